From an optimization exercise on the open Yosys and OpenROAD flow, aimed at small area; shortcuts taken in it are not production practice. Only simulation tests tie the RTL to the original design; equivalence was not proved. The runs stand in the order in which they began. Some may have run side by side, so a run need not build on the results above it, and the first need not be the original design. Not every run is shown, and edits may drop behaviour that the tests do not exercise. No activity file was given, so power comes from the tool's default toggle rates.

==> flow/config.mk <==
export PLATFORM = sky130hd
export DESIGN_NAME = TCAM_TOP
export DESIGN_NICKNAME = TCAM_TOP
export VERILOG_FILES = /design/flow/design.v
export SDC_FILE = /design/flow/constraint.sdc
export NUM_CORES = 4
export LEC_CHECK = 0
export CAP_MARGIN = 20
export CORE_MARGIN = 2
export CORE_UTILIZATION = 40
export SLEW_MARGIN = 20
==> flow/constraint.sdc <==
create_clock -name core_clock -period 10.0 [get_ports {CLK}]
set_input_delay 2.0000 -clock core_clock [delete_from_list [all_inputs] [get_ports {CLK}]]
set_output_delay 2.0000 -clock core_clock [all_outputs]
set_load 0.01 [all_outputs]
==> flow/design.v <==
module TCAM_TOP (
        input                   CLK
       ,input                   RESET
       ,input                   SEARCH
       ,input                   SETTING
       ,input   [DATA_BITS-1:0] KEY
       ,input   [IDWID-1:0]     SETTING_ID
       ,input   [MASKWID-1:0]   SETTING_MASKID
       ,input   [IDWID-1:0]     SETTING_PRIORITY
       ,output  [IDWID-1:0]     RULEID
       ,output                  SETTING_COMPLETE
       ,output                  SEARCH_COMPLETE
       ,output                  MISMATCH
       ,input                     DDR3_AVL_INIT
       ,input   [SDRAM_DATA-1:0]  DDR3_AVL_READDATA
       ,input                     DDR3_AVL_WAITREQUEST
       ,input                     DDR3_AVL_READDATAVALID
       ,output                    DDR3_AVL_READ
       ,output                    DDR3_AVL_WRITE
       ,output  [SDRAM_ADDR-1:0]  DDR3_AVL_ADDRESS
       ,output  [SDRAM_DATA-1:0]  DDR3_AVL_WRITEDATA
       ,output                    DDR3_AVL_BURSTCOUNT
       ,output                    DDR3_AVL_INITCOMPLETE
	);
    parameter   DATA_BITS = 128;  
    parameter   FRAGMENTS = 8;	 
    parameter   FRAG_BITS = 3;	 
    parameter   IDWID     = 16;   
    parameter   MASKWID   = 18;
    parameter   SDRAM_ADDR = 19;
    parameter   SDRAM_DATA = 256;
    localparam  FRAG_WID  = (DATA_BITS/FRAGMENTS);
    localparam  ADDR_WID  = FRAG_BITS+FRAG_WID;
    localparam  PRIOWID   = IDWID;
    localparam  KWID      = DATA_BITS;
    localparam  SEGWID    = 2+IDWID+MASKWID+KWID+PRIOWID;  
    wire [ DATA_BITS-1:0 ] in_key      = KEY;
    wire [     IDWID-1:0 ] in_id       = SETTING_ID;
    wire [   MASKWID-1:0 ] in_maskid   = SETTING_MASKID;
    wire [   PRIOWID-1:0 ] in_priority = SETTING_PRIORITY;
    wire                 w_read;
    wire                 w_write;
    wire  [ADDR_WID-1:0] w_address;
    wire  [  SEGWID-1:0] w_readdata;
    wire  [  SEGWID-1:0] w_writedata;
    wire                 w_waitrequest;
    wire                 w_readdatavalid;
    TCAM_CONTROLLER
    #( 
        .DATA_BITS            ( DATA_BITS ), 
        .FRAGMENTS            ( FRAGMENTS ), 
        .FRAG_BITS            ( FRAG_BITS ), 
        .IDWID                ( IDWID     ),
        .MASKWID              ( MASKWID   )
    )    
    TCAM_TOP_INST    
    (
        .CLK                  ( CLK              ),
        .RESET                ( RESET            ),
        .SEARCH               ( SEARCH           ),   
        .SETTING              ( SETTING          ),   
        .KEY                  ( in_key           ),   
        .SETTING_ID           ( in_id            ),   
        .SETTING_MASKID       ( in_maskid        ),   
        .SETTING_PRIORITY     ( in_priority      ),   
        .RULEID               ( RULEID           ),   
        .SETTING_COMPLETE     ( SETTING_COMPLETE ),   
        .SEARCH_COMPLETE      ( SEARCH_COMPLETE  ),   
        .MISMATCH             ( MISMATCH         ),   
        .SDRAM_READ           ( w_read           ),
        .SDRAM_WRITE          ( w_write          ),
        .SDRAM_ADDRESS        ( w_address        ),
        .SDRAM_READDATA       ( w_readdata       ),
        .SDRAM_WRITEDATA      ( w_writedata      ),
        .SDRAM_WAITREQUEST    ( w_waitrequest    ),
        .SDRAM_READDATAVALID  ( w_readdatavalid  )
    );
    SDRAM_CONTROLLER  
    #(
        .ADDR_WID                   ( SDRAM_ADDR ),
        .DATA_WID                   ( SDRAM_DATA )
    )	
    SDRAM_CONTROLLER_INST 
    (
        .CLK                        ( CLK                    ),
        .RESET                      ( RESET                  ),
        .AVM_M0_WAITREQUEST         ( DDR3_AVL_WAITREQUEST   ),
        .AVM_M0_READDATA            ( DDR3_AVL_READDATA      ),
        .AVM_M0_READDATAVALID       ( DDR3_AVL_READDATAVALID ),
        .AVM_M0_READ                ( DDR3_AVL_READ          ),
        .AVM_M0_WRITE               ( DDR3_AVL_WRITE         ),
        .AVM_M0_WRITEDATA           ( DDR3_AVL_WRITEDATA     ),
        .AVM_M0_ADDRESS             ( DDR3_AVL_ADDRESS       ),	
        .AVM_M0_BURSTCOUNT          ( DDR3_AVL_BURSTCOUNT    ),
        .AVM_S0_INIT                ( DDR3_AVL_INIT          ),   
        .AVM_S0_READ                ( w_read                 ),   
        .AVM_S0_WRITE               ( w_write                ),   
        .AVM_S0_ADDRESS             ( w_address              ),   
        .AVM_S0_WRITEDATA           ( w_writedata            ),   
        .AVM_S0_READDATA            ( w_readdata             ),   
        .AVM_S0_WAITREQUEST         ( w_waitrequest          ),   
        .AVM_S0_READDATAVALID       ( w_readdatavalid        ),   
        .AVM_S0_INITCOMPLETE        ( DDR3_AVL_INITCOMPLETE  )    
    );
endmodule
module TCAM_CONTROLLER  (
        input                       CLK
       ,input                       RESET
       ,input                       SEARCH
       ,input                       SETTING
       ,input     [    KWID-1:0 ]   KEY
       ,input     [   IDWID-1:0 ]   SETTING_ID
       ,input     [ MASKWID-1:0 ]   SETTING_MASKID
       ,input     [ PRIOWID-1:0 ]   SETTING_PRIORITY
       ,output    [   IDWID-1:0 ]   RULEID
       ,output                      SETTING_COMPLETE
       ,output                      SEARCH_COMPLETE
       ,output                      MISMATCH
       ,input     [   SEGWID-1:0 ]  SDRAM_READDATA
       ,input                       SDRAM_WAITREQUEST
       ,input                       SDRAM_READDATAVALID
       ,output                      SDRAM_READ
       ,output                      SDRAM_WRITE
       ,output    [ ADDR_WID-1:0 ]  SDRAM_ADDRESS
       ,output    [   SEGWID-1:0 ]  SDRAM_WRITEDATA
	);
    parameter   DATA_BITS = 10;  
    parameter   FRAGMENTS = 5;	 
    parameter   FRAG_BITS = 3;	 
    parameter   IDWID     = 2;   
    parameter   MASKWID   = 5;
    localparam  FRAG_WID  = (DATA_BITS/FRAGMENTS);
    localparam  ADDR_WID  = FRAG_BITS+FRAG_WID;
    localparam  PRIOWID   = IDWID;
    localparam  KWID      = DATA_BITS;
    localparam  SEGWID    = 2+IDWID+MASKWID+KWID+PRIOWID;  
    reg                  search_en_sync1;
    reg                  setting_en_sync1;
    reg  [   KWID-1:0]	 key_sync1;
    reg  [  IDWID-1:0]	 setting_id_sync1;
    reg  [MASKWID-1:0]   setting_maskid_sync1;
    reg  [PRIOWID-1:0]   setting_priority_sync1;
    always @(posedge CLK or posedge RESET)
    begin 
        if (RESET) begin 
            key_sync1              <= 0;
            search_en_sync1        <= 0;
            setting_en_sync1       <= 0;
            setting_id_sync1       <= 0;
            setting_maskid_sync1   <= 0;
            setting_priority_sync1 <= 0;
        end 
        else begin
            key_sync1		       <= KEY;
            search_en_sync1        <= SEARCH;
            setting_en_sync1       <= SETTING;
            setting_id_sync1       <= SETTING_ID;
            setting_maskid_sync1   <= SETTING_MASKID;
            setting_priority_sync1 <= SETTING_PRIORITY;
        end
    end
    wire                    w_cntl_searchcomplete;	
    wire                    w_cntl_searchdatavalid;
    wire    [SEGWID-1:0] 	w_confirm_segment;
    wire                    w_compare_complete;
    segment_engine  
    #( 
        .DATA_BITS                  ( DATA_BITS ), 
        .FRAGMENTS                  ( FRAGMENTS ), 
        .FRAG_BITS                  ( FRAG_BITS ), 
        .IDWID                      ( IDWID     ),
        .MASKWID                    ( MASKWID   )
    ) 
    SEGMENTATION_INST   
    (
        .clk                        ( CLK                    ),
        .reset                      ( RESET                  ), 
        .i_search                   ( search_en_sync1        ),
        .i_setting                  ( setting_en_sync1       ),
        .i_key                      ( key_sync1              ),
        .i_setting_id               ( setting_id_sync1       ),
        .i_setting_maskid           ( setting_maskid_sync1   ),
        .i_setting_priority         ( setting_priority_sync1 ),
        .o_search_complete          ( w_cntl_searchcomplete  ),
        .o_setting_complete			( SETTING_COMPLETE       ),
        .o_cntl_m0_searchdatavalid  ( w_cntl_searchdatavalid ),
        .i_sdram_readdata           ( SDRAM_READDATA         ),
        .i_sdram_waitrequest        ( SDRAM_WAITREQUEST      ),
        .i_sdram_readdatavalid		( SDRAM_READDATAVALID    ),
        .o_sdram_read               ( SDRAM_READ             ),
        .o_sdram_write              ( SDRAM_WRITE            ),
        .o_sdram_address            ( SDRAM_ADDRESS          ),
        .o_sdram_writedata          ( SDRAM_WRITEDATA        )
    );
    wire [  IDWID-1:0] w_mask_confirm_id;
    wire [MASKWID-1:0] w_mask_confirm_maskid;
    wire [PRIOWID-1:0] w_mask_confirm_priority;
    wire [   KWID-1:0] w_mask_confirm_key;
    wire               w_mask_confirm_id_update;
    wire               w_mask_complete;
    mask_engine 
    #( 
        .DATA_BITS                  ( DATA_BITS ), 
        .FRAGMENTS                  ( FRAGMENTS ), 
        .FRAG_BITS                  ( FRAG_BITS ), 
        .IDWID                      ( IDWID     ),
        .MASKWID                    ( MASKWID   )
    )
    MASK_ENGINE_INST   
    (
        .clk                        ( CLK                      ),
        .reset                      ( RESET                    ),
        .i_sdram_readdata           ( SDRAM_READDATA           ),
        .o_id                       ( w_mask_confirm_id        ),
        .o_maskid                   ( w_mask_confirm_maskid    ),
        .o_confirm_key              ( w_mask_confirm_key       ),
        .o_priority                 ( w_mask_confirm_priority  ),
        .i_cntl_s0_searchdatavalid  ( w_cntl_searchdatavalid   ),
        .i_segment_complete         ( w_cntl_searchcomplete    ),
        .o_id_update                ( w_mask_confirm_id_update ),
        .o_mask_complete            ( w_mask_complete          )
    );
    wire [KWID-1:0] w_pp_key6;
    ffxkclkx #(6,KWID) pp_search_key (CLK,RESET,key_sync1,w_pp_key6);
    wire [  IDWID-1:0]  w_confirm_prio_ruleid;
    wire [PRIOWID-1:0]  w_confirm_prio_priority;
    wire                w_confirm_complete;
    wire                w_confirm_prio_valid;
    confirm_engine 
    #( 
        .DATA_BITS                  ( DATA_BITS ), 
        .FRAGMENTS                  ( FRAGMENTS ), 
        .FRAG_BITS                  ( FRAG_BITS ), 
        .IDWID                      ( IDWID     ),
        .MASKWID                    ( MASKWID   )
    )
    CONFIRM_ENGINE_INST   
    (
        .clk                        ( CLK                      ),
        .reset                      ( RESET                    ),
        .i_key                      ( w_pp_key6                ),
        .i_id                       ( w_mask_confirm_id        ),
        .i_maskid                   ( w_mask_confirm_maskid    ),
        .i_priority                 ( w_mask_confirm_priority  ),
        .i_confirm_key              ( w_mask_confirm_key       ),
        .o_confirm_ruleid           ( w_confirm_prio_ruleid    ),
        .o_confirm_priority         ( w_confirm_prio_priority  ),
        .i_id_update                ( w_mask_confirm_id_update ),     
        .i_mask_complete            ( w_mask_complete          ),
        .o_confirm_complete         ( w_confirm_complete       ), 
        .o_confirm_valid            ( w_confirm_prio_valid     )
    );
    priority_engine 
    #( 
        .DATA_BITS                  ( DATA_BITS ), 
        .FRAGMENTS                  ( FRAGMENTS ), 
        .FRAG_BITS                  ( FRAG_BITS ), 
        .IDWID                      ( IDWID     ),
        .MASKWID                    ( MASKWID   )
    )
    PRIORITY_ENGINE_INST    
    (   
        .clk                        ( CLK                     ),
        .reset                      ( RESET                   ),
        .i_confirm_ruleid           ( w_confirm_prio_ruleid   ),
        .i_confirm_priority         ( w_confirm_prio_priority ),
        .o_final_id                 ( RULEID                  ), 
        .o_mismatch                 ( MISMATCH                ),
        .i_confirm_valid            ( w_confirm_prio_valid    ),
        .i_confirm_complete         ( w_confirm_complete      ),
        .o_priority_complete        ( SEARCH_COMPLETE         )
    );
endmodule
module SDRAM_CONTROLLER (
        input 		                CLK
       ,input 		                RESET
       ,input                       AVM_M0_WAITREQUEST
       ,input       [DATA_WID-1:0]	AVM_M0_READDATA
       ,input                       AVM_M0_READDATAVALID
       ,output                      AVM_M0_READ
       ,output                      AVM_M0_WRITE
       ,output reg  [DATA_WID-1:0]	AVM_M0_WRITEDATA
       ,output reg  [ADDR_WID-1:0]	AVM_M0_ADDRESS
       ,output      [        10:0]  AVM_M0_BURSTCOUNT
       ,input                       AVM_S0_INIT
       ,input                       AVM_S0_READ
       ,input                       AVM_S0_WRITE
       ,input       [ADDR_WID-1:0]  AVM_S0_ADDRESS
       ,input       [DATA_WID-1:0]  AVM_S0_WRITEDATA
       ,output reg  [DATA_WID-1:0]  AVM_S0_READDATA
       ,output                      AVM_S0_INITCOMPLETE
       ,output                      AVM_S0_WAITREQUEST
       ,output                      AVM_S0_READDATAVALID
	);
    parameter ADDR_WID = 27;
    parameter DATA_WID = 32;
    localparam IDLE  = 2'd0;
    localparam INIT  = 2'd1;
    localparam READ  = 2'd2;
    localparam WRITE = 2'd3;
    reg [ADDR_WID-1:0] 	avs_address_sync1;
    reg [DATA_WID-1:0] 	avs_writedata_sync1;
    reg 				avs_init_sync1;
    reg 				avs_read_sync1;
    reg 				avs_write_sync1;
    always @(posedge CLK or posedge RESET)
    begin 
        if (RESET) begin 
            avs_init_sync1  	<= 0;
            avs_read_sync1  	<= 0;
            avs_write_sync1 	<= 0;
            avs_address_sync1 	<= 0;
            avs_writedata_sync1 <= 0;
        end 
        else begin 
            avs_init_sync1  	<= AVM_S0_INIT;
            avs_read_sync1  	<= AVM_S0_READ;
            avs_write_sync1 	<= AVM_S0_WRITE;
            avs_address_sync1 	<= AVM_S0_ADDRESS;
            avs_writedata_sync1 <= AVM_S0_WRITEDATA;
        end
    end
    wire [ADDR_WID-1:0] max_address;
    assign max_address = {ADDR_WID{1'b1}};
    wire max_avm_address;
    assign max_avm_address = (AVM_M0_ADDRESS == max_address) ? 1'b1 : 1'b0;
    reg [3:0] wr_burst_count;
    reg drv_status_waitrequest;
    reg drv_status_init_complete;
    reg drv_status_readdatavalid;
    reg [1:0] current_state;
    always @(posedge CLK or posedge RESET) 	 
    begin 
        if (RESET) begin
            current_state <= IDLE;
            drv_status_init_complete <= 0;
        end
        else begin
            case (current_state)
                IDLE : begin
                    drv_status_waitrequest   <= 1'b0;
                    drv_status_readdatavalid <= 1'b1;
                    if (avs_init_sync1 == 1) begin
                        AVM_M0_ADDRESS   <= 0;
                        AVM_M0_WRITEDATA <= 0;
                        wr_burst_count 	 <= 0;
                        current_state 	 <= INIT;	 
                        drv_status_init_complete <= 0;
                    end
                    else if (avs_read_sync1 == 1) begin 
                        AVM_M0_ADDRESS <= avs_address_sync1;
                        drv_status_readdatavalid <= 1'b0;
                        current_state  <= READ;	 
                    end 
                    else if (avs_write_sync1 == 1) begin
                        AVM_M0_ADDRESS   <= avs_address_sync1;
                        AVM_M0_WRITEDATA <= avs_writedata_sync1;
                        current_state    <= WRITE;  
                    end
                    else begin
                        AVM_M0_ADDRESS   <= AVM_M0_ADDRESS;
                        AVM_M0_WRITEDATA <= AVM_M0_WRITEDATA;
                        current_state <= IDLE; 	 
                    end
                end
                INIT : begin
                    drv_status_waitrequest <= 1'b1;
                    if (!AVM_M0_WAITREQUEST & !max_avm_address) begin 
                        if (wr_burst_count == 0) begin 
                            AVM_M0_ADDRESS <= AVM_M0_ADDRESS + 1;
                            wr_burst_count <= 0;
                        end
                        else begin 
                            wr_burst_count <= wr_burst_count + 1;
                        end
                    end
                    else if (!AVM_M0_WAITREQUEST & max_avm_address) begin 
                        if (wr_burst_count == 0) begin 
                            drv_status_init_complete <= 1;
                            current_state <= IDLE;	 
                        end
                        else begin 
                            wr_burst_count <= wr_burst_count + 1;
                        end
                    end
                    else begin 
                        wr_burst_count <= wr_burst_count + 1;
                    end 
                end
                READ : begin
                    drv_status_waitrequest <= 1'b1;
                    if (!AVM_M0_WAITREQUEST & !AVM_M0_READDATAVALID) begin
                        current_state <= READ;	 
                    end
                    else if (!AVM_M0_WAITREQUEST & AVM_M0_READDATAVALID) begin
                        drv_status_readdatavalid <= 1'b1;
                        current_state <= IDLE; 
                    end
                    else begin
                        current_state <= READ;  
                    end
                end
                WRITE : begin
                    drv_status_waitrequest <= 1'b1;
                    if (!AVM_M0_WAITREQUEST)	current_state <= IDLE;
                    else 						current_state <= WRITE;  
                end 
                default : begin 
                    current_state <= current_state;
                end 
            endcase
        end
    end 
    assign AVM_M0_BURSTCOUNT = 1;
    assign AVM_M0_WRITE = ((current_state==WRITE || current_state==INIT) && RESET==0) ? 1'b1 : 1'b0;
    assign AVM_M0_READ  = (current_state==READ && RESET==0) ? 1'b1 : 1'b0;
    assign AVM_S0_WAITREQUEST   = drv_status_waitrequest;
    assign AVM_S0_INITCOMPLETE  = drv_status_init_complete;
    assign AVM_S0_READDATAVALID = drv_status_readdatavalid;
    always @(posedge CLK or posedge RESET) 
    begin 
        if 		(RESET)					AVM_S0_READDATA <= 0;
        else if (AVM_M0_READDATAVALID)	AVM_S0_READDATA <= AVM_M0_READDATA;
        else 							AVM_S0_READDATA <= AVM_S0_READDATA;
    end 
endmodule
module segment_engine (
        input 					clk
       ,input 					reset
       ,input                   i_search
       ,input                   i_setting
       ,input   [   KWID-1:0]   i_key
       ,input   [MASKWID-1:0]   i_setting_maskid
       ,input   [PRIOWID-1:0]   i_setting_priority
       ,input   [  IDWID-1:0]   i_setting_id
       ,output                  o_search_complete
       ,output                  o_setting_complete
       ,output                  o_cntl_m0_searchdatavalid
       ,input   [ SEGWID-1:0]   i_sdram_readdata
       ,input                   i_sdram_waitrequest
       ,input                   i_sdram_readdatavalid
       ,output                  o_sdram_read
       ,output                  o_sdram_write
       ,output  [ADDR_WID-1:0]  o_sdram_address
       ,output  [  SEGWID-1:0]  o_sdram_writedata
	);
    parameter   DATA_BITS = 10;  
    parameter   FRAGMENTS = 5;	 
    parameter   FRAG_BITS = 3;	 
    parameter   IDWID     = 2;   
    parameter   MASKWID   = 5;
    localparam  FRAG_WID  = (DATA_BITS/FRAGMENTS);
    localparam  ADDR_WID  = FRAG_BITS+FRAG_WID;
    localparam  PRIOWID   = IDWID;
    localparam  KWID      = DATA_BITS;
    localparam  SEGWID    = 2+IDWID+MASKWID+KWID+PRIOWID;  
	reg 				search_en_sync1;
	reg 				setting_en_sync1;
	reg   [   KWID-1:0]	key_sync1;
	reg   [  IDWID-1:0]	setting_id_sync1;
	reg	  [MASKWID-1:0]	setting_maskid_sync1;
    reg   [PRIOWID-1:0] setting_priority_sync1;
	always @(posedge clk or posedge reset)
	begin 
		if (reset) begin 
			key_sync1 		  	   <= 0;
			search_en_sync1   	   <= 0;
			setting_en_sync1  	   <= 0;
			setting_id_sync1  	   <= 0;
			setting_maskid_sync1   <= 0;
            setting_priority_sync1 <= 0;
		end 
		else begin
			key_sync1		       <= i_key;
			search_en_sync1        <= i_search;
			setting_en_sync1       <= i_setting;
			setting_id_sync1       <= i_setting_id;
			setting_maskid_sync1   <= i_setting_maskid;
            setting_priority_sync1 <= i_setting_priority;
		end
	end 
    wire					w_cntl_load;
    wire 					w_cntl_modify;
    wire					w_cntl_shift;
    wire 					w_cntl_search;
    wire 					w_cntl_modify_done;
    wire   [ADDR_WID-1:0]	w_fragment_key;
    fragmentation  
    #( 
        .DATA_BITS                 ( DATA_BITS          ), 
        .FRAGMENTS                 ( FRAGMENTS          ), 
        .FRAG_BITS                 ( FRAG_BITS          ), 
        .IDWID                     ( IDWID              ),
        .MASKWID                   ( MASKWID            )
    )
    FRAGMENT_INST  
    (
        .clk	                   ( clk                ),
        .reset                     ( reset              ),
        .i_key                     ( key_sync1          ),
        .o_fragment_key            ( w_fragment_key     ),
        .i_load				       ( w_cntl_load        ),
        .i_shift                   ( w_cntl_shift       )
    );
    segment_controller 
    #( 
        .FRAGMENTS                 ( FRAGMENTS                 )  
    )	
    SEGMENT_CONTROLLER_INST   
    (
        .clk                       ( clk                       ),
        .reset                     ( reset                     ), 
        .i_search_enable           ( search_en_sync1           ),
        .i_setting_enable          ( setting_en_sync1          ),
        .o_sdram_read              ( o_sdram_read              ),
        .o_sdram_write             ( o_sdram_write             ),
        .i_sdram_waitrequest       ( i_sdram_waitrequest       ),
        .i_sdram_readdatavalid     ( i_sdram_readdatavalid     ),
        .o_cntl_m0_load            ( w_cntl_load               ),
        .o_cntl_m0_modify          ( w_cntl_modify             ),
        .o_cntl_m0_shift           ( w_cntl_shift              ),
        .i_cntl_m0_modify_done     ( w_cntl_modify_done        ),
        .o_cntl_m0_searchdatavalid ( o_cntl_m0_searchdatavalid ),
        .o_search_complete         ( o_search_complete         ),
        .o_setting_complete        ( o_setting_complete        )
    );
    segment_datapath  
    #( 
        .DATA_BITS                 ( DATA_BITS              ), 
        .FRAGMENTS                 ( FRAGMENTS              ), 
        .FRAG_BITS                 ( FRAG_BITS              ), 
        .IDWID                     ( IDWID                  ),
        .MASKWID                   ( MASKWID                )
    )	
    SEGMENT_DATAPATH_INST  
    (
        .clk					   ( clk                    ),
        .reset					   ( reset                  ), 
        .i_setting_id		       ( setting_id_sync1       ),
        .i_setting_key		       ( key_sync1              ),
        .i_setting_maskid		   ( setting_maskid_sync1   ),
        .i_setting_priority        ( setting_priority_sync1 ),
        .i_fragment_key            ( w_fragment_key         ),
        .i_sdram_readdata          ( i_sdram_readdata       ),		
        .o_sdram_writedata		   ( o_sdram_writedata      ),
        .o_sdram_segment_address   ( o_sdram_address        ), 
        .i_cntl_s0_modify          ( w_cntl_modify          ),
        .o_cntl_s0_modify_done     ( w_cntl_modify_done     )
    );
endmodule
module segment_controller (
        input 		 clk
       ,input 		 reset
       ,input 		 i_search_enable
       ,input		 i_setting_enable
       ,input 		 i_sdram_waitrequest
       ,input 		 i_sdram_readdatavalid
       ,output 	reg	 o_sdram_read
       ,output 	reg	 o_sdram_write
       ,input 		 i_cntl_m0_modify_done
       ,output  	 o_cntl_m0_load
       ,output 	reg  o_cntl_m0_modify
       ,output	reg  o_cntl_m0_shift
       ,output  reg  o_cntl_m0_searchdatavalid
       ,output       o_search_complete
       ,output       o_setting_complete
	);
    parameter  FRAGMENTS = 5;	 
    localparam IDLE        = 4'b0000;  
    localparam SHIFT       = 4'b0001;  
    localparam STABLE_RD_1 = 4'b0010;  
    localparam STABLE_RD_2 = 4'b0011;  
    localparam READ        = 4'b0100;  
    localparam MODIFY      = 4'b0101;  
    localparam STABLE_WR   = 4'b0110;  
    localparam WRITE       = 4'b0111;  
    localparam COUNT       = 4'b1000;  
	reg search_mode;
	reg setting_mode;
	reg [3:0] loop_count;  
	reg [3:0] current_state; 
	always @(posedge clk or posedge reset)
	begin 
		if (reset) begin
			loop_count    <= FRAGMENTS;
			search_mode   <= 0;
			setting_mode  <= 0;
			current_state <= IDLE;
			o_sdram_read     <= 0;
			o_sdram_write    <= 0;
			o_cntl_m0_shift  <= 0;
			o_cntl_m0_modify <= 0;
			o_cntl_m0_searchdatavalid <= 0;
		end
		else begin 
			case (current_state) 
				IDLE : begin
					o_sdram_read     <= 0;
					o_sdram_write    <= 0;
					o_cntl_m0_shift  <= 0;
					o_cntl_m0_modify <= 0;
					o_cntl_m0_searchdatavalid <= 0;
					search_mode <= 0;
					setting_mode <= 0;
					loop_count <= FRAGMENTS;
					if (i_setting_enable) begin
						setting_mode  <= 1'b1;   
						current_state <= SHIFT;	 
					end 
					else if (i_search_enable) begin 
						search_mode    <= 1'b1;   
						current_state  <= SHIFT;  
					end 
					else begin 
						current_state <= IDLE;	 
					end 
				end 
				SHIFT : begin 
					o_cntl_m0_shift <= 1'b1;
					current_state <= STABLE_RD_1;  
				end 
				STABLE_RD_1 : begin
					o_cntl_m0_shift <= 1'b0;
					current_state <= STABLE_RD_2;
				end
				STABLE_RD_2 : begin
					current_state <= READ;
				end
				READ : begin
					o_sdram_read    <= 1'b1;  
					if (i_sdram_waitrequest & !i_sdram_readdatavalid) begin 
						o_sdram_read    <= 1'b0;  
						current_state <= READ;  
					end
					else if (i_sdram_waitrequest & i_sdram_readdatavalid & setting_mode) begin
						o_sdram_read    <= 1'b0;  
						current_state <= MODIFY;  
					end
					else if (i_sdram_waitrequest & i_sdram_readdatavalid & search_mode) begin
						o_sdram_read    <= 1'b0;  
						o_cntl_m0_searchdatavalid <= 1'b1;  
						current_state <= COUNT;  
					end 
					else begin 
						current_state <= READ;  
					end 
				end 
				MODIFY : begin
					o_cntl_m0_modify <= 1'b1;  
					if (i_cntl_m0_modify_done == 1) begin 
						o_cntl_m0_modify <= 1'b0;
						current_state  <= STABLE_WR;  
					end 
					else begin
						current_state <= MODIFY;  
					end 
				end 
				STABLE_WR : begin
					o_cntl_m0_modify <= 1'b0;
					current_state <= WRITE;
				end 
				WRITE : begin
					o_sdram_write    <= 1'b1;
					if 	  (i_sdram_waitrequest) 	current_state <= COUNT;	 
					else 						current_state <= WRITE;
				end 
				COUNT : begin
					o_sdram_read  <= 1'b0;
					o_sdram_write <= 1'b0;
					o_cntl_m0_searchdatavalid <= 1'b0;
					if (loop_count > 1) begin 
						loop_count <= loop_count - 1;
						current_state <= SHIFT;  
					end 
					else begin 
						current_state <= IDLE;  
					end 
				end
				default : begin
					current_state <= current_state;
				end	 
			endcase 
		end 
	end
	assign o_cntl_m0_load 	  = (current_state==IDLE & reset==0) ? 1'b1 : 1'b0;
	assign o_search_complete  = (search_mode==0 	 & reset==0) ? 1'b1 : 1'b0;
	assign o_setting_complete = (setting_mode==0 	 & reset==0) ? 1'b1 : 1'b0;
endmodule 
module segment_datapath (
        input                   clk
       ,input                   reset
       ,input   [  IDWID-1:0]   i_setting_id
       ,input   [   KWID-1:0]   i_setting_key
       ,input   [MASKWID-1:0]   i_setting_maskid
       ,input   [PRIOWID-1:0]   i_setting_priority
       ,input   [ SEGWID-1:0]   i_sdram_readdata    
       ,output  [ SEGWID-1:0]   o_sdram_writedata   
       ,input   [ADDR_WID-1:0]	i_fragment_key
       ,output  [ADDR_WID-1:0]	o_sdram_segment_address  
       ,input                   i_cntl_s0_modify
       ,output                  o_cntl_s0_modify_done
    );
    parameter	DATA_BITS = 10;  
    parameter 	FRAGMENTS = 5;	 
    parameter 	FRAG_BITS = 3;	 
    parameter	IDWID     = 2;   
    parameter   MASKWID   = 5;
    localparam 	FRAG_WID  = (DATA_BITS/FRAGMENTS);
    localparam 	ADDR_WID  = FRAG_BITS+FRAG_WID;
    localparam  PRIOWID   = IDWID;
    localparam 	KWID	  = DATA_BITS;
    localparam 	SEGWID	  = 2+IDWID+MASKWID+KWID+PRIOWID;  
    reg [SEGWID-1:0] sdram_readdata;
    always @(posedge clk or posedge reset)
    begin 
        if (reset) begin 
            sdram_readdata <= 0;
        end
        else begin 
            sdram_readdata <= i_sdram_readdata;
        end 
    end 
    addresspath_orientator 
    #( 
        .DATA_BITS                ( DATA_BITS          ), 
        .FRAGMENTS                ( FRAGMENTS          ), 
        .FRAG_BITS                ( FRAG_BITS          )
    )  
    ADDRESS_ORIENTATOR_INST   
    (
        .clk                      (clk),
        .reset                    (reset), 
        .i_fragment_key           (i_fragment_key),
        .o_sdram_segment_address  (o_sdram_segment_address)  
    );
    status_generator 
    #( 
        .DATA_BITS             ( DATA_BITS            ), 
        .FRAGMENTS             ( FRAGMENTS            ), 
        .FRAG_BITS             ( FRAG_BITS            ), 
        .IDWID                 ( IDWID                ),
        .MASKWID               ( MASKWID              )
    )
    STATUS_GENERATOR_INST   
    (
        .clk                   ( clk                   ),
        .reset                 ( reset                 ), 
        .i_modify              ( i_cntl_s0_modify      ),
        .i_setting_id          ( i_setting_id          ),
        .i_setting_key         ( i_setting_key         ),
        .i_setting_maskid      ( i_setting_maskid      ),  
        .i_setting_priority    ( i_setting_priority    ),
        .i_sdram_readdata      ( sdram_readdata        ),
        .o_sdram_writedata     ( o_sdram_writedata     ),  
        .o_modify_complete     ( o_cntl_s0_modify_done )
    );
endmodule
module addresspath_orientator (
        input						clk,
        input 						reset, 
        input		[ADDR_WID-1:0]	i_fragment_key,
        output 	reg [ADDR_WID-1:0]	o_sdram_segment_address  
	);
    parameter	DATA_BITS = 10;  
    parameter 	FRAGMENTS = 5;	 
    parameter 	FRAG_BITS = 3;	 
    localparam 	FRAG_WID  = (DATA_BITS/FRAGMENTS);
    localparam 	ADDR_WID  = FRAG_BITS+FRAG_WID;
	always @(posedge clk or posedge reset)
	begin 
		if   (reset)	o_sdram_segment_address <= 0;
		else 			o_sdram_segment_address <= i_fragment_key;
	end
endmodule
module status_generator (
        input			            clk
       ,input 			            reset 
       ,input 						i_modify
       ,input       [    KWID-1:0 ] i_setting_key
       ,input  		[   IDWID-1:0 ]	i_setting_id
       ,input 		[ MASKWID-1:0 ]	i_setting_maskid
       ,input       [ PRIOWID-1:0 ] i_setting_priority
       ,input		[  SEGWID-1:0 ]	i_sdram_readdata
       ,output 	reg	[  SEGWID-1:0 ]	o_sdram_writedata
       ,output 	 					o_modify_complete
	);
    parameter   DATA_BITS = 10;  
    parameter   FRAGMENTS = 5;	 
    parameter   FRAG_BITS = 3;	 
    parameter   IDWID     = 2;   
    parameter   MASKWID   = 5;
    localparam  FRAG_WID  = (DATA_BITS/FRAGMENTS);
    localparam  ADDR_WID  = FRAG_BITS+FRAG_WID;
    localparam  PRIOWID   = IDWID;
    localparam  KWID      = DATA_BITS;
    localparam  SEGWID    = 2+IDWID+MASKWID+KWID+PRIOWID;  
    localparam IDLE     = 0;
    localparam MODIFY   = 1;
    localparam COMPLETE = 2;
    wire cell_empty;
    assign cell_empty = ~i_sdram_readdata[SEGWID-2];
    reg [		1:0] current_state;
    reg [SEGWID-1:0] writedata_mod;
    reg				 reg_modify_complete;
    always @(posedge clk or posedge reset) 
    begin 
        if (reset) begin
            writedata_mod <= 0;
            current_state <= IDLE;
            reg_modify_complete	<= 0;
        end
        else begin 
            case (current_state)
                IDLE : begin
                    reg_modify_complete <= 1'b0;
                    if   (i_modify)	current_state <= MODIFY;  
                    else            current_state <= IDLE;  
                end 
                MODIFY : begin
                    reg_modify_complete <= 1'b0;
                    if (cell_empty) begin 
                        writedata_mod <= {2'b01, i_setting_id, i_setting_maskid, i_setting_key, i_setting_priority};
                        reg_modify_complete <= 1'b1;
                        current_state <= COMPLETE;	 
                    end
                    else begin 
                        writedata_mod <= {2'b11, i_sdram_readdata[SEGWID-3:0]};
                        reg_modify_complete <= 1'b1;
                        current_state <= COMPLETE;	 
                    end 
                end 
                COMPLETE : begin 
                    reg_modify_complete <= 1'b1;
                    current_state <= IDLE;  
                end 
                default : begin 
                    writedata_mod <= writedata_mod;
                end 
            endcase 
        end 
    end
    always @(posedge clk or posedge reset)
    begin 
        if (reset) begin 
            o_sdram_writedata <= 0;
        end 
        else if (reg_modify_complete) begin 
            o_sdram_writedata <= writedata_mod;
        end
        else begin 
            o_sdram_writedata <= o_sdram_writedata;
        end 
    end 
    assign o_modify_complete = reg_modify_complete;
endmodule
module fragmentation (
        input                       clk
       ,input                       reset
       ,input       [    KWID-1:0]  i_key
       ,output reg  [ADDR_WID-1:0]  o_fragment_key
       ,input                       i_load
       ,input                       i_shift
	);
    parameter   DATA_BITS = 10;  
    parameter   FRAGMENTS = 5;	 
    parameter   FRAG_BITS = 3;	 
    parameter   IDWID     = 2;   
    parameter   MASKWID   = 5;
    localparam  FRAG_WID  = (DATA_BITS/FRAGMENTS);
    localparam  ADDR_WID  = FRAG_BITS+FRAG_WID;
    localparam  PRIOWID   = IDWID;
    localparam  KWID      = DATA_BITS;
    localparam  SEGWID    = 2+IDWID+MASKWID+KWID+PRIOWID;  
    wire [FRAG_WID-1:0] zeros;
    assign zeros = {FRAG_WID{1'b0}};
    reg [     KWID-1:0] shift_register;
    reg [FRAG_BITS-1:0] prefix_address;
    always @(posedge clk or posedge reset)
    begin 
        if (reset) begin
            o_fragment_key <= 0;		
            shift_register <= 0;
            prefix_address <= 0;
        end 
        else if (i_load) begin 
            shift_register <= i_key;
            prefix_address <= 0;
        end
        else if (i_shift) begin
            prefix_address <= prefix_address + 1;
            o_fragment_key <= {prefix_address, shift_register[FRAG_WID-1:0]};
            shift_register <= {zeros, shift_register[KWID-1:FRAG_WID]};
        end 
        else begin
            prefix_address <= prefix_address;
            shift_register <= shift_register; 
        end
    end 
endmodule
module mask_engine (
        input                         clk
       ,input                         reset
       ,input       [  SEGWID-1:0 ]   i_sdram_readdata    
       ,output      [   IDWID-1:0 ]   o_id
       ,output      [ MASKWID-1:0 ]   o_maskid
       ,output      [    KWID-1:0 ]   o_confirm_key
       ,output      [ PRIOWID-1:0 ]   o_priority
       ,input                         i_cntl_s0_searchdatavalid
       ,input                         i_segment_complete
       ,output                        o_id_update
       ,output                        o_mask_complete
    );
    parameter	DATA_BITS = 10;  
    parameter 	FRAGMENTS = 5;	 
    parameter 	FRAG_BITS = 3;	 
    parameter	IDWID     = 2;   
    parameter   MASKWID   = 5;
    localparam  PRIOWID   = IDWID;
    localparam 	KWID	  = DATA_BITS;
    localparam 	SEGWID	  = 2+IDWID+MASKWID+KWID+PRIOWID;  
    reg               r_id_valid;
    reg [  IDWID-1:0] r_id;
    reg [MASKWID-1:0] r_maskid;
    reg [   KWID-1:0] r_confirm_key;
    reg [PRIOWID-1:0] r_priority;
    always @(posedge clk or posedge reset)
    begin 
        if (reset) begin 
            r_id_valid    <= 'h0;
            r_id          <= 'h0;
            r_maskid      <= 'h0;
            r_priority    <= 'h0;
            r_confirm_key <= 'h0;
        end
        else if (i_cntl_s0_searchdatavalid) begin
            r_id_valid    <= (~i_sdram_readdata[SEGWID-1] & i_sdram_readdata[SEGWID-2]);  
            r_id          <= i_sdram_readdata[       SEGWID-3:KWID+MASKWID+PRIOWID ];
            r_maskid      <= i_sdram_readdata[ KWID+MASKWID+PRIOWID-1:KWID+PRIOWID ];
            r_confirm_key <= i_sdram_readdata[ KWID+PRIOWID-1:PRIOWID ];
            r_priority    <= i_sdram_readdata[      PRIOWID-1:0            ];
        end 
    end
    reg r_searchdatavalid_sync1;
    always @(posedge clk or posedge reset)
    begin 
        if (reset)  r_searchdatavalid_sync1 <= 0;
        else        r_searchdatavalid_sync1 <= i_cntl_s0_searchdatavalid;
    end 
    wire p_searchdatavalid; 
    assign p_searchdatavalid = (i_cntl_s0_searchdatavalid & ~r_searchdatavalid_sync1);
    reg r_segment_complete_sync1;
    always @(posedge clk or posedge reset)
    begin 
        if   (reset) r_segment_complete_sync1 <= 0;
        else         r_segment_complete_sync1 <= i_segment_complete;
    end 
    wire p_segment_complete;
    assign p_segment_complete = (i_segment_complete & ~r_segment_complete_sync1);
    wire p_segment_processing;
    assign p_segment_processing = (~i_segment_complete & r_segment_complete_sync1);
    reg [        1:0] ro_id_valid;
    reg [  IDWID-1:0] ro_id;
    reg [MASKWID-1:0] ro_maskid;
    reg [   KWID-1:0] ro_confirm_key;
    reg [PRIOWID-1:0] ro_priority;
    always @(posedge clk or posedge reset)
    begin 
        if (reset) begin 
            ro_id          <= 'h0;
            ro_maskid      <= 'h0;
            ro_priority    <= 'h0;
            ro_confirm_key <= 'h0;
        end
        else if (p_segment_complete) begin 
            ro_id          <= 'h0;
            ro_maskid      <= 'h0;
            ro_priority    <= 'h0;
            ro_confirm_key <= 'h0;
        end
        else if (r_id_valid) begin 
            ro_id          <= r_id;
            ro_maskid      <= r_maskid;
            ro_priority    <= r_priority;
            ro_confirm_key <= r_confirm_key;
        end  
        else begin 
            ro_id          <= ro_id;
            ro_maskid      <= ro_maskid;
            ro_priority    <= ro_priority;
            ro_confirm_key <= ro_confirm_key;
        end 
    end
    assign o_id          = ro_id;            
    assign o_maskid      = ro_maskid;     
    assign o_priority    = ro_priority;   
    assign o_confirm_key = ro_confirm_key;
    wire w_new_id;
    assign w_new_id = ~p_segment_complete & p_searchdatavalid & r_id_valid;
    reg ro_id_update;
    always @(posedge clk or posedge reset)
    begin 
        if      ( reset        )  ro_id_update <= 1'b0;
        else if ( w_new_id     )  ro_id_update <= 1'b1;
        else if ( ro_id_update )  ro_id_update <= 1'b0;
        else                      ro_id_update <= ro_id_update;
    end 
    assign o_id_update = ro_id_update;
    reg ro_mask_complete;
    always @(posedge clk or posedge reset)
    begin 
        if      ( reset                )  ro_mask_complete <= 1'b0;
        else if ( p_segment_complete   )  ro_mask_complete <= 1'b1;
        else if ( p_segment_processing )  ro_mask_complete <= 1'b0;
        else                              ro_mask_complete <= ro_mask_complete;
    end
    assign o_mask_complete = ro_mask_complete;
endmodule
module confirm_engine (
        input                       clk
       ,input                       reset
       ,input   [     KWID-1:0 ]    i_key
       ,input   [    IDWID-1:0 ]    i_id
       ,input   [  MASKWID-1:0 ]    i_maskid
       ,input   [  PRIOWID-1:0 ]    i_priority
       ,input   [     KWID-1:0 ]    i_confirm_key
       ,output  [    IDWID-1:0 ] 	o_confirm_ruleid
       ,output  [  PRIOWID-1:0 ]    o_confirm_priority
       ,input                       i_id_update       
       ,input                       i_mask_complete
       ,output                      o_confirm_complete
       ,output                      o_confirm_valid
	);
    parameter   DATA_BITS = 10;  
    parameter   FRAGMENTS = 5;	 
    parameter   FRAG_BITS = 3;	 
    parameter   IDWID     = 2;   
    parameter   MASKWID   = 5;
    localparam  FRAG_WID  = (DATA_BITS/FRAGMENTS);
    localparam  PRIOWID   = IDWID;
    localparam  KWID      = DATA_BITS;
    localparam  SEGWID    = 2+IDWID+MASKWID+KWID+PRIOWID;  
    localparam  CNFM_WID  = (DATA_BITS/MASKWID);
    reg r_mask_complete_sync1;
    always @(posedge clk or posedge reset)
    begin 
        if   (reset) r_mask_complete_sync1 <= 0;
        else         r_mask_complete_sync1 <= i_mask_complete;
    end 
    wire p_mask_complete;
    assign p_mask_complete = (i_mask_complete & ~r_mask_complete_sync1);
    wire p_mask_processing;
    assign p_mask_processing = (~i_mask_complete & r_mask_complete_sync1);
    reg [   KWID-1:0] r_key;
    reg [  IDWID-1:0] r_id;
    reg [MASKWID-1:0] r_maskid;
    reg [   KWID-1:0] r_confirm_key;
    reg [PRIOWID-1:0] r_priority; 
    always @(posedge clk or posedge reset)
    begin 
        if (reset) begin 
            r_key         <= 'h0;
            r_id          <= 'h0;
            r_maskid      <= 'h0;
            r_priority    <= 'h0;
            r_confirm_key <= 'h0;
        end 
        else if (p_mask_complete) begin 
            r_key         <= i_key;
            r_id          <= 'h0;
            r_maskid      <= 'h0;
            r_priority    <= 'h0;
            r_confirm_key <= 'h0;
        end 
        else if (i_id_update) begin 
            r_key         <= i_key;
            r_id          <= i_id;
            r_maskid      <= i_maskid;
            r_priority    <= i_priority;
            r_confirm_key <= i_confirm_key;
        end 
        else begin 
            r_key         <= r_key;
            r_id          <= r_id;
            r_maskid      <= r_maskid;
            r_priority    <= r_priority;
            r_confirm_key <= r_confirm_key;
        end 
    end 
    reg [MASKWID-1:0] r_id_match_vector;
    generate 
        genvar mask_idx;
    for (mask_idx = 0; mask_idx < MASKWID; mask_idx=mask_idx+1)
        begin: mask_bit
            always @(posedge clk or posedge reset)
            begin 
                if (reset) begin
                    r_id_match_vector[mask_idx] <= 0;
                end 
                else begin 
                    r_id_match_vector[mask_idx] <= (r_maskid[mask_idx]) ? 1'b1 : (r_confirm_key[(CNFM_WID+(CNFM_WID*mask_idx)-1):(CNFM_WID*mask_idx)] == r_key[(CNFM_WID+(CNFM_WID*mask_idx)-1):(CNFM_WID*mask_idx)]);
                end
            end
        end
    endgenerate
    wire w_id_match;
    assign w_id_match = &r_id_match_vector;
    reg [  IDWID-1:0] ro_confirm_ruleid;
    reg [PRIOWID-1:0] ro_confirm_priority;
    reg               ro_confirm_valid;
    always @(posedge clk or posedge reset)
    begin 
        if      ( reset      )  ro_confirm_ruleid <= 'h0;
        else if ( w_id_match )  ro_confirm_ruleid <= r_id;   
        else                    ro_confirm_ruleid <= ro_confirm_ruleid;
    end
    always @(posedge clk or posedge reset)
    begin 
        if      ( reset      )  ro_confirm_priority <= 'h0;
        else if ( w_id_match )  ro_confirm_priority <= r_priority; 
        else                    ro_confirm_priority <= ro_confirm_priority;
    end 
    always @(posedge clk or posedge reset) 
    begin 
        if      ( reset            )  ro_confirm_valid <= 1'b0;
        else if ( w_id_match       )  ro_confirm_valid <= 1'b1;
        else if ( ro_confirm_valid )  ro_confirm_valid <= 1'b0;
        else                          ro_confirm_valid <= ro_confirm_valid;
    end 
    assign o_confirm_ruleid   = ro_confirm_ruleid;
    assign o_confirm_priority = ro_confirm_priority;
    assign o_confirm_valid    = ro_confirm_valid;
    reg ro_confirm_complete; 
    always @(posedge clk or posedge reset)
    begin 
        if      ( reset             ) ro_confirm_complete <= 1'b0;
        else if ( p_mask_complete   ) ro_confirm_complete <= 1'b1;
        else if ( p_mask_processing ) ro_confirm_complete <= 1'b0;
        else                          ro_confirm_complete <= ro_confirm_complete;
    end 
    assign o_confirm_complete = ro_confirm_complete;
endmodule
module priority_engine (
        input                   clk
       ,input                   reset
       ,input  [   IDWID-1:0 ]  i_confirm_ruleid
       ,input  [ PRIOWID-1:0 ]  i_confirm_priority
       ,output [   IDWID-1:0 ]  o_final_id
       ,output                  o_mismatch
       ,input                   i_confirm_valid
       ,input                   i_confirm_complete
       ,output                  o_priority_complete
    );
    parameter	DATA_BITS = 10;  
    parameter 	FRAGMENTS = 5;	 
    parameter 	FRAG_BITS = 3;	 
    parameter	IDWID     = 2;   
    parameter   MASKWID   = 5;
    localparam  PRIOWID   = IDWID;
    localparam  KWID      = DATA_BITS;
    localparam  SEGWID    = 2+IDWID+MASKWID+KWID+PRIOWID;  
    reg r_confirm_complete_sync1;
    always @(posedge clk or posedge reset)
    begin 
        if   (reset) r_confirm_complete_sync1 <= 0;
        else         r_confirm_complete_sync1 <= i_confirm_complete;
    end 
    wire p_confirm_complete;
    assign p_confirm_complete = (i_confirm_complete & ~r_confirm_complete_sync1);
    wire p_confirm_processing; 
    assign p_confirm_processing = (~i_confirm_complete & r_confirm_complete_sync1);
    reg [  IDWID-1:0] r_confirm_ruleid;
    reg [PRIOWID-1:0] r_confirm_priority;
    always @(posedge clk or posedge reset)
    begin 
        if (reset) begin 
            r_confirm_ruleid   <= 'h0;
            r_confirm_priority <= 'h0;
        end 
        else if (i_confirm_complete) begin 
            r_confirm_ruleid   <= 'h0;
            r_confirm_priority <= 'h0;
        end
        else if (i_confirm_valid) begin 
            r_confirm_ruleid   <= i_confirm_ruleid;
            r_confirm_priority <= i_confirm_priority;
        end  
        else begin 
            r_confirm_ruleid   <= r_confirm_ruleid;  
            r_confirm_priority <= r_confirm_priority;
        end 
    end 
    wire w_id_select; 
    assign w_id_select = (r_confirm_priority > r_stored_priority) ? 1'b1 : 1'b0;
    reg [  IDWID-1:0] r_stored_id; 
    reg [PRIOWID-1:0] r_stored_priority;
    always @(posedge clk or posedge reset)
    begin 
        if (reset) begin 
            r_stored_id       <= 'h0;
            r_stored_priority <= 'h0;
        end 
        else if (p_confirm_complete) begin 
            r_stored_id       <= 'h0;
            r_stored_priority <= 'h0;
        end
        else if (w_id_select) begin 
            r_stored_id       <= r_confirm_ruleid;
            r_stored_priority <= r_confirm_priority;
        end
        else begin 
            r_stored_id       <= r_stored_id;
            r_stored_priority <= r_stored_priority;      
        end 
    end 
    wire w_id_match;
    assign w_id_match = ( i_confirm_valid & ~i_confirm_complete );
    reg ro_mismatch;
    always @(posedge clk or posedge reset)
    begin 
        if      ( reset              ) ro_mismatch <= 1'b1;  
        else if ( p_confirm_complete ) ro_mismatch <= 1'b1;
        else if ( w_id_match         ) ro_mismatch <= 1'b0;
        else                           ro_mismatch <= ro_mismatch;
    end
    assign o_mismatch = ro_mismatch;
    reg ro_priority_complete;
    always @(posedge clk or posedge reset)
    begin 
        if      ( reset                )  ro_priority_complete <= 1'b0;
        else if ( p_confirm_complete   )  ro_priority_complete <= 1'b1;
        else if ( p_confirm_processing )  ro_priority_complete <= 1'b0;
        else                              ro_priority_complete <= 1'b0;
    end
    assign o_priority_complete = ro_priority_complete;
    reg [IDWID-1:0] ro_final_id;
    always @(posedge clk or posedge reset)
    begin 
        if   ( reset )  ro_final_id <= 'h0;
        else            ro_final_id <= r_stored_id;    
    end 
    assign o_final_id = ro_final_id;
endmodule
module ffxkclk
    (
     clk,
     rst,
     idat,
     odat
     );
parameter           K = 3;     
input               clk,
                    rst;
input               idat;
output              odat;
wire                odat;
reg [K-1:0]         shift_dat;
wire [K:0]          shift_in;
assign              shift_in = {shift_dat,idat};
always @ (posedge clk)
    begin
    shift_dat <= shift_in[K-1:0];
    end
assign odat = shift_dat[K-1];
endmodule 
module ffxkclkx
    (
     clk,
     rst,
     idat,
     odat
     );
parameter           K = 3;   
parameter           W = 10;  
input               clk;
input               rst;
input [W-1:0]       idat;
output [W-1:0]      odat;
wire [W-1:0]        odat;
generate
    genvar bit_idx;
for (bit_idx=0;bit_idx<W;bit_idx=bit_idx+1'b1)
    begin: i_bit
    ffxkclk #(K)    flxodat (clk,rst,idat[bit_idx],odat[bit_idx]);
    end
endgenerate
endmodule 
==> flow/run.sh <==
#!/bin/bash
# synth_recipe.tcl (not shown) runs the flow's synth.tcl, then flattens the netlist and writes it again
# the make line also repeats each setting of config.mk as NAME=value (left out here)
make -C /OpenROAD-flow-scripts/flow DESIGN_CONFIG=/design/flow/config.mk WORK_HOME=/design/flow/orfs CLKGATE_MAP_FILE= SYNTH_SCRIPT=/design/flow/synth_recipe.tcl finish
==> out/metrics.csv, run 1 <==
metric;value;unit
clk_skew;0.0965;ns
cell area after synthesis;104000;sq um
post-route worst setup slack;4.33;ns
die area;265000;sq um
worst skew pair latency;0.97;ns
Initial Util;0.402;
clock-pin slew on the worst setup and hold paths;0.06;ns
Final period util;0.567;
Final Hold Violating Endpoints;0;
setup_tns;0;ns
mean post-synth cell area;15.1;sq um
slowest stage cell, crit path;clkdlybuf4s50_1;
Total GRT Usage;0.183;
1st-pass router iterations;5;
I/O pins;739;
worst path arrival time;3.67;ns
final wirelength;242000;um
initial DRC count;3528;
outcome;finished clean;
critical-path cell list;clkdlybuf4s50_1 > nor3_1 > clkdlybuf4s50_1;
Setup CP Type;primary input to output pin;
Overflow after GRT;0;
CP Max Fanout;10;
Die Ht;515;um
Synth Flop Type;dfrtp_1;
WP data required;8.00;ns
most frequent cells in the layout;dfrtp_1 (2256), dfxtp_1 (756), mux2_2 (675), mux2i_1 (675), nor2_1 (616);
max cap viols;0;
most frequent cell on the critical path;clkdlybuf4s50_1;
clock buffer depth;4;
post-synthesis sequential area ratio;0.747;
# setup viols final;0;
Slew headroom;0.268;
DRC viols;0;
H-tree depth;5;
clock period minus worst slack;5.67;ns
post-DP HPWL;155000;um
Synth Register Bits;3227;
Tot Pwr;35.5;mW
vias in the first global route;56100;
Post-synth EDFFs;205;
root buffer cell;clkbuf_16;
Hold Buf Count CTS;0;
Max VDD drop;174;uV
yosys warns;15;
TritonCTS clock tree;built;
Num CTS Buffers;338;
Hold WC Path Type;flip-flop to flip-flop;
routability-driven placement congestion ratio;0.804;
overall die width;515;um
CP endpoint kind;output pin;
port bufs;585;
Max Slew Vio Count;0;
P&R area growth vs syn;19.9;%
P_leak;54.1;nW
largest net degree at the start of global routing;182;
Post-CTS Resized;0;
vias per cell;4.76;
number of setup buffers added after CTS;0;
via count;53600;
Antenna Nets Post-Route;0;
Core Region;260000;sq um
unrepaired setup endpoints after global routing;false;
pre-CTS WS;4.28;ns
Peak Freq;177;MHz
async set or reset register ratio after synthesis;0.702;
first-pass GRT wire length;366000;um
initial antenna violation count;16;
DR WL/cell;21.5;um
Worst Tran Pin Value;1.10;ns
share of layout cells above drive strength 1;0.171;
synth unique cells;61;
commonest non-fill, non-tap cell in the layout;dfrtp_1;
Final nets;8040;
PD cells;284;nW/um^2
clk sinks;3227;
critical path startpoint category;primary input;
# rows;187;
Synth Instances;6913;
CP peak stage delay;0.77;ns
-- through the flow --
stage	cells	hold slack, ns	instance area (sq um)	utilization
after floorplan	6988	0.310	105000	-
after global placement	10600	0.310	114000	0.438
after detailed placement	10600	0.312	114000	0.438
after CTS	11200	0.258	125000	0.482
after global routing	11200	0.273	125000	0.482
final	11200	0.256	125000	0.482
-- final timing paths --
check,startpoint,end,slack [ns],depth (start not counted)
max in group asynchronous,RESET,TCAM_TOP_INST.SEGMENTATION_INST.key_sync1[105],5.75,4
worst max-delay path,RESET,DDR3_AVL_READ,4.33,3
worst max register to register,TCAM_TOP_INST.MASK_ENGINE_INST.ro_mask_complete,TCAM_TOP_INST.CONFIRM_ENGINE_INST.r_key[78],6.58,5
min in group asynchronous,RESET,TCAM_TOP_INST.CONFIRM_ENGINE_INST.r_maskid[4],2.10,2
worst min register to register,flip-flop,flip-flop,0.26,0
worst min-delay path,flip-flop,flip-flop,0.26,0
-- layer usage --
layer  vias to the layer above  global-route usage  wire length, um
met3                       364              0.0316            10200
met2                      1102               0.299           117000
met1                     27500               0.254           110000
li1                      24600                   -                -
met4                        10              0.0470             5380
met5                         -                   0               61
-- where the power goes --
group	total [mW]	leakage, nW	switching [mW]	internal [mW]
sequential	17.5	35.8	1.67	15.9
combinational	5.32	12.7	2.68	2.64
clock	12.7	5.65	4.99	7.68
-- cells in the mapped netlist, types with 18 or more instances --
| cell | count | area share |
|---|---|---|
| nor2b_1 | 184 | 0.011 |
| buf_4 | 83 | 0.0060 |
| o221ai_2 | 30 | 0.0043 |
| nor2_1 | 617 | 0.022 |
| a41o_1 | 18 | 0.0017 |
| buf_2 | 41 | 0.0020 |
| o21ai_1 | 125 | 0.0060 |
| mux2i_1 | 675 | 0.065 |
| nand2_1 | 299 | 0.011 |
| clkbuf_1 | 240 | 0.0086 |
| mux2_2 | 675 | 0.073 |
| edfxtp_1 | 205 | 0.059 |
| ha_1 | 27 | 0.0032 |
| dfxtp_1 | 756 | 0.14 |
| o21ai_0 | 25 | 0.0012 |
| nand4_1 | 43 | 0.0026 |
| dfrtp_1 | 2264 | 0.54 |
| a21oi_1 | 193 | 0.0092 |
| xor2_1 | 86 | 0.0072 |
| buf_1 | 45 | 0.0016 |
| xnor2_1 | 64 | 0.0054 |
| inv_1 | 35 | 0.0013 |
| nor4_1 | 23 | 0.0014 |
| nand3_1 | 62 | 0.0030 |
-- worst max-delay path, delay by kind of cell --
| kind | cells | cell delay (ns) |
|---|---|---|
| simple gates | 1 | 0.32 |
| buf+inv | 2 | 1.34 |
-- cells by family after synthesis --
| group | count (synthesis) | synth area share |
|---|---|---|
| DFF | 3227 | 0.747 |
| AOI/OAI and AO/OA | 415 | 0.0243 |
| and+or+nand+nor | 1281 | 0.0543 |
| other | 2 | 0.0000719 |
| muxes | 1361 | 0.139 |
| adders and majority gates | 27 | 0.00323 |
| buffers and inverters | 450 | 0.0203 |
| xor gates and xnor gates | 150 | 0.0126 |
-- area by class of cell --
type / instances / area, sq um
Fill cell: 22200 / 134000
Inverter: 36 / 139
Clock buffer: 489 / 10100
Timing Repair Buffer: 658 / 6720
Sequential cell: 3227 / 78000
Antenna cell: 7 / 17.5
Tap cell: 3402 / 4260
Clock inverter: 117 / 1320
Multi-Input combinational cell: 3311 / 24700
==> inputs of run 2 (changes only) <==
==> flow/design.v (replaced) <==
module TCAM_TOP (
        input                   CLK
       ,input                   RESET
       ,input                   SEARCH
       ,input                   SETTING
       ,input   [127:0]         KEY
       ,input   [15:0]          SETTING_ID
       ,input   [17:0]          SETTING_MASKID
       ,input   [15:0]          SETTING_PRIORITY
       ,output  [15:0]          RULEID
       ,output                  SETTING_COMPLETE
       ,output                  SEARCH_COMPLETE
       ,output                  MISMATCH
       ,input                   DDR3_AVL_INIT
       ,input   [255:0]         DDR3_AVL_READDATA
       ,input                   DDR3_AVL_WAITREQUEST
       ,input                   DDR3_AVL_READDATAVALID
       ,output                  DDR3_AVL_READ
       ,output                  DDR3_AVL_WRITE
       ,output  [18:0]          DDR3_AVL_ADDRESS
       ,output  [255:0]         DDR3_AVL_WRITEDATA
       ,output                  DDR3_AVL_BURSTCOUNT
       ,output                  DDR3_AVL_INITCOMPLETE
	);
    reg search_s1, setting_s1, search_s2, setting_s2;
    always @(posedge CLK or posedge RESET)
        if (RESET) begin
            search_s1 <= 0; setting_s1 <= 0; search_s2 <= 0; setting_s2 <= 0;
        end else begin
            search_s1 <= SEARCH;    setting_s1 <= SETTING;
            search_s2 <= search_s1; setting_s2 <= setting_s1;
        end
    localparam S_IDLE = 4'd0, S_SHIFT = 4'd1, S_RD1 = 4'd2, S_RD2 = 4'd3, S_READ = 4'd4,
               S_MODIFY = 4'd5, S_STWR = 4'd6, S_WRITE = 4'd7, S_COUNT = 4'd8;
    reg [3:0] sc_state;
    reg [3:0] loop_count;
    reg       search_mode, setting_mode;
    reg       sc_read, sc_write, sc_shift, sc_modify, sc_sdv;
    wire      drv_wr, drv_rdv;    
    wire      modify_done;        
    always @(posedge CLK or posedge RESET)
        if (RESET) begin
            loop_count <= 4'd8; search_mode <= 0; setting_mode <= 0; sc_state <= S_IDLE;
            sc_read <= 0; sc_write <= 0; sc_shift <= 0; sc_modify <= 0; sc_sdv <= 0;
        end else begin
            case (sc_state)
                S_IDLE: begin
                    sc_read <= 0; sc_write <= 0; sc_shift <= 0; sc_modify <= 0; sc_sdv <= 0;
                    search_mode <= 0; setting_mode <= 0; loop_count <= 4'd8;
                    if (setting_s2)     begin setting_mode <= 1'b1; sc_state <= S_SHIFT; end
                    else if (search_s2) begin search_mode  <= 1'b1; sc_state <= S_SHIFT; end
                end
                S_SHIFT: begin sc_shift <= 1'b1; sc_state <= S_RD1; end
                S_RD1:   begin sc_shift <= 1'b0; sc_state <= S_RD2; end
                S_RD2:   sc_state <= S_READ;
                S_READ: begin
                    sc_read <= 1'b1;
                    if (drv_wr & !drv_rdv) sc_read <= 1'b0;
                    else if (drv_wr & drv_rdv & setting_mode) begin sc_read <= 1'b0; sc_state <= S_MODIFY; end
                    else if (drv_wr & drv_rdv & search_mode) begin sc_read <= 1'b0; sc_sdv <= 1'b1; sc_state <= S_COUNT; end
                end
                S_MODIFY: begin
                    sc_modify <= 1'b1;
                    if (modify_done) begin sc_modify <= 1'b0; sc_state <= S_STWR; end
                end
                S_STWR:  begin sc_modify <= 1'b0; sc_state <= S_WRITE; end
                S_WRITE: begin
                    sc_write <= 1'b1;
                    if (drv_wr) sc_state <= S_COUNT;
                end
                S_COUNT: begin
                    sc_read <= 1'b0; sc_write <= 1'b0; sc_sdv <= 1'b0;
                    if (loop_count > 1) begin loop_count <= loop_count - 1'b1; sc_state <= S_SHIFT; end
                    else sc_state <= S_IDLE;
                end
                default: sc_state <= sc_state;
            endcase
        end
    wire seg_search_complete = ~search_mode & ~RESET;
    assign SETTING_COMPLETE  = ~setting_mode & ~RESET;
    reg [2:0] frag_idx, addr_idx, avs_idx;
    always @(posedge CLK or posedge RESET)
        if (RESET) begin
            frag_idx <= 0; addr_idx <= 0; avs_idx <= 0;
        end else begin
            if (sc_shift && sc_state != S_IDLE) frag_idx <= 3'd0 - loop_count[2:0];
            addr_idx <= frag_idx;
            avs_idx  <= addr_idx;
        end
    reg [15:0] key_frag;
    always @* begin
        case (avs_idx)
            3'd0: key_frag = KEY[ 15:  0];
            3'd1: key_frag = KEY[ 31: 16];
            3'd2: key_frag = KEY[ 47: 32];
            3'd3: key_frag = KEY[ 63: 48];
            3'd4: key_frag = KEY[ 79: 64];
            3'd5: key_frag = KEY[ 95: 80];
            3'd6: key_frag = KEY[111: 96];
            default: key_frag = KEY[127:112];
        endcase
    end
    localparam M_IDLE = 2'd0, M_INIT = 2'd1, M_READ = 2'd2, M_WRITE = 2'd3;
    reg         avs_init, avs_read, avs_write;
    always @(posedge CLK or posedge RESET)
        if (RESET) begin avs_init <= 0; avs_read <= 0; avs_write <= 0; end
        else begin avs_init <= DDR3_AVL_INIT; avs_read <= sc_read; avs_write <= sc_write; end
    reg [1:0]   m_state;
    reg         init_complete;
    reg         st_wr, st_rdv;
    reg [3:0]   burst_cnt;
    reg [18:0]  m_addr;
    reg [179:0] m_wdata;
    reg [179:0] wdata_mod;
    wire max_addr = &m_addr;
    always @(posedge CLK or posedge RESET)
        if (RESET) begin
            m_state <= M_IDLE; init_complete <= 0;
        end else begin
            case (m_state)
                M_IDLE: begin
                    if (avs_init) begin init_complete <= 0; m_state <= M_INIT; end
                    else if (avs_read) m_state <= M_READ;
                    else if (avs_write) m_state <= M_WRITE;
                end
                M_INIT: if (!DDR3_AVL_WAITREQUEST & max_addr & burst_cnt == 0) begin
                    init_complete <= 1; m_state <= M_IDLE;
                end
                M_READ: if (!DDR3_AVL_WAITREQUEST & DDR3_AVL_READDATAVALID) m_state <= M_IDLE;
                M_WRITE: if (!DDR3_AVL_WAITREQUEST) m_state <= M_IDLE;
            endcase
        end
    always @(posedge CLK)
        if (!RESET) begin
            case (m_state)
                M_IDLE: begin
                    st_wr  <= 1'b0;
                    st_rdv <= 1'b1;
                    if (avs_init) begin
                        m_addr <= 0; m_wdata <= 0; burst_cnt <= 0;
                    end else if (avs_read) begin
                        m_addr <= {avs_idx, key_frag}; st_rdv <= 1'b0;
                    end else if (avs_write) begin
                        m_addr <= {avs_idx, key_frag}; m_wdata <= wdata_mod;
                    end
                end
                M_INIT: begin
                    st_wr <= 1'b1;
                    if (!DDR3_AVL_WAITREQUEST) begin
                        if (burst_cnt == 0) begin
                            if (!max_addr) m_addr <= m_addr + 1'b1;
                        end else burst_cnt <= burst_cnt + 1'b1;
                    end else burst_cnt <= burst_cnt + 1'b1;
                end
                M_READ: begin
                    st_wr <= 1'b1;
                    if (!DDR3_AVL_WAITREQUEST & DDR3_AVL_READDATAVALID) st_rdv <= 1'b1;
                end
                M_WRITE: st_wr <= 1'b1;
            endcase
        end
    assign drv_wr  = st_wr;
    assign drv_rdv = st_rdv;
    assign DDR3_AVL_BURSTCOUNT   = 1'b1;
    assign DDR3_AVL_WRITE        = (m_state == M_WRITE) | (m_state == M_INIT);
    assign DDR3_AVL_READ         = (m_state == M_READ);
    assign DDR3_AVL_ADDRESS      = m_addr;
    assign DDR3_AVL_WRITEDATA    = {76'd0, m_wdata};
    assign DDR3_AVL_INITCOMPLETE = init_complete;
    reg [179:0] rdata;
    always @(posedge CLK)
        if (DDR3_AVL_READDATAVALID) rdata <= DDR3_AVL_READDATA[179:0];
    localparam G_IDLE = 2'd0, G_MODIFY = 2'd1, G_COMPLETE = 2'd2;
    reg [1:0] sg_state;
    reg       sg_done;
    always @(posedge CLK or posedge RESET)
        if (RESET) begin
            sg_state <= G_IDLE; sg_done <= 0;
        end else begin
            case (sg_state)
                G_IDLE:     begin sg_done <= 0; if (sc_modify) sg_state <= G_MODIFY; end
                G_MODIFY:   begin sg_done <= 1; sg_state <= G_COMPLETE; end
                G_COMPLETE: begin sg_done <= 1; sg_state <= G_IDLE; end
                default:    ;
            endcase
        end
    assign modify_done = sg_done;
    always @(posedge CLK)
        if (sg_state == G_IDLE && sc_modify)
            wdata_mod <= rdata[178] ? {2'b11, rdata[177:0]}
                                    : {2'b01, SETTING_ID, SETTING_MASKID, KEY, SETTING_PRIORITY};
    reg         r_id_valid;
    reg [15:0]  r_id, r_prio;
    reg [17:0]  r_mask;
    reg [125:0] r_ckey;
    always @(posedge CLK or posedge RESET)
        if (RESET) r_id_valid <= 0;
        else if (sc_sdv) r_id_valid <= ~rdata[179] & rdata[178];
    always @(posedge CLK)
        if (!RESET && sc_sdv) begin
            r_id   <= rdata[177:162];
            r_mask <= rdata[161:144];
            r_ckey <= rdata[141:16];
            r_prio <= rdata[15:0];
        end
    reg sdv_d, segc_d;
    always @(posedge CLK or posedge RESET)
        if (RESET) begin sdv_d <= 0; segc_d <= 0; end
        else begin sdv_d <= sc_sdv; segc_d <= seg_search_complete; end
    wire p_sdv      = sc_sdv & ~sdv_d;
    wire p_segc     = seg_search_complete & ~segc_d;
    wire p_segproc  = ~seg_search_complete & segc_d;
    wire w_new_id   = ~p_segc & p_sdv & r_id_valid;
    reg id_update, mask_complete;
    always @(posedge CLK or posedge RESET)
        if (RESET) begin id_update <= 0; mask_complete <= 0; end
        else begin
            id_update <= w_new_id;
            if (p_segc) mask_complete <= 1'b1;
            else if (p_segproc) mask_complete <= 1'b0;
        end
    wire [17:0] grp_ok;
    genvar gi;
    generate for (gi = 0; gi < 18; gi = gi + 1) begin : grp
        assign grp_ok[gi] = r_mask[gi] | (r_ckey[7*gi +: 7] == KEY[7*gi +: 7]);
    end endgenerate
    reg [15:0] h_id, h_prio;
    reg        h_match;
    always @(posedge CLK)
        if (!RESET && w_new_id) begin
            h_id <= r_id; h_prio <= r_prio; h_match <= &grp_ok;
        end
    reg mc_d;
    always @(posedge CLK or posedge RESET)
        if (RESET) mc_d <= 0; else mc_d <= mask_complete;
    wire p_mc   = mask_complete & ~mc_d;
    wire p_mproc = ~mask_complete & mc_d;
    reg        first_mc;      
    reg [15:0] c_id, c_prio;
    reg        c_match, c_match_d;
    always @(posedge CLK or posedge RESET)
        if (RESET) begin
            first_mc <= 1; c_id <= 0; c_prio <= 0; c_match <= 1; c_match_d <= 0;
        end else begin
            c_match_d <= c_match;
            if (p_mc) begin
                first_mc <= 0; c_id <= 0; c_prio <= 0;
                c_match <= first_mc | ~|KEY[125:0];
            end else if (id_update) begin
                c_id <= h_id; c_prio <= h_prio; c_match <= h_match;
            end
        end
    wire w_id_match = c_match_d;
    reg [15:0] cf_id, cf_prio;
    reg        cf_valid, cf_complete;
    always @(posedge CLK or posedge RESET)
        if (RESET) begin
            cf_id <= 0; cf_prio <= 0; cf_valid <= 0; cf_complete <= 0;
        end else begin
            if (w_id_match) begin cf_id <= c_id; cf_prio <= c_prio; end
            if (w_id_match) cf_valid <= 1'b1; else if (cf_valid) cf_valid <= 1'b0;
            if (p_mc) cf_complete <= 1'b1; else if (p_mproc) cf_complete <= 1'b0;
        end
    reg cc_d;
    always @(posedge CLK or posedge RESET)
        if (RESET) cc_d <= 0; else cc_d <= cf_complete;
    wire p_cc    = cf_complete & ~cc_d;
    wire p_cproc = ~cf_complete & cc_d;
    reg [15:0] p_id, p_prio, s_id, s_prio, final_id;
    reg        mismatch, prio_complete;
    wire       id_select = p_prio > s_prio;
    always @(posedge CLK or posedge RESET)
        if (RESET) begin
            p_id <= 0; p_prio <= 0; s_id <= 0; s_prio <= 0; final_id <= 0;
            mismatch <= 1; prio_complete <= 0;
        end else begin
            if (cf_complete) begin p_id <= 0; p_prio <= 0; end
            else if (cf_valid) begin p_id <= cf_id; p_prio <= cf_prio; end
            if (p_cc) begin s_id <= 0; s_prio <= 0; end
            else if (id_select) begin s_id <= p_id; s_prio <= p_prio; end
            if (p_cc) mismatch <= 1'b1;
            else if (cf_valid & ~cf_complete) mismatch <= 1'b0;
            prio_complete <= p_cc;
            final_id <= s_id;
        end
    assign RULEID          = final_id;
    assign MISMATCH        = mismatch;
    assign SEARCH_COMPLETE = prio_complete;
endmodule
==> run 2 against run 1 <==
Compared with the run above: via count decreased by 57%; maximum frequency grew 0.63%; synthesized cell count down 65%; power shrank 65%; sequential cell count shrank 2259; still clean on timing, DRC and antenna; register-to-register slack gained 0.31 ns; worst hold slack improved by 0.092 ns; clock-buffer cell count decreased by 349; sequential share of layout area down 4.8 points; core utilization grew 3.1 points; global-route usage is 5.2 points higher.
==> out/metrics.csv, run 2 <==
metric;value;unit
most frequent cell on the critical path;clkdlybuf4s50_1;
Yosys top cell by area;edfxtp_1;
async set or reset register ratio after synthesis;0.201;
clock buffer depth;3;
synth unique cells;65;
initial antenna violation count;29;
Cells after DPL;4188;
final instance area;48900;sq um
TritonCTS clock tree;built;
P&R area growth vs syn;26.8;%
# rows;113;
I/O pins;739;
top-count cell post-synth;edfxtp_1;
worst path bufs/invs;2;
Met3 Wirelength;9480;um
Max VDD drop;470;uV
Final period util;0.563;
Synth area leaders;edfxtp_1 (60%), dfrtp_1 (12%), mux2_2 (6.6%);
placed cell areas;45500;sq um
WP data required;8.00;ns
Setup CP Type;primary input to output pin;
Hold Buf Count CTS;0;
wire length on met2;57900;um
Synth Register Bits;968;
pre-CTS WS;4.33;ns
Hold WC Path Type;flip-flop to flip-flop;
# setup viols final;0;
vias in the first global route;23200;
clk sinks;968;
clock-pin slew on the worst setup and hold paths;0.06;ns
wl on met1;47500;um
post-DP HPWL;84100;um
1st-pass router iterations;7;
Post-synth EDFFs;773;
Post-CTS Resized;0;
mean post-synth cell area;15.9;sq um
Final nets;3493;
number of setup buffers added after CTS;0;
CP endpoint kind;output pin;
Max Slew Vio Count;0;
clock period minus worst slack;5.63;ns
largest net degree at the start of global routing;134;
Num CTS Buffers;101;
most frequent cells in the layout;edfxtp_1 (773), clkdlybuf4s50_1 (584), mux2_2 (226);
Synth Flop Type;edfxtp_1;
Synth Instances;2416;
Core Region;95200;sq um
Total GRT Usage;0.236;
Finished Layout Cells;4389;
Peak Freq;178;MHz
commonest non-fill, non-tap cell in the layout;edfxtp_1;
unrepaired setup endpoints after global routing;false;
CP top delay family;buffers and inverters;
initial DRC count;1963;
vias per cell;5.22;
clk_skew;0.0237;ns
post-synthesis sequential area ratio;0.729;
Synth top area share;0.603;
Fill cells;7947;
post-route worst setup slack;4.37;ns
outcome;finished clean;
cell area after synthesis;38500;sq um
Slew headroom;0.140;
max cap viols;0;
worst path arrival time;3.63;ns
Synth top cells by count;edfxtp_1 (773), mux2_2 (226), dfrtp_1 (191), nor2b_1 (190), nor2_1 (108);
DR WL/cell;26.9;um
Final Hold Violating Endpoints;0;
worst skew pair latency;0.69;ns
Antenna Nets Post-Route;0;
port bufs;585;
Die Ht;314;um
PD cells;253;nW/um^2
FF-to-FF setup slack;6.89;ns
H-tree depth;3;
Initial Util;0.405;
Highest Signal Layer;met5;
DRC viols;0;
area of the multi-input gates;9550;sq um
first-pass GRT wire length;167000;um
sequential cell area;28100;sq um
root buffer cell;clkbuf_16;
Overflow after GRT;0;
die area;98800;sq um
Worst Tran Pin Value;1.29;ns
final wirelength;118000;um
share of layout cells above drive strength 1;0.142;
routability-driven placement congestion ratio;0.871;
P_leak;17.4;nW
CP Max Fanout;9;
overall die width;314;um
critical-path cell list;clkdlybuf4s50_1 > nor2_1 > clkdlybuf4s50_1;
yosys warns;1;
slowest stage cell, crit path;clkdlybuf4s50_1;
CP peak stage delay;0.82;ns
setup_tns;0;ns
via count;22900;
Top Registers;m_wdata (180), rdata (180), wdata_mod (179);
critical path startpoint category;primary input;
run 2: changes by cell type after synthesis, sizes merged, moves of 460 or more:
cell	change
mux2i	-601
edfxtp	+568
dfrtp	-2073
mux2	-460
nor2	-508
dfxtp	-756
run 2: metrics by stage:
stage	total power, mW	util	hold slack [ns]
6_report	12.3	0.513	0.348
5_1_grt	12.9	0.513	0.352
4_1_cts	12.5	0.513	0.350
3_5_place_dp	8.69	0.478	0.336
3_3_place_gp	8.58	0.478	0.335
2_1_floorplan	7.50	-	0.331
run 2: area by class of cell:
class,instances,area share
Antenna cell,10,0.000512
Clock buffer,140,0.0600
Clock inverter,51,0.00807
Inverter,36,0.00292
Multi-Input combinational cell,1300,0.195
Sequential cell,968,0.575
Tap cell,1265,0.0324
Timing Repair Buffer,619,0.125
run 2: power breakdown:
part           switching (mW)  internal, mW  total, mW
registers               0.383          5.13       5.51
logic                    1.99          1.09       3.08
clock network            1.57          2.18       3.75
total                    3.95          8.39       12.3
run 2: final timing paths:
path | from | endpoint | depth (start not counted)
worst min-delay path | addr_idx[0] | avs_idx[0] | 0
worst max-delay path | RESET | SETTING_COMPLETE | 3
worst max register to register | rdata[178] | wdata_mod[104] | 3
max in group asynchronous | RESET | cf_valid | 3
worst min register to register | addr_idx[0] | avs_idx[0] | 0
min in group asynchronous | RESET | avs_init | 2
run 2: cell families (layout without fill, tap and decap cells):
kind of cell | Yosys count | count (layout) | share of synthesized area
DFF | 968 | 968 | 0.729
and+or+nand+nor | 509 | 509 | 0.0721
muxes | 304 | 304 | 0.0876
AOI/OAI and AO/OA | 236 | 236 | 0.0373
buffers and inverters | 223 | 846 | 0.0313
xor gates and xnor gates | 148 | 148 | 0.0336
adders and majority gates | 26 | 26 | 0.00844
other | 2 | 87 | 0.000195
run 2: worst register-to-register path, cell delays in order (launching register included):
cell      delay (ns)
edfxtp_1        0.53
buf_4           0.76
buf_4           0.99
mux2_2          0.56
run 2: routing by layer:
metal / track usage / vias up
li1: - / 10100
met1: 0.298 / 11700
met2: 0.390 / 896
met3: 0.0685 / 187
met4: 0.0755 / 28
met5: 0 / -
==> inputs of run 3 (changes only) <==
--- a/flow/design.v
+++ b/flow/design.v
@@ -111,6 +111,4 @@
     reg [3:0]   burst_cnt;
     reg [18:0]  m_addr;
-    reg [179:0] m_wdata;
-    reg [179:0] wdata_mod;
     wire max_addr = &m_addr;
     always @(posedge CLK or posedge RESET)
@@ -138,9 +136,9 @@
                     st_rdv <= 1'b1;
                     if (avs_init) begin
-                        m_addr <= 0; m_wdata <= 0; burst_cnt <= 0;
+                        m_addr <= 0; burst_cnt <= 0;
                     end else if (avs_read) begin
                         m_addr <= {avs_idx, key_frag}; st_rdv <= 1'b0;
                     end else if (avs_write) begin
-                        m_addr <= {avs_idx, key_frag}; m_wdata <= wdata_mod;
+                        m_addr <= {avs_idx, key_frag};
                     end
                 end
@@ -166,9 +164,14 @@
     assign DDR3_AVL_READ         = (m_state == M_READ);
     assign DDR3_AVL_ADDRESS      = m_addr;
-    assign DDR3_AVL_WRITEDATA    = {76'd0, m_wdata};
+    reg  [179:0] rdata;
+    assign DDR3_AVL_WRITEDATA    = {76'd0, rdata[178], m_state[1], rdata[177:0]};
     assign DDR3_AVL_INITCOMPLETE = init_complete;
-    reg [179:0] rdata;
+    wire take_init  = (m_state == M_IDLE) & avs_init;
+    wire take_write = (m_state == M_IDLE) & ~avs_init & ~avs_read & avs_write;
     always @(posedge CLK)
         if (DDR3_AVL_READDATAVALID) rdata <= DDR3_AVL_READDATA[179:0];
+        else if (take_init) rdata <= 180'd0;
+        else if (take_write & ~rdata[178])
+            rdata[177:0] <= {SETTING_ID, SETTING_MASKID, KEY, SETTING_PRIORITY};
     localparam G_IDLE = 2'd0, G_MODIFY = 2'd1, G_COMPLETE = 2'd2;
     reg [1:0] sg_state;
@@ -186,17 +189,14 @@
         end
     assign modify_done = sg_done;
-    always @(posedge CLK)
-        if (sg_state == G_IDLE && sc_modify)
-            wdata_mod <= rdata[178] ? {2'b11, rdata[177:0]}
-                                    : {2'b01, SETTING_ID, SETTING_MASKID, KEY, SETTING_PRIORITY};
     reg         r_id_valid;
     reg [15:0]  r_id, r_prio;
     reg [17:0]  r_mask;
     reg [125:0] r_ckey;
+    reg sdv_d, segc_d;
     always @(posedge CLK or posedge RESET)
         if (RESET) r_id_valid <= 0;
-        else if (sc_sdv) r_id_valid <= ~rdata[179] & rdata[178];
+        else if (sdv_d) r_id_valid <= ~rdata[179] & rdata[178];
     always @(posedge CLK)
-        if (!RESET && sc_sdv) begin
+        if (sdv_d) begin
             r_id   <= rdata[177:162];
             r_mask <= rdata[161:144];
@@ -204,5 +204,4 @@
             r_prio <= rdata[15:0];
         end
-    reg sdv_d, segc_d;
     always @(posedge CLK or posedge RESET)
         if (RESET) begin sdv_d <= 0; segc_d <= 0; end
@@ -225,10 +224,4 @@
         assign grp_ok[gi] = r_mask[gi] | (r_ckey[7*gi +: 7] == KEY[7*gi +: 7]);
     end endgenerate
-    reg [15:0] h_id, h_prio;
-    reg        h_match;
-    always @(posedge CLK)
-        if (!RESET && w_new_id) begin
-            h_id <= r_id; h_prio <= r_prio; h_match <= &grp_ok;
-        end
     reg mc_d;
     always @(posedge CLK or posedge RESET)
@@ -248,5 +241,5 @@
                 c_match <= first_mc | ~|KEY[125:0];
             end else if (id_update) begin
-                c_id <= h_id; c_prio <= h_prio; c_match <= h_match;
+                c_id <= r_id; c_prio <= r_prio; c_match <= &grp_ok;
             end
         end
==> run 3 against run 2 <==
Compared with the run above: non-clock buffer count is 5 lower; sequential share of layout area decreased by 9.9 points; area after synthesis shrank 30%; register-to-register slack lost 0.44 ns; still clean on timing, DRC and antenna; maximum frequency is 4.3% higher; synthesized cell count down 13%; via count fell by 15%.
==> out/metrics.csv, run 3 <==
metric;value;unit
TritonCTS clock tree;built;
clock period minus worst slack;5.40;ns
post-route worst setup slack;4.60;ns
critical path startpoint category;primary input;
Synth top area share;0.422;
largest net degree at the start of global routing;128;
top-count cell post-synth;edfxtp_1;
r2r worst-path depth;5;
post-synthesis sequential area ratio;0.603;
Die Ht;264;um
Synth Register Bits;576;
root buffer cell;clkbuf_16;
die area;69800;sq um
outcome;finished clean;
via count;19400;
Post-synth EDFFs;381;
port bufs;585;
pre-CTS WS;4.61;ns
Initial Util;0.403;
Final period util;0.540;
Synth Area in Compound Gates;0.125;
main combinational cell family by area after synthesis;compound AO/OA/AOI/OAI gates;
Overflow after GRT;0;
Tot Pwr;6.32;mW
synth unique cells;61;
WP data required;8.00;ns
first-pass GRT wire length;142000;um
Max VDD drop;96.9;uV
hold_sp;addr_idx[1];
Setup CP Type;primary input to output pin;
P&R area growth vs syn;26.7;%
Num CTS Buffers;66;
Synth area leaders;edfxtp_1 (42%), dfrtp_1 (18%), buf_4 (7.1%);
clock-pin slew on the worst setup and hold paths;0.06;ns
WHS Path Cells;0;
initial DRC count;1948;
number of setup buffers added after CTS;0;
Hold EP;avs_idx[1];
Antenna Nets Post-Route;0;
XOR/XNOR Fraction of Synth Area;0.0482;
async set or reset register ratio after synthesis;0.339;
Peak Freq;185;MHz
Synth Area in Simple Gates;0.0664;
Worst Tran Pin Value;1.17;ns
Synth Instances;2107;
Slew headroom;0.218;
commonest non-fill, non-tap cell in the layout;clkdlybuf4s50_1;
vias per cell;5.64;
clk sinks;576;
max cap viols;0;
Final nets;2951;
clock buffer depth;3;
DRC viols;0;
worst path arrival time;3.40;ns
unrepaired setup endpoints after global routing;false;
post-DP HPWL;74900;um
post-synthesis mux area share;0.0512;
Synth top cells by count;edfxtp_1 (381), buf_4 (258), dfrtp_1 (191), a22o_1 (178), nor2_1 (127);
I/O pins;739;
yosys warns;1;
Worst R2R End;rdata[62];
setup_tns;0;ns
Post-Synth Adder-Cell Area;0.0120;
Core Region;67200;sq um
Synth Flop Type;edfxtp_1;
overall die width;264;um
Yosys top cell by area;edfxtp_1;
1st-pass router iterations;6;
worst flop-to-flop path startpoint;m_state[0];
share of layout cells above drive strength 1;0.0659;
initial antenna violation count;35;
vias in the first global route;19400;
FF-to-FF setup slack;6.45;ns
most frequent cells in the layout;clkdlybuf4s50_1 (584), edfxtp_1 (381), dfrtp_1 (187);
P_leak;12.8;nW
clk_skew;0.0206;ns
final wirelength;101000;um
# setup viols final;0;
routability-driven placement congestion ratio;0.959;
mean post-synth cell area;12.9;sq um
Max Slew Vio Count;0;
max reg flops;180;
Post-CTS Resized;0;
Hold Buf Count CTS;0;
Hold WC Path Type;flip-flop to flip-flop;
# rows;95;
CP Max Fanout;6;
DR WL/cell;29.4;um
PD cells;184;nW/um^2
Total GRT Usage;0.284;
Top Registers;rdata (180), r_ckey (126), m_addr (19);
Final Hold Violating Endpoints;0;
H-tree depth;3;
worst skew pair latency;0.61;ns
Largest Register;rdata;
CP endpoint kind;output pin;
cell area after synthesis;27100;sq um
run 3: changes by cell type in the layout (fill, tap and decap cells not counted), moves of 33 or more:
| cell | delta |
|---|---|
| edfxtp_1 | -392 |
| mux2_2 | -220 |
| a22o_1 | +177 |
| nor2b_1 | -174 |
| o21ai_0 | -61 |
| mux2_1 | +45 |
| clkbuf_16 | -41 |
| nand3_1 | -34 |
| o21ai_1 | +34 |
| o221ai_1 | +34 |
| a21oi_1 | -33 |
run 3: worst max-delay path by stage:
stage / start / endpoint / cells after the start
after detailed placement: RESET / SETTING_COMPLETE / 3
after floorplan: RESET / addr_idx[0] / 1
after global routing: RESET / SETTING_COMPLETE / 3
after global placement: RESET / SETTING_COMPLETE / 3
final: RESET / SETTING_COMPLETE / 3
after CTS: RESET / SETTING_COMPLETE / 3
run 3: kinds of logic after synthesis:
logic type      count (synthesis)
fa+ha+maj                      26
buf+inv                       416
mux                           126
xor+xnor                      149
other cells                     2
simple gates                  367
flops                         576
compound gates                445
run 3: report_power, final:
| part | switching, mW | internal (mW) |
|---|---|---|
| combinational | 0.628 | 0.478 |
| clock | 1.01 | 1.32 |
| sequential | 0.159 | 2.73 |
| total | 1.79 | 4.53 |
run 3: stage by stage:
step / util / hold WS, ns / instance area (sq um) / instances
after detailed placement: 0.480 / 0.338 / 32200 / 3289
final: 0.511 / 0.351 / 34300 / 3431
after global placement: 0.480 / 0.336 / 32200 / 3289
after global routing: 0.511 / 0.363 / 34300 / 3422
after floorplan: - / 0.331 / 27400 / 2182
after CTS: 0.510 / 0.351 / 34300 / 3407
run 3: per-layer routing:
layer	GRT usage	vias to the layer above	share of wire
li1	-	8396	-
met1	0.354	9818	0.39
met5	0	-	0.00041
met2	0.458	948	0.48
met4	0.139	6	0.042
met3	0.0748	191	0.084
run 3: layout make-up:
class	count	area, sq um
clock buffer	87	1820
sequential	576	16300
clock inverter	31	239
inverter	36	143
antenna	24	60.1
multi-input combinational	1190	8550
fill	5743	32800
timing repair buffer	614	6090
tap	873	1090
run 3: worst max-delay path, cell delays in order:
cell             delay (ns)
clkdlybuf4s50_1        0.65
nor2_1                 0.19
clkdlybuf4s50_1        0.55
==> inputs of run 4 (changes only) <==
--- a/flow/design.v
+++ b/flow/design.v
@@ -193,10 +193,10 @@
     reg [17:0]  r_mask;
     reg [125:0] r_ckey;
-    reg sdv_d, segc_d;
+    reg sdv_d, sdv_dd, segc_d;
     always @(posedge CLK or posedge RESET)
         if (RESET) r_id_valid <= 0;
-        else if (sdv_d) r_id_valid <= ~rdata[179] & rdata[178];
+        else if (sdv_dd) r_id_valid <= ~rdata[179] & rdata[178];
     always @(posedge CLK)
-        if (sdv_d) begin
+        if (sdv_dd) begin
             r_id   <= rdata[177:162];
             r_mask <= rdata[161:144];
@@ -205,6 +205,6 @@
         end
     always @(posedge CLK or posedge RESET)
-        if (RESET) begin sdv_d <= 0; segc_d <= 0; end
-        else begin sdv_d <= sc_sdv; segc_d <= seg_search_complete; end
+        if (RESET) begin sdv_d <= 0; sdv_dd <= 0; segc_d <= 0; end
+        else begin sdv_d <= sc_sdv; sdv_dd <= sdv_d; segc_d <= seg_search_complete; end
     wire p_sdv      = sc_sdv & ~sdv_d;
     wire p_segc     = seg_search_complete & ~segc_d;
@@ -230,27 +230,23 @@
     wire p_mproc = ~mask_complete & mc_d;
     reg        first_mc;      
+    reg        iu_d, pmc_d;
     reg [15:0] c_id, c_prio;
-    reg        c_match, c_match_d;
+    reg        c_match, c_match_d, cf_valid, cf_complete;
     always @(posedge CLK or posedge RESET)
         if (RESET) begin
             first_mc <= 1; c_id <= 0; c_prio <= 0; c_match <= 1; c_match_d <= 0;
-        end else begin
+            iu_d <= 0; pmc_d <= 0; cf_valid <= 0; cf_complete <= 0;
+        end else begin
+            iu_d <= id_update;
+            pmc_d <= p_mc;
             c_match_d <= c_match;
             if (p_mc) begin
-                first_mc <= 0; c_id <= 0; c_prio <= 0;
+                first_mc <= 0;
                 c_match <= first_mc | ~|KEY[125:0];
-            end else if (id_update) begin
-                c_id <= r_id; c_prio <= r_prio; c_match <= &grp_ok;
-            end
-        end
-    wire w_id_match = c_match_d;
-    reg [15:0] cf_id, cf_prio;
-    reg        cf_valid, cf_complete;
-    always @(posedge CLK or posedge RESET)
-        if (RESET) begin
-            cf_id <= 0; cf_prio <= 0; cf_valid <= 0; cf_complete <= 0;
-        end else begin
-            if (w_id_match) begin cf_id <= c_id; cf_prio <= c_prio; end
-            if (w_id_match) cf_valid <= 1'b1; else if (cf_valid) cf_valid <= 1'b0;
+            end else if (id_update)
+                c_match <= &grp_ok;
+            if (pmc_d) begin c_id <= 0; c_prio <= 0; end
+            else if (iu_d) begin c_id <= r_id; c_prio <= r_prio; end
+            cf_valid <= c_match_d;
             if (p_mc) cf_complete <= 1'b1; else if (p_mproc) cf_complete <= 1'b0;
         end
@@ -260,22 +256,25 @@
     wire p_cc    = cf_complete & ~cc_d;
     wire p_cproc = ~cf_complete & cc_d;
-    reg [15:0] p_id, p_prio, s_id, s_prio, final_id;
+    wire       cand_load = cf_valid & ~cf_complete;
+    wire       c_chg     = iu_d | pmc_d;
+    reg        cand_new, cand_cmp, pcc_d;
+    reg [15:0] best_id, best_prio;
     reg        mismatch, prio_complete;
-    wire       id_select = p_prio > s_prio;
-    always @(posedge CLK or posedge RESET)
-        if (RESET) begin
-            p_id <= 0; p_prio <= 0; s_id <= 0; s_prio <= 0; final_id <= 0;
+    always @(posedge CLK or posedge RESET)
+        if (RESET) begin
+            cand_new <= 0; cand_cmp <= 0; pcc_d <= 0;
+            best_id <= 0; best_prio <= 0;
             mismatch <= 1; prio_complete <= 0;
         end else begin
-            if (cf_complete) begin p_id <= 0; p_prio <= 0; end
-            else if (cf_valid) begin p_id <= cf_id; p_prio <= cf_prio; end
-            if (p_cc) begin s_id <= 0; s_prio <= 0; end
-            else if (id_select) begin s_id <= p_id; s_prio <= p_prio; end
+            cand_new <= cand_load & ~c_chg;
+            cand_cmp <= cand_new & ~c_chg;
+            pcc_d    <= p_cc;
+            if (pcc_d) begin best_id <= 0; best_prio <= 0; end
+            else if (cand_cmp && c_prio > best_prio) begin best_id <= c_id; best_prio <= c_prio; end
             if (p_cc) mismatch <= 1'b1;
-            else if (cf_valid & ~cf_complete) mismatch <= 1'b0;
+            else if (cand_load) mismatch <= 1'b0;
             prio_complete <= p_cc;
-            final_id <= s_id;
-        end
-    assign RULEID          = final_id;
+        end
+    assign RULEID          = best_id;
     assign MISMATCH        = mismatch;
     assign SEARCH_COMPLETE = prio_complete;
==> flow/flow/run.sh (new file) <==
#!/bin/bash
# Standard ORFS layout; ports are buffered with the smallest buffer and CTS
# adds no dummy loads. Each tool's output is logged by ORFS under orfs/logs.
export BUFFER_PORTS_ARGS="-buffer_cell sky130_fd_sc_hd__buf_1"
export CTS_ARGS="-sink_clustering_enable -repair_clock_nets -dont_use_dummy_load"
bash standard.sh > standard.log 2>&1
==> flow/standard.sh (new file) <==
#!/bin/bash
# synth_recipe.tcl (not shown) runs the flow's synth.tcl, then flattens the netlist and writes it again
# the make line also repeats each setting of config.mk as NAME=value (left out here)
make -C /OpenROAD-flow-scripts/flow DESIGN_CONFIG=/design/flow/config.mk WORK_HOME=/design/flow/orfs CLKGATE_MAP_FILE= SYNTH_SCRIPT=/design/flow/synth_recipe.tcl "${@:-finish}"
removed: flow/run.sh
==> run 4 against run 3 <==
Compared with the run above: still clean on timing, DRC and antenna; non-clock buffer count shrank 2; global-route usage shrank 2.9 points; cell area shrank 22%; sequential cell count shrank 75; first-iteration DRC count shrank 27%; core utilization shrank 5.9 points; final cell count shrank 13%; wire length shrank 20%; largest cell class unchanged; highest routed layer unchanged.
==> out/metrics.csv, run 4 <==
metric;value;unit
outcome;finished clean;
initial DRC count;1428;
Synth Instances;1820;
cell area after synthesis;23900;sq um
main combinational cell family by area after synthesis;compound AO/OA/AOI/OAI gates;
worst skew pair latency;0.62;ns
share of layout cells above drive strength 1;0.0573;
Final period util;0.454;
Max VDD drop;191;uV
most frequent cells in the layout;buf_1 (584), edfxtp_1 (381), a22o_1 (176);
Slew headroom;0.256;
max reg flops;180;
critical-path cell list;buf_1 > nor2_1 > buf_1;
post-route worst setup slack;5.46;ns
Synth Area in Simple Gates;0.0739;
pre-CTS WS;5.14;ns
Largest Register;rdata;
Initial Util;0.405;
slowest stage cell, crit path;buf_1;
Worst setup endpoint;SETTING_COMPLETE;
Post-CTS Resized;0;
critical path startpoint category;primary input;
crit path from;RESET;
async set or reset register ratio after synthesis;0.240;
Tot Pwr;5.59;mW
post-synthesis mux area share;0.0466;
Worst Tran Pin Value;1.12;ns
WP data required;8.00;ns
Finished Layout Cells;2993;
Final nets;2686;
post-synthesis sequential area ratio;0.604;
Overflow after GRT;0;
I/O pins;739;
Top Registers;rdata (180), r_ckey (126), m_addr (19);
# setup viols final;0;
final wirelength;80800;um
via count;16400;
port bufs;585;
Hold Buf Count CTS;0;
# rows;89;
routability-driven placement congestion ratio;0.849;
Core Region;59000;sq um
worst path bufs/invs;2;
clock period minus worst slack;4.54;ns
Synth top cells by count;edfxtp_1 (381), buf_4 (257), a22o_1 (176), dfrtp_1 (116), xnor2_1 (81);
1st-pass router iterations;5;
most frequent cell on the critical path;buf_1;
Max Slew Vio Count;0;
Final Hold Violating Endpoints;0;
CP endpoint kind;output pin;
Antenna Nets Post-Route;0;
DRC viols;0;
unrepaired setup endpoints after global routing;false;
vias per cell;5.49;
Synth Area in Compound Gates;0.107;
clk sinks;501;
Synth Register Bits;501;
overall die width;249;um
CP Max Fanout;6;
post-DP HPWL;61200;um
Post-Synth Adder-Cell Area;0.0136;
Crit. path cell count;3;
Peak Freq;220;MHz
worst path arrival time;2.54;ns
Num CTS Buffers;54;
Total GRT Usage;0.255;
vias in the first global route;16200;
Synth top area share;0.478;
Synth area leaders;edfxtp_1 (48%), dfrtp_1 (12%), buf_4 (8.1%);
FF-to-FF setup slack;6.76;ns
die area;61800;sq um
DR WL/cell;27.0;um
Synth Flop Type;edfxtp_1;
XOR/XNOR Fraction of Synth Area;0.0538;
clock buffer depth;3;
PD cells;209;nW/um^2
P&R area growth vs syn;11.7;%
Worst R2R End;rdata[19];
synth unique cells;63;
TritonCTS clock tree;built;
mean post-synth cell area;13.1;sq um
Post-synth EDFFs;381;
commonest non-fill, non-tap cell in the layout;buf_1;
largest net degree at the start of global routing;78;
max cap viols;0;
worst flop-to-flop path startpoint;m_state[1];
Yosys top cell by area;edfxtp_1;
CP peak stage delay;0.32;ns
number of setup buffers added after CTS;0;
CP top delay family;buffers and inverters;
setup_tns;0;ns
Setup CP Type;primary input to output pin;
top-count cell post-synth;edfxtp_1;
clock-pin slew on the worst setup and hold paths;0.06;ns
Hold WC Path Type;flip-flop to flip-flop;
H-tree depth;2;
root buffer cell;clkbuf_16;
r2r worst-path depth;4;
Die Ht;249;um
P_leak;9.42;nW
clk_skew;0.0477;ns
Cells after DPL;2936;
initial antenna violation count;13;
first-pass GRT wire length;115000;um
yosys warns;1;
-- run 4: worst min-delay path by stage --
stage / start / endpoint / slack [ns] / cells past startpoint
after floorplan: addr_idx[0] / avs_idx[0] / 0.33 / 0
after global placement: addr_idx[1] / avs_idx[1] / 0.33 / 0
after detailed placement: addr_idx[2] / avs_idx[2] / 0.33 / 0
after CTS: setting_s1 / setting_s2 / 0.35 / 0
after global routing: search_s1 / search_s2 / 0.36 / 0
final: setting_s1 / setting_s2 / 0.34 / 0
-- run 4: routing by layer --
metal  up-vias  track usage  routed length (um)
li1       7184            -                   -
met1      8224        0.337               33400
met2       867        0.414               38000
met3       131       0.0738                7520
met4        12       0.0609                1770
met5         -            0                  75
-- run 4: per-stage QoR --
step	util	hold slack, ns	area, sq um
2_1_floorplan	-	0.331	24200
3_3_place_gp	0.429	0.332	25300
3_5_place_dp	0.429	0.335	25300
4_1_cts	0.452	0.345	26700
5_1_grt	0.452	0.356	26700
6_report	0.453	0.338	26700
-- run 4: cell families after synthesis --
family / count (synthesis)
adders and majority gates: 26
and+or+nand+nor: 328
DFF: 501
AOI/OAI and AO/OA: 338
xor gates and xnor gates: 147
other: 2
muxes: 98
buffers and inverters: 380
-- run 4: cell type report --
cell class	instances	area (sq um)
sequential	501	14500
multi-input combinational	1014	7380
antenna	3	7.51
timing repair buffer	612	2400
inverter	36	138
fill	5464	32300
tap	773	967
clock buffer	54	1350
-- run 4: power breakdown --
part | internal [mW] | switching (mW)
Combinational | 0.408 | 0.664
Sequential | 2.59 | 0.217
Clock | 0.939 | 0.771
Total | 3.94 | 1.65
==> inputs of run 5 (changes only) <==
==> flow/flow/run.sh (replaced) <==
#!/bin/bash
export BUFFER_PORTS_ARGS="-buffer_cell sky130_fd_sc_hd__buf_1"
export CTS_ARGS="-sink_clustering_enable -repair_clock_nets -dont_use_dummy_load -buf_list {sky130_fd_sc_hd__clkbuf_4 sky130_fd_sc_hd__clkbuf_8}"
bash standard.sh > standard.log 2>&1
--- a/flow/config.mk
+++ b/flow/config.mk
@@ -6,4 +6,5 @@
 export NUM_CORES = 4
 export LEC_CHECK = 0
+export ABC_AREA = 1
 export CAP_MARGIN = 20
 export CORE_MARGIN = 2
==> run 5 against run 4 <==
Compared with the run above: via count rose by 14%; cell area rose by 1.3%; worst hold slack got worse by 0.017 ns; synthesized cell count rose by 27%; highest routed layer unchanged.
==> out/metrics.csv, run 5 <==
metric;value;unit
Worst Tran Pin Value;1.06;ns
Num CTS Buffers;90;
initial DRC count;1959;
Synth top cells by count;edfxtp_1 (381), nand2_1 (374), inv_1 (264), buf_4 (263), o21ai_0 (179);
worst flop-to-flop path startpoint;avs_init;
Psw;2.18;mW
overall die width;251;um
Antenna Nets Post-Route;0;
r2r worst-path depth;7;
Total GRT Usage;0.275;
Die Ht;251;um
DRC viols;0;
most frequent cells in the layout;buf_1 (584), edfxtp_1 (381), nand2_1 (374);
number of setup buffers added after CTS;0;
clock-pin slew on the worst setup and hold paths;0.06;ns
Final nets;3214;
critical path startpoint category;primary input;
Synth top area share;0.469;
largest net degree at the start of global routing;81;
Final Hold Violating Endpoints;0;
Synth Register Bits;501;
max reg flops;180;
hold_sp;addr_idx[2];
Setup CP Type;primary input to output pin;
Overflow after GRT;0;
worst path arrival time;2.49;ns
Top Registers;rdata (180), r_ckey (126), m_addr (19);
Max VDD drop;110;uV
vias per cell;5.27;
clock period minus worst slack;4.49;ns
Synth Flop Type;edfxtp_1;
Sw Share;0.357;
clk_skew;0.0654;ns
post-DP HPWL;67400;um
CP endpoint kind;output pin;
Synth area leaders;edfxtp_1 (47%), dfrtp_1 (12%), buf_4 (8.1%);
Synth Instances;2311;
cell area after synthesis;24400;sq um
CP Max Fanout;4;
internal power;3.94;mW
# rows;90;
first-pass GRT wire length;125000;um
top-count cell post-synth;edfxtp_1;
mean post-synth cell area;10.6;sq um
hold_ws;0.321;ns
die area;63000;sq um
yosys warns;1;
Core Region;60400;sq um
worst skew pair latency;0.70;ns
Largest Register;rdata;
root buffer cell;clkbuf_8;
post-route worst setup slack;5.51;ns
Post-CTS Resized;0;
TritonCTS clock tree;built;
Post-synth EDFFs;381;
initial antenna violation count;31;
PD cells;226;nW/um^2
post-synthesis sequential area ratio;0.592;
vias in the first global route;18300;
power share of the sequential group;0.486;
via count;18700;
Hold EP;avs_idx[2];
outcome;finished clean;
setup_tns;0;ns
pre-CTS WS;5.12;ns
FF-to-FF setup slack;6.76;ns
final wirelength;88800;um
Initial Util;0.404;
Tot Pwr;6.12;mW
async set or reset register ratio after synthesis;0.240;
DR WL/cell;25.1;um
Combinational Power Share;0.255;
clock buffer depth;3;
Peak Freq;223;MHz
Final period util;0.449;
Worst R2R End;rdata[95];
1st-pass router iterations;6;
WP data required;8.00;ns
unrepaired setup endpoints after global routing;false;
WHS Path Cells;0;
share of layout cells above drive strength 1;0.0597;
I/O pins;739;
clock network fraction of total power;0.259;
max cap viols;0;
Hold Buf Count CTS;0;
H-tree depth;3;
routability-driven placement congestion ratio;0.956;
commonest non-fill, non-tap cell in the layout;buf_1;
Max Slew Vio Count;0;
P_leak;10.6;nW
clk sinks;501;
Finished Layout Cells;3544;
P&R area growth vs syn;10.8;%
# setup viols final;0;
Slew headroom;0.290;
port bufs;585;
Hold WC Path Type;flip-flop to flip-flop;
Yosys top cell by area;edfxtp_1;
Cells after DPL;3436;
Fill cells;5880;
synth unique cells;53;
[run 5: changes by cell type after synthesis, sizes merged, moves of 17 or more]
cell	delta
clkbuf	-36
nor2	+32
inv	+241
nand2	+343
a22o	-118
nor4	-41
o31ai	+29
xor2	-38
mux2i	-72
nand3	+90
nor3	+17
nand2b	-74
buf	+23
o21ai	+165
[run 5: area by class of cell]
class | instances | area [sq um] | share of cell area
multi-input cells | 1276 | 6960 | 0.257
repair buffers | 600 | 2340 | 0.0863
clock buffers | 90 | 1240 | 0.0458
inverters | 278 | 1050 | 0.0387
flip-flops and latches | 501 | 14500 | 0.534
well taps | 782 | 978 | 0.0362
diodes | 17 | 42.5 | 0.00157
[run 5: through the flow]
step	area (sq um)	utilization
2_1_floorplan	24700	-
3_3_place_gp	25700	0.426
3_5_place_dp	25700	0.426
4_1_cts	27000	0.447
5_1_grt	27000	0.448
6_report	27100	0.448
[run 5: cell families after synthesis]
kind of cell,after synthesis,share of synthesized area
compound gates,407,0.103
other cells,2,0.000308
flops,501,0.592
fa+ha+maj,26,0.0133
mux,3,0.00138
xor+xnor,97,0.0348
simple gates,666,0.120
buf+inv,609,0.136
[run 5: how the worst max path moves through the flow]
stage | to | cells after the start | slack (ns) | startpoint
finish | SETTING_COMPLETE | 3 | 5.51 | RESET
global placement | rdata[151] | 5 | 5.21 | DDR3_AVL_READDATAVALID
global route | SETTING_COMPLETE | 3 | 5.50 | RESET
detailed placement | rdata[86] | 5 | 5.12 | DDR3_AVL_READDATAVALID
CTS | SETTING_COMPLETE | 3 | 5.51 | RESET
floorplan | rdata[0] | 5 | 0.60 | m_state[1]
[run 5: per-layer routing]
metal	vias up	wire [um]	global-route usage
met3	164	8890	0.0899
met2	1035	40900	0.438
met5	-	126	0
met1	9065	36500	0.360
met4	20	2390	0.0804
li1	8380	-	-
[run 5: power groups by stage]
| stage | Sequential, mW | Clock [mW] | Combinational [mW] |
|---|---|---|---|
| 6_report | 2.98 | 1.58 | 1.56 |
| 3_5_place_dp | 3.01 | 0 | 1.54 |
| 2_1_floorplan | 2.99 | 0 | 1.11 |
| 4_1_cts | 2.98 | 1.62 | 1.55 |
| 3_3_place_gp | 2.99 | 0 | 1.52 |
| 5_1_grt | 3.01 | 1.70 | 1.69 |
[run 5: worst max-delay path, cell delays in order]
cell and delay, ns:
buf_1 0.27, nor2_1 0.08, buf_1 0.14
==> inputs of run 6 (changes only) <==
==> flow/flow/run.sh (replaced) <==
#!/bin/bash
export BUFFER_PORTS_ARGS="-buffer_cell sky130_fd_sc_hd__buf_1"
export CTS_ARGS="-sink_clustering_enable -repair_clock_nets -dont_use_dummy_load -sink_clustering_size 25 -sink_clustering_max_diameter 60"
bash standard.sh > standard.log 2>&1
--- a/flow/config.mk
+++ b/flow/config.mk
@@ -6,7 +6,6 @@
 export NUM_CORES = 4
 export LEC_CHECK = 0
-export ABC_AREA = 1
 export CAP_MARGIN = 20
 export CORE_MARGIN = 2
-export CORE_UTILIZATION = 40
+export CORE_UTILIZATION = 60
 export SLEW_MARGIN = 20
==> run 6 against run 5 <==
Compared with the run above: the flow now stops in I/O pin placement (3_2_place_iop); synthesized cell count shrank 21%; area after synthesis down 2.0%.
==> out/metrics.csv, run 6 <==
metric;value;unit
synth unique cells;63;
Synth Instances;1820;
Synth Flop Type;edfxtp_1;
error message;[ERROR PPL-0024] Number of IO pins (739) exceeds maximum number of available positions (732). Increase the die perimeter from 814.66um to 1005.04um.;
Yosys top cell by area;edfxtp_1;
overall die width;204;um
Synth top area share;0.478;
Synth Register Bits;501;
Initial Util;0.605;
top-count cell post-synth;edfxtp_1;
async set or reset register ratio after synthesis;0.240;
cell area after synthesis;23900;sq um
Post-synth EDFFs;381;
post-synthesis sequential area ratio;0.604;
Halt Stage;I/O pin placement (3_2_place_iop);
Synth area leaders;edfxtp_1 (48%), dfrtp_1 (12%), buf_4 (8.1%);
yosys warns;1;
outcome;aborted with a tool error;
# rows;73;
mean post-synth cell area;13.1;sq um
Die Ht;204;um
Synth top cells by count;edfxtp_1 (381), buf_4 (257), a22o_1 (176), dfrtp_1 (116), xnor2_1 (81);
-- run 6: logic make-up after synthesis --
family                   synth area share
multiplexers                       0.0466
adder cells (fa/ha/maj)            0.0136
flip-flops                          0.604
buffers and inverters               0.100
AO/OA/AOI/OAI                       0.107
AND/OR/NAND/NOR                    0.0739
other                            0.000314
XOR/XNOR                           0.0538
==> inputs of run 7 (changes only) <==
--- a/flow/design.v
+++ b/flow/design.v
@@ -79,13 +79,9 @@
     wire seg_search_complete = ~search_mode & ~RESET;
     assign SETTING_COMPLETE  = ~setting_mode & ~RESET;
-    reg [2:0] frag_idx, addr_idx, avs_idx;
-    always @(posedge CLK or posedge RESET)
-        if (RESET) begin
-            frag_idx <= 0; addr_idx <= 0; avs_idx <= 0;
-        end else begin
-            if (sc_shift && sc_state != S_IDLE) frag_idx <= 3'd0 - loop_count[2:0];
-            addr_idx <= frag_idx;
-            avs_idx  <= addr_idx;
-        end
+    reg [2:0] frag_idx;
+    always @(posedge CLK or posedge RESET)
+        if (RESET) frag_idx <= 0;
+        else if (sc_shift && sc_state != S_IDLE) frag_idx <= 3'd0 - loop_count[2:0];
+    wire [2:0] avs_idx = frag_idx;
     reg [15:0] key_frag;
     always @* begin
@@ -193,5 +189,5 @@
     reg [17:0]  r_mask;
     reg [125:0] r_ckey;
-    reg sdv_d, sdv_dd, segc_d;
+    reg sdv_d, sdv_dd, sdv_d3, sdv_d4, sdv_d5, sdv_d6, segc_d;
     always @(posedge CLK or posedge RESET)
         if (RESET) r_id_valid <= 0;
@@ -199,12 +195,19 @@
     always @(posedge CLK)
         if (sdv_dd) begin
-            r_id   <= rdata[177:162];
             r_mask <= rdata[161:144];
             r_ckey <= rdata[141:16];
+        end
+    always @(posedge CLK)
+        if (sdv_d6) begin
+            r_id   <= rdata[177:162];
             r_prio <= rdata[15:0];
         end
     always @(posedge CLK or posedge RESET)
-        if (RESET) begin sdv_d <= 0; sdv_dd <= 0; segc_d <= 0; end
-        else begin sdv_d <= sc_sdv; sdv_dd <= sdv_d; segc_d <= seg_search_complete; end
+        if (RESET) begin
+            sdv_d <= 0; sdv_dd <= 0; sdv_d3 <= 0; sdv_d4 <= 0; sdv_d5 <= 0; sdv_d6 <= 0; segc_d <= 0;
+        end else begin
+            sdv_d <= sc_sdv; sdv_dd <= sdv_d; sdv_d3 <= sdv_dd; sdv_d4 <= sdv_d3; sdv_d5 <= sdv_d4; sdv_d6 <= sdv_d5;
+            segc_d <= seg_search_complete;
+        end
     wire p_sdv      = sc_sdv & ~sdv_d;
     wire p_segc     = seg_search_complete & ~segc_d;
@@ -230,13 +233,13 @@
     wire p_mproc = ~mask_complete & mc_d;
     reg        first_mc;      
-    reg        iu_d, pmc_d;
-    reg [15:0] c_id, c_prio;
+    reg        iu_d, iu_d2, iu_d3, iu_d4, iu_d5, pmc_d;
     reg        c_match, c_match_d, cf_valid, cf_complete;
     always @(posedge CLK or posedge RESET)
         if (RESET) begin
-            first_mc <= 1; c_id <= 0; c_prio <= 0; c_match <= 1; c_match_d <= 0;
-            iu_d <= 0; pmc_d <= 0; cf_valid <= 0; cf_complete <= 0;
-        end else begin
-            iu_d <= id_update;
+            first_mc <= 1; c_match <= 1; c_match_d <= 0;
+            iu_d <= 0; iu_d2 <= 0; iu_d3 <= 0; iu_d4 <= 0; iu_d5 <= 0;
+            pmc_d <= 0; cf_valid <= 0; cf_complete <= 0;
+        end else begin
+            iu_d <= id_update; iu_d2 <= iu_d; iu_d3 <= iu_d2; iu_d4 <= iu_d3; iu_d5 <= iu_d4;
             pmc_d <= p_mc;
             c_match_d <= c_match;
@@ -246,6 +249,4 @@
             end else if (id_update)
                 c_match <= &grp_ok;
-            if (pmc_d) begin c_id <= 0; c_prio <= 0; end
-            else if (iu_d) begin c_id <= r_id; c_prio <= r_prio; end
             cf_valid <= c_match_d;
             if (p_mc) cf_complete <= 1'b1; else if (p_mproc) cf_complete <= 1'b0;
@@ -271,5 +272,5 @@
             pcc_d    <= p_cc;
             if (pcc_d) begin best_id <= 0; best_prio <= 0; end
-            else if (cand_cmp && c_prio > best_prio) begin best_id <= c_id; best_prio <= c_prio; end
+            else if (cand_cmp && (iu_d4 | iu_d5) && r_prio > best_prio) begin best_id <= r_id; best_prio <= r_prio; end
             if (p_cc) mismatch <= 1'b1;
             else if (cand_load) mismatch <= 1'b0;
==> flow/flow/run.sh (replaced) <==
#!/bin/bash
export BUFFER_PORTS_ARGS="-buffer_cell sky130_fd_sc_hd__buf_1"
export CTS_ARGS="-sink_clustering_enable -repair_clock_nets -dont_use_dummy_load -sink_clustering_size 12 -sink_clustering_max_diameter 50 -buf_list sky130_fd_sc_hd__clkbuf_8"
bash standard.sh > standard.log 2>&1
--- a/flow/config.mk
+++ b/flow/config.mk
@@ -8,4 +8,4 @@
 export CAP_MARGIN = 20
 export CORE_MARGIN = 2
-export CORE_UTILIZATION = 60
+export CORE_UTILIZATION = 40
 export SLEW_MARGIN = 20
==> run 7 against run 6 <==
Compared with the run above: the run now finishes clean; area after synthesis shrank 4.8%; synthesized cell count shrank 5.8%.
==> out/metrics.csv, run 7 <==
metric;value;unit
Hold Buf Count CTS;0;
mean post-synth cell area;13.3;sq um
clk sinks;471;
post-synthesis sequential area ratio;0.601;
overall die width;243;um
Max Slew Vio Count;0;
Final Hold Violating Endpoints;0;
Yosys top cell by area;edfxtp_1;
Hold WC Path Type;flip-flop to flip-flop;
FF-to-FF setup slack;6.85;ns
Psw;1.70;mW
Final period util;0.450;
share of layout cells above drive strength 1;0.0616;
outcome;finished clean;
die area;58900;sq um
Sw Share;0.322;
worst skew pair latency;0.66;ns
number of setup buffers added after CTS;0;
synth unique cells;67;
pre-CTS WS;4.93;ns
Synth top area share;0.502;
clock-pin slew on the worst setup and hold paths;0.08;ns
initial DRC count;1495;
root buffer cell;clkbuf_8;
Die Ht;243;um
Peak Freq;222;MHz
clock network fraction of total power;0.223;
vias per cell;5.43;
final core occ;0.443;
r2r worst-path depth;5;
# rows;87;
top-count cell post-synth;edfxtp_1;
Post-synth EDFFs;381;
CP Max Fanout;6;
routability-driven placement congestion ratio;0.879;
Synth Register Bits;471;
commonest non-fill, non-tap cell in the layout;buf_1;
yosys warns;1;
async set or reset register ratio after synthesis;0.191;
crit path from;RESET;
internal power;3.58;mW
cell area after synthesis;22800;sq um
1st-pass router iterations;5;
via count;15700;
I/O pins;739;
Worst Tran Pin Value;1.41;ns
Max VDD drop;116;uV
vias in the first global route;15200;
max cap viols;0;
Synth Flop Type;edfxtp_1;
initial antenna violation count;19;
clock buffer depth;3;
final wirelength;77900;um
first-pass GRT wire length;108000;um
port bufs;585;
Top Registers;rdata (180), r_ckey (126), m_addr (19);
Slew headroom;0.0606;
post-route worst setup slack;5.50;ns
Worst R2R End;rdata[94];
Setup CP Type;primary input to output pin;
Synth Instances;1715;
Combinational Power Share;0.236;
Core Region;56400;sq um
Synth top cells by count;edfxtp_1 (381), buf_4 (257), a22o_1 (180), dfrtp_1 (86), xnor2_1 (74);
CP endpoint kind;output pin;
Largest Register;rdata;
unrepaired setup endpoints after global routing;false;
post-DP HPWL;59300;um
setup_tns;0;ns
Synth area leaders;edfxtp_1 (50%), dfrtp_1 (9.4%), buf_4 (8.5%);
most frequent cells in the layout;buf_1 (584), edfxtp_1 (381), a22o_1 (180);
Num CTS Buffers;58;
WP data required;8.00;ns
Post-CTS Resized;0;
DRC viols;0;
Antenna Nets Post-Route;0;
max reg flops;180;
Initial Util;0.404;
worst path arrival time;2.50;ns
TritonCTS clock tree;built;
P&R area growth vs syn;9.71;%
Overflow after GRT;0;
Worst setup endpoint;SETTING_COMPLETE;
# setup viols final;0;
Final nets;2595;
DR WL/cell;27.0;um
PD cells;211;nW/um^2
power share of the sequential group;0.541;
clk_skew;0.0434;ns
worst flop-to-flop path startpoint;m_state[1];
critical path startpoint category;primary input;
largest net degree at the start of global routing;180;
Total GRT Usage;0.255;
H-tree depth;2;
P_leak;8.79;nW
clock period minus worst slack;4.50;ns
==> run 7: area by class of cell <==
type	instances	area [sq um]
fill	5345	31400
sequential	471	13700
multi-input combinational	951	6970
timing repair buffer	613	2430
tap	756	946
clock buffer	58	798
inverter	33	125
antenna	8	20.0
==> run 7: worst min-delay path by stage <==
stage / from / end / cells past startpoint
2_1_floorplan: c_match_d / cf_valid / 0
3_3_place_gp: sdv_d5 / sdv_d6 / 0
3_5_place_dp: setting_s1 / setting_s2 / 0
4_1_cts: sdv_d5 / sdv_d6 / 0
5_1_grt: sdv_d5 / sdv_d6 / 0
6_report: sdv_d5 / sdv_d6 / 0
==> run 7: per-layer routing <==
metal | track usage | up-vias | wire length, um
li1 | - | 6891 | -
met1 | 0.331 | 7858 | 31300
met2 | 0.434 | 845 | 38500
met3 | 0.0545 | 109 | 6440
met4 | 0.0664 | 4 | 1640
met5 | 0 | - | 24
==> run 7: metrics by stage <==
| step | power, mW | std cells | instance area [sq um] | hold slack [ns] |
|---|---|---|---|---|
| floorplan | 3.76 | 1790 | 23100 | 0.331 |
| global placement | 4.10 | 2824 | 24200 | 0.331 |
| detailed placement | 4.13 | 2824 | 24200 | 0.336 |
| CTS | 5.32 | 2882 | 25000 | 0.313 |
| global route | 5.54 | 2885 | 25000 | 0.320 |
| finish | 5.27 | 2890 | 25000 | 0.306 |
==> run 7: worst max-delay path, stage by stage <==
cell and delay, ns:
buf_1 0.28, nor2_1 0.08, buf_1 0.14
==> run 7: kinds of logic after synthesis <==
group,share of synthesized area
DFF,0.601
buffers and inverters,0.106
AOI/OAI and AO/OA,0.116
and+or+nand+nor,0.0750
xor gates and xnor gates,0.0565
muxes,0.0309
adders and majority gates,0.0143
other,0.000330
==> run 7: power by group through the flow <==
stage | Sequential, mW | Clock (mW) | Combinational, mW
finish | 2.85 | 1.18 | 1.25
CTS | 2.86 | 1.22 | 1.25
detailed placement | 2.89 | 0 | 1.24
global route | 2.89 | 1.29 | 1.36
global placement | 2.88 | 0 | 1.21
floorplan | 2.88 | 0 | 0.881
==> inputs of run 8 (changes only) <==
==> flow/flow/run.sh (replaced) <==
#!/bin/bash
export BUFFER_PORTS_ARGS="-buffer_cell sky130_fd_sc_hd__buf_1"
export CTS_ARGS="-sink_clustering_enable -repair_clock_nets -dont_use_dummy_load -sink_clustering_size 24 -sink_clustering_max_diameter 60 -buf_list sky130_fd_sc_hd__clkbuf_16"
bash standard.sh > standard.log 2>&1
==> run 8 against run 7 <==
Compared with the run above: power increased by 4.2%; clock-buffer cell count down 17; maximum frequency fell by 0.84%; via count down 0.43%; die area stayed put; combinational power is essentially flat; sequential share of layout area shrank 0.51 points; clock skew rose by 0.025 ns; critical endpoint unchanged; still clean; global-route usage down 0.13 points; core utilization rose by 0.41 points.
==> out/metrics.csv, run 8 <==
metric;value;unit
initial DRC count;1376;
clk sinks;471;
P_leak;8.88;nW
Synth Flop Type;edfxtp_1;
mean post-synth cell area;13.3;sq um
setup_tns;0;ns
Initial Util;0.404;
Synth top area share;0.502;
critical-path cell list;buf_1 > nor2_1 > buf_1;
most frequent cells in the layout;buf_1 (584), edfxtp_1 (381), a22o_1 (180);
pre-CTS WS;4.93;ns
initial antenna violation count;19;
Cells after DPL;2824;
synth unique cells;67;
I/O pins;739;
final wirelength;77700;um
Peak Freq;220;MHz
Max Slew Vio Count;0;
Final nets;2578;
number of setup buffers added after CTS;0;
cell area after synthesis;22800;sq um
CP endpoint kind;output pin;
Finished Layout Cells;2873;
Fill cells;5304;
root buffer cell;clkbuf_16;
worst skew pair latency;0.58;ns
Final period util;0.454;
async set or reset register ratio after synthesis;0.191;
# rows;87;
hold_sp;sdv_d5;
largest net degree at the start of global routing;180;
Slew headroom;0.0686;
max cap viols;0;
Synth Instances;1715;
commonest non-fill, non-tap cell in the layout;buf_1;
Met3 Wirelength;6100;um
clock-pin slew on the worst setup and hold paths;0.10;ns
Synth top cells by count;edfxtp_1 (381), buf_4 (257), a22o_1 (180), dfrtp_1 (86), xnor2_1 (74);
Final Hold Violating Endpoints;0;
critical path startpoint category;primary input;
yosys warns;1;
clock period minus worst slack;4.54;ns
Hold Buf Count CTS;0;
WP data required;8.00;ns
TritonCTS clock tree;built;
Max VDD drop;133;uV
Synth Register Bits;471;
H-tree depth;2;
clock buffer depth;3;
area of the multi-input gates;6970;sq um
port bufs;585;
# setup viols final;0;
Total GRT Usage;0.254;
die area;58900;sq um
Die Ht;243;um
DR WL/cell;27.1;um
Synth area leaders;edfxtp_1 (50%), dfrtp_1 (9.4%), buf_4 (8.5%);
Antenna Nets Post-Route;0;
Num CTS Buffers;41;
unrepaired setup endpoints after global routing;false;
Worst Tran Pin Value;1.40;ns
outcome;finished clean;
Overflow after GRT;0;
most frequent cell on the critical path;buf_1;
CP Max Fanout;6;
wire length on met2;38200;um
via count;15600;
Top Registers;rdata (180), r_ckey (126), m_addr (19);
overall die width;243;um
post-route worst setup slack;5.46;ns
Largest Register;rdata;
vias in the first global route;15100;
Yosys top cell by area;edfxtp_1;
DRC viols;0;
Highest Signal Layer;met5;
worst flop-to-flop path startpoint;m_state[1];
P&R area growth vs syn;10.7;%
wl on met1;31700;um
sequential cell area;13700;sq um
PD cells;218;nW/um^2
first-pass GRT wire length;108000;um
Hold WC Path Type;flip-flop to flip-flop;
Post-synth EDFFs;381;
clk_skew;0.0685;ns
worst path arrival time;2.54;ns
Core Region;56400;sq um
vias per cell;5.44;
1st-pass router iterations;5;
CP peak stage delay;0.31;ns
routability-driven placement congestion ratio;0.879;
Setup CP Type;primary input to output pin;
top-count cell post-synth;edfxtp_1;
Tot Pwr;5.49;mW
post-synthesis sequential area ratio;0.601;
post-DP HPWL;59300;um
max reg flops;180;
hold_ws;0.314;ns
share of layout cells above drive strength 1;0.0545;
crit path from;RESET;
Post-CTS Resized;0;
slowest stage cell, crit path;buf_1;
[run 8: cell counts after synthesis]
No cell type changed its count.
[run 8: cell families (layout without fill, tap and decap cells)]
| kind of cell | count (synthesis) | in the layout | synth area share |
|---|---|---|---|
| compound gates | 341 | 341 | 0.116 |
| xor+xnor | 147 | 147 | 0.0565 |
| fa+ha+maj | 26 | 26 | 0.0143 |
| buf+inv | 368 | 687 | 0.106 |
| flops | 471 | 471 | 0.601 |
| mux | 62 | 62 | 0.0309 |
| other cells | 2 | 85 | 0.000330 |
| simple gates | 298 | 298 | 0.0750 |
[run 8: final timing paths]
check / to / slack (ns) / cells past startpoint
max in group asynchronous: sdv_dd / 7.09 / 3
hold / removal: sdv_d6 / 0.31 / 0
hold reg to reg: sdv_d6 / 0.31 / 0
setup / recovery: SETTING_COMPLETE / 5.46 / 3
setup reg to reg: rdata[22] / 6.85 / 5
min in group asynchronous: avs_write / 1.54 / 2
[run 8: metrics by stage]
| step | area, sq um | util |
|---|---|---|
| global route | 25200 | 0.447 |
| floorplan | 23100 | - |
| CTS | 25200 | 0.447 |
| global placement | 24200 | 0.429 |
| detailed placement | 24200 | 0.429 |
| finish | 25200 | 0.447 |
[run 8: worst max-delay path, delay by kind of cell]
family	cells	cell delay, ns
simple gates	1	0.08
buf+inv	2	0.45
[run 8: area by class of cell]
| cell class | instances | area share |
|---|---|---|
| sequential | 471 | 0.543 |
| multi-input combinational | 951 | 0.277 |
| timing repair buffer | 613 | 0.0962 |
| clock buffer | 41 | 0.0407 |
| tap | 756 | 0.0375 |
| inverter | 33 | 0.00496 |
| antenna | 8 | 0.000794 |
[run 8: where the power goes]
part	internal, mW	total (mW)	switching (mW)	leakage (nW)
clock network	0.721	1.40	0.680	0.505
logic	0.478	1.24	0.764	3.49
registers	2.59	2.85	0.262	4.88
total	3.79	5.49	1.71	8.88
[run 8: routing by layer]
layer	track usage	up-vias
met5	0	-
met1	0.332	7866
li1	-	6863
met2	0.428	793
met4	0.0687	6
met3	0.0534	112
==> inputs of run 9 (changes only) <==
==> flow/flow/run.sh (replaced) <==
#!/bin/bash
# Standard ORFS layout; ports are buffered with the smallest buffer, CTS uses
# small clock buffers on small sink clusters and adds no dummy loads. Each
# tool writes its own log under orfs/logs; make output goes to standard.log.
export BUFFER_PORTS_ARGS="-buffer_cell sky130_fd_sc_hd__buf_1"
export CTS_ARGS="-sink_clustering_enable -repair_clock_nets -dont_use_dummy_load -sink_clustering_size 12 -sink_clustering_max_diameter 50 -buf_list sky130_fd_sc_hd__clkbuf_8"
bash standard.sh > standard.log 2>&1
==> run 9 against run 8 <==
Compared with the run above: combinational power barely moved; maximum frequency increased by 0.84%; global-route usage grew 0.13 points; area after synthesis did not move; synthesized cell count did not move; worst setup slack gained 0.038 ns; sequential power about the same; first-iteration DRC count up 8.6%; worst hold slack worse by 0.0081 ns; largest power group unchanged; highest routed layer unchanged; sequential cell count did not move; critical path depth unchanged.
==> out/metrics.csv, run 9 <==
metric;value;unit
Hold WC Path Type;flip-flop to flip-flop;
FF-to-FF setup slack;6.85;ns
critical path startpoint category;primary input;
pre-CTS WS;4.93;ns
port bufs;585;
mean post-synth cell area;13.3;sq um
Setup CP Type;primary input to output pin;
Max VDD drop;116;uV
Core Region;56400;sq um
post-synthesis sequential area ratio;0.601;
r2r worst-path depth;5;
Hold EP;sdv_d6;
first-pass GRT wire length;108000;um
most frequent cells in the layout;buf_1 (584), edfxtp_1 (381), a22o_1 (180);
Final Hold Violating Endpoints;0;
clock buffer depth;3;
Total GRT Usage;0.255;
WHS Path Cells;0;
Synth area leaders;edfxtp_1 (50%), dfrtp_1 (9.4%), buf_4 (8.5%);
final wirelength;77900;um
CP endpoint kind;output pin;
largest net degree at the start of global routing;180;
via count;15700;
Worst R2R End;rdata[94];
post-DP HPWL;59300;um
worst skew pair latency;0.66;ns
initial antenna violation count;19;
Post-synth EDFFs;381;
Top Registers;rdata (180), r_ckey (126), m_addr (19);
vias per cell;5.43;
# setup viols final;0;
Initial Util;0.404;
initial DRC count;1495;
die area;58900;sq um
Worst Tran Pin Value;1.41;ns
Die Ht;243;um
cell area after synthesis;22800;sq um
CP Max Fanout;6;
Num CTS Buffers;58;
final core occ;0.443;
clk sinks;471;
Finished Layout Cells;2890;
Synth Register Bits;471;
DR WL/cell;27.0;um
vias in the first global route;15200;
max reg flops;180;
Synth top area share;0.502;
Max Slew Vio Count;0;
Peak Freq;222;MHz
hold_sp;sdv_d5;
root buffer cell;clkbuf_8;
Antenna Nets Post-Route;0;
1st-pass router iterations;5;
top-count cell post-synth;edfxtp_1;
Largest Register;rdata;
Yosys top cell by area;edfxtp_1;
PD cells;211;nW/um^2
unrepaired setup endpoints after global routing;false;
clk_skew;0.0434;ns
Final period util;0.450;
TritonCTS clock tree;built;
outcome;finished clean;
H-tree depth;2;
routability-driven placement congestion ratio;0.879;
overall die width;243;um
worst path arrival time;2.50;ns
yosys warns;1;
Post-CTS Resized;0;
Synth Flop Type;edfxtp_1;
clock period minus worst slack;4.50;ns
Hold Buf Count CTS;0;
Cells after DPL;2824;
Slew headroom;0.0606;
share of layout cells above drive strength 1;0.0616;
Synth Instances;1715;
worst flop-to-flop path startpoint;m_state[1];
I/O pins;739;
async set or reset register ratio after synthesis;0.191;
max cap viols;0;
synth unique cells;67;
clock-pin slew on the worst setup and hold paths;0.08;ns
commonest non-fill, non-tap cell in the layout;buf_1;
number of setup buffers added after CTS;0;
Final nets;2595;
post-route worst setup slack;5.50;ns
setup_tns;0;ns
WP data required;8.00;ns
Synth top cells by count;edfxtp_1 (381), buf_4 (257), a22o_1 (180), dfrtp_1 (86), xnor2_1 (74);
DRC viols;0;
P_leak;8.79;nW
Tot Pwr;5.27;mW
Overflow after GRT;0;
# rows;87;
P&R area growth vs syn;9.71;%
-- run 9: changes by cell type in the layout (fill, tap and decap cells not counted) --
| cell | before | now |
|---|---|---|
| clkbuf_8 | 0 | 58 |
| clkbuf_16 | 41 | 0 |
| a2111oi_1 | 0 | 1 |
| a2111oi_2 | 1 | 0 |
-- run 9: final cells by class --
class / count / area, sq um
Fill cell: 5345 / 31400
Sequential cell: 471 / 13700
Multi-Input combinational cell: 951 / 6970
Timing Repair Buffer: 613 / 2430
Tap cell: 756 / 946
Clock buffer: 58 / 798
Inverter: 33 / 125
Antenna cell: 8 / 20.0
-- run 9: cell families after synthesis --
family	share of synthesized area
muxes	0.0309
AOI/OAI and AO/OA	0.116
and+or+nand+nor	0.0750
adders and majority gates	0.0143
DFF	0.601
buffers and inverters	0.106
xor gates and xnor gates	0.0565
other	0.000330
-- run 9: per-layer routing --
| metal | share of wire | up-vias | wire (um) | track usage |
|---|---|---|---|---|
| li1 | - | 6891 | - | - |
| met1 | 0.40 | 7858 | 31300 | 0.331 |
| met2 | 0.49 | 845 | 38500 | 0.434 |
| met3 | 0.083 | 109 | 6440 | 0.0545 |
| met4 | 0.021 | 4 | 1640 | 0.0664 |
| met5 | 0.00031 | - | 24 | 0 |
-- run 9: power by group --
group	switching, mW	internal [mW]
sequential	0.262	2.59
combinational	0.768	0.477
clock	0.666	0.509
total	1.70	3.58
-- run 9: how the worst max path moves through the flow --
stage,end,depth (start not counted),start,slack (ns)
finish,SETTING_COMPLETE,3,RESET,5.50
detailed placement,c_match,8,KEY[113],4.93
global route,SETTING_COMPLETE,3,RESET,5.45
global placement,c_match,8,KEY[113],4.92
CTS,SETTING_COMPLETE,3,RESET,5.50
floorplan,rdata[0],3,DDR3_AVL_READDATAVALID,2.60
-- run 9: critical path: stages --
cell and delay [ns]:
buf_1 0.28, nor2_1 0.08, buf_1 0.14
-- run 9: stage by stage --
stage	cell area [sq um]	hold WS [ns]
floorplan	23100	0.331
global placement	24200	0.331
detailed placement	24200	0.336
CTS	25000	0.313
global route	25000	0.320
finish	25000	0.306
==> inputs of run 10 (changes only) <==
==> flow/flow/run.sh (replaced) <==
#!/bin/bash
export BUFFER_PORTS_ARGS="-buffer_cell sky130_fd_sc_hd__buf_1"
export CTS_ARGS="-sink_clustering_enable -repair_clock_nets -dont_use_dummy_load -sink_clustering_size 18 -sink_clustering_max_diameter 60 -buf_list sky130_fd_sc_hd__clkbuf_8"
bash standard.sh > standard.log 2>&1
==> run 10 against run 9 <==
Compared with the run above: clock skew up 0.022 ns; sequential share of layout area up 0.44 points; die area is the same; largest cell class unchanged; area after synthesis unchanged; wire length down 0.30%; power fell by 3.3%; worst setup slack got worse by 0.035 ns; the layout now fails its checks (slew limit); maximum frequency is 0.76% lower; register-to-register slack barely moved.
==> out/metrics.csv, run 10 <==
metric;value;unit
Post-synth EDFFs;381;
# setup viols final;0;
pre-CTS WS;4.93;ns
CP Max Fanout;6;
CP endpoint kind;output pin;
routability-driven placement congestion ratio;0.879;
final wirelength;77700;um
Core Region;56400;sq um
initial DRC count;1347;
Slew headroom;-0.0148;
Synth top cells by count;edfxtp_1 (381), buf_4 (257), a22o_1 (180), dfrtp_1 (86), xnor2_1 (74);
critical-path cell list;buf_1 > nor2_1 > buf_1;
clock-pin slew on the worst setup and hold paths;0.11;ns
clock period minus worst slack;4.53;ns
P_leak;8.68;nW
top-count cell post-synth;edfxtp_1;
worst path arrival time;2.53;ns
vias per cell;5.44;
Total GRT Usage;0.254;
commonest non-fill, non-tap cell in the layout;buf_1;
Final period util;0.453;
PD cells;206;nW/um^2
Largest Register;rdata;
Num CTS Buffers;43;
WP data required;8.00;ns
# rows;87;
TritonCTS clock tree;built;
root buffer cell;clkbuf_8;
number of setup buffers added after CTS;0;
most frequent cells in the layout;buf_1 (584), edfxtp_1 (381), a22o_1 (180);
P&R area growth vs syn;8.83;%
Synth area leaders;edfxtp_1 (50%), dfrtp_1 (9.4%), buf_4 (8.5%);
outcome;complete, but fails checks;
Max Slew Vio Count;25;
DR WL/cell;27.0;um
Final Hold Violating Endpoints;0;
worst path bufs/invs;2;
Die Ht;243;um
Synth Instances;1715;
Top Registers;rdata (180), r_ckey (126), m_addr (19);
clock buffer depth;3;
Peak Freq;221;MHz
synth unique cells;67;
Max VDD drop;120;uV
largest net degree at the start of global routing;180;
port bufs;585;
DRC viols;0;
worst skew pair latency;0.64;ns
async set or reset register ratio after synthesis;0.191;
initial antenna violation count;20;
CP top delay family;buffers and inverters;
CP peak stage delay;0.31;ns
vias in the first global route;15100;
setup_tns;0;ns
via count;15700;
final core occ;0.440;
die area;58900;sq um
Synth Flop Type;edfxtp_1;
Post-CTS Resized;0;
max reg flops;180;
Final nets;2580;
share of layout cells above drive strength 1;0.0554;
Setup CP Type;primary input to output pin;
first-pass GRT wire length;108000;um
slowest stage cell, crit path;buf_1;
yosys warns;1;
cell area after synthesis;22800;sq um
post-route worst setup slack;5.47;ns
placed cell areas;24200;sq um
max cap viols;0;
Initial Util;0.404;
Hold Buf Count CTS;0;
Worst Tran Pin Value;1.52;ns
I/O pins;739;
post-synthesis sequential area ratio;0.601;
mean post-synth cell area;13.3;sq um
clk_skew;0.0651;ns
SO Faults;slew limit;
overall die width;243;um
clk sinks;471;
final instance area;24800;sq um
critical path startpoint category;primary input;
Yosys top cell by area;edfxtp_1;
Hold WC Path Type;flip-flop to flip-flop;
unrepaired setup endpoints after global routing;false;
Synth Register Bits;471;
Synth top area share;0.502;
post-DP HPWL;59300;um
most frequent cell on the critical path;buf_1;
H-tree depth;2;
1st-pass router iterations;5;
Antenna Nets Post-Route;0;
Overflow after GRT;0;
run 10: cell counts after synthesis:
Identical to the previous run, type by type.
run 10: cells by family (layout without fill, tap and decap cells):
family	Yosys count	count (layout)	synth area share
flip-flops	471	471	0.601
buffers and inverters	368	689	0.106
AO/OA/AOI/OAI	341	341	0.116
AND/OR/NAND/NOR	298	298	0.0750
XOR/XNOR	147	147	0.0565
multiplexers	62	62	0.0309
adder cells (fa/ha/maj)	26	26	0.0143
other	2	86	0.000330
run 10: cell type report:
type                            count  area (sq um)
Antenna cell                        9          22.5
Inverter                           33           125
Multi-Input combinational cell    951          6970
Sequential cell                   471         13700
Clock buffer                       43           592
Timing Repair Buffer              613          2430
Tap cell                          756           946
Fill cell                        5367         31600
run 10: worst paths after layout:
path / startpoint / end / slack (ns) / cells past startpoint
hold reg to reg: sdv_d5 / sdv_d6 / 0.30 / 0
hold / removal: sdv_d5 / sdv_d6 / 0.30 / 0
setup reg to reg: m_state[1] / rdata[22] / 6.85 / 5
min in group asynchronous: RESET / avs_write / 1.48 / 2
setup / recovery: RESET / SETTING_COMPLETE / 5.47 / 3
max in group asynchronous: RESET / sdv_dd / 7.16 / 3
run 10: through the flow:
| stage | power [mW] | hold slack, ns | instances |
|---|---|---|---|
| 2_1_floorplan | 3.76 | 0.331 | 1790 |
| 3_3_place_gp | 4.10 | 0.331 | 2824 |
| 3_5_place_dp | 4.13 | 0.336 | 2824 |
| 4_1_cts | 5.15 | 0.304 | 2867 |
| 5_1_grt | 5.36 | 0.303 | 2870 |
| 6_report | 5.10 | 0.299 | 2876 |
run 10: power breakdown:
part | switching, mW | internal [mW]
Combinational | 0.764 | 0.478
Clock | 0.627 | 0.384
Sequential | 0.261 | 2.59
run 10: metal layers:
metal  share of wire  routed length, um  vias up  track usage
met5         0.00031                 24        -            0
met1            0.40              31100     7840        0.331
met2            0.49              38000      830        0.430
met4           0.025               1920        4       0.0696
met3           0.084               6560      117       0.0531
li1                -                  -     6865            -
==> inputs of run 11 (changes only) <==
--- a/flow/design.v
+++ b/flow/design.v
@@ -126,5 +126,5 @@
         end
     always @(posedge CLK)
-        if (!RESET) begin
+        begin
             case (m_state)
                 M_IDLE: begin
@@ -233,4 +233,9 @@
     wire p_mproc = ~mask_complete & mc_d;
     reg        first_mc;      
+    wire [15:0] kf_bits = {key_frag[15:14] & {2{avs_idx != 3'd7}}, key_frag[13:0]};
+    reg         key_zero;
+    always @(posedge CLK)
+        if (sc_state == S_SHIFT && loop_count == 4'd8) key_zero <= ~|kf_bits;
+        else key_zero <= key_zero & ~|kf_bits;
     reg        iu_d, iu_d2, iu_d3, iu_d4, iu_d5, pmc_d;
     reg        c_match, c_match_d, cf_valid, cf_complete;
@@ -246,5 +251,5 @@
             if (p_mc) begin
                 first_mc <= 0;
-                c_match <= first_mc | ~|KEY[125:0];
+                c_match <= first_mc | key_zero;
             end else if (id_update)
                 c_match <= &grp_ok;
==> flow/flow/run.sh (replaced) <==
#!/bin/bash
# Standard ORFS layout; ports are buffered with the smallest buffer, CTS uses
# small clock buffers on small sink clusters and adds no dummy loads. Each
# tool writes its own log under orfs/logs; make output goes to standard.log.
export BUFFER_PORTS_ARGS="-buffer_cell sky130_fd_sc_hd__buf_1"
export CTS_ARGS="-sink_clustering_enable -repair_clock_nets -dont_use_dummy_load -sink_clustering_size 12 -sink_clustering_max_diameter 50 -buf_list sky130_fd_sc_hd__clkbuf_8"
bash standard.sh > standard.log 2>&1
==> run 11 against run 10 <==
Compared with the run above: the run now finishes clean; worst hold slack better by 0.031 ns; synthesized cell count down 1.5%; die area down 0.30%; largest cell class unchanged; non-clock buffer count down 10; via count down 4.0%; first-iteration DRC count down 19%; highest routed layer unchanged.
==> out/metrics.csv, run 11 <==
metric;value;unit
initial antenna violation count;9;
Max Slew Vio Count;0;
setup_tns;0;ns
first-pass GRT wire length;102000;um
H-tree depth;2;
Hold Buf Count CTS;0;
Final nets;2559;
CP endpoint kind;output pin;
WP data required;8.00;ns
Tot Pwr;6.00;mW
Antenna Nets Post-Route;0;
port bufs;585;
# setup viols final;0;
Synth area leaders;edfxtp_1 (50%), dfrtp_1 (9.5%), buf_4 (8.7%);
unrepaired setup endpoints after global routing;false;
post-route worst setup slack;5.53;ns
FF-to-FF setup slack;6.95;ns
clk sinks;472;
Top Registers;rdata (180), r_ckey (126), m_addr (19);
vias per cell;5.27;
commonest non-fill, non-tap cell in the layout;buf_1;
Highest Signal Layer;met5;
wl on met1;29700;um
async set or reset register ratio after synthesis;0.191;
hold_ws;0.330;ns
Worst R2R End;best_prio[10];
max reg flops;180;
Hold WC Path Type;flip-flop to flip-flop;
Worst Tran Pin Value;1.43;ns
WHS Path Cells;0;
clock period minus worst slack;4.47;ns
mean post-synth cell area;13.4;sq um
Peak Freq;224;MHz
die area;58700;sq um
Slew headroom;0.0469;
PD cells;242;nW/um^2
root buffer cell;clkbuf_8;
TritonCTS clock tree;built;
Setup CP Type;primary input to output pin;
cell area after synthesis;22700;sq um
Synth Instances;1689;
DR WL/cell;25.3;um
number of setup buffers added after CTS;0;
Max VDD drop;149;uV
vias in the first global route;14900;
overall die width;242;um
Largest Register;rdata;
post-DP HPWL;54400;um
Synth Flop Type;edfxtp_1;
Overflow after GRT;0;
largest net degree at the start of global routing;184;
max cap viols;0;
worst skew pair latency;0.65;ns
clock buffer depth;3;
share of layout cells above drive strength 1;0.0589;
clock-pin slew on the worst setup and hold paths;0.07;ns
top-count cell post-synth;edfxtp_1;
P&R area growth vs syn;9.25;%
Die Ht;242;um
I/O pins;739;
pre-CTS WS;5.30;ns
worst flop-to-flop path startpoint;r_prio[1];
Hold EP;sdv_d6;
# rows;87;
Post-CTS Resized;0;
P_leak;8.82;nW
Initial Util;0.403;
critical path startpoint category;primary input;
worst path arrival time;2.47;ns
most frequent cells in the layout;buf_1 (584), edfxtp_1 (380), a22o_1 (180);
clk_skew;0.0573;ns
r2r worst-path depth;9;
Num CTS Buffers;57;
outcome;finished clean;
Post-synth EDFFs;380;
Yosys top cell by area;edfxtp_1;
DRC viols;0;
via count;15000;
Met3 Wirelength;4800;um
Synth top cells by count;edfxtp_1 (380), buf_4 (263), a22o_1 (180), dfrtp_1 (86), xnor2_1 (80);
CP Max Fanout;3;
Final period util;0.447;
Synth Register Bits;472;
synth unique cells;87;
Final Hold Violating Endpoints;0;
final wirelength;72300;um
routability-driven placement congestion ratio;0.866;
yosys warns;1;
Synth top area share;0.503;
hold_sp;sdv_d5;
post-synthesis sequential area ratio;0.604;
wire length on met2;35800;um
Core Region;56300;sq um
initial DRC count;1088;
Total GRT Usage;0.239;
1st-pass router iterations;6;
[run 11: cell count changes after synthesis, moves of 7 or more]
cell and change:
mux2_2 -7, a221oi_1 -9, nand2_1 +11, o21ai_0 -9, buf_2 -9, nor4_1 -35, mux2i_1 +7, nor2b_1 -9
[run 11: worst max-delay path by stage]
stage                            from               end
4_1_cts                         RESET  SETTING_COMPLETE
5_1_grt                         RESET  SETTING_COMPLETE
2_1_floorplan  DDR3_AVL_READDATAVALID          rdata[0]
3_5_place_dp                 KEY[112]           c_match
3_3_place_gp                 KEY[112]           c_match
6_report                        RESET  SETTING_COMPLETE
[run 11: power breakdown]
part           switching, mW  internal, mW
combinational           1.09         0.606
sequential             0.351          2.79
clock                  0.658         0.502
[run 11: per-stage QoR]
stage	utilization	std cells	instance area (sq um)
after floorplan	-	1764	23000
after global placement	0.427	2789	24000
after detailed placement	0.427	2789	24000
after CTS	0.440	2846	24800
after global routing	0.441	2851	24800
final	0.441	2851	24800
[run 11: area by class of cell]
class | instances | area, sq um
Tap cell | 756 | 946
Clock buffer | 57 | 785
Sequential cell | 472 | 13700
Multi-Input combinational cell | 919 | 6840
Antenna cell | 5 | 12.5
Timing Repair Buffer | 603 | 2360
Inverter | 39 | 149
Fill cell | 5316 | 31500
[run 11: kinds of logic (layout without fill, tap and decap cells)]
kind of cell / Yosys count / count (layout) / share of synthesized area
mux: 66 / 66 / 0.0334
xor+xnor: 149 / 149 / 0.0575
buf+inv: 373 / 699 / 0.108
fa+ha+maj: 26 / 26 / 0.0143
other cells: 2 / 82 / 0.000331
flops: 472 / 472 / 0.604
compound gates: 335 / 335 / 0.117
simple gates: 266 / 266 / 0.0656
[run 11: per-layer routing]
| metal | global-route usage | vias to the layer above |
|---|---|---|
| li1 | - | 6706 |
| met1 | 0.312 | 7517 |
| met2 | 0.403 | 699 |
| met3 | 0.0433 | 100 |
| met4 | 0.0777 | 2 |
| met5 | 0 | - |
[run 11: critical path, cell delays in order]
cell and delay, ns:
buf_1 0.14, nor2_1 0.11, buf_1 0.22
==> inputs of run 12 (changes only) <==
==> flow/flow/run.sh (replaced) <==
#!/bin/bash
export BUFFER_PORTS_ARGS="-buffer_cell sky130_fd_sc_hd__buf_1"
export CTS_ARGS="-sink_clustering_enable -repair_clock_nets -dont_use_dummy_load -sink_clustering_size 8 -sink_clustering_max_diameter 40 -buf_list {sky130_fd_sc_hd__clkbuf_4 sky130_fd_sc_hd__clkbuf_8} -sink_clustering_buffer sky130_fd_sc_hd__clkbuf_4"
bash standard.sh > standard.log 2>&1
==> run 12 against run 11 <==
Compared with the run above: still clean on timing, DRC and antenna; synthesized cell count is the same; power is 0.96% lower; first-iteration DRC count grew 0.18%; final cell count is 1.0% higher; wire length increased by 0.25%; via count rose by 1.3%; global-route usage rose by 0.18 points; sequential cell count stayed put; largest cell class unchanged; largest power group unchanged.
==> out/metrics.csv, run 12 <==
metric;value;unit
outcome;finished clean;
Post-CTS Resized;0;
Worst Tran Pin Value;1.44;ns
Max Slew Vio Count;0;
Peak Freq;224;MHz
top-count cell post-synth;edfxtp_1;
clk sinks;472;
Setup CP Type;primary input to output pin;
mean post-synth cell area;13.4;sq um
largest net degree at the start of global routing;184;
async set or reset register ratio after synthesis;0.191;
final core occ;0.439;
vias per cell;5.28;
post-synthesis sequential area ratio;0.604;
routability-driven placement congestion ratio;0.866;
Total GRT Usage;0.241;
root buffer cell;clkbuf_8;
Synth Register Bits;472;
setup_tns;0;ns
I/O pins;739;
max cap viols;0;
share of layout cells above drive strength 1;0.0717;
final instance area;24700;sq um
Overflow after GRT;0;
max reg flops;180;
placed cell areas;24000;sq um
Synth top cells by count;edfxtp_1 (380), buf_4 (263), a22o_1 (180), dfrtp_1 (86), xnor2_1 (80);
clock buffer depth;3;
Fill cells;5316;
# setup viols final;0;
Synth top area share;0.503;
overall die width;242;um
Synth Flop Type;edfxtp_1;
Synth Instances;1689;
port bufs;585;
Largest Register;rdata;
Core Region;56300;sq um
TritonCTS clock tree;built;
1st-pass router iterations;6;
worst path arrival time;2.46;ns
first-pass GRT wire length;103000;um
Final Hold Violating Endpoints;0;
# rows;87;
clk_skew;0.0818;ns
final wirelength;72400;um
cell area after synthesis;22700;sq um
clock-pin slew on the worst setup and hold paths;0.09;ns
Yosys top cell by area;edfxtp_1;
critical path startpoint category;primary input;
vias in the first global route;15100;
Antenna Nets Post-Route;0;
P_leak;8.83;nW
Hold WC Path Type;flip-flop to flip-flop;
Slew headroom;0.0428;
Post-synth EDFFs;380;
DRC viols;0;
P&R area growth vs syn;8.88;%
Hold Buf Count CTS;0;
die area;58700;sq um
Top Registers;rdata (180), r_ckey (126), m_addr (19);
Final nets;2588;
Die Ht;242;um
H-tree depth;3;
CP Max Fanout;3;
Final period util;0.446;
FF-to-FF setup slack;6.96;ns
unrepaired setup endpoints after global routing;false;
Num CTS Buffers;86;
commonest non-fill, non-tap cell in the layout;buf_1;
worst skew pair latency;0.67;ns
initial DRC count;1090;
most frequent cells in the layout;buf_1 (584), edfxtp_1 (380), a22o_1 (180);
synth unique cells;87;
number of setup buffers added after CTS;0;
WP data required;8.00;ns
via count;15200;
post-DP HPWL;54400;um
yosys warns;1;
Initial Util;0.403;
clock period minus worst slack;4.46;ns
Tot Pwr;5.94;mW
initial antenna violation count;9;
CP endpoint kind;output pin;
PD cells;240;nW/um^2
DR WL/cell;25.2;um
Max VDD drop;103;uV
Synth area leaders;edfxtp_1 (50%), dfrtp_1 (9.5%), buf_4 (8.7%);
run 12: cell type report:
type                    instances  area (sq um)  area share
flip-flops and latches        472         13700       0.555
multi-input cells             919          6840       0.276
repair buffers                603          2360      0.0956
well taps                     756           946      0.0383
clock buffers                  86           702      0.0284
inverters                      39           149     0.00602
diodes                          5          12.5    0.000506
run 12: metrics by stage:
step / instances / setup slack, ns / hold slack (ns)
2_1_floorplan: 1764 / 2.87 / 0.331
3_3_place_gp: 2789 / 5.32 / 0.333
3_5_place_dp: 2789 / 5.30 / 0.335
4_1_cts: 2875 / 5.53 / 0.320
5_1_grt: 2880 / 5.50 / 0.319
6_report: 2880 / 5.54 / 0.315
run 12: path summary, 6_finish.rpt:
kind	cells past startpoint	start	to
worst max-delay path	3	RESET	SETTING_COMPLETE
worst max register to register	4	m_state[0]	rdata[66]
max in group asynchronous	3	RESET	sdv_dd
min in group asynchronous	2	RESET	setting_s1
worst min register to register	0	iu_d3	iu_d4
worst min-delay path	0	iu_d3	iu_d4
run 12: per-layer routing:
layer	track usage	wire, um
met5	0	10
met4	0.0764	2000
met3	0.0526	5260
met2	0.404	35700
met1	0.310	29400
run 12: worst max-delay path: stages:
cell and delay [ns]:
buf_1 0.13, nor2_1 0.11, buf_1 0.22
run 12: power breakdown:
| group | internal, mW | switching [mW] |
|---|---|---|
| clock network | 0.436 | 0.669 |
| registers | 2.79 | 0.350 |
| logic | 0.606 | 1.10 |
run 12: cells by family (layout without fill, tap and decap cells):
logic type | count (synthesis) | count (layout) | share of synthesized area
fa+ha+maj | 26 | 26 | 0.0143
compound gates | 335 | 335 | 0.117
buf+inv | 373 | 728 | 0.108
flops | 472 | 472 | 0.604
xor+xnor | 149 | 149 | 0.0575
other cells | 2 | 82 | 0.000331
mux | 66 | 66 | 0.0334
simple gates | 266 | 266 | 0.0656
==> inputs of run 13 (changes only) <==
==> flow/flow/run.sh (replaced) <==
#!/bin/bash
# Standard ORFS layout (standard.sh) with three changes that only
# affect cell choice, not the design or its constraints:
#  - synthesis maps logic with an area-oriented ABC script (flow/abc_area.script);
#    registers are untouched (ABC maps combinational logic only),
#  - ports are buffered with the smallest buffer (buf_1),
#  - CTS uses small clock buffers on small sink clusters, no dummy loads.
# Each tool writes its own log under orfs/logs; make's output is standard.log.
HERE=$(pwd)
{ head -n 1 synth_recipe.tcl
  echo "proc abc {args} { set i [lsearch \$args -script]; if {\$i >= 0} { lset args [expr {\$i + 1}] $HERE/flow/abc_area.script }; yosys abc {*}\$args }"
  tail -n +2 synth_recipe.tcl; } > synth_area.tcl
export BUFFER_PORTS_ARGS="-buffer_cell sky130_fd_sc_hd__buf_1"
export CTS_ARGS="-sink_clustering_enable -repair_clock_nets -dont_use_dummy_load -sink_clustering_size 8 -sink_clustering_max_diameter 40 -buf_list {sky130_fd_sc_hd__clkbuf_4 sky130_fd_sc_hd__clkbuf_8} -sink_clustering_buffer sky130_fd_sc_hd__clkbuf_4"
bash standard.sh SYNTH_SCRIPT=$HERE/synth_area.tcl finish > standard.log 2>&1
==> flow/flow/abc_area.script (new file) <==
&get -n
&st
&dch -f
&nf -a -R 1000
&put
==> run 13 against run 12 <==
Compared with the run above: first-iteration DRC count up 18%; clock-buffer cell count up 1; register-to-register slack got worse by 0.38 ns; clock skew grew 0.0049 ns; core utilization increased by 1.0 points; wire length fell by 4.8%; worst setup slack improved by 0.011 ns; area after synthesis fell by 6.1%; critical path type unchanged; largest cell class unchanged.
==> out/metrics.csv, run 13 <==
metric;value;unit
clk sinks;472;
overall die width;235;um
TritonCTS clock tree;built;
clock network fraction of total power;0.197;
post-synthesis sequential area ratio;0.643;
Cells after DPL;2604;
Synth top area share;0.535;
Synth top cells by count;edfxtp_1 (380), buf_4 (257), a22o_1 (212), dfrtp_1 (86), xor2_1 (68);
via count;14700;
Slew headroom;0.266;
Tot Pwr;5.62;mW
Worst Tran Pin Value;1.10;ns
first-pass GRT wire length;98600;um
final instance area;23700;sq um
Psw;1.99;mW
# setup viols final;0;
H-tree depth;3;
cell area after synthesis;21300;sq um
Die Ht;235;um
root buffer cell;clkbuf_8;
Max VDD drop;103;uV
post-DP HPWL;52000;um
clk_skew;0.0867;ns
post-route worst setup slack;5.55;ns
1st-pass router iterations;6;
initial DRC count;1281;
Hold EP;avs_read;
clock buffer depth;3;
post-synthesis mux area share;0.00305;
Max Slew Vio Count;0;
Final nets;2472;
Peak Freq;225;MHz
Initial Util;0.405;
power share of the sequential group;0.536;
Post-CTS Resized;0;
Largest Register;rdata;
Post-Synth Adder-Cell Area;0.0153;
internal power;3.63;mW
WP data required;8.00;ns
commonest non-fill, non-tap cell in the layout;buf_1;
worst path arrival time;2.45;ns
Yosys top cell by area;edfxtp_1;
outcome;finished clean;
die area;55100;sq um
WHS Path Cells;0;
CP endpoint kind;output pin;
Synth Area in Simple Gates;0.0484;
Core Region;52700;sq um
unrepaired setup endpoints after global routing;false;
Worst R2R End;rdata[64];
vias in the first global route;14800;
largest net degree at the start of global routing;152;
Post-synth EDFFs;380;
P_leak;8.47;nW
max reg flops;180;
Setup CP Type;primary input to output pin;
Finished Layout Cells;2699;
setup_tns;0;ns
final wirelength;69000;um
DRC viols;0;
wire length on met2;34500;um
pre-CTS WS;4.92;ns
share of layout cells above drive strength 1;0.0624;
most frequent cells in the layout;buf_1 (584), edfxtp_1 (380), a22o_1 (212);
vias per cell;5.44;
# rows;84;
routability-driven placement congestion ratio;0.868;
DR WL/cell;25.5;um
Synth area leaders;edfxtp_1 (54%), dfrtp_1 (10%), buf_4 (9.1%);
XOR/XNOR Fraction of Synth Area;0.0555;
PD cells;237;nW/um^2
async set or reset register ratio after synthesis;0.191;
P&R area growth vs syn;11.1;%
Synth Flop Type;edfxtp_1;
Synth Instances;1493;
critical path startpoint category;primary input;
max cap viols;0;
Overflow after GRT;0;
FF-to-FF setup slack;6.58;ns
main combinational cell family by area after synthesis;compound AO/OA/AOI/OAI gates;
clock-pin slew on the worst setup and hold paths;0.09;ns
mean post-synth cell area;14.3;sq um
Final period util;0.445;
hold_ws;0.315;ns
clock period minus worst slack;4.45;ns
wl on met1;26300;um
Num CTS Buffers;87;
Antenna Nets Post-Route;0;
final core occ;0.450;
worst skew pair latency;0.67;ns
worst flop-to-flop path startpoint;m_state[0];
port bufs;585;
hold_sp;sc_read;
Hold Buf Count CTS;0;
Combinational Power Share;0.267;
I/O pins;739;
synth unique cells;52;
top-count cell post-synth;edfxtp_1;
CP Max Fanout;3;
Sw Share;0.354;
Met3 Wirelength;6540;um
r2r worst-path depth;7;
Final Hold Violating Endpoints;0;
placed cell areas;23000;sq um
Synth Register Bits;472;
Synth Area in Compound Gates;0.138;
yosys warns;1;
number of setup buffers added after CTS;0;
initial antenna violation count;12;
Total GRT Usage;0.244;
Top Registers;rdata (180), r_ckey (126), m_addr (19);
Hold WC Path Type;flip-flop to flip-flop;
Highest Signal Layer;met5;
crit path from;RESET;
[run 13: changes by cell type after synthesis, sizes merged, moves of 16 or more]
cell	delta
nand2b	-59
clkbuf	-48
mux2i	-45
inv	-39
a22o	+32
clkinv	+30
buf	-28
a22oi	+25
a222oi	+16
[run 13: worst max-delay path by stage]
stage	cells after the start	slack, ns	to
finish	3	5.55	SETTING_COMPLETE
global route	3	5.47	SETTING_COMPLETE
CTS	3	5.51	SETTING_COMPLETE
detailed placement	9	4.92	c_match
global placement	9	4.91	c_match
floorplan	2	-7.78	rdata[0]
[run 13: cell families after synthesis]
logic type	after synthesis
other	2
AOI/OAI and AO/OA	370
xor gates and xnor gates	135
DFF	472
muxes	6
adders and majority gates	26
and+or+nand+nor	194
buffers and inverters	288
[run 13: final cells by class]
class,count,area (sq um)
Clock buffer,87,709
Inverter,30,114
Fill cell,4920,29000
Sequential cell,472,13700
Multi-Input combinational cell,808,5900
Antenna cell,8,20.0
Tap cell,688,861
Timing Repair Buffer,606,2370
[run 13: power groups by stage]
stage | combinational, mW | sequential (mW) | clock, mW
2_1_floorplan | 1.03 | 3.07 | 0
3_3_place_gp | 1.48 | 3.03 | 0
3_5_place_dp | 1.52 | 3.05 | 0
4_1_cts | 1.52 | 3.01 | 1.15
5_1_grt | 1.65 | 3.06 | 1.22
6_report | 1.50 | 3.01 | 1.11
[run 13: critical path: stages]
cell,delay [ns]
buf_1,0.12
nor2_1,0.14
buf_1,0.18
[run 13: routing by layer]
layer / global-route usage / vias to the layer above
met5: 0 / -
met4: 0.0750 / 6
met3: 0.0703 / 105
met2: 0.414 / 824
met1: 0.301 / 7245
li1: - / 6494
==> inputs of run 14 (changes only) <==
--- a/flow/flow/run.sh
+++ b/flow/flow/run.sh
@@ -12,4 +12,4 @@
   tail -n +2 synth_recipe.tcl; } > synth_area.tcl
 export BUFFER_PORTS_ARGS="-buffer_cell sky130_fd_sc_hd__buf_1"
-export CTS_ARGS="-sink_clustering_enable -repair_clock_nets -dont_use_dummy_load -sink_clustering_size 8 -sink_clustering_max_diameter 40 -buf_list {sky130_fd_sc_hd__clkbuf_4 sky130_fd_sc_hd__clkbuf_8} -sink_clustering_buffer sky130_fd_sc_hd__clkbuf_4"
+export CTS_ARGS="-sink_clustering_enable -repair_clock_nets -dont_use_dummy_load -sink_clustering_size 6 -sink_clustering_max_diameter 30 -buf_list {sky130_fd_sc_hd__clkbuf_2 sky130_fd_sc_hd__clkbuf_4 sky130_fd_sc_hd__clkbuf_8} -sink_clustering_buffer sky130_fd_sc_hd__clkbuf_2"
 bash standard.sh SYNTH_SCRIPT=$HERE/synth_area.tcl finish > standard.log 2>&1
==> run 14 against run 13 <==
Compared with the run above: still clean on timing, DRC and antenna; area after synthesis is the same; clock skew decreased by 0.0012 ns; worst setup slack got worse by 0.0015 ns; synthesized cell count is the same; cell area decreased by 0.33%; global-route usage is 0.072 points higher; worst hold slack worse by 0.024 ns; first-iteration DRC count grew 5.2%; maximum frequency is essentially flat; critical path depth is the same; via count is 0.48% higher; critical path type unchanged; largest power group unchanged.
==> out/metrics.csv, run 14 <==
metric;value;unit
outcome;finished clean;
mean post-synth cell area;14.3;sq um
Fill cells;4946;
Synth Instances;1493;
Overflow after GRT;0;
Max Slew Vio Count;0;
yosys warns;1;
Hold EP;sdv_d4;
critical path startpoint category;primary input;
Final Hold Violating Endpoints;0;
unrepaired setup endpoints after global routing;false;
TritonCTS clock tree;built;
Hold Buf Count CTS;0;
CP Max Fanout;3;
Setup CP Type;primary input to output pin;
CP endpoint kind;output pin;
Top Registers;rdata (180), r_ckey (126), m_addr (19);
Total GRT Usage;0.245;
max cap viols;0;
Post-synth EDFFs;380;
P_leak;8.54;nW
Initial Util;0.405;
clk sinks;472;
synth unique cells;52;
P&R area growth vs syn;10.8;%
Hold WC Path Type;flip-flop to flip-flop;
post-DP HPWL;52000;um
share of layout cells above drive strength 1;0.0735;
Post-CTS Resized;0;
final wirelength;69200;um
pre-CTS WS;4.92;ns
Worst Tran Pin Value;1.10;ns
root buffer cell;clkbuf_8;
die area;55100;sq um
clock-pin slew on the worst setup and hold paths;0.11;ns
WHS Path Cells;0;
via count;14700;
DRC viols;0;
Max VDD drop;115;uV
Peak Freq;225;MHz
top-count cell post-synth;edfxtp_1;
final core occ;0.448;
vias per cell;5.42;
Synth top area share;0.535;
initial DRC count;1348;
Die Ht;235;um
overall die width;235;um
Num CTS Buffers;111;
FF-to-FF setup slack;6.62;ns
H-tree depth;3;
initial antenna violation count;13;
Core Region;52700;sq um
clock period minus worst slack;4.45;ns
Antenna Nets Post-Route;0;
hold_sp;sdv_d3;
Tot Pwr;5.56;mW
# setup viols final;0;
worst flop-to-flop path startpoint;m_state[1];
Slew headroom;0.266;
clock buffer depth;3;
I/O pins;739;
first-pass GRT wire length;99000;um
DR WL/cell;25.4;um
Final period util;0.445;
async set or reset register ratio after synthesis;0.191;
max reg flops;180;
worst skew pair latency;0.66;ns
cell area after synthesis;21300;sq um
number of setup buffers added after CTS;0;
routability-driven placement congestion ratio;0.868;
final instance area;23600;sq um
Synth area leaders;edfxtp_1 (54%), dfrtp_1 (10%), buf_4 (9.1%);
area of the multi-input gates;5900;sq um
Synth Flop Type;edfxtp_1;
Synth Register Bits;472;
clk_skew;0.0854;ns
commonest non-fill, non-tap cell in the layout;buf_1;
WP data required;8.00;ns
Final nets;2496;
r2r worst-path depth;7;
placed cell areas;23000;sq um
sequential cell area;13700;sq um
largest net degree at the start of global routing;152;
Largest Register;rdata;
# rows;84;
Synth top cells by count;edfxtp_1 (380), buf_4 (257), a22o_1 (212), dfrtp_1 (86), xor2_1 (68);
1st-pass router iterations;6;
worst path arrival time;2.45;ns
Worst R2R End;rdata[31];
PD cells;235;nW/um^2
most frequent cells in the layout;buf_1 (584), edfxtp_1 (380), a22o_1 (212);
port bufs;585;
post-route worst setup slack;5.55;ns
vias in the first global route;15000;
post-synthesis sequential area ratio;0.643;
Yosys top cell by area;edfxtp_1;
## run 14: layout make-up
type                    instances  share of cell area
inverters                      30             0.00482
flip-flops and latches        472               0.581
well taps                     688              0.0365
multi-input cells             808               0.250
repair buffers                606               0.100
diodes                          7            0.000742
clock buffers                 111              0.0269
## run 14: cells by family (layout without fill, tap and decap cells)
kind of cell / after synthesis / in the layout / synth area share
AOI/OAI and AO/OA: 370 / 370 / 0.138
other: 2 / 84 / 0.000352
adders and majority gates: 26 / 26 / 0.0153
and+or+nand+nor: 194 / 194 / 0.0484
DFF: 472 / 472 / 0.643
muxes: 6 / 6 / 0.00305
xor gates and xnor gates: 135 / 135 / 0.0555
buffers and inverters: 288 / 747 / 0.0960
## run 14: worst max-delay path, cell delays in order
cell	delay, ns
buf_1	0.12
nor2_1	0.14
buf_1	0.18
## run 14: how the worst max path moves through the flow
stage | slack, ns | cells past startpoint | endpoint | from
5_1_grt | 5.47 | 3 | SETTING_COMPLETE | RESET
6_report | 5.55 | 3 | SETTING_COMPLETE | RESET
4_1_cts | 5.51 | 3 | SETTING_COMPLETE | RESET
2_1_floorplan | -7.78 | 2 | rdata[0] | DDR3_AVL_READDATAVALID
3_3_place_gp | 4.91 | 9 | c_match | KEY[28]
3_5_place_dp | 4.92 | 9 | c_match | KEY[28]
## run 14: report_power, final
part           total [mW]  internal [mW]  switching (mW)
logic                1.50          0.486            1.02
clock network        1.04          0.350           0.695
registers            3.01           2.70           0.307
total                5.56           3.54            2.02
## run 14: routing by layer
metal | GRT usage | share of wire | vias to the layer above
met3 | 0.0735 | 0.095 | 106
met1 | 0.301 | 0.38 | 7275
met5 | 0 | 0.00071 | -
li1 | - | - | 6537
met2 | 0.410 | 0.50 | 819
met4 | 0.0819 | 0.025 | 8
## run 14: metrics by stage
step / TNS (ns) / hold WS (ns) / cells
floorplan: -1384.05 / 0.331 / 1568
global placement: 0 / 0.334 / 2604
detailed placement: 0 / 0.335 / 2604
CTS: 0 / 0.292 / 2715
global route: 0 / 0.295 / 2720
finish: 0 / 0.292 / 2722
==> inputs of run 15 (changes only) <==
--- a/flow/design.v
+++ b/flow/design.v
@@ -125,33 +125,23 @@
             endcase
         end
-    always @(posedge CLK)
-        begin
-            case (m_state)
-                M_IDLE: begin
-                    st_wr  <= 1'b0;
-                    st_rdv <= 1'b1;
-                    if (avs_init) begin
-                        m_addr <= 0; burst_cnt <= 0;
-                    end else if (avs_read) begin
-                        m_addr <= {avs_idx, key_frag}; st_rdv <= 1'b0;
-                    end else if (avs_write) begin
-                        m_addr <= {avs_idx, key_frag};
-                    end
-                end
-                M_INIT: begin
-                    st_wr <= 1'b1;
-                    if (!DDR3_AVL_WAITREQUEST) begin
-                        if (burst_cnt == 0) begin
-                            if (!max_addr) m_addr <= m_addr + 1'b1;
-                        end else burst_cnt <= burst_cnt + 1'b1;
-                    end else burst_cnt <= burst_cnt + 1'b1;
-                end
-                M_READ: begin
-                    st_wr <= 1'b1;
-                    if (!DDR3_AVL_WAITREQUEST & DDR3_AVL_READDATAVALID) st_rdv <= 1'b1;
-                end
-                M_WRITE: st_wr <= 1'b1;
-            endcase
-        end
+    always @(posedge CLK) begin
+        st_wr  <= (m_state != M_IDLE);
+        st_rdv <= (m_state == M_IDLE) ? ~(~avs_init & avs_read)
+                : (m_state == M_READ) ? (st_rdv | (~DDR3_AVL_WAITREQUEST & DDR3_AVL_READDATAVALID))
+                : st_rdv;
+    end
+    wire addr_take = (m_state == M_IDLE) & ~avs_init & (avs_read | avs_write);
+    wire addr_zero = (m_state == M_IDLE) & avs_init;
+    wire addr_inc  = (m_state == M_INIT) & ~DDR3_AVL_WAITREQUEST & (burst_cnt == 4'd0) & ~max_addr;
+    wire addr_hold = ~addr_take & ~addr_zero & ~addr_inc;
+    wire [18:0] addr_next = m_addr + 1'b1;
+    wire burst_inc  = (m_state == M_INIT) & (DDR3_AVL_WAITREQUEST | (burst_cnt != 4'd0));
+    wire burst_hold = ~addr_zero & ~burst_inc;
+    wire [3:0] burst_next = burst_cnt + 1'b1;
+    always @(posedge CLK) begin
+        m_addr    <= ({19{addr_take}} & {avs_idx, key_frag}) | ({19{addr_inc}} & addr_next)
+                   | ({19{addr_hold}} & m_addr);
+        burst_cnt <= ({4{burst_inc}} & burst_next) | ({4{burst_hold}} & burst_cnt);
+    end
     assign drv_wr  = st_wr;
     assign drv_rdv = st_rdv;
@@ -165,9 +155,14 @@
     wire take_init  = (m_state == M_IDLE) & avs_init;
     wire take_write = (m_state == M_IDLE) & ~avs_init & ~avs_read & avs_write;
-    always @(posedge CLK)
-        if (DDR3_AVL_READDATAVALID) rdata <= DDR3_AVL_READDATA[179:0];
-        else if (take_init) rdata <= 180'd0;
-        else if (take_write & ~rdata[178])
-            rdata[177:0] <= {SETTING_ID, SETTING_MASKID, KEY, SETTING_PRIORITY};
+    wire sel_mem    = DDR3_AVL_READDATAVALID;
+    wire sel_rule   = ~DDR3_AVL_READDATAVALID & ~take_init & take_write & ~rdata[178];
+    wire hold_hi    = ~DDR3_AVL_READDATAVALID & ~take_init;
+    wire hold_lo    = hold_hi & ~sel_rule;
+    wire [177:0] rule_bits = {SETTING_ID, SETTING_MASKID, KEY, SETTING_PRIORITY};
+    always @(posedge CLK) begin
+        rdata[179:178] <= ({2{sel_mem}} & DDR3_AVL_READDATA[179:178]) | ({2{hold_hi}} & rdata[179:178]);
+        rdata[177:0]   <= ({178{sel_mem}} & DDR3_AVL_READDATA[177:0]) | ({178{sel_rule}} & rule_bits)
+                        | ({178{hold_lo}} & rdata[177:0]);
+    end
     localparam G_IDLE = 2'd0, G_MODIFY = 2'd1, G_COMPLETE = 2'd2;
     reg [1:0] sg_state;
--- a/flow/flow/run.sh
+++ b/flow/flow/run.sh
@@ -12,4 +12,4 @@
   tail -n +2 synth_recipe.tcl; } > synth_area.tcl
 export BUFFER_PORTS_ARGS="-buffer_cell sky130_fd_sc_hd__buf_1"
-export CTS_ARGS="-sink_clustering_enable -repair_clock_nets -dont_use_dummy_load -sink_clustering_size 6 -sink_clustering_max_diameter 30 -buf_list {sky130_fd_sc_hd__clkbuf_2 sky130_fd_sc_hd__clkbuf_4 sky130_fd_sc_hd__clkbuf_8} -sink_clustering_buffer sky130_fd_sc_hd__clkbuf_2"
+export CTS_ARGS="-sink_clustering_enable -repair_clock_nets -dont_use_dummy_load -sink_clustering_size 8 -sink_clustering_max_diameter 40 -buf_list {sky130_fd_sc_hd__clkbuf_4 sky130_fd_sc_hd__clkbuf_8} -sink_clustering_buffer sky130_fd_sc_hd__clkbuf_4"
 bash standard.sh SYNTH_SCRIPT=$HERE/synth_area.tcl finish > standard.log 2>&1
==> run 15 against run 14 <==
Compared with the run above: first-iteration DRC count is 63% higher; register-to-register slack got worse by 0.50 ns; core utilization up 0.43 points; largest cell class unchanged; highest routed layer unchanged.
==> out/metrics.csv, run 15 <==
metric;value;unit
number of setup buffers added after CTS;0;
mean post-synth cell area;11.9;sq um
CP Max Fanout;3;
cell area after synthesis;20400;sq um
worst path arrival time;2.50;ns
Core Region;50300;sq um
Max VDD drop;114;uV
worst flop-to-flop path startpoint;m_state[0];
Hold WC Path Type;flip-flop to flip-flop;
P_leak;8.16;nW
vias in the first global route;15200;
Synth Flop Type;dfxtp_1;
initial antenna violation count;27;
Max Slew Vio Count;0;
Overflow after GRT;0;
CP top delay family;buffers and inverters;
clk sinks;472;
I/O pins;739;
post-synthesis sequential area ratio;0.572;
DR WL/cell;24.7;um
outcome;finished clean;
# rows;82;
WP data required;8.00;ns
Peak Freq;222;MHz
clk_skew;0.0772;ns
initial DRC count;2203;
Synth Register Bits;472;
top-count cell post-synth;buf_4;
Post-CTS Resized;0;
slowest stage cell, crit path;buf_1;
Synth top area share;0.260;
placed cell areas;22000;sq um
unrepaired setup endpoints after global routing;false;
Num CTS Buffers;78;
final wirelength;71900;um
Total GRT Usage;0.263;
synth unique cells;56;
Setup CP Type;primary input to output pin;
Synth area leaders;edfxtp_1 (26%), dfxtp_1 (20%), dfrtp_1 (11%);
Synth top cells by count;buf_4 (257), clkinv_1 (213), dfxtp_1 (205), a222oi_1 (195), edfxtp_1 (177);
sequential cell area;11700;sq um
Die Ht;230;um
worst path bufs/invs;2;
overall die width;230;um
1st-pass router iterations;11;
clock-pin slew on the worst setup and hold paths;0.07;ns
Hold Buf Count CTS;0;
port bufs;585;
Largest Register;rdata;
vias per cell;5.56;
Slew headroom;0.276;
final instance area;22800;sq um
DRC viols;0;
PD cells;228;nW/um^2
Cells after DPL;2815;
clock period minus worst slack;4.50;ns
P&R area growth vs syn;11.4;%
clock buffer depth;3;
most frequent cell on the critical path;buf_1;
setup_tns;0;ns
Antenna Nets Post-Route;0;
async set or reset register ratio after synthesis;0.191;
Post-synth EDFFs;177;
Yosys top cell by area;edfxtp_1;
Worst Tran Pin Value;1.09;ns
Top Registers;rdata (180), r_ckey (126), m_addr (19);
max cap viols;0;
commonest non-fill, non-tap cell in the layout;buf_1;
first-pass GRT wire length;102000;um
critical-path cell list;buf_1 > nor2_1 > buf_1;
final core occ;0.453;
H-tree depth;3;
Initial Util;0.406;
post-DP HPWL;54900;um
Final nets;2691;
Final period util;0.450;
max reg flops;180;
critical path startpoint category;primary input;
root buffer cell;clkbuf_8;
die area;52900;sq um
TritonCTS clock tree;built;
hold_sp;iu_d3;
Final Hold Violating Endpoints;0;
routability-driven placement congestion ratio;0.887;
yosys warns;1;
worst skew pair latency;0.66;ns
most frequent cells in the layout;buf_1 (584), clkinv_1 (212), dfxtp_1 (205);
crit path from;RESET;
CP peak stage delay;0.22;ns
Finished Layout Cells;2907;
Synth Instances;1717;
share of layout cells above drive strength 1;0.0536;
via count;16200;
Fill cells;4827;
# setup viols final;0;
area of the multi-input gates;6350;sq um
largest net degree at the start of global routing;99;
Tot Pwr;5.19;mW
CP endpoint kind;output pin;
-- run 15: cell count changes in the layout (fill, tap and decap cells not counted), sizes merged, moves of 12 or more --
cell | before | now
a22oi | 30 | 18
nand2 | 34 | 54
edfxtp | 380 | 177
clkbuf | 112 | 79
nor2 | 31 | 56
a22o | 212 | 28
mux2i | 2 | 18
clkinv | 30 | 213
dfxtp | 2 | 205
a222oi | 16 | 195
-- run 15: routing by layer --
layer  part of all wire  GRT usage
met5            0.00057          0
met4              0.033     0.0986
met3              0.092     0.0641
met2               0.49      0.440
met1               0.39      0.330
-- run 15: cell families (layout without fill, tap and decap cells) --
family / after synthesis / count (layout) / share of synthesized area
flops: 472 / 472 / 0.572
buf+inv: 471 / 901 / 0.134
compound gates: 345 / 345 / 0.148
simple gates: 238 / 238 / 0.0582
xor+xnor: 139 / 139 / 0.0596
fa+ha+maj: 26 / 26 / 0.0159
mux: 24 / 24 / 0.0121
other cells: 2 / 90 / 0.000368
-- run 15: final timing paths --
check | slack (ns) | endpoint | depth (start not counted)
worst max-delay path | 5.50 | SETTING_COMPLETE | 3
worst min-delay path | 0.27 | iu_d4 | 0
worst max register to register | 6.12 | rdata[131] | 10
worst min register to register | 0.27 | iu_d4 | 0
max in group asynchronous | 7.35 | sc_read | 3
min in group asynchronous | 1.48 | best_id[0] | 2
-- run 15: layout make-up --
| class | instances | area share |
|---|---|---|
| Sequential cell | 472 | 0.513 |
| Multi-Input combinational cell | 849 | 0.279 |
| Timing Repair Buffer | 610 | 0.106 |
| Tap cell | 672 | 0.0370 |
| Inverter | 213 | 0.0352 |
| Clock buffer | 78 | 0.0282 |
| Antenna cell | 13 | 0.00143 |
-- run 15: power by group --
part,total (mW),switching [mW],internal [mW]
Combinational,1.45,0.957,0.494
Clock,1.03,0.634,0.400
Sequential,2.70,0.301,2.40
-- run 15: per-stage QoR --
step / setup slack (ns) / hold slack [ns]
global placement: 4.83 / 0.333
CTS: 5.42 / 0.302
detailed placement: 4.76 / 0.339
finish: 5.50 / 0.273
floorplan: -1.76 / 0.331
global route: 5.46 / 0.292
==> inputs of run 16 (changes only) <==
--- a/flow/flow/run.sh
+++ b/flow/flow/run.sh
@@ -12,4 +12,4 @@
   tail -n +2 synth_recipe.tcl; } > synth_area.tcl
 export BUFFER_PORTS_ARGS="-buffer_cell sky130_fd_sc_hd__buf_1"
-export CTS_ARGS="-sink_clustering_enable -repair_clock_nets -dont_use_dummy_load -sink_clustering_size 8 -sink_clustering_max_diameter 40 -buf_list {sky130_fd_sc_hd__clkbuf_4 sky130_fd_sc_hd__clkbuf_8} -sink_clustering_buffer sky130_fd_sc_hd__clkbuf_4"
+export CTS_ARGS="-sink_clustering_enable -repair_clock_nets -dont_use_dummy_load -sink_clustering_size 10 -sink_clustering_max_diameter 40 -buf_list {sky130_fd_sc_hd__clkbuf_4 sky130_fd_sc_hd__clkbuf_8} -sink_clustering_buffer sky130_fd_sc_hd__clkbuf_4"
 bash standard.sh SYNTH_SCRIPT=$HERE/synth_area.tcl finish > standard.log 2>&1
==> run 16 against run 15 <==
Compared with the run above: critical endpoint unchanged; worst setup slack lost 0.036 ns; final cell count shrank 0.28%; cell area down 0.27%; area after synthesis did not move; maximum frequency fell by 0.80%; via count decreased by 0.56%; die area did not move; wire length decreased by 0.21%.
==> out/metrics.csv, run 16 <==
metric;value;unit
Num CTS Buffers;71;
final core occ;0.451;
Synth Instances;1717;
clk_skew;0.0685;ns
Antenna Nets Post-Route;0;
unrepaired setup endpoints after global routing;false;
Synth Area in Simple Gates;0.0582;
number of setup buffers added after CTS;0;
Top Registers;rdata (180), r_ckey (126), m_addr (19);
Synth top area share;0.260;
CP Max Fanout;3;
final instance area;22700;sq um
CP endpoint kind;output pin;
Hold Buf Count CTS;0;
Peak Freq;221;MHz
I/O pins;739;
Setup CP Type;primary input to output pin;
mean post-synth cell area;11.9;sq um
root buffer cell;clkbuf_8;
first-pass GRT wire length;101000;um
Post-synth EDFFs;177;
most frequent cells in the layout;buf_1 (584), clkinv_1 (212), dfxtp_1 (205);
worst skew pair latency;0.63;ns
vias in the first global route;15200;
overall die width;230;um
synth unique cells;56;
routability-driven placement congestion ratio;0.887;
PD cells;227;nW/um^2
Synth Flop Type;dfxtp_1;
# setup viols final;0;
share of layout cells above drive strength 1;0.0506;
top-count cell post-synth;buf_4;
final wirelength;71700;um
H-tree depth;3;
TritonCTS clock tree;built;
Core Region;50300;sq um
via count;16100;
cell area after synthesis;20400;sq um
clock buffer depth;3;
port bufs;585;
worst path arrival time;2.53;ns
post-route worst setup slack;5.47;ns
Tot Pwr;5.15;mW
Initial Util;0.406;
critical path startpoint category;primary input;
Synth Register Bits;472;
P_leak;8.12;nW
clock period minus worst slack;4.53;ns
main combinational cell family by area after synthesis;compound AO/OA/AOI/OAI gates;
DR WL/cell;24.7;um
die area;52900;sq um
Final nets;2684;
XOR/XNOR Fraction of Synth Area;0.0596;
placed cell areas;22000;sq um
1st-pass router iterations;11;
Highest Signal Layer;met5;
post-synthesis mux area share;0.0121;
Slew headroom;0.221;
initial DRC count;2120;
Synth area leaders;edfxtp_1 (26%), dfxtp_1 (20%), dfrtp_1 (11%);
post-synthesis sequential area ratio;0.572;
DRC viols;0;
wire length on met2;34700;um
Post-Synth Adder-Cell Area;0.0159;
pre-CTS WS;4.76;ns
max reg flops;180;
Max VDD drop;109;uV
P&R area growth vs syn;11.1;%
Overflow after GRT;0;
initial antenna violation count;28;
Hold WC Path Type;flip-flop to flip-flop;
clock-pin slew on the worst setup and hold paths;0.08;ns
Final period util;0.453;
Max Slew Vio Count;0;
commonest non-fill, non-tap cell in the layout;buf_1;
largest net degree at the start of global routing;99;
Die Ht;230;um
Synth Area in Compound Gates;0.148;
yosys warns;1;
Total GRT Usage;0.262;
WP data required;8.00;ns
setup_tns;0;ns
post-DP HPWL;54900;um
# rows;82;
wl on met1;27300;um
Synth top cells by count;buf_4 (257), clkinv_1 (213), dfxtp_1 (205), a222oi_1 (195), edfxtp_1 (177);
vias per cell;5.54;
Worst Tran Pin Value;1.17;ns
clk sinks;472;
Yosys top cell by area;edfxtp_1;
async set or reset register ratio after synthesis;0.191;
Largest Register;rdata;
Met3 Wirelength;7090;um
max cap viols;0;
Final Hold Violating Endpoints;0;
Post-CTS Resized;0;
outcome;finished clean;
-- run 16: cell counts after synthesis --
No cell type changed its count.
-- run 16: layout make-up --
cell class,instances,area [sq um]
Fill cell,4840,27600
Sequential cell,472,11700
Multi-Input combinational cell,849,6350
Timing Repair Buffer,610,2400
Tap cell,672,841
Inverter,213,801
Clock buffer,71,589
Antenna cell,12,30.0
-- run 16: worst max-delay path, stage by stage --
cell	delay, ns
buf_1	0.11
nor2_1	0.20
buf_1	0.22
-- run 16: final timing paths --
check | from | to | slack, ns | depth (start not counted)
setup / recovery | RESET | SETTING_COMPLETE | 5.47 | 3
hold / removal | iu_d3 | iu_d4 | 0.29 | 0
setup reg to reg | m_state[0] | rdata[138] | 6.21 | 10
hold reg to reg | iu_d3 | iu_d4 | 0.29 | 0
max in group asynchronous | RESET | sc_read | 7.34 | 3
min in group asynchronous | RESET | best_prio[12] | 1.49 | 2
-- run 16: cell families (layout without fill, tap and decap cells) --
family	Yosys count	count (layout)
flip-flops	472	472
buffers and inverters	471	894
AO/OA/AOI/OAI	345	345
AND/OR/NAND/NOR	238	238
XOR/XNOR	139	139
adder cells (fa/ha/maj)	26	26
multiplexers	24	24
other	2	89
-- run 16: report_power, final --
part	internal (mW)	leakage, nW	switching [mW]
Clock	0.369	0.350	0.630
Combinational	0.493	3.26	0.955
Sequential	2.40	4.51	0.301
-- run 16: per-stage QoR --
stage | cells | hold WS, ns
floorplan | 1792 | 0.331
global placement | 2815 | 0.333
detailed placement | 2815 | 0.339
CTS | 2886 | 0.297
global route | 2894 | 0.291
finish | 2899 | 0.291
-- run 16: per-layer routing --
| metal | vias to the layer above | global-route usage |
|---|---|---|
| li1 | 7154 | - |
| met1 | 7842 | 0.328 |
| met2 | 940 | 0.439 |
| met3 | 127 | 0.0588 |
| met4 | 8 | 0.108 |
| met5 | - | 0 |
==> inputs of run 17 (changes only) <==
--- a/flow/design.v
+++ b/flow/design.v
@@ -34,23 +34,24 @@
                S_MODIFY = 4'd5, S_STWR = 4'd6, S_WRITE = 4'd7, S_COUNT = 4'd8;
     reg [3:0] sc_state;
-    reg [3:0] loop_count;
+    reg [2:0] frag_cnt;           
     reg       search_mode, setting_mode;
-    reg       sc_read, sc_write, sc_shift, sc_modify, sc_sdv;
+    reg       sc_read, sc_write;
+    reg [1:0] mod_cnt;            
     wire      drv_wr, drv_rdv;    
-    wire      modify_done;        
-    always @(posedge CLK or posedge RESET)
-        if (RESET) begin
-            loop_count <= 4'd8; search_mode <= 0; setting_mode <= 0; sc_state <= S_IDLE;
-            sc_read <= 0; sc_write <= 0; sc_shift <= 0; sc_modify <= 0; sc_sdv <= 0;
-        end else begin
+    always @(posedge CLK or posedge RESET)
+        if (RESET) begin
+            frag_cnt <= 3'd0; search_mode <= 0; setting_mode <= 0; sc_state <= S_IDLE;
+            sc_read <= 0; sc_write <= 0; mod_cnt <= 0;
+        end else begin
+            mod_cnt <= (sc_state == S_MODIFY) ? mod_cnt + 1'b1 : 2'd0;
             case (sc_state)
                 S_IDLE: begin
-                    sc_read <= 0; sc_write <= 0; sc_shift <= 0; sc_modify <= 0; sc_sdv <= 0;
-                    search_mode <= 0; setting_mode <= 0; loop_count <= 4'd8;
+                    sc_read <= 0; sc_write <= 0;
+                    search_mode <= 0; setting_mode <= 0; frag_cnt <= 3'd0;
                     if (setting_s2)     begin setting_mode <= 1'b1; sc_state <= S_SHIFT; end
                     else if (search_s2) begin search_mode  <= 1'b1; sc_state <= S_SHIFT; end
                 end
-                S_SHIFT: begin sc_shift <= 1'b1; sc_state <= S_RD1; end
-                S_RD1:   begin sc_shift <= 1'b0; sc_state <= S_RD2; end
+                S_SHIFT: sc_state <= S_RD1;
+                S_RD1:   sc_state <= S_RD2;
                 S_RD2:   sc_state <= S_READ;
                 S_READ: begin
@@ -58,11 +59,8 @@
                     if (drv_wr & !drv_rdv) sc_read <= 1'b0;
                     else if (drv_wr & drv_rdv & setting_mode) begin sc_read <= 1'b0; sc_state <= S_MODIFY; end
-                    else if (drv_wr & drv_rdv & search_mode) begin sc_read <= 1'b0; sc_sdv <= 1'b1; sc_state <= S_COUNT; end
-                end
-                S_MODIFY: begin
-                    sc_modify <= 1'b1;
-                    if (modify_done) begin sc_modify <= 1'b0; sc_state <= S_STWR; end
-                end
-                S_STWR:  begin sc_modify <= 1'b0; sc_state <= S_WRITE; end
+                    else if (drv_wr & drv_rdv & search_mode) begin sc_read <= 1'b0; sc_state <= S_COUNT; end
+                end
+                S_MODIFY: if (mod_cnt == 2'd3) sc_state <= S_STWR;
+                S_STWR:  sc_state <= S_WRITE;
                 S_WRITE: begin
                     sc_write <= 1'b1;
@@ -70,6 +68,6 @@
                 end
                 S_COUNT: begin
-                    sc_read <= 1'b0; sc_write <= 1'b0; sc_sdv <= 1'b0;
-                    if (loop_count > 1) begin loop_count <= loop_count - 1'b1; sc_state <= S_SHIFT; end
+                    sc_read <= 1'b0; sc_write <= 1'b0;
+                    if (frag_cnt != 3'd7) begin frag_cnt <= frag_cnt + 1'b1; sc_state <= S_SHIFT; end
                     else sc_state <= S_IDLE;
                 end
@@ -77,11 +75,8 @@
             endcase
         end
+    wire sc_sdv = (sc_state == S_COUNT) & search_mode;
     wire seg_search_complete = ~search_mode & ~RESET;
     assign SETTING_COMPLETE  = ~setting_mode & ~RESET;
-    reg [2:0] frag_idx;
-    always @(posedge CLK or posedge RESET)
-        if (RESET) frag_idx <= 0;
-        else if (sc_shift && sc_state != S_IDLE) frag_idx <= 3'd0 - loop_count[2:0];
-    wire [2:0] avs_idx = frag_idx;
+    wire [2:0] avs_idx = (sc_state == S_SHIFT || sc_state == S_RD1) ? frag_cnt - 1'b1 : frag_cnt;
     reg [15:0] key_frag;
     always @* begin
@@ -165,24 +160,10 @@
                         | ({178{hold_lo}} & rdata[177:0]);
     end
-    localparam G_IDLE = 2'd0, G_MODIFY = 2'd1, G_COMPLETE = 2'd2;
-    reg [1:0] sg_state;
-    reg       sg_done;
-    always @(posedge CLK or posedge RESET)
-        if (RESET) begin
-            sg_state <= G_IDLE; sg_done <= 0;
-        end else begin
-            case (sg_state)
-                G_IDLE:     begin sg_done <= 0; if (sc_modify) sg_state <= G_MODIFY; end
-                G_MODIFY:   begin sg_done <= 1; sg_state <= G_COMPLETE; end
-                G_COMPLETE: begin sg_done <= 1; sg_state <= G_IDLE; end
-                default:    ;
-            endcase
-        end
-    assign modify_done = sg_done;
     reg         r_id_valid;
     reg [15:0]  r_id, r_prio;
     reg [17:0]  r_mask;
     reg [125:0] r_ckey;
-    reg sdv_d, sdv_dd, sdv_d3, sdv_d4, sdv_d5, sdv_d6, segc_d;
+    reg sdv_d, sdv_dd, sdv_d3, sdv_d4, sdv_d5, sdv_d6;
+    reg mask_complete;    
     always @(posedge CLK or posedge RESET)
         if (RESET) r_id_valid <= 0;
@@ -200,21 +181,15 @@
     always @(posedge CLK or posedge RESET)
         if (RESET) begin
-            sdv_d <= 0; sdv_dd <= 0; sdv_d3 <= 0; sdv_d4 <= 0; sdv_d5 <= 0; sdv_d6 <= 0; segc_d <= 0;
+            sdv_d <= 0; sdv_dd <= 0; sdv_d3 <= 0; sdv_d4 <= 0; sdv_d5 <= 0; sdv_d6 <= 0; mask_complete <= 0;
         end else begin
             sdv_d <= sc_sdv; sdv_dd <= sdv_d; sdv_d3 <= sdv_dd; sdv_d4 <= sdv_d3; sdv_d5 <= sdv_d4; sdv_d6 <= sdv_d5;
-            segc_d <= seg_search_complete;
+            mask_complete <= seg_search_complete;
         end
     wire p_sdv      = sc_sdv & ~sdv_d;
-    wire p_segc     = seg_search_complete & ~segc_d;
-    wire p_segproc  = ~seg_search_complete & segc_d;
-    wire w_new_id   = ~p_segc & p_sdv & r_id_valid;
-    reg id_update, mask_complete;
-    always @(posedge CLK or posedge RESET)
-        if (RESET) begin id_update <= 0; mask_complete <= 0; end
-        else begin
-            id_update <= w_new_id;
-            if (p_segc) mask_complete <= 1'b1;
-            else if (p_segproc) mask_complete <= 1'b0;
-        end
+    wire w_new_id   = p_sdv & r_id_valid;
+    reg id_update;
+    always @(posedge CLK or posedge RESET)
+        if (RESET) id_update <= 0;
+        else id_update <= w_new_id;
     wire [17:0] grp_ok;
     genvar gi;
@@ -222,25 +197,23 @@
         assign grp_ok[gi] = r_mask[gi] | (r_ckey[7*gi +: 7] == KEY[7*gi +: 7]);
     end endgenerate
-    reg mc_d;
-    always @(posedge CLK or posedge RESET)
-        if (RESET) mc_d <= 0; else mc_d <= mask_complete;
-    wire p_mc   = mask_complete & ~mc_d;
-    wire p_mproc = ~mask_complete & mc_d;
+    reg cf_complete;      
+    always @(posedge CLK or posedge RESET)
+        if (RESET) cf_complete <= 0; else cf_complete <= mask_complete;
+    wire p_mc   = mask_complete & ~cf_complete;
     reg        first_mc;      
     wire [15:0] kf_bits = {key_frag[15:14] & {2{avs_idx != 3'd7}}, key_frag[13:0]};
     reg         key_zero;
     always @(posedge CLK)
-        if (sc_state == S_SHIFT && loop_count == 4'd8) key_zero <= ~|kf_bits;
+        if (sc_state == S_SHIFT && frag_cnt == 3'd0) key_zero <= ~|kf_bits;
         else key_zero <= key_zero & ~|kf_bits;
-    reg        iu_d, iu_d2, iu_d3, iu_d4, iu_d5, pmc_d;
-    reg        c_match, c_match_d, cf_valid, cf_complete;
+    reg        iu_d, iu_d2, iu_d3, iu_d4, iu_d5;
+    reg        c_match, c_match_d, cf_valid;
     always @(posedge CLK or posedge RESET)
         if (RESET) begin
             first_mc <= 1; c_match <= 1; c_match_d <= 0;
             iu_d <= 0; iu_d2 <= 0; iu_d3 <= 0; iu_d4 <= 0; iu_d5 <= 0;
-            pmc_d <= 0; cf_valid <= 0; cf_complete <= 0;
+            cf_valid <= 0;
         end else begin
             iu_d <= id_update; iu_d2 <= iu_d; iu_d3 <= iu_d2; iu_d4 <= iu_d3; iu_d5 <= iu_d4;
-            pmc_d <= p_mc;
             c_match_d <= c_match;
             if (p_mc) begin
@@ -250,5 +223,4 @@
                 c_match <= &grp_ok;
             cf_valid <= c_match_d;
-            if (p_mc) cf_complete <= 1'b1; else if (p_mproc) cf_complete <= 1'b0;
         end
     reg cc_d;
@@ -256,18 +228,16 @@
         if (RESET) cc_d <= 0; else cc_d <= cf_complete;
     wire p_cc    = cf_complete & ~cc_d;
-    wire p_cproc = ~cf_complete & cc_d;
     wire       cand_load = cf_valid & ~cf_complete;
-    wire       c_chg     = iu_d | pmc_d;
     reg        cand_new, cand_cmp, pcc_d;
     reg [15:0] best_id, best_prio;
-    reg        mismatch, prio_complete;
+    reg        mismatch;
     always @(posedge CLK or posedge RESET)
         if (RESET) begin
             cand_new <= 0; cand_cmp <= 0; pcc_d <= 0;
             best_id <= 0; best_prio <= 0;
-            mismatch <= 1; prio_complete <= 0;
-        end else begin
-            cand_new <= cand_load & ~c_chg;
-            cand_cmp <= cand_new & ~c_chg;
+            mismatch <= 1;
+        end else begin
+            cand_new <= cand_load;
+            cand_cmp <= cand_new;
             pcc_d    <= p_cc;
             if (pcc_d) begin best_id <= 0; best_prio <= 0; end
@@ -275,8 +245,7 @@
             if (p_cc) mismatch <= 1'b1;
             else if (cand_load) mismatch <= 1'b0;
-            prio_complete <= p_cc;
         end
     assign RULEID          = best_id;
     assign MISMATCH        = mismatch;
-    assign SEARCH_COMPLETE = prio_complete;
+    assign SEARCH_COMPLETE = pcc_d;
 endmodule
--- a/flow/flow/run.sh
+++ b/flow/flow/run.sh
@@ -12,4 +12,4 @@
   tail -n +2 synth_recipe.tcl; } > synth_area.tcl
 export BUFFER_PORTS_ARGS="-buffer_cell sky130_fd_sc_hd__buf_1"
-export CTS_ARGS="-sink_clustering_enable -repair_clock_nets -dont_use_dummy_load -sink_clustering_size 10 -sink_clustering_max_diameter 40 -buf_list {sky130_fd_sc_hd__clkbuf_4 sky130_fd_sc_hd__clkbuf_8} -sink_clustering_buffer sky130_fd_sc_hd__clkbuf_4"
+export CTS_ARGS="-sink_clustering_enable -repair_clock_nets -dont_use_dummy_load -sink_clustering_size 8 -sink_clustering_max_diameter 40 -buf_list {sky130_fd_sc_hd__clkbuf_4 sky130_fd_sc_hd__clkbuf_8} -sink_clustering_buffer sky130_fd_sc_hd__clkbuf_4"
 bash standard.sh SYNTH_SCRIPT=$HERE/synth_area.tcl finish > standard.log 2>&1
==> run 17 against run 16 <==
Compared with the run above: power up 2.7%; sequential power down 7.4%; critical path depth up 5; largest power group unchanged.
==> out/metrics.csv, run 17 <==
metric;value;unit
Max Slew Vio Count;0;
XOR/XNOR Fraction of Synth Area;0.0621;
worst path arrival time;5.07;ns
clock-pin slew on the worst setup and hold paths;0.08;ns
Slew headroom;0.171;
Max VDD drop;103;uV
post-DP HPWL;55000;um
worst skew pair latency;0.65;ns
Synth Register Bits;461;
# setup viols final;0;
Die Ht;227;um
r2r worst-path depth;11;
Synth Flop Type;dfxtp_1;
yosys warns;1;
Synth top cells by count;buf_4 (257), clkinv_1 (210), dfxtp_1 (205), a222oi_1 (194), edfxtp_1 (177);
DR WL/cell;25.1;um
post-synthesis mux area share;0.00264;
mean post-synth cell area;11.9;sq um
initial antenna violation count;35;
P&R area growth vs syn;11.4;%
cell area after synthesis;19900;sq um
P_leak;7.89;nW
Final nets;2633;
share of layout cells above drive strength 1;0.0531;
CP endpoint kind;flip-flop;
final instance area;22100;sq um
PD cells;239;nW/um^2
Core Region;49000;sq um
port bufs;585;
Synth Area in Simple Gates;0.0522;
most frequent cells in the layout;buf_1 (584), clkinv_1 (209), dfxtp_1 (205);
WP data required;10.59;ns
Post-Synth Adder-Cell Area;0.0151;
async set or reset register ratio after synthesis;0.171;
clock period minus worst slack;4.48;ns
Initial Util;0.406;
number of setup buffers added after CTS;0;
Yosys top cell by area;edfxtp_1;
Final period util;0.448;
Hold Buf Count CTS;0;
vias per cell;5.47;
TritonCTS clock tree;built;
critical path startpoint category;primary input;
clk sinks;461;
commonest non-fill, non-tap cell in the layout;buf_1;
pre-CTS WS;4.74;ns
die area;51500;sq um
Synth top area share;0.267;
final wirelength;71500;um
unrepaired setup endpoints after global routing;false;
CP Max Fanout;3;
Final Hold Violating Endpoints;0;
via count;15600;
Largest Register;rdata;
H-tree depth;3;
1st-pass router iterations;13;
placed cell areas;21500;sq um
Hold WC Path Type;flip-flop to flip-flop;
post-synthesis sequential area ratio;0.574;
overall die width;227;um
vias in the first global route;14800;
root buffer cell;clkbuf_8;
Total GRT Usage;0.270;
clk_skew;0.0968;ns
outcome;finished clean;
Post-CTS Resized;0;
WHS Path Cells;0;
main combinational cell family by area after synthesis;compound AO/OA/AOI/OAI gates;
Antenna Nets Post-Route;0;
Overflow after GRT;0;
clock buffer depth;3;
largest net degree at the start of global routing;179;
post-route worst setup slack;5.52;ns
first-pass GRT wire length;99100;um
Worst Tran Pin Value;1.24;ns
Peak Freq;223;MHz
max reg flops;180;
Synth Area in Compound Gates;0.157;
Post-synth EDFFs;177;
synth unique cells;50;
Num CTS Buffers;76;
# rows;81;
DRC viols;0;
max cap viols;0;
Tot Pwr;5.29;mW
top-count cell post-synth;buf_4;
Setup CP Type;primary input to flip-flop;
initial DRC count;2198;
final core occ;0.452;
Synth Instances;1666;
I/O pins;739;
Top Registers;rdata (180), r_ckey (126), m_addr (19);
Synth area leaders;edfxtp_1 (27%), dfxtp_1 (21%), a222oi_1 (9.8%);
routability-driven placement congestion ratio;0.865;
## run 17: critical path, cell delays in order
cell,delay (ns)
buf_1,0.17
xnor2_1,0.31
nand4_1,0.26
nor4_1,0.55
o22ai_1,0.35
or4_1,0.58
nor4_1,0.61
o32a_1,0.23
## run 17: kinds of logic (layout without fill, tap and decap cells)
family / count (synthesis) / after routing
buf+inv: 468 / 893
flops: 461 / 461
compound gates: 360 / 360
simple gates: 205 / 205
xor+xnor: 141 / 141
fa+ha+maj: 24 / 24
mux: 5 / 5
other cells: 2 / 95
## run 17: stage by stage
step	TNS, ns	hold slack [ns]	instances
final	0	0.313	2848
after global routing	0	0.342	2833
after CTS	0	0.312	2830
after global placement	0	0.332	2754
after floorplan	-313.12	0.331	1741
after detailed placement	0	0.335	2754
## run 17: worst paths after layout
check                             from     endpoint  slack [ns]
setup reg to reg           sc_state[0]     key_zero        5.64
hold / removal                  sdv_d4       sdv_d5        0.31
hold reg to reg                 sdv_d4       sdv_d5        0.31
max in group asynchronous        RESET       sdv_d3        7.43
setup / recovery              KEY[119]      c_match        5.52
min in group asynchronous        RESET  sc_state[0]        1.41
## run 17: per-layer routing
layer  vias up  track usage  share of wire
li1       6981            -              -
met1      7520        0.332           0.38
met2       943        0.441           0.47
met3       117       0.0938           0.12
met4        14       0.0938          0.030
met5         -            0         0.0013
## run 17: power by group
| group | internal, mW | leakage (nW) | switching [mW] |
|---|---|---|---|
| sequential | 2.25 | 4.37 | 0.248 |
| clock | 0.391 | 0.373 | 0.624 |
| combinational | 0.569 | 3.14 | 1.21 |
| total | 3.21 | 7.89 | 2.08 |
## run 17: cell type report
class | instances | area (sq um)
diodes | 18 | 45.0
flip-flops and latches | 461 | 11400
well taps | 664 | 831
multi-input cells | 812 | 6070
inverters | 210 | 790
fillers | 4805 | 26800
repair buffers | 607 | 2380
clock buffers | 76 | 627
==> inputs of run 18 (changes only) <==
--- a/flow/config.mk
+++ b/flow/config.mk
@@ -9,3 +9,4 @@
 export CORE_MARGIN = 2
 export CORE_UTILIZATION = 40
+export PLACE_DENSITY = 0.75
 export SLEW_MARGIN = 20
==> run 18 against run 17 <==
Compared with the run above: sequential power is essentially flat; sequential share of layout area shrank 0.084 points; still clean; clock skew decreased by 0.015 ns; clock power is essentially flat; power is 0.52% higher.
==> out/metrics.csv, run 18 <==
metric;value;unit
clock buffer depth;3;
Setup CP Type;primary input to flip-flop;
vias in the first global route;15000;
Initial Util;0.406;
worst skew pair latency;0.66;ns
Worst R2R End;key_zero;
Post-synth EDFFs;177;
overall die width;227;um
Hold EP;cand_cmp;
via count;16000;
Max VDD drop;121;uV
clock-pin slew on the worst setup and hold paths;0.08;ns
most frequent cells in the layout;buf_1 (584), clkinv_1 (209), dfxtp_1 (205);
Final nets;2635;
Hold Buf Count CTS;0;
Core Region;49000;sq um
TritonCTS clock tree;built;
PD cells;240;nW/um^2
Num CTS Buffers;77;
internal power;3.21;mW
Largest Register;rdata;
clk sinks;461;
unrepaired setup endpoints after global routing;false;
Overflow after GRT;0;
synth unique cells;50;
share of layout cells above drive strength 1;0.0544;
async set or reset register ratio after synthesis;0.171;
1st-pass router iterations;14;
I/O pins;739;
max cap viols;0;
Psw;2.10;mW
power share of the sequential group;0.469;
# setup viols final;0;
CP Max Fanout;3;
Peak Freq;222;MHz
Synth Register Bits;461;
WP data required;10.58;ns
final wirelength;72600;um
FF-to-FF setup slack;5.51;ns
r2r worst-path depth;12;
Die Ht;227;um
Yosys top cell by area;edfxtp_1;
root buffer cell;clkbuf_8;
vias per cell;5.59;
Slew headroom;0.181;
Synth top cells by count;buf_4 (257), clkinv_1 (210), dfxtp_1 (205), a222oi_1 (194), edfxtp_1 (177);
largest net degree at the start of global routing;179;
Synth area leaders;edfxtp_1 (27%), dfxtp_1 (21%), a222oi_1 (9.8%);
clock network fraction of total power;0.190;
mean post-synth cell area;11.9;sq um
hold_sp;cand_new;
initial antenna violation count;44;
P_leak;7.90;nW
Tot Pwr;5.32;mW
Hold WC Path Type;flip-flop to flip-flop;
post-DP HPWL;56300;um
routability-driven placement congestion ratio;0.889;
port bufs;585;
Fill cells;4591;
die area;51500;sq um
yosys warns;1;
DRC viols;0;
H-tree depth;3;
WHS Path Cells;0;
Top Registers;rdata (180), r_ckey (126), m_addr (19);
Synth Instances;1666;
commonest non-fill, non-tap cell in the layout;buf_1;
clock period minus worst slack;4.50;ns
Final Hold Violating Endpoints;0;
cell area after synthesis;19900;sq um
Antenna Nets Post-Route;0;
Sw Share;0.395;
number of setup buffers added after CTS;0;
worst path arrival time;5.07;ns
Combinational Power Share;0.341;
P&R area growth vs syn;11.6;%
DR WL/cell;25.5;um
first-pass GRT wire length;99000;um
Synth top area share;0.267;
Max Slew Vio Count;0;
Post-CTS Resized;0;
final core occ;0.453;
# rows;81;
worst flop-to-flop path startpoint;sc_state[1];
Final period util;0.450;
critical path startpoint category;primary input;
post-synthesis sequential area ratio;0.574;
Synth Flop Type;dfxtp_1;
clk_skew;0.0819;ns
max reg flops;180;
outcome;finished clean;
top-count cell post-synth;buf_4;
CP endpoint kind;flip-flop;
initial DRC count;2418;
Worst Tran Pin Value;1.23;ns
Total GRT Usage;0.270;
[run 18: kinds of logic after synthesis]
logic type,synth area share
other cells,0.000378
buf+inv,0.137
mux,0.00264
xor+xnor,0.0621
fa+ha+maj,0.0151
flops,0.574
simple gates,0.0522
compound gates,0.157
[run 18: layer usage]
layer / vias to the layer above / wire length (um) / share of wire / GRT usage
met4: 6 / 2780 / 0.038 / 0.119
met5: - / 34 / 0.00047 / 0
li1: 6981 / - / - / -
met1: 7721 / 26700 / 0.37 / 0.324
met3: 135 / 7240 / 0.10 / 0.0683
met2: 1115 / 35900 / 0.49 / 0.458
[run 18: cell type report]
cell class / instances / area [sq um] / share of cell area
clock buffer: 77 / 634 / 0.0286
tap: 664 / 831 / 0.0375
timing repair buffer: 608 / 2380 / 0.108
inverter: 210 / 790 / 0.0356
antenna: 22 / 55.1 / 0.00248
sequential: 461 / 11400 / 0.514
multi-input combinational: 812 / 6080 / 0.274
[run 18: worst max-delay path by stage]
stage          depth (start not counted)  slack [ns]              startpoint  endpoint
5_1_grt                               12        5.32             sc_state[1]  key_zero
4_1_cts                               12        5.46             sc_state[1]  key_zero
6_report                               8        5.50                 KEY[49]   c_match
3_3_place_gp                           8        4.85                KEY[115]   c_match
2_1_floorplan                          4       -1.76  DDR3_AVL_READDATAVALID  rdata[0]
3_5_place_dp                           8        4.82                KEY[115]   c_match
[run 18: power by group through the flow]
stage,logic [mW],clock network [mW],registers [mW]
final,1.81,1.01,2.49
after global routing,1.96,1.11,2.52
after CTS,1.83,1.04,2.48
after detailed placement,1.82,0,2.52
after global placement,1.79,0,2.51
after floorplan,1.15,0,2.47
[run 18: worst max-delay path, cell delays in order]
cell     delay (ns)
buf_1          0.18
xnor2_1        0.43
nand4_1        0.14
nor4_1         0.65
o22ai_1        0.24
or4_1          0.54
nor4_1         0.64
o32a_1         0.24
[run 18: metrics by stage]
stage / setup TNS, ns / instances / hold WS, ns / worst slack, ns / area [sq um]
finish: 0 / 2854 / 0.339 / 5.50 / 22200
global route: 0 / 2846 / 0.344 / 5.32 / 22200
CTS: 0 / 2832 / 0.342 / 5.46 / 22100
detailed placement: 0 / 2755 / 0.336 / 4.82 / 21500
global placement: 0 / 2755 / 0.332 / 4.85 / 21500
floorplan: -313.12 / 1741 / 0.331 / -1.76 / 20200
==> inputs of run 19 (changes only) <==
--- a/flow/config.mk
+++ b/flow/config.mk
@@ -6,7 +6,6 @@
 export NUM_CORES = 4
 export LEC_CHECK = 0
-export CAP_MARGIN = 20
+export CAP_MARGIN = 0
 export CORE_MARGIN = 2
 export CORE_UTILIZATION = 40
-export PLACE_DENSITY = 0.75
-export SLEW_MARGIN = 20
+export SLEW_MARGIN = 0
==> run 19 against run 18 <==
Compared with the run above: still clean; maximum frequency grew 0.46%; critical path depth is the same; synthesized cell count is the same; worst setup slack gained 0.020 ns; via count shrank 2.4%; sequential power is essentially flat; first-iteration DRC count shrank 9.1%; critical path type unchanged; largest power group unchanged.
==> out/metrics.csv, run 19 <==
metric;value;unit
Final nets;2633;
TritonCTS clock tree;built;
root buffer cell;clkbuf_8;
Initial Util;0.406;
clock-pin slew on the worst setup and hold paths;0.08;ns
CP Max Fanout;3;
Hold Buf Count CTS;0;
Slew headroom;0.171;
Num CTS Buffers;76;
met3 GRT Util;0.0938;
final wirelength;71500;um
top-count cell post-synth;buf_4;
P&R area growth vs syn;11.4;%
most frequent cells in the layout;buf_1 (584), clkinv_1 (209), dfxtp_1 (205);
Synth Area in Compound Gates;0.157;
hold_ws;0.313;ns
outcome;finished clean;
post-route worst setup slack;5.52;ns
Max VDD drop;103;uV
met2 usage;0.441;
post-DP HPWL;55000;um
post-synthesis mux area share;0.00264;
DR WL/cell;25.1;um
cell area after synthesis;19900;sq um
Post-CTS Resized;0;
Largest Register;rdata;
Post-synth EDFFs;177;
routability-driven placement congestion ratio;0.865;
Die Ht;227;um
CP endpoint kind;flip-flop;
met1 Usage GRT;0.332;
initial DRC count;2198;
Synth area leaders;edfxtp_1 (27%), dfxtp_1 (21%), a222oi_1 (9.8%);
Synth Area in Simple Gates;0.0522;
Worst Tran Pin Value;1.24;ns
worst path arrival time;5.07;ns
PD cells;239;nW/um^2
clk_skew;0.0968;ns
max cap viols;0;
unrepaired setup endpoints after global routing;false;
async set or reset register ratio after synthesis;0.171;
critical path startpoint category;primary input;
Synth top cells by count;buf_4 (257), clkinv_1 (210), dfxtp_1 (205), a222oi_1 (194), edfxtp_1 (177);
clock period minus worst slack;4.48;ns
commonest non-fill, non-tap cell in the layout;buf_1;
Final period util;0.448;
pre-CTS WS;4.74;ns
first-pass GRT wire length;99100;um
main combinational cell family by area after synthesis;compound AO/OA/AOI/OAI gates;
# setup viols final;0;
Synth Flop Type;dfxtp_1;
1st-pass router iterations;13;
Total GRT Usage;0.270;
DRC viols;0;
post-synthesis sequential area ratio;0.574;
Top Usage Layer GRT;met2;
XOR/XNOR Fraction of Synth Area;0.0621;
vias in the first global route;14800;
Peak Freq;223;MHz
Hold WC Path Type;flip-flop to flip-flop;
clock buffer depth;3;
synth unique cells;50;
overall die width;227;um
WP data required;10.59;ns
Synth top area share;0.267;
number of setup buffers added after CTS;0;
Yosys top cell by area;edfxtp_1;
Antenna Nets Post-Route;0;
H-tree depth;3;
clk sinks;461;
I/O pins;739;
via count;15600;
worst skew pair latency;0.65;ns
largest net degree at the start of global routing;179;
Top Registers;rdata (180), r_ckey (126), m_addr (19);
# rows;81;
Synth Instances;1666;
P_leak;7.89;nW
Core Region;49000;sq um
Post-Synth Adder-Cell Area;0.0151;
Setup CP Type;primary input to flip-flop;
share of layout cells above drive strength 1;0.0531;
mean post-synth cell area;11.9;sq um
initial antenna violation count;35;
Max Slew Vio Count;0;
vias per cell;5.47;
port bufs;585;
Overflow after GRT;0;
yosys warns;1;
die area;51500;sq um
max reg flops;180;
Final Hold Violating Endpoints;0;
Synth Register Bits;461;
run 19: cell counts after synthesis:
No cell type changed its count.
run 19: routing by layer:
metal | up-vias | part of all wire | routed length [um]
met3 | 117 | 0.12 | 8280
li1 | 6981 | - | -
met4 | 14 | 0.030 | 2170
met2 | 943 | 0.47 | 33900
met5 | - | 0.0013 | 91
met1 | 7520 | 0.38 | 27100
run 19: cells by family (layout without fill, tap and decap cells):
family / Yosys count / count (layout)
buffers and inverters: 468 / 893
flip-flops: 461 / 461
AO/OA/AOI/OAI: 360 / 360
AND/OR/NAND/NOR: 205 / 205
XOR/XNOR: 141 / 141
adder cells (fa/ha/maj): 24 / 24
multiplexers: 5 / 5
other: 2 / 95
run 19: final timing paths:
path	from	cells past startpoint	endpoint	slack [ns]
worst max-delay path	KEY[119]	8	c_match	5.52
worst min-delay path	sdv_d4	0	sdv_d5	0.31
worst max register to register	sc_state[0]	11	key_zero	5.64
worst min register to register	sdv_d4	0	sdv_d5	0.31
max in group asynchronous	RESET	3	sdv_d3	7.43
min in group asynchronous	RESET	2	sc_state[0]	1.41
run 19: critical path: stages:
cell and delay (ns):
buf_1 0.17, xnor2_1 0.31, nand4_1 0.26, nor4_1 0.55, o22ai_1 0.35, or4_1 0.58, nor4_1 0.61, o32a_1 0.23
run 19: layout make-up:
cell class,instances,area [sq um]
Fill cell,4805,26800
Sequential cell,461,11400
Multi-Input combinational cell,812,6070
Timing Repair Buffer,607,2380
Tap cell,664,831
Inverter,210,790
Clock buffer,76,627
Antenna cell,18,45.0
run 19: where the power goes:
| part | leakage, nW | internal, mW | switching (mW) | total (mW) |
|---|---|---|---|---|
| sequential | 4.37 | 2.25 | 0.248 | 2.50 |
| clock | 0.373 | 0.391 | 0.624 | 1.01 |
| combinational | 3.14 | 0.569 | 1.21 | 1.78 |
run 19: stage by stage:
stage	setup TNS [ns]	cells	power (mW)	utilization	area (sq um)
3_3_place_gp	0	2754	4.28	0.439	21500
4_1_cts	0	2830	5.34	0.451	22100
5_1_grt	0	2833	5.58	0.452	22100
2_1_floorplan	-313.12	1741	3.62	-	20200
6_report	0	2848	5.29	0.452	22100
3_5_place_dp	0	2754	4.32	0.439	21500
==> inputs of run 20 (changes only) <==
--- a/flow/design.v
+++ b/flow/design.v
@@ -95,6 +95,7 @@
     reg         avs_init, avs_read, avs_write;
     always @(posedge CLK or posedge RESET)
-        if (RESET) begin avs_init <= 0; avs_read <= 0; avs_write <= 0; end
-        else begin avs_init <= DDR3_AVL_INIT; avs_read <= sc_read; avs_write <= sc_write; end
+        if (RESET) avs_init <= 0;
+        else avs_init <= DDR3_AVL_INIT;
+    always @(posedge CLK) begin avs_read <= sc_read; avs_write <= sc_write; end
     reg [1:0]   m_state;
     reg         init_complete;
@@ -179,17 +180,12 @@
             r_prio <= rdata[15:0];
         end
-    always @(posedge CLK or posedge RESET)
-        if (RESET) begin
-            sdv_d <= 0; sdv_dd <= 0; sdv_d3 <= 0; sdv_d4 <= 0; sdv_d5 <= 0; sdv_d6 <= 0; mask_complete <= 0;
-        end else begin
-            sdv_d <= sc_sdv; sdv_dd <= sdv_d; sdv_d3 <= sdv_dd; sdv_d4 <= sdv_d3; sdv_d5 <= sdv_d4; sdv_d6 <= sdv_d5;
-            mask_complete <= seg_search_complete;
-        end
+    always @(posedge CLK) begin
+        sdv_d <= sc_sdv; sdv_dd <= sdv_d; sdv_d3 <= sdv_dd; sdv_d4 <= sdv_d3; sdv_d5 <= sdv_d4; sdv_d6 <= sdv_d5;
+        mask_complete <= seg_search_complete;
+    end
     wire p_sdv      = sc_sdv & ~sdv_d;
     wire w_new_id   = p_sdv & r_id_valid;
     reg id_update;
-    always @(posedge CLK or posedge RESET)
-        if (RESET) id_update <= 0;
-        else id_update <= w_new_id;
+    always @(posedge CLK) id_update <= w_new_id;
     wire [17:0] grp_ok;
     genvar gi;
@@ -198,6 +194,5 @@
     end endgenerate
     reg cf_complete;      
-    always @(posedge CLK or posedge RESET)
-        if (RESET) cf_complete <= 0; else cf_complete <= mask_complete;
+    always @(posedge CLK) cf_complete <= mask_complete;
     wire p_mc   = mask_complete & ~cf_complete;
     reg        first_mc;      
@@ -208,12 +203,13 @@
         else key_zero <= key_zero & ~|kf_bits;
     reg        iu_d, iu_d2, iu_d3, iu_d4, iu_d5;
+    always @(posedge CLK) begin
+        iu_d <= id_update; iu_d2 <= iu_d; iu_d3 <= iu_d2; iu_d4 <= iu_d3; iu_d5 <= iu_d4;
+    end
     reg        c_match, c_match_d, cf_valid;
     always @(posedge CLK or posedge RESET)
         if (RESET) begin
             first_mc <= 1; c_match <= 1; c_match_d <= 0;
-            iu_d <= 0; iu_d2 <= 0; iu_d3 <= 0; iu_d4 <= 0; iu_d5 <= 0;
             cf_valid <= 0;
         end else begin
-            iu_d <= id_update; iu_d2 <= iu_d; iu_d3 <= iu_d2; iu_d4 <= iu_d3; iu_d5 <= iu_d4;
             c_match_d <= c_match;
             if (p_mc) begin
@@ -225,19 +221,17 @@
         end
     reg cc_d;
-    always @(posedge CLK or posedge RESET)
-        if (RESET) cc_d <= 0; else cc_d <= cf_complete;
+    always @(posedge CLK) cc_d <= cf_complete;
     wire p_cc    = cf_complete & ~cc_d;
     wire       cand_load = cf_valid & ~cf_complete;
     reg        cand_new, cand_cmp, pcc_d;
+    always @(posedge CLK) begin cand_new <= cand_load; cand_cmp <= cand_new; end
     reg [15:0] best_id, best_prio;
     reg        mismatch;
     always @(posedge CLK or posedge RESET)
         if (RESET) begin
-            cand_new <= 0; cand_cmp <= 0; pcc_d <= 0;
+            pcc_d <= 0;
             best_id <= 0; best_prio <= 0;
             mismatch <= 1;
         end else begin
-            cand_new <= cand_load;
-            cand_cmp <= cand_new;
             pcc_d    <= p_cc;
             if (pcc_d) begin best_id <= 0; best_prio <= 0; end
--- a/flow/config.mk
+++ b/flow/config.mk
@@ -6,6 +6,6 @@
 export NUM_CORES = 4
 export LEC_CHECK = 0
-export CAP_MARGIN = 0
+export CAP_MARGIN = 20
 export CORE_MARGIN = 2
 export CORE_UTILIZATION = 40
-export SLEW_MARGIN = 0
+export SLEW_MARGIN = 20
==> run 20 against run 19 <==
Compared with the run above: still clean; clock-buffer cell count is 2 higher; wire length is 5.3% lower; largest power group unchanged; maximum frequency hardly changed.
==> out/metrics.csv, run 20 <==
metric;value;unit
outcome;finished clean;
clock buffer depth;3;
Final period util;0.448;
I/O pins;739;
hold_ws;0.313;ns
die area;51400;sq um
unrepaired setup endpoints after global routing;false;
Synth area leaders;edfxtp_1 (27%), dfxtp_1 (23%), a222oi_1 (9.7%);
CP endpoint kind;flip-flop;
Largest Register;rdata;
synth unique cells;49;
share of layout cells above drive strength 1;0.0554;
clock period minus worst slack;4.48;ns
WP data required;10.54;ns
H-tree depth;3;
mean post-synth cell area;11.8;sq um
FF-to-FF setup slack;6.16;ns
Synth top cells by count;buf_4 (257), dfxtp_1 (224), clkinv_1 (209), a222oi_1 (193), edfxtp_1 (177);
clk sinks;461;
yosys warns;1;
wire length on met2;32900;um
most frequent cells in the layout;buf_1 (584), dfxtp_1 (223), clkinv_1 (208);
P&R area growth vs syn;11.5;%
1st-pass router iterations;9;
Tot Pwr;5.15;mW
max reg flops;180;
Max Slew Vio Count;0;
Slew headroom;0.242;
Worst setup endpoint;c_match;
Synth Register Bits;461;
max cap viols;0;
worst skew pair latency;0.64;ns
port bufs;585;
Final Hold Violating Endpoints;0;
P_leak;7.80;nW
Sw Share;0.385;
via count;15500;
vias per cell;5.43;
Psw;1.98;mW
Final nets;2653;
# rows;81;
Hold Buf Count CTS;0;
initial DRC count;2004;
CP Max Fanout;3;
Max VDD drop;123;uV
PD cells;233;nW/um^2
wl on met1;26900;um
Highest Signal Layer;met5;
cell area after synthesis;19800;sq um
TritonCTS clock tree;built;
Finished Layout Cells;2858;
Post-synth EDFFs;177;
internal power;3.16;mW
Synth Instances;1681;
critical path startpoint category;primary input;
clock network fraction of total power;0.200;
Worst Tran Pin Value;1.14;ns
Synth Flop Type;dfxtp_1;
root buffer cell;clkbuf_8;
Total GRT Usage;0.255;
Cells after DPL;2772;
top-count cell post-synth;buf_4;
DRC viols;0;
Top Registers;rdata (180), r_ckey (126), m_addr (19);
crit path from;KEY[120];
worst flop-to-flop path startpoint;sc_state[3];
final wirelength;67700;um
Initial Util;0.405;
Core Region;49000;sq um
clock-pin slew on the worst setup and hold paths;0.09;ns
post-synthesis sequential area ratio;0.570;
Hold WC Path Type;flip-flop to flip-flop;
largest net degree at the start of global routing;97;
Combinational Power Share;0.323;
Peak Freq;223;MHz
clk_skew;0.0827;ns
number of setup buffers added after CTS;0;
post-DP HPWL;51500;um
r2r worst-path depth;10;
DR WL/cell;23.7;um
overall die width;227;um
worst path arrival time;5.02;ns
Setup CP Type;primary input to flip-flop;
Fill cells;4764;
Worst R2R End;key_zero;
vias in the first global route;14800;
final instance area;22100;sq um
async set or reset register ratio after synthesis;0.130;
initial antenna violation count;16;
Post-CTS Resized;0;
power share of the sequential group;0.477;
Num CTS Buffers;78;
commonest non-fill, non-tap cell in the layout;buf_1;
# setup viols final;0;
Die Ht;227;um
routability-driven placement congestion ratio;0.864;
Overflow after GRT;0;
Yosys top cell by area;edfxtp_1;
placed cell areas;21500;sq um
Synth top area share;0.268;
Antenna Nets Post-Route;0;
first-pass GRT wire length;94600;um
Met3 Wirelength;6380;um
[run 20: changes by cell type after synthesis, sizes merged, moves of 3 or more]
cell,change
dfrtp,-19
mux2i,+14
nand3,+8
a221o,+3
a22oi,+5
and3,-9
a221oi,-3
a22o,-14
nor2,+19
dfxtp,+19
o21ai,-6
[run 20: how the worst min path moves through the flow]
stage | from | endpoint | cells past startpoint
after global routing | sdv_d3 | sdv_d4 | 0
after floorplan | cand_new | cand_cmp | 0
after global placement | sdv_d3 | sdv_d4 | 0
after CTS | iu_d2 | iu_d3 | 0
after detailed placement | sdv_d3 | sdv_d4 | 0
final | iu_d2 | iu_d3 | 0
[run 20: stage by stage]
step,worst slack [ns],TNS (ns),utilization
after detailed placement,4.78,0,0.438
after floorplan,-1.76,-313.12,-
after global placement,4.81,0,0.438
final,5.52,0,0.452
after global routing,5.34,0,0.452
after CTS,5.46,0,0.451
[run 20: area by class of cell]
cell class | instances | area [sq um] | share of cell area
Tap cell | 664 | 831 | 0.0376
Inverter | 209 | 785 | 0.0355
Clock buffer | 78 | 642 | 0.0290
Multi-Input combinational cell | 828 | 6150 | 0.278
Antenna cell | 8 | 20.0 | 0.000905
Timing Repair Buffer | 610 | 2390 | 0.108
Sequential cell | 461 | 11300 | 0.511
[run 20: worst max-delay path, stage by stage]
cell	delay, ns
buf_1	0.16
xnor2_1	0.15
nand4_1	0.14
nor4_1	0.61
o22ai_1	0.42
or4_1	0.61
nor4_1	0.69
o32a_1	0.24
[run 20: cell families after synthesis]
logic type | Yosys count | share of synthesized area
adder cells (fa/ha/maj) | 24 | 0.0151
XOR/XNOR | 140 | 0.0618
AO/OA/AOI/OAI | 344 | 0.151
AND/OR/NAND/NOR | 223 | 0.0550
multiplexers | 20 | 0.0103
other | 2 | 0.000378
flip-flops | 461 | 0.570
buffers and inverters | 467 | 0.137
[run 20: layer usage]
metal	up-vias	GRT usage
met2	888	0.425
met3	102	0.0660
met4	6	0.0745
li1	7022	-
met5	-	0
met1	7508	0.324
[run 20: power groups by stage]
stage	Combinational, mW	Clock [mW]	Sequential, mW
3_3_place_gp	1.64	0	2.48
3_5_place_dp	1.67	0	2.49
5_1_grt	1.80	1.14	2.48
6_report	1.66	1.03	2.45
4_1_cts	1.68	1.07	2.45
2_1_floorplan	1.08	0	2.44
==> inputs of run 21 (changes only) <==
==> flow/design.v: back to that of run 17 <==
--- a/flow/flow/run.sh
+++ b/flow/flow/run.sh
@@ -12,4 +12,4 @@
   tail -n +2 synth_recipe.tcl; } > synth_area.tcl
 export BUFFER_PORTS_ARGS="-buffer_cell sky130_fd_sc_hd__buf_1"
-export CTS_ARGS="-sink_clustering_enable -repair_clock_nets -dont_use_dummy_load -sink_clustering_size 8 -sink_clustering_max_diameter 40 -buf_list {sky130_fd_sc_hd__clkbuf_4 sky130_fd_sc_hd__clkbuf_8} -sink_clustering_buffer sky130_fd_sc_hd__clkbuf_4"
+export CTS_ARGS="-sink_clustering_enable -repair_clock_nets -dont_use_dummy_load -sink_clustering_size 10 -sink_clustering_max_diameter 32 -buf_list {sky130_fd_sc_hd__clkbuf_4 sky130_fd_sc_hd__clkbuf_8} -sink_clustering_buffer sky130_fd_sc_hd__clkbuf_4"
 bash standard.sh SYNTH_SCRIPT=$HERE/synth_area.tcl finish > standard.log 2>&1
==> run 21 against run 20 <==
Compared with the run above: critical endpoint unchanged; still clean on timing, DRC and antenna; cell area increased by 0.34%; largest cell class unchanged; sequential power increased by 2%; wire length up 5.7%.
==> out/metrics.csv, run 21 <==
metric;value;unit
PD cells;240;nW/um^2
1st-pass router iterations;10;
max cap viols;0;
Sw Share;0.390;
Max Slew Vio Count;0;
pre-CTS WS;4.74;ns
# setup viols final;0;
Setup CP Type;primary input to flip-flop;
max reg flops;180;
Overflow after GRT;0;
unrepaired setup endpoints after global routing;false;
most frequent cells in the layout;buf_1 (584), clkinv_1 (209), dfxtp_1 (205);
Largest Register;rdata;
worst skew pair latency;0.66;ns
Psw;2.07;mW
routability-driven placement congestion ratio;0.865;
Num CTS Buffers;84;
CP peak stage delay;0.62;ns
clock network fraction of total power;0.198;
clock-pin slew on the worst setup and hold paths;0.10;ns
clk sinks;461;
Final Hold Violating Endpoints;0;
Total GRT Usage;0.269;
port bufs;585;
vias in the first global route;14800;
critical path startpoint category;primary input;
WP data required;10.60;ns
initial DRC count;2133;
Worst Tran Pin Value;1.30;ns
Post-synth EDFFs;177;
Finished Layout Cells;2854;
vias per cell;5.50;
Cells after DPL;2754;
I/O pins;739;
Synth area leaders;edfxtp_1 (27%), dfxtp_1 (21%), a222oi_1 (9.8%);
Top Registers;rdata (180), r_ckey (126), m_addr (19);
clk_skew;0.0884;ns
synth unique cells;50;
clock buffer depth;3;
post-DP HPWL;55000;um
Post-CTS Resized;0;
post-route worst setup slack;5.42;ns
first-pass GRT wire length;98500;um
DRC viols;0;
critical-path cell list;buf_1 > xnor2_1 > nand4_1 > nor4_1 > o22ai_1 > or4_1 > nor4_1 > o32a_1;
Peak Freq;219;MHz
final wirelength;71600;um
DR WL/cell;25.1;um
Die Ht;227;um
yosys warns;1;
r2r worst-path depth;11;
Synth top cells by count;buf_4 (257), clkinv_1 (210), dfxtp_1 (205), a222oi_1 (194), edfxtp_1 (177);
# rows;81;
internal power;3.25;mW
most frequent cell on the critical path;nor4_1;
mean post-synth cell area;11.9;sq um
Final period util;0.458;
worst path arrival time;5.18;ns
power share of the sequential group;0.470;
CP Max Fanout;3;
overall die width;227;um
commonest non-fill, non-tap cell in the layout;buf_1;
Hold Buf Count CTS;0;
Synth top area share;0.267;
outcome;finished clean;
Yosys top cell by area;edfxtp_1;
slowest stage cell, crit path;nor4_1;
P&R area growth vs syn;11.7;%
top-count cell post-synth;buf_4;
initial antenna violation count;36;
share of layout cells above drive strength 1;0.0566;
Initial Util;0.406;
CP endpoint kind;flip-flop;
H-tree depth;3;
via count;15700;
die area;51500;sq um
Max VDD drop;103;uV
Synth Register Bits;461;
TritonCTS clock tree;built;
number of setup buffers added after CTS;0;
Slew headroom;0.132;
largest net degree at the start of global routing;179;
Combinational Power Share;0.332;
root buffer cell;clkbuf_8;
cell area after synthesis;19900;sq um
WHS Path Cells;0;
clock period minus worst slack;4.58;ns
Antenna Nets Post-Route;0;
Synth Instances;1666;
Fill cells;4811;
P_leak;7.92;nW
Final nets;2641;
Synth Flop Type;dfxtp_1;
async set or reset register ratio after synthesis;0.171;
Hold WC Path Type;flip-flop to flip-flop;
Core Region;49000;sq um
post-synthesis sequential area ratio;0.574;
-- run 21: changes by cell type after synthesis, moves of 3 or more --
cell / before / now
dfrtp_1: 57 / 76
dfxtp_1: 224 / 205
nor2_1: 65 / 46
a22o_1: 27 / 41
mux2i_1: 17 / 3
and3_1: 9 / 18
nand3_1: 26 / 18
o21ai_0: 18 / 24
a22oi_1: 24 / 19
a221o_1: 7 / 4
a221oi_1: 7 / 10
-- run 21: worst max-delay path, delay by kind of cell --
kind / cells / cell delay [ns]
AO/OA/AOI/OAI: 2 / 0.58
XOR/XNOR: 1 / 0.36
buffers and inverters: 1 / 0.17
AND/OR/NAND/NOR: 4 / 2.06
-- run 21: cell families (layout without fill, tap and decap cells) --
group	after synthesis	after routing	share of synthesized area
AO/OA/AOI/OAI	360	360	0.157
other	2	93	0.000378
flip-flops	461	461	0.574
multiplexers	5	5	0.00264
AND/OR/NAND/NOR	205	205	0.0522
XOR/XNOR	141	141	0.0621
buffers and inverters	468	901	0.137
adder cells (fa/ha/maj)	24	24	0.0151
-- run 21: layout make-up --
| type | instances | area, sq um | share of cell area |
|---|---|---|---|
| sequential | 461 | 11400 | 0.514 |
| multi-input combinational | 812 | 6070 | 0.273 |
| timing repair buffer | 607 | 2380 | 0.107 |
| tap | 664 | 831 | 0.0374 |
| inverter | 210 | 790 | 0.0356 |
| clock buffer | 84 | 687 | 0.0309 |
| antenna | 16 | 40.0 | 0.00180 |
-- run 21: per-stage QoR --
| stage | power (mW) | TNS, ns | hold WS, ns | util | area [sq um] |
|---|---|---|---|---|---|
| floorplan | 3.62 | -313.12 | 0.331 | - | 20200 |
| global placement | 4.28 | 0 | 0.332 | 0.439 | 21500 |
| detailed placement | 4.32 | 0 | 0.335 | 0.439 | 21500 |
| CTS | 5.38 | 0 | 0.295 | 0.453 | 22200 |
| global route | 5.61 | 0 | 0.317 | 0.453 | 22200 |
| finish | 5.32 | 0 | 0.309 | 0.453 | 22200 |
-- run 21: worst paths after layout --
| check | start | end | slack (ns) |
|---|---|---|---|
| worst max-delay path | KEY[119] | c_match | 5.42 |
| worst min-delay path | sdv_d5 | sdv_d6 | 0.31 |
| worst max register to register | sc_state[1] | key_zero | 5.77 |
| worst min register to register | sdv_d5 | sdv_d6 | 0.31 |
| max in group asynchronous | RESET | sdv_d3 | 7.46 |
| min in group asynchronous | RESET | m_state[1] | 1.40 |
-- run 21: layer usage --
metal	GRT usage	vias up	share of wire	wire length [um]
met5	0	-	0.0011	80
met1	0.333	7572	0.39	27700
met4	0.0917	12	0.029	2080
met2	0.441	988	0.47	34000
met3	0.0894	130	0.11	7670
li1	-	6997	-	-
-- run 21: power groups by stage --
stage,clock network (mW),logic [mW],registers (mW)
2_1_floorplan,0,1.15,2.47
3_3_place_gp,0,1.76,2.52
3_5_place_dp,0,1.78,2.53
4_1_cts,1.09,1.79,2.50
5_1_grt,1.16,1.92,2.53
6_report,1.05,1.77,2.50
==> inputs of run 22 (changes only) <==
--- a/flow/flow/run.sh
+++ b/flow/flow/run.sh
@@ -12,4 +12,4 @@
   tail -n +2 synth_recipe.tcl; } > synth_area.tcl
 export BUFFER_PORTS_ARGS="-buffer_cell sky130_fd_sc_hd__buf_1"
-export CTS_ARGS="-sink_clustering_enable -repair_clock_nets -dont_use_dummy_load -sink_clustering_size 10 -sink_clustering_max_diameter 32 -buf_list {sky130_fd_sc_hd__clkbuf_4 sky130_fd_sc_hd__clkbuf_8} -sink_clustering_buffer sky130_fd_sc_hd__clkbuf_4"
+export CTS_ARGS="-sink_clustering_enable -repair_clock_nets -dont_use_dummy_load -sink_clustering_size 9 -sink_clustering_max_diameter 36 -buf_list {sky130_fd_sc_hd__clkbuf_4 sky130_fd_sc_hd__clkbuf_8} -sink_clustering_buffer sky130_fd_sc_hd__clkbuf_4"
 bash standard.sh SYNTH_SCRIPT=$HERE/synth_area.tcl finish > standard.log 2>&1
==> run 22 against run 21 <==
Compared with the run above: synthesized cell count is the same; sequential share of layout area rose by 0.099 points; area after synthesis did not move; sequential power about the same; global-route usage up 0.12 points; wire length is essentially flat; maximum frequency increased by 1.7%; first-iteration DRC count rose by 6.8%; core utilization is 0.087 points lower; final cell count decreased by 0.18%; die area is the same.
==> out/metrics.csv, run 22 <==
metric;value;unit
placed cell areas;21500;sq um
met2 usage;0.444;
final instance area;22200;sq um
Sw Share;0.393;
TritonCTS clock tree;built;
Final nets;2635;
Max VDD drop;108;uV
Synth Instances;1666;
I/O pins;739;
Synth top area share;0.267;
# setup viols final;0;
setup_tns;0;ns
Synth Flop Type;dfxtp_1;
critical path startpoint category;primary input;
P&R area growth vs syn;11.5;%
initial DRC count;2279;
share of layout cells above drive strength 1;0.0540;
Post-synth EDFFs;177;
met1 Usage GRT;0.333;
Hold WC Path Type;flip-flop to flip-flop;
Final period util;0.450;
pre-CTS WS;4.74;ns
largest net degree at the start of global routing;179;
cell area after synthesis;19900;sq um
Largest Register;rdata;
WP data required;10.61;ns
Synth Register Bits;461;
Overflow after GRT;0;
top-count cell post-synth;buf_4;
Setup CP Type;primary input to flip-flop;
Core Region;49000;sq um
CP Max Fanout;3;
1st-pass router iterations;13;
overall die width;227;um
post-route worst setup slack;5.50;ns
worst path arrival time;5.11;ns
Post-CTS Resized;0;
vias per cell;5.49;
P_leak;7.90;nW
initial antenna violation count;37;
post-DP HPWL;55000;um
Slew headroom;0.165;
Combinational Power Share;0.336;
# rows;81;
FF-to-FF setup slack;5.71;ns
DRC viols;0;
port bufs;585;
Tot Pwr;5.30;mW
CP endpoint kind;flip-flop;
root buffer cell;clkbuf_8;
final wirelength;71500;um
Synth area leaders;edfxtp_1 (27%), dfxtp_1 (21%), a222oi_1 (9.8%);
internal power;3.22;mW
routability-driven placement congestion ratio;0.865;
Finished Layout Cells;2849;
Final Hold Violating Endpoints;0;
PD cells;239;nW/um^2
post-synthesis sequential area ratio;0.574;
clock period minus worst slack;4.50;ns
Antenna Nets Post-Route;0;
DR WL/cell;25.1;um
final core occ;0.453;
Cells after DPL;2754;
unrepaired setup endpoints after global routing;false;
power share of the sequential group;0.471;
Worst Tran Pin Value;1.25;ns
Psw;2.08;mW
H-tree depth;3;
max reg flops;180;
Top Registers;rdata (180), r_ckey (126), m_addr (19);
max cap viols;0;
Hold Buf Count CTS;0;
clk sinks;461;
async set or reset register ratio after synthesis;0.171;
Yosys top cell by area;edfxtp_1;
synth unique cells;50;
hold_ws;0.329;ns
clock network fraction of total power;0.193;
first-pass GRT wire length;99000;um
worst skew pair latency;0.66;ns
Initial Util;0.406;
clock-pin slew on the worst setup and hold paths;0.09;ns
clock buffer depth;3;
die area;51500;sq um
most frequent cells in the layout;buf_1 (584), clkinv_1 (209), dfxtp_1 (205);
via count;15700;
commonest non-fill, non-tap cell in the layout;buf_1;
met3 GRT Util;0.0898;
Die Ht;227;um
clk_skew;0.0822;ns
Synth top cells by count;buf_4 (257), clkinv_1 (210), dfxtp_1 (205), a222oi_1 (194), edfxtp_1 (177);
yosys warns;1;
Peak Freq;222;MHz
mean post-synth cell area;11.9;sq um
Total GRT Usage;0.270;
outcome;finished clean;
Max Slew Vio Count;0;
vias in the first global route;14800;
number of setup buffers added after CTS;0;
Num CTS Buffers;78;
Top Usage Layer GRT;met2;
## run 22: cell counts after synthesis
Identical to the previous run, type by type.
## run 22: worst paths after layout
| check | from | endpoint | depth (start not counted) |
|---|---|---|---|
| setup reg to reg | sc_state[1] | key_zero | 11 |
| hold / removal | search_s1 | search_s2 | 0 |
| hold reg to reg | search_s1 | search_s2 | 0 |
| setup / recovery | KEY[119] | c_match | 8 |
| max in group asynchronous | RESET | sdv_d3 | 3 |
| min in group asynchronous | RESET | sc_state[3] | 2 |
## run 22: area by class of cell
class	count	area, sq um
Fill cell	4809	26800
Sequential cell	461	11400
Multi-Input combinational cell	812	6070
Timing Repair Buffer	607	2380
Tap cell	664	831
Inverter	210	790
Clock buffer	78	642
Antenna cell	17	42.5
## run 22: logic make-up (layout without fill, tap and decap cells)
family,count (synthesis),after routing,share of synthesized area
multiplexers,5,5,0.00264
AO/OA/AOI/OAI,360,360,0.157
adder cells (fa/ha/maj),24,24,0.0151
flip-flops,461,461,0.574
XOR/XNOR,141,141,0.0621
AND/OR/NAND/NOR,205,205,0.0522
buffers and inverters,468,895,0.137
other,2,94,0.000378
## run 22: power groups by stage
| stage | registers, mW | logic [mW] | clock network [mW] |
|---|---|---|---|
| 4_1_cts | 2.49 | 1.79 | 1.06 |
| 2_1_floorplan | 2.47 | 1.15 | 0 |
| 6_report | 2.50 | 1.78 | 1.02 |
| 3_3_place_gp | 2.52 | 1.76 | 0 |
| 5_1_grt | 2.53 | 1.92 | 1.13 |
| 3_5_place_dp | 2.53 | 1.78 | 0 |
## run 22: critical path: stages
cell     delay, ns
buf_1         0.16
xnor2_1       0.34
nand4_1       0.26
nor4_1        0.57
o22ai_1       0.36
or4_1         0.58
nor4_1        0.60
o32a_1        0.23
## run 22: per-layer routing
| layer | vias up | routed length [um] |
|---|---|---|
| li1 | 6981 | - |
| met1 | 7576 | 27200 |
| met2 | 957 | 34000 |
| met3 | 124 | 8170 |
| met4 | 12 | 2070 |
| met5 | - | 80 |
==> inputs of run 23 (changes only) <==
--- a/flow/flow/run.sh
+++ b/flow/flow/run.sh
@@ -12,4 +12,4 @@
   tail -n +2 synth_recipe.tcl; } > synth_area.tcl
 export BUFFER_PORTS_ARGS="-buffer_cell sky130_fd_sc_hd__buf_1"
-export CTS_ARGS="-sink_clustering_enable -repair_clock_nets -dont_use_dummy_load -sink_clustering_size 9 -sink_clustering_max_diameter 36 -buf_list {sky130_fd_sc_hd__clkbuf_4 sky130_fd_sc_hd__clkbuf_8} -sink_clustering_buffer sky130_fd_sc_hd__clkbuf_4"
+export CTS_ARGS="-sink_clustering_enable -repair_clock_nets -dont_use_dummy_load -sink_clustering_size 8 -sink_clustering_max_diameter 40 -buf_list {sky130_fd_sc_hd__clkbuf_4 sky130_fd_sc_hd__clkbuf_8} -sink_clustering_buffer sky130_fd_sc_hd__clkbuf_4"
 bash standard.sh SYNTH_SCRIPT=$HERE/synth_area.tcl finish > standard.log 2>&1
==> flow/flow/abc_area.script (replaced) <==
&get -n
&st
&dch -f
&nf -a -R 1000
&put
strash
&get -n
&st
&dch -f
&nf -a -R 1000
&put
==> run 23 against run 22 <==
Compared with the run above: combinational power about the same; synthesized cell count decreased by 0.72%; clock-buffer cell count increased by 6; final cell count decreased by 0.56%; worst hold slack got worse by 0.029 ns; critical path type is now flip-flop to flip-flop; largest power group unchanged.
==> out/metrics.csv, run 23 <==
metric;value;unit
max reg flops;180;
critical path startpoint category;flip-flop;
1st-pass router iterations;11;
worst path arrival time;5.26;ns
Initial Util;0.405;
Num CTS Buffers;84;
initial DRC count;2365;
setup_tns;0;ns
final core occ;0.452;
top-count cell post-synth;buf_4;
Synth top cells by count;buf_4 (257), clkinv_1 (208), dfxtp_1 (205), a222oi_1 (202), edfxtp_1 (177);
Antenna Nets Post-Route;0;
Post-synth EDFFs;177;
# rows;81;
placed cell areas;21400;sq um
port bufs;585;
Top Registers;rdata (180), r_ckey (126), m_addr (19);
clock buffer depth;3;
Synth Register Bits;461;
vias in the first global route;14600;
DR WL/cell;23.9;um
Max VDD drop;161;uV
Yosys top cell by area;edfxtp_1;
clk sinks;461;
Synth Flop Type;dfxtp_1;
Synth Instances;1654;
root buffer cell;clkbuf_8;
most frequent cells in the layout;buf_1 (584), clkinv_1 (207), dfxtp_1 (205);
Die Ht;227;um
area of the multi-input gates;6020;sq um
Hold WC Path Type;flip-flop to flip-flop;
synth unique cells;47;
Largest Register;rdata;
final wirelength;67600;um
sequential cell area;11400;sq um
clock period minus worst slack;4.71;ns
Post-CTS Resized;0;
mean post-synth cell area;12.0;sq um
Tot Pwr;5.32;mW
Setup CP Type;flip-flop to flip-flop;
Final nets;2630;
H-tree depth;3;
clock-pin slew on the worst setup and hold paths;0.08;ns
cell area after synthesis;19800;sq um
final instance area;22100;sq um
TritonCTS clock tree;built;
CP Max Fanout;9;
Overflow after GRT;0;
P_leak;7.87;nW
via count;15600;
# setup viols final;0;
Fill cells;4743;
Worst Tran Pin Value;1.10;ns
vias per cell;5.51;
DRC viols;0;
number of setup buffers added after CTS;0;
unrepaired setup endpoints after global routing;false;
hold_ws;0.300;ns
yosys warns;1;
commonest non-fill, non-tap cell in the layout;buf_1;
Peak Freq;212;MHz
async set or reset register ratio after synthesis;0.171;
Total GRT Usage;0.255;
worst skew pair latency;0.65;ns
post-synthesis sequential area ratio;0.576;
max cap viols;0;
WP data required;10.55;ns
initial antenna violation count;13;
Hold Buf Count CTS;0;
CP endpoint kind;flip-flop;
die area;51300;sq um
PD cells;240;nW/um^2
first-pass GRT wire length;94700;um
Final period util;0.471;
Slew headroom;0.267;
outcome;finished clean;
Core Region;49000;sq um
Final Hold Violating Endpoints;0;
share of layout cells above drive strength 1;0.0578;
post-DP HPWL;50600;um
Synth area leaders;edfxtp_1 (27%), dfxtp_1 (21%), a222oi_1 (10%);
Max Slew Vio Count;0;
largest net degree at the start of global routing;95;
routability-driven placement congestion ratio;0.873;
overall die width;227;um
I/O pins;739;
clk_skew;0.0707;ns
Synth top area share;0.268;
P&R area growth vs syn;11.7;%
-- run 23: cells by family after synthesis --
| kind of cell | Yosys count | share of synthesized area |
|---|---|---|
| buf+inv | 466 | 0.137 |
| simple gates | 200 | 0.0505 |
| compound gates | 359 | 0.158 |
| fa+ha+maj | 24 | 0.0152 |
| mux | 2 | 0.00114 |
| other cells | 2 | 0.000379 |
| flops | 461 | 0.576 |
| xor+xnor | 140 | 0.0619 |
-- run 23: area by class of cell --
class	count	share of cell area
diodes	6	0.000679
clock buffers	84	0.0311
inverters	208	0.0354
multi-input cells	802	0.272
flip-flops and latches	461	0.516
well taps	664	0.0376
repair buffers	608	0.107
-- run 23: stage by stage --
stage / std cells / worst slack, ns
6_report: 2833 / 5.29
5_1_grt: 2831 / 4.92
4_1_cts: 2827 / 5.26
3_5_place_dp: 2743 / 4.79
3_3_place_gp: 2743 / 4.84
2_1_floorplan: 1729 / -3.93
-- run 23: per-layer routing --
metal  vias up  share of wire  GRT usage
met5         -        0.00015          0
met2       894           0.48      0.426
li1       6961              -          -
met1      7635           0.40      0.323
met4         2          0.028     0.0836
met3       116          0.092     0.0645
-- run 23: path summary, 6_finish.rpt --
check | cells past startpoint | slack, ns | endpoint | start
setup / recovery | 12 | 5.29 | key_zero | sc_state[0]
hold / removal | 0 | 0.30 | sdv_d6 | sdv_d5
setup reg to reg | 12 | 5.29 | key_zero | sc_state[0]
hold reg to reg | 0 | 0.30 | sdv_d6 | sdv_d5
max in group asynchronous | 3 | 7.47 | sdv_d5 | RESET
min in group asynchronous | 2 | 1.32 | mod_cnt[0] | RESET
-- run 23: power breakdown --
group          internal, mW  switching (mW)
registers              2.24           0.237
clock network         0.426           0.638
logic                 0.554            1.22
total                  3.22            2.10
-- run 23: critical path, cell delays in order, from the launching register on --
cell	delay, ns
dfrtp_1	0.42
and2_0	0.23
nor4_1	0.61
nand2_1	0.21
xor2_1	0.71
nor2_2	0.34
buf_4	0.30
a22oi_1	0.19
nand3_1	0.12
a21oi_1	0.51
nand4_1	0.19
or4_1	0.50
nor4_1	0.28
==> inputs of run 24 (changes only) <==
==> flow/flow/abc_area.script (replaced) <==
&get -n
&st
&dc2
&dch -f
&nf -a -R 1000
&put
==> run 24 against run 23 <==
Compared with the run above: still clean on timing, DRC and antenna; critical path depth shrank 9; worst hold slack better by 0.030 ns; non-clock buffer count is 3 lower; clock-buffer cell count is 7 lower; wire length rose by 5.2%; maximum frequency is 6.0% higher; combinational power down 6%; global-route usage up 0.94 points; highest routed layer unchanged.
==> out/metrics.csv, run 24 <==
metric;value;unit
Synth top cells by count;buf_4 (257), clkinv_1 (207), dfxtp_1 (205), a222oi_1 (192), edfxtp_1 (177);
synth unique cells;49;
Worst Tran Pin Value;1.10;ns
H-tree depth;3;
Final Hold Violating Endpoints;0;
largest net degree at the start of global routing;92;
Setup CP Type;primary input to output pin;
main combinational cell family by area after synthesis;compound AO/OA/AOI/OAI gates;
Synth Area in Compound Gates;0.160;
Final period util;0.444;
Max Slew Vio Count;0;
outcome;finished clean;
1st-pass router iterations;12;
Synth area leaders;edfxtp_1 (27%), dfxtp_1 (21%), buf_4 (9.7%);
Largest Register;rdata;
post-synthesis sequential area ratio;0.574;
number of setup buffers added after CTS;0;
final wirelength;71100;um
vias in the first global route;14900;
cell area after synthesis;19900;sq um
setup_tns;0;ns
clock period minus worst slack;4.44;ns
Final nets;2622;
P_leak;7.78;nW
vias per cell;5.61;
overall die width;227;um
I/O pins;739;
Top Registers;rdata (180), r_ckey (126), m_addr (19);
Hold Buf Count CTS;0;
yosys warns;1;
Synth top area share;0.268;
via count;15900;
worst path arrival time;2.44;ns
top-count cell post-synth;buf_4;
CP peak stage delay;0.21;ns
Post-Synth Adder-Cell Area;0.0151;
most frequent cells in the layout;buf_1 (584), clkinv_1 (206), dfxtp_1 (205);
post-DP HPWL;53900;um
Hold WC Path Type;flip-flop to flip-flop;
Crit. path cell count;3;
most frequent cell on the critical path;buf_1;
mean post-synth cell area;12.0;sq um
post-synthesis mux area share;0.00170;
die area;51400;sq um
slowest stage cell, crit path;buf_1;
# setup viols final;0;
CP endpoint kind;output pin;
worst skew pair latency;0.64;ns
Yosys top cell by area;edfxtp_1;
Slew headroom;0.264;
worst path bufs/invs;2;
PD cells;233;nW/um^2
share of layout cells above drive strength 1;0.0538;
initial antenna violation count;23;
async set or reset register ratio after synthesis;0.171;
Synth Area in Simple Gates;0.0501;
clk_skew;0.0778;ns
Antenna Nets Post-Route;0;
DR WL/cell;25.1;um
initial DRC count;2387;
Core Region;49000;sq um
Overflow after GRT;0;
TritonCTS clock tree;built;
max reg flops;180;
Total GRT Usage;0.264;
Die Ht;227;um
DRC viols;0;
WHS Path Cells;0;
max cap viols;0;
WP data required;8.00;ns
# rows;81;
Num CTS Buffers;77;
clock buffer depth;3;
Tot Pwr;5.16;mW
unrepaired setup endpoints after global routing;false;
clock-pin slew on the worst setup and hold paths;0.08;ns
first-pass GRT wire length;97000;um
Synth Flop Type;dfxtp_1;
Synth Instances;1656;
Peak Freq;225;MHz
Initial Util;0.406;
CP Max Fanout;3;
Post-CTS Resized;0;
Post-synth EDFFs;177;
XOR/XNOR Fraction of Synth Area;0.0617;
CP top delay family;buffers and inverters;
critical-path cell list;buf_1 > nor2_1 > buf_1;
Cells after DPL;2742;
Synth Register Bits;461;
clk sinks;461;
r2r worst-path depth;10;
critical path startpoint category;primary input;
Finished Layout Cells;2833;
port bufs;585;
root buffer cell;clkbuf_8;
commonest non-fill, non-tap cell in the layout;buf_1;
P&R area growth vs syn;11.4;%
Max VDD drop;95.2;uV
routability-driven placement congestion ratio;0.894;
run 24: cell count changes in the layout (fill, tap and decap cells not counted), sizes merged, moves of 6 or more:
cell,previous run,this run
a222oi,202,192
a31oi,3,9
clkbuf,85,78
diode,6,14
nor2,47,35
o32ai,0,6
run 24: worst paths after layout:
check                                  from  slack [ns]               end
worst min-delay path              c_match_d        0.33          cf_valid
max in group asynchronous             RESET        7.85            sdv_d4
worst max register to register  sc_state[1]        5.65          key_zero
min in group asynchronous             RESET        1.57     best_prio[15]
worst min register to register    c_match_d        0.33          cf_valid
worst max-delay path                  RESET        5.56  SETTING_COMPLETE
run 24: power by group:
group	leakage, nW	switching (mW)	internal, mW	total [mW]
logic	3.03	1.13	0.536	1.66
clock network	0.378	0.627	0.396	1.02
registers	4.37	0.234	2.24	2.47
run 24: kinds of logic (layout without fill, tap and decap cells):
logic type,count (synthesis),count (layout)
flops,461,461
buf+inv,465,889
other cells,2,91
xor+xnor,140,140
fa+ha+maj,24,24
mux,3,3
simple gates,192,192
compound gates,369,369
run 24: per-stage QoR:
step	hold slack (ns)	util	setup WS [ns]	area, sq um
floorplan	0.331	-	2.26	20100
finish	0.330	0.452	5.56	22100
global route	0.336	0.452	5.47	22100
detailed placement	0.336	0.438	4.93	21400
CTS	0.337	0.451	5.34	22100
global placement	0.331	0.438	4.90	21400
run 24: routing by layer:
metal	wire length, um	global-route usage
met5	37	0
met4	2630	0.115
met3	6950	0.0661
met2	34900	0.444
met1	26600	0.322
run 24: cell type report:
cell class | count | area [sq um]
antenna | 14 | 35.0
clock buffer | 77 | 634
fill | 4757 | 26800
inverter | 207 | 778
multi-input combinational | 805 | 6090
sequential | 461 | 11400
tap | 664 | 831
timing repair buffer | 605 | 2350

-- re-timing with driven ports --
No port has a modelled driver above. Below, the same layouts with a new extraction and two added sets of constraints. Step 1 sets driving cells, clkbuf_16 on the clock port and buf_2 on the other inputs (assumed; they add their load-dependent delay and slew). Step 2 adds t to the input delays and takes it off the output delays; t is the mean of the earliest and latest rising clock arrival at the registers after step 1. Input paths then give back, and output paths get back, about the clock's delay inside the block. Three values: no drivers, after step 1, after step 2; two values: the first two.
run | t (ns) | setup slack, ns | clock arrival spread, ns | pins driven straight from the clock port
run 1 | 1.008 | 4.335 / 4.307 / 4.307 | 0.111 / 0.111 | 1
run 2 | 0.745 | 4.370 / 4.345 / 4.345 | 0.028 / 0.028 | 1
run 3 | 0.667 | 4.604 / 4.582 / 4.582 | 0.024 / 0.023 | 1
run 4 | 0.661 | 5.457 / 5.432 / 5.176 | 0.050 / 0.051 | 1
run 5 | 0.730 | 5.512 / 5.482 / 5.078 | 0.072 / 0.073 | 1
run 7 | 0.695 | 5.501 / 5.475 / 4.946 | 0.050 / 0.051 | 1
run 8 | 0.615 | 5.463 / 5.437 / 4.980 | 0.077 / 0.077 | 1
run 9 | 0.695 | 5.501 / 5.475 / 4.946 | 0.050 / 0.051 | 1
run 10 | 0.677 | 5.467 / 5.440 / 5.007 | 0.088 / 0.088 | 1
run 11 | 0.681 | 5.535 / 5.488 / 5.355 | 0.068 / 0.067 | 1
run 12 | 0.677 | 5.543 / 5.503 / 5.242 | 0.098 / 0.097 | 1
run 13 | 0.682 | 5.553 / 5.528 / 5.113 | 0.087 / 0.088 | 1
run 14 | 0.681 | 5.552 / 5.526 / 5.096 | 0.100 / 0.101 | 1
run 15 | 0.674 | 5.504 / 5.460 / 4.897 | 0.077 / 0.077 | 1
run 16 | 0.658 | 5.468 / 5.419 / 5.043 | 0.075 / 0.075 | 1
run 17 | 0.652 | 5.522 / 5.534 / 4.903 | 0.102 / 0.102 | 1
run 18 | 0.668 | 5.501 / 5.513 / 4.859 | 0.083 / 0.082 | 1
run 19 | 0.652 | 5.522 / 5.534 / 4.903 | 0.102 / 0.102 | 1
run 20 | 0.661 | 5.520 / 5.538 / 4.891 | 0.088 / 0.087 | 1
run 21 | 0.668 | 5.424 / 5.460 / 4.792 | 0.089 / 0.089 | 1
run 22 | 0.670 | 5.499 / 5.525 / 4.861 | 0.082 / 0.082 | 1
run 23 | 0.664 | 5.290 / 5.290 / 5.096 | 0.081 / 0.081 | 1
run 24 | 0.664 | 5.556 / 5.511 / 5.048 | 0.081 / 0.081 | 1
The setup slack of run 18, which loses most, moves by +0.012 ns with the drivers and by -0.642 ns with both steps.
